Background: an optimization exercise with open tools, aiming at small area, a short achievable clock period and few clock cycles. Do not read the settings as production practice. Function was checked by simulation only, so behaviour that the tests miss may differ from the original. The runs stand in the order in which they began. Some may have run side by side, so a run need not build on the results above it, and the first need not be the original design. The series may have gaps, and a smaller design here may also do less where the tests do not look.

==> flow/taylor_coeffs.mem <==
00111111100000000000000000000000
00111111100000000000000000000000
00111111000000000000000000000000
00111110001010101010101010101011
00111101001010101010101010101011
00111100000010001000100010001001
00111010101101100000101101100001
00111001010100000000110100000001
00110111110100000000110100000001
00110110001110001110111100011101
00110100100100111111001001111101
00110010110101110011001000101011
00110001000011110111011011000111
00101111001100001001001000110001
00101101010010011100101110100101
00101011010101110011111110011111
00101001010101110011111110011111
00100111010010101001011000111011
00100101001101000001001111000011
00100011000101111010010011011011
00100000111100101010000101011101
00011110101110001101110001110111
00011100100001100111000111001011
00011010001110110000110110100001
00010111111110010110011110000001
00010101100111111001111001100111
00010011010001000111010000101111
00010000111010001101010110001111
00001110100001010000110001010001
00001100000100101100111111001101
00001001100111001001100101100011
==> flow/run.sh <==
#!/bin/bash
# synth_recipe.tcl (not shown) runs the flow's synth.tcl, then flattens the netlist and writes it again
# the make line also repeats each setting of config.mk as NAME=value (left out here)
make -C /OpenROAD-flow-scripts/flow DESIGN_CONFIG=/design/flow/config.mk WORK_HOME=/design/flow/orfs CLKGATE_MAP_FILE= SYNTH_SCRIPT=/design/flow/synth_recipe.tcl finish
==> flow/config.mk <==
export PLATFORM = sky130hd
export DESIGN_NAME = mac
export DESIGN_NICKNAME = mac
export VERILOG_FILES = /design/flow/design.v
export SDC_FILE = /design/flow/constraint.sdc
export NUM_CORES = 4
export LEC_CHECK = 0
export CAP_MARGIN = 20
export CORE_MARGIN = 2
export CORE_UTILIZATION = 40
export SLEW_MARGIN = 20
==> flow/constraint.sdc <==
create_clock -name core_clock -period 6.0 [get_ports {clk_i}]
set_input_delay 1.2000 -clock core_clock [delete_from_list [all_inputs] [get_ports {clk_i}]]
set_output_delay 1.2000 -clock core_clock [all_outputs]
set_load 0.01 [all_outputs]
==> flow/design.v <==
module cntlz8(
  input wire [7:0] in,
  output reg [3:0] o
);
  always @(in) begin
    casez (in)
      8'b1???????: o = 0;
      8'b01??????: o = 1;
      8'b001?????: o = 2;
      8'b0001????: o = 3;
      8'b00001???: o = 4;
      8'b000001??: o = 5;
      8'b0000001?: o = 6;
      8'b00000001: o = 7;
      default: o = 8;
    endcase
  end
endmodule
module cntlz24(
  input [23:0] i,
  output [4:0] o
);
  wire [3:0] cnt1, cnt2, cnt3;
  cntlz8 u1 (i[7: 0],cnt1);
  cntlz8 u2 (i[15: 8],cnt2);
  cntlz8 u3 (i[23:16],cnt3);
  assign o =
    !cnt3[3] ? {1'b0, cnt3} :
    !cnt2[3] ? {1'b0, cnt2} + 4'b1000 :
      {1'b0, cnt1} + 5'b10000;
endmodule
module PE5B (
    input wire [31:0] in,
    output reg [4:0] out
);
    always @(*) begin
        casex (in)
            32'bxxxxxxxxxxxxxxxxxxxxxxxxxxxxxxx1: out = 5'd0;
            32'bxxxxxxxxxxxxxxxxxxxxxxxxxxxxxx10: out = 5'd1;
            32'bxxxxxxxxxxxxxxxxxxxxxxxxxxxxx100: out = 5'd2;
            32'bxxxxxxxxxxxxxxxxxxxxxxxxxxxx1000: out = 5'd3;
            32'bxxxxxxxxxxxxxxxxxxxxxxxxxxx10000: out = 5'd4;
            32'bxxxxxxxxxxxxxxxxxxxxxxxxxx100000: out = 5'd5;
            32'bxxxxxxxxxxxxxxxxxxxxxxxxx1000000: out = 5'd6;
            32'bxxxxxxxxxxxxxxxxxxxxxxxx10000000: out = 5'd7;
            32'bxxxxxxxxxxxxxxxxxxxxxxx100000000: out = 5'd8;
            32'bxxxxxxxxxxxxxxxxxxxxxx1000000000: out = 5'd9;
            32'bxxxxxxxxxxxxxxxxxxxxx10000000000: out = 5'd10;
            32'bxxxxxxxxxxxxxxxxxxxx100000000000: out = 5'd11;
            32'bxxxxxxxxxxxxxxxxxxx1000000000000: out = 5'd12;
            32'bxxxxxxxxxxxxxxxxxx10000000000000: out = 5'd13;
            32'bxxxxxxxxxxxxxxxxx100000000000000: out = 5'd14;
            32'bxxxxxxxxxxxxxxxx1000000000000000: out = 5'd15;
            32'bxxxxxxxxxxxxxxx10000000000000000: out = 5'd16;
            32'bxxxxxxxxxxxxxx100000000000000000: out = 5'd17;
            32'bxxxxxxxxxxxxx1000000000000000000: out = 5'd18;
            32'bxxxxxxxxxxxx10000000000000000000: out = 5'd19;
            32'bxxxxxxxxxxx100000000000000000000: out = 5'd20;
            32'bxxxxxxxxxx1000000000000000000000: out = 5'd21;
            32'bxxxxxxxxx10000000000000000000000: out = 5'd22;
            32'bxxxxxxxx100000000000000000000000: out = 5'd23;
            32'bxxxxxxx1000000000000000000000000: out = 5'd24;
            32'bxxxxxx10000000000000000000000000: out = 5'd25;
            32'bxxxxx100000000000000000000000000: out = 5'd26;
            32'bxxxx1000000000000000000000000000: out = 5'd27;
            32'bxxx10000000000000000000000000000: out = 5'd28;
            32'bxx100000000000000000000000000000: out = 5'd29;
            32'bx1000000000000000000000000000000: out = 5'd30;
            32'b10000000000000000000000000000000: out = 5'd31;
            default: out = 5'b00000;
        endcase
    end
endmodule
`timescale 1ns / 100ps
module dual_port_ram #(
  parameter DATA_WIDTH = 32,                                  
  parameter ADDR_LINES = 4,                                  
  parameter RAM_DEPTH = 1 << ADDR_LINES                      
) (
  input wire [ADDR_LINES-1:0] addra,          
  input wire [ADDR_LINES-1:0] addrb,          
  input wire [DATA_WIDTH-1:0] dina,            
  input wire clk_i,                           
  input wire wea,                             
  input wire ena,                             
  input wire enb,                             
  input wire rstnb,                           
  input wire regceb,                          
  output wire [DATA_WIDTH-1:0] doutb           
);
  reg [DATA_WIDTH-1:0] BRAM [RAM_DEPTH-1:0];
  reg [DATA_WIDTH-1:0] ram_data_b;
  always @(posedge clk_i)
    if (ena)
      if (wea) BRAM[addra] <= dina;
  always @(posedge clk_i)
    if (enb)
      ram_data_b <= BRAM[addrb];
  generate
    reg [DATA_WIDTH-1:0] doutb_reg;
    always @(posedge clk_i) begin
        if (~rstnb)
            doutb_reg <= {DATA_WIDTH{1'b0}};
        else if (regceb)
            doutb_reg <= ram_data_b;
    end
    assign doutb = doutb_reg;
  endgenerate
endmodule
`timescale 1ns / 100ps
module rom_block #(
    parameter DATA_WIDTH = 32,
    parameter ADDR_LINES = 5,
    parameter INIT_FILE = "taylor_coeffs.mem"
) (
    input wire clk_i,
    input wire [ADDR_LINES-1:0] addr,      
    input wire rd_en_i,                      
    output reg [DATA_WIDTH-1:0] data_o      
);
    reg [DATA_WIDTH-1:0] ROM [(1 << ADDR_LINES)-1:0];
    always @(posedge clk_i) begin
        if (rd_en_i)
            data_o <= ROM[addr];
    end
    initial begin
        $readmemb("taylor_coeffs.mem", ROM);
    end
endmodule
`timescale 1ns / 100ps
module CoeffROM #(
    parameter DATA_WIDTH = 32,
    parameter ADDR_LINES = 5,
    parameter INIT_FILE = "taylor_coeffs.mem"
) (
    input wire clk_i,
    input wire rd_en_i,
    input wire [ADDR_LINES-1:0] coeff_addr_i,
    output wire [DATA_WIDTH-1:0] data_o
);
    rom_block #(
        .DATA_WIDTH(DATA_WIDTH),
        .ADDR_LINES(ADDR_LINES),
        .INIT_FILE(INIT_FILE)
    ) ROM (
        .clk_i(clk_i),
        .addr(coeff_addr_i),
        .rd_en_i(rd_en_i),
        .data_o(data_o)
    );
endmodule
`timescale 1ns / 100ps
module InputFIFO #(
    parameter DATA_WIDTH = 32,
    parameter ADDR_LINES = 5
) (
    input wire clk_i,
    input wire rstn_i,
    input wire wr_en_i,    
    input wire rd_en_i,    
    input wire [DATA_WIDTH-1:0] data_i,
    output wire full_o, empty_o, idle_o,
    output wire [DATA_WIDTH-1:0] data_o
);
    reg [(1 << ADDR_LINES)-1:0] status;
    wire [ADDR_LINES - 1:0] wr_ptr, rd_ptr;
     PE5B cntr_write (       
         .in(~status),
         .out(wr_ptr)
     );
     PE5B cntr_read (        
         .in(status),
         .out(rd_ptr)
     );
    always @ (posedge clk_i or negedge rstn_i) begin
        if (~rstn_i)
            status <= 'b0;
        else begin
            if (wr_en_i) begin
                if(~status[wr_ptr])
                    status[wr_ptr] <= ~status[wr_ptr];
            end
            else if (rd_en_i) begin
                if (status[rd_ptr])
                    status[rd_ptr] <= ~status[rd_ptr];
            end
        end
    end
    assign full_o = status[(1 << ADDR_LINES)-1];
    assign empty_o = (status == 'b0);
    assign idle_o = ~(wr_en_i | rd_en_i);
    dual_port_ram #(
        .DATA_WIDTH(DATA_WIDTH),     
        .ADDR_LINES(ADDR_LINES)      
    ) FIFO (
        .addra(wr_ptr),              
        .addrb(rd_ptr),              
        .dina(data_i),               
        .clk_i(clk_i),               
        .wea(wr_en_i),                 
        .ena(~full_o),               
        .enb(status[rd_ptr]),        
        .rstnb(rstn_i),              
        .regceb(rd_en_i),              
        .doutb(data_o)               
    );
endmodule
`timescale 1ns / 1ps
module R4Booth #(
  parameter N = 24
)(
  input clk_i, input rstn_i,
  input [N-1:0] multiplicand,
  input [N-1:0] multiplier,
  output reg [(2*N)-1:0] product
);
  reg [2*N-1:0] partial_product[0:N/2];
  reg [2*N-1:0] partial_product_hold[0:N/2];
  reg [2:0] mul_mod[0:N/2];
  wire [(N % 2 == 0) ? (N+2): (N+1) : 0] _multiplier_; 
  wire [N:0] _multiplicand;
  reg [2*N-1:0] val[0:N/4-1];
  reg [2*N-1:0] val_next[0:N/4-1];
  reg [N-1:0] multiplicand_hold;
  reg [N-1:0] multiplier_hold;
  reg [2*N-1:0] partial_product_last;
  reg  [(2*N)-1:0] accum;
  integer i;
  always @(posedge clk_i or negedge rstn_i) begin
    if (~rstn_i) begin
      multiplicand_hold <= 'b0;
      multiplier_hold <= 'b0;
    end else begin
      multiplicand_hold <= multiplicand;
      multiplier_hold <= multiplier;
    end
  end
  assign _multiplier_ = (N % 2 == 0) ? {1'b0, 1'b0, multiplier_hold, 1'b0} : {1'b0, multiplier_hold, 1'b0};
  assign _multiplicand = {1'b0, multiplicand_hold};
  always @(*) begin
    for (i = 0; i < N/2+1; i=i+1)
        mul_mod[i] = _multiplier_[2*i +: 3];
    for (i = 0; i < N/2+1; i = i + 1) begin
      case(mul_mod[i])
        3'b000: partial_product[i] = 'b0;
        3'b001: partial_product[i] = _multiplicand;
        3'b010: partial_product[i] = _multiplicand;
        3'b011: partial_product[i] = _multiplicand << 1;
        3'b100: partial_product[i] = ~(_multiplicand << 1) + 1'b1;
        3'b101: partial_product[i] = ~_multiplicand + 1'b1;
        3'b110: partial_product[i] = ~_multiplicand + 1'b1;
        3'b111: partial_product[i] = 'b0;
      endcase
    end
  end
  always @(posedge clk_i or negedge rstn_i) begin
    if (~rstn_i)
      for (i = 0; i < N/2 + 1; i = i + 1)
        partial_product_hold[i] <= 'b0;
    else
      for (i = 0; i < N/2 + 1; i = i + 1)
        partial_product_hold[i] <= partial_product[i];
  end
  always @(*) begin
    for (i = 0; i < N/4; i = i + 1) 
      val[i] = partial_product_hold[2*i] + (partial_product_hold[2*i+1] << 2);
  end
  always @(posedge clk_i or negedge rstn_i) begin
    if (~rstn_i)
      for (i = 0; i < N/4; i = i + 1)
        val_next[i] <= 'b0;
    else
      for (i = 0; i < N/4; i = i + 1)
        val_next[i] <= val[i];
  end
  always @(posedge clk_i or negedge rstn_i) begin
    if (~rstn_i) 
      partial_product_last <= 'b0;
    else 
      partial_product_last <= (N % 2 == 0) ? (partial_product_hold[N/2] << N) : (partial_product_hold[N/2] << (N-1));
  end
  always @(*) begin
    accum = partial_product_last;
    for (i = 0; i < N/4; i = i + 1) 
      accum = accum + (val_next[i] << (4 * i));
  end
  always @(posedge clk_i or negedge rstn_i) begin
    if (~rstn_i) 
      product <= 'b0;
    else 
      product <= accum;
  end
endmodule
`timescale 1ns / 1ps
module karatsuba #(
    parameter WIDTH = 24
) (
    input logic clk_i,
    input logic rstn_i,
    input logic [WIDTH-1:0] multiplicand,
    input logic [WIDTH-1:0] multiplier,
    output logic [(2*WIDTH)-1:0] product
);
    localparam HALF_WIDTH = WIDTH / 2;
    localparam MID_WIDTH = HALF_WIDTH + 1;
    logic [HALF_WIDTH-1:0] A_high, A_low, B_high, B_low;
    always_ff @(posedge clk_i or negedge rstn_i) begin
        if (!rstn_i) begin
            A_high <= 0;
            A_low  <= 0;
            B_high <= 0;
            B_low  <= 0;
        end else begin
            A_high <= multiplicand[WIDTH-1:HALF_WIDTH];
            A_low  <= multiplicand[HALF_WIDTH-1:0];
            B_high <= multiplier[WIDTH-1:HALF_WIDTH];
            B_low  <= multiplier[HALF_WIDTH-1:0];
        end
    end
    logic [WIDTH-1:0] P_low_raw, P_high_raw;
    logic [WIDTH+1:0] P_middle;
    R4Booth #(HALF_WIDTH) booth_mult1 (
        .clk_i(clk_i),
        .rstn_i(rstn_i),
        .multiplicand(A_low),
        .multiplier(B_low),
        .product(P_low_raw)
    );
    R4Booth #(HALF_WIDTH) booth_mult2 (
        .clk_i(clk_i),
        .rstn_i(rstn_i),
        .multiplicand(A_high),
        .multiplier(B_high),
        .product(P_high_raw)
    );
    logic [MID_WIDTH-1:0] temp1, temp2;
    always_ff @(posedge clk_i or negedge rstn_i) begin
        if (!rstn_i) begin
            temp1 <= 0;
            temp2 <= 0;
        end else begin
            temp1 <= A_high + A_low;
            temp2 <= B_high + B_low;
        end
    end
    R4Booth #(MID_WIDTH) booth_mult3 (
        .clk_i(clk_i),
        .rstn_i(rstn_i),
        .multiplicand(temp1),
        .multiplier(temp2),
        .product(P_middle)
    );
    logic [WIDTH-1:0] P_high, P_low;
    always_ff @(posedge clk_i or negedge rstn_i) begin
        if (!rstn_i) begin
            P_high <= 0;
            P_low  <= 0;
        end else begin
            P_high <= P_high_raw;
            P_low  <= P_low_raw;
        end
    end
    logic [WIDTH+1:0] temp3_stage1, P_low2;
    always_ff @(posedge clk_i or negedge rstn_i) begin
        if (!rstn_i) begin
            temp3_stage1 <= 0;
            P_low2 <= 'b0;
        end else begin
            temp3_stage1 <= P_middle - P_high;
            P_low2 <= P_low;
        end
    end
    logic [WIDTH:0] temp3;
    always_ff @(posedge clk_i or negedge rstn_i) begin
        if (!rstn_i) begin
            temp3 <= 0;
        end else begin
            temp3 <= temp3_stage1 - P_low2;
        end
    end
    logic [(2*WIDTH)-1:0] P_high_shifted, P_high_shifted1, P_high_shifted2;
    always_ff @(posedge clk_i or negedge rstn_i) begin
        if (!rstn_i) begin
            P_high_shifted <= 0;
            P_high_shifted1 <= 0;
            P_high_shifted2 <= 0;
        end else begin
            P_high_shifted <= P_high << WIDTH;
            P_high_shifted1 <= P_high_shifted;
            P_high_shifted2 <= P_high_shifted1;
        end
    end
    logic [(2*WIDTH)-1:0] temp3_shifted;
    always_ff @(posedge clk_i or negedge rstn_i) begin
        if (!rstn_i) begin
            temp3_shifted <= 0;
        end else begin
            temp3_shifted <= temp3 << HALF_WIDTH;
        end
    end
    logic [(2*WIDTH)-1:0] partial_product;
    always_ff @(posedge clk_i or negedge rstn_i) begin
        if (!rstn_i) begin
            partial_product <= 0;
        end else begin
            partial_product <= P_high_shifted2 + temp3_shifted;
        end
    end
    logic [(2*WIDTH)-1:0] P_low_extended, P_low_extended1, P_low_extended2;
    always_ff @(posedge clk_i or negedge rstn_i) begin
        if (!rstn_i) begin
            P_low_extended <= 0;
            P_low_extended1 <= 0;
            P_low_extended2 <= 0;
        end else begin
            P_low_extended <= P_low2;
            P_low_extended1 <= P_low_extended;
            P_low_extended2 <= P_low_extended1;
        end
    end
    always_ff @(posedge clk_i or negedge rstn_i) begin
        if (!rstn_i) begin
            product <= 0;
        end else begin
            product <= partial_product + P_low_extended2;
        end
    end
endmodule
`timescale 1ns / 100ps
module multiply_32 (
    input wire clk_i,
    input wire rstn_i,
    input wire valid_i,         
    input wire [31:0] A,
    input wire [31:0] B,
    output wire [31:0] Result,
    output wire done_o          
);
    reg [23:0] A_Mantissa, B_Mantissa;
    reg [7:0] A_Exponent, B_Exponent;
    reg sign, sign_A, sign_B;
    reg [7:0] Temp_Exponent;
    wire [47:0] Temp_Mantissa;
    reg [22:0] intermediateMan, ManChoice1, ManChoice2;
    reg [7:0] intermediateExp, ExpChoice1, ExpChoice2;
    reg intermediateSign, signChoice, choice;
    localparam bias = 7'b1111111;  
    localparam shiftStages = 5;
    reg valid_stage [0:shiftStages+3];
    always @(posedge clk_i or negedge rstn_i) begin
        if (~rstn_i) begin
            valid_stage[0] <= 1'b0;
        end else begin
            valid_stage[0] <= valid_i;
        end
    end
    always @(posedge clk_i) begin
        if (valid_i) begin
            if ((~|A[30:0]) | (~|B[30:0])) begin
                sign_A <= 'b0;
                sign_B <= 'b0;
                A_Mantissa <= 'b0;
                A_Exponent <= 'b0;
                B_Mantissa <= 'b0;
                B_Exponent <= 'b0;
            end else begin
                sign_A <= A[31];
                sign_B <= B[31];
                A_Mantissa <= {1'b1, A[22:0]};
                A_Exponent <= A[30:23] - bias;
                B_Mantissa <= {1'b1, B[22:0]};
                B_Exponent <= B[30:23];
            end
        end
    end
    karatsuba #(24) karatsuba (
        .clk_i(clk_i),
        .rstn_i(rstn_i),
        .multiplicand(A_Mantissa),
        .multiplier(B_Mantissa),
        .product(Temp_Mantissa)
    );
    reg capture_valid;
    always @(posedge clk_i or negedge rstn_i) begin
        if (~rstn_i) begin
            capture_valid <= 1'b0;
        end else begin
            capture_valid <= valid_stage[0];
        end
    end
    reg [7:0] A_Exponent_reg, B_Exponent_reg;
    always @(posedge clk_i) begin
        if (valid_stage[0]) begin
            sign <= sign_A ^ sign_B;
            A_Exponent_reg <= A_Exponent;
            B_Exponent_reg <= B_Exponent;
        end
    end
    reg lowest_valid, second_valid, third_valid, final_valid;
    always @(posedge clk_i or negedge rstn_i) begin
        if (~rstn_i) begin
            lowest_valid <= 1'b0;
            second_valid <= 1'b0;
            third_valid <= 1'b0;
            final_valid <= 1'b0;
        end else begin
            lowest_valid <= capture_valid;
            second_valid <= lowest_valid;
            third_valid <= second_valid;
            final_valid <= third_valid;
        end
    end
    reg [2:0] lowest_sum, second_sum, third_sum;
    reg [4:0] final_sum;
    always @(posedge clk_i) begin
        if (capture_valid) begin
            lowest_sum <= A_Exponent_reg[1:0] + B_Exponent_reg[1:0];
        end
    end
    always @(posedge clk_i) begin
        if (lowest_valid) begin
            second_sum <= A_Exponent_reg[3:2] + B_Exponent_reg[3:2] + lowest_sum[2];
        end
    end
    always @(posedge clk_i) begin
        if (second_valid) begin
            third_sum <= A_Exponent_reg[5:4] + B_Exponent_reg[5:4] + second_sum[2];
        end
    end
    always @(posedge clk_i) begin
        if (third_valid) begin
            final_sum <= A_Exponent_reg[7:6] + B_Exponent_reg[7:6] + third_sum[2];
        end
    end
    always @(posedge clk_i or negedge rstn_i) begin
        if (~rstn_i) begin
            valid_stage[1] <= 1'b0;
        end else begin
            valid_stage[1] <= final_valid;
        end
    end
    always @(posedge clk_i) begin
        if (final_valid) begin
            Temp_Exponent <= {final_sum[3:0], third_sum[1:0], second_sum[1:0], lowest_sum[1:0]};
        end
    end
    always @(posedge clk_i or negedge rstn_i) begin
        if (~rstn_i) begin
            for (int i = 1; i <= shiftStages; i = i + 1) begin
                valid_stage[i + 1] <= 1'b0;
            end
        end else begin
            for (int i = 1; i <= shiftStages; i = i + 1) begin
                valid_stage[i + 1] <= valid_stage[i];
            end
        end
    end
    reg pipe_sign [1:shiftStages];
    reg [7:0] pipe_Exponent [1:shiftStages];
    always @(posedge clk_i) begin
        for (int i = 1; i <= shiftStages; i = i + 1) begin
            if (valid_stage[i]) begin
                pipe_sign[i] <= (i == 1) ? sign : pipe_sign[i - 1];
                pipe_Exponent[i] <= (i == 1) ? Temp_Exponent : pipe_Exponent[i - 1];
            end
        end
    end
    always @(posedge clk_i or negedge rstn_i) begin
        if (~rstn_i) begin
            valid_stage[7] <= 1'b0;
            valid_stage[8] <= 1'b0;
        end else begin
            valid_stage[7] <= valid_stage[6];
            valid_stage[8] <= valid_stage[7];
        end
    end
    always @(posedge clk_i) begin
        if (valid_stage[6]) begin
            choice <= Temp_Mantissa[47];
            signChoice <= pipe_sign[shiftStages];
            ExpChoice1 <= pipe_Exponent[shiftStages] + 1'b1;
            ExpChoice2 <= pipe_Exponent[shiftStages];
            ManChoice1 <= Temp_Mantissa[46:24];
            ManChoice2 <= Temp_Mantissa[45:23];
        end
    end
    always @(posedge clk_i) begin
        if (valid_stage[7]) begin
            intermediateSign <= signChoice;
            intermediateExp <= choice ? ExpChoice1 : ExpChoice2;
            intermediateMan <= choice ? ManChoice1 : ManChoice2;
        end
    end
    assign Result[31] = intermediateSign;
    assign Result[30:23] = intermediateExp;
    assign Result[22:0] = intermediateMan;
    assign done_o = valid_stage[8];
endmodule
`timescale 1ns / 100ps
module Adder_32 (
     input wire clk_i,
     input wire rstn_i,
     input wire valid_i,
     input wire [31:0] A,
     input wire [31:0] B,
     output wire [31:0] Result,
     output wire done_o
);
    wire [4:0] zerocount;
    reg Sign;
    reg [7:0] Exponent;
    reg [22:0] Mantissa;
    wire comp, magcheck, zero;
    reg carry, check, check_delayed, check_delayed_delayed;
    reg [7:0] BigExp, BigExp_delayed, BigExp_delayed_delayed, BigExp_delayed_delayed_delayed;
    reg [7:0] SmallExp, DifferenceExp;
    reg [23:0] BigMan, BigMan_delayed, BigMan_delayed_delayed, SmallMan;
    reg [23:0] SmallMan_delayed, Temp_SmallMan, TempMan;
    reg valid_stage1, valid_stage2, valid_stage3, valid_stage4, valid_stage5, valid_stage6;
    reg A_sign, B_sign;
    reg sign, sign_delayed, sign_delayed_delayed, sign_delayed_delayed_delayed;
    reg [7:0] A_Exp, B_Exp;
    reg [22:0] A_Man, B_Man;
    always @(posedge clk_i or negedge rstn_i) begin
        if (~rstn_i) begin
            valid_stage1 <= 1'b0;
        end else begin
            valid_stage1 <= valid_i;
        end
    end
    always @(posedge clk_i) begin
        if (valid_i) begin
            A_sign <= A[31];
            B_sign <= B[31];
            A_Exp <= A[30:23];
            B_Exp <= B[30:23];
            A_Man <= A[22:0];
            B_Man <= B[22:0];
        end
    end
    assign comp = (A_Exp > B_Exp) ? 1'b1 : 1'b0;
    assign magcheck = (A_Exp ^ B_Exp) ? 1'b0 : ((A_Man > B_Man) ? 1'b1 : 1'b0);
    assign zero = (~|{A_Exp, A_Man} && ~|{B_Exp, B_Man});
    always @(posedge clk_i or negedge rstn_i) begin
        if (~rstn_i) begin
            valid_stage2 <= 1'b0;
        end else begin
            valid_stage2 <= valid_stage1;
        end
    end
    always @(posedge clk_i) begin
        if (valid_stage1) begin
            check <= A_sign ^ B_sign;
            sign <= (comp | magcheck) ? A_sign : (zero ? 1'b0 : B_sign);
            if (zero) begin
                BigExp <= 8'b0;
                SmallExp <= 8'b0;
                BigMan <= 24'b0;
                SmallMan <= 24'b0;
            end else begin
                BigExp <= comp ? A_Exp : B_Exp;
                SmallExp <= comp ? B_Exp : A_Exp;
                BigMan <= {1'b1, (comp | magcheck) ? A_Man : B_Man};
                SmallMan <= {1'b1, (comp | magcheck) ? B_Man : A_Man};
            end
        end
    end
    always @(posedge clk_i or negedge rstn_i) begin
        if (~rstn_i) begin
            valid_stage3 <= 1'b0;
        end else begin
            valid_stage3 <= valid_stage2;
        end
    end
    always @(posedge clk_i) begin
        if (valid_stage2) begin
            DifferenceExp <= BigExp - SmallExp;
            sign_delayed <= sign;
            SmallMan_delayed <= SmallMan;
            BigExp_delayed <= BigExp;
            BigMan_delayed <= BigMan;
            check_delayed <= check;
        end
    end
    always @(posedge clk_i or negedge rstn_i) begin
        if (~rstn_i) begin
            valid_stage4 <= 1'b0;
        end else begin
            valid_stage4 <= valid_stage3;
        end
    end
    always @(posedge clk_i) begin
        if (valid_stage3) begin
            Temp_SmallMan <= SmallMan_delayed >> DifferenceExp;
            sign_delayed_delayed <= sign_delayed;
            BigExp_delayed_delayed <= BigExp_delayed;
            BigMan_delayed_delayed <= BigMan_delayed;
            check_delayed_delayed <= check_delayed;
        end
    end
    always @(posedge clk_i or negedge rstn_i) begin
        if (~rstn_i) begin
            valid_stage5 <= 1'b0;
        end else begin
            valid_stage5 <= valid_stage4;
        end
    end
    always @(posedge clk_i) begin
        if (valid_stage4) begin
            {carry, TempMan} <= check_delayed_delayed ?
                (BigMan_delayed_delayed - Temp_SmallMan) :
                (BigMan_delayed_delayed + Temp_SmallMan);
            sign_delayed_delayed_delayed <= sign_delayed_delayed;
            BigExp_delayed_delayed_delayed <= BigExp_delayed_delayed;
        end
    end
    cntlz24 stage_31 (       
        .i(TempMan),
        .o(zerocount)
    );
    always @(posedge clk_i or negedge rstn_i) begin
        if (~rstn_i) begin
            valid_stage6 <= 1'b0;
            Sign <= 1'b0;         
            Exponent <= 8'b0;     
            Mantissa <= 23'b0;    
        end else begin
            valid_stage6 <= valid_stage5;
            if (valid_stage5) begin
                if (carry) begin
                    Mantissa <= TempMan[23:1];
                    Exponent <= BigExp_delayed_delayed_delayed + 1;
                end
                else if (|TempMan[22:0]) begin
                    Mantissa <= TempMan[22:0] << zerocount;
                    Exponent <= BigExp_delayed_delayed_delayed - {3'b0, zerocount};
                end else begin
                    Mantissa <= TempMan[22:0];
                    Exponent <= BigExp_delayed_delayed_delayed;
                end
                Sign <= sign_delayed_delayed_delayed;
            end
        end
    end
    assign Result = {Sign, Exponent, Mantissa};
    assign done_o = valid_stage6;
endmodule
`timescale 1ns / 100ps
module datapath #(parameter DATA_WIDTH = 32)
    (
        input wire clk_i,
        input wire rstn_i,
        input wire [DATA_WIDTH - 1:0] signal_i,
        input wire [DATA_WIDTH - 1:0] coeff_i,
        input wire load_result_i,
        input wire add_valid_i,
        input wire mul_valid_i,
        output wire add_done_o,
        output wire mul_done_o,
        output reg [DATA_WIDTH - 1:0] result_o
    );
    reg [DATA_WIDTH - 1:0] mul_in1, mul_in2, add_in1, add_in2;
    wire [DATA_WIDTH - 1:0] adder_result, mul_result;
    always @(posedge clk_i) begin
        add_in1 <= coeff_i;
        add_in2 <= mul_result;
        mul_in1 <= signal_i;
        mul_in2 <= adder_result;
        result_o <= load_result_i ? adder_result : result_o;
    end
    Adder_32 ADD (
        .clk_i(clk_i),
        .rstn_i(rstn_i),
        .valid_i(add_valid_i),
        .A(add_in1),
        .B(add_in2),
        .Result(adder_result),
        .done_o(add_done_o)
    );
    multiply_32 MUL (
        .clk_i(clk_i),
        .rstn_i(rstn_i),
        .valid_i(mul_valid_i),
        .A(mul_in1),
        .B(mul_in2),
        .Result(mul_result),
        .done_o(mul_done_o)
    );
endmodule
`timescale 1ns / 100ps
module controller #(
    parameter int ADDR_LINES = 5
) (
    input  logic                    clk_i,
    input  logic                    rstn_i,
    input  logic                    start_i,     
    input  logic                    empty_i,     
    input  logic [ADDR_LINES-1:0]   terms_i,     
    input  logic                    mul_done_i,
    input  logic                    add_done_i,
    output logic                    mul_valid_i,  
    output logic                    add_valid_i,  
    output logic                    dp_reset_o,   
    output logic                    rd_signal_o,    
    output logic                    rd_coeff_o,     
    output logic                    load_result_o,  
    output logic [ADDR_LINES-1:0]   coeff_addr_o,   
    output logic                    done_o          
);
    typedef enum logic [3:0] {
        IDLE,
        RESET_DATAPATH,
        LOAD_SIGNAL,
        LOAD_COEFF,
        MULTIPLY,
        WAIT_MUL,
        ADD,
        WAIT_ADD,
        CHECK_TERMS,
        STORE_RESULT
    } state_t;
    logic reload_o;
    state_t current_state, next_state;
    logic [ADDR_LINES-1:0] term_count;
    logic [ADDR_LINES-1:0] term_count_next;
    logic done_comb;
    logic [4:0] done_shift_reg;
    always_ff @(posedge clk_i or negedge rstn_i) begin
        if (!rstn_i) begin
            current_state <= IDLE;
            term_count <= '0;
            done_shift_reg <= 5'b0;
        end else begin
            current_state <= next_state;
            term_count <= term_count_next;
            done_shift_reg <= {done_shift_reg[3:0], done_comb};
        end
    end
    assign done_o = done_shift_reg[4];
    always_comb begin
        if (!rstn_i || reload_o) begin
            coeff_addr_o = terms_i - 1;
        end else begin
            coeff_addr_o = terms_i - 1 - term_count;
        end
    end
    always_comb begin
        next_state = current_state;
        term_count_next = term_count;
        mul_valid_i = 1'b0;
        add_valid_i = 1'b0;
        rd_signal_o = 1'b0;
        rd_coeff_o = 1'b0;
        reload_o = 1'b0;
        load_result_o = 1'b0;
        dp_reset_o = 1'b0;
        done_comb = 1'b0;   
        case (current_state)
            IDLE: begin
                term_count_next = '0;
                reload_o = 1'b1;
                if (start_i) begin
                    next_state = RESET_DATAPATH;
                end
            end
            RESET_DATAPATH: begin
                dp_reset_o = 1'b1;   
                next_state = LOAD_SIGNAL;
            end
            LOAD_SIGNAL: begin
                rd_signal_o = 1'b1;
                next_state = LOAD_COEFF;
            end
            LOAD_COEFF: begin
                rd_coeff_o = 1'b1;
                next_state = MULTIPLY;
            end
            MULTIPLY: begin
                mul_valid_i = 1'b1;
                next_state = WAIT_MUL;
            end
            WAIT_MUL: begin
                if (mul_done_i) begin
                    next_state = ADD;
                end
            end
            ADD: begin
                add_valid_i = 1'b1;
                next_state = WAIT_ADD;
            end
            WAIT_ADD: begin
                if (add_done_i) begin
                    next_state = CHECK_TERMS;
                end
            end
            CHECK_TERMS: begin
                if (term_count < terms_i - 1) begin
                    term_count_next = term_count + 1'b1;
                    next_state = LOAD_COEFF;
                end else begin
                    next_state = STORE_RESULT;
                end
            end
            STORE_RESULT: begin
                load_result_o = 1'b1;
                if (start_i) begin
                    next_state = IDLE;
                end else if (!empty_i) begin
                    reload_o = 1'b1;
                    term_count_next = '0;
                    done_comb = 1'b1;
                    next_state = RESET_DATAPATH;
                end else begin
                    next_state = IDLE;
                    done_comb = 1'b1;   
                end
            end
            default: begin
                next_state = IDLE;
            end
        endcase
    end
endmodule
`timescale 1ns / 100ps
module mac #(
    parameter int DATA_WIDTH    = 32,
    parameter int ADDR_LINES    = 5
) (
    input  logic                        clk_i,      
    input  logic                        rstn_i,    
    input  logic [DATA_WIDTH-1:0]       signal_i,   
    input  logic                        wr_en_i,    
    input  logic                        last_i,     
    input  logic [ADDR_LINES-1:0]       terms_i,    
    output logic                        full_o,     
    output logic                        empty_o,    
    output logic                        idle_o,     
    output logic [DATA_WIDTH-1:0]       result_o,   
    output logic done_o
);
    logic [DATA_WIDTH-1:0] signal_data, coeff_data;
    logic rd_en_signal, rd_en_coeff, load_result, dp_reset_o;
    logic add_valid, mul_valid, add_done, mul_done;
    logic [ADDR_LINES-1:0] coeff_addr;
    logic datapath_reset_n;
    assign datapath_reset_n = rstn_i & ~dp_reset_o;
    InputFIFO #(
        .DATA_WIDTH  (DATA_WIDTH),
        .ADDR_LINES  (ADDR_LINES)
    ) signal_fifo_inst (
        .clk_i      (clk_i),
        .rstn_i     (rstn_i),
        .full_o     (full_o),
        .empty_o    (empty_o),
        .idle_o     (idle_o),
        .wr_en_i    (wr_en_i),
        .rd_en_i    (rd_en_signal),
        .data_i     (signal_i),
        .data_o     (signal_data)
    );
    CoeffROM #(
        .DATA_WIDTH  (DATA_WIDTH),
        .ADDR_LINES  (ADDR_LINES),
        .INIT_FILE   ("taylor_coeffs.mem")
    ) coeff_rom_inst (
        .clk_i          (clk_i),
        .rd_en_i        (rd_en_coeff),
        .coeff_addr_i   (coeff_addr),
        .data_o         (coeff_data)
    );
    datapath #(
        .DATA_WIDTH  (DATA_WIDTH)
    ) datapath_inst (
        .clk_i          (clk_i),
        .rstn_i         (datapath_reset_n),   
        .signal_i       (signal_data),
        .coeff_i        (coeff_data),
        .load_result_i  (load_result),
        .add_valid_i    (add_valid),
        .mul_valid_i    (mul_valid),
        .add_done_o     (add_done),
        .mul_done_o     (mul_done),
        .result_o       (result_o)
    );
    controller #(
        .ADDR_LINES  (ADDR_LINES)
    ) controller_inst (
        .clk_i          (clk_i),
        .rstn_i         (rstn_i),
        .start_i        (last_i),
        .empty_i        (empty_o),
        .terms_i        (terms_i+1'd1),
        .mul_valid_i    (mul_valid),
        .mul_done_i     (mul_done),
        .add_valid_i    (add_valid),
        .add_done_i     (add_done),
        .rd_signal_o    (rd_en_signal),
        .rd_coeff_o     (rd_en_coeff),
        .load_result_o  (load_result),
        .coeff_addr_o   (coeff_addr),
        .dp_reset_o     (dp_reset_o),
        .done_o         (done_o)
    );
endmodule
==> results of run 1 <==
## cell usage after synthesis, types with 108 or more instances
library cell     n  share of area
nor2_1         616          0.018
edfxtp_1      1622           0.37
a21oi_1        609          0.023
and2_1         173         0.0083
mux2i_1        177          0.014
ha_1           442          0.042
xnor2_1        365          0.024
inv_1          316         0.0091
dfrtp_1       1226           0.23
mux2_2         108         0.0093
clkbuf_1       427          0.012
o22ai_1        131         0.0063
o21ai_0        464          0.018
dfxtp_1        158          0.024
nand2_1       1393          0.040
nor3_1         142         0.0054
and3_1         157         0.0075
nand3_1        457          0.018
## layout make-up
type                       instances  area share
sequential                      3006       0.559
inverter                         325     0.00837
tap                             4325      0.0367
multi-input combinational       6877       0.305
timing repair buffer             282      0.0177
clock buffer                     443      0.0622
clock inverter                   148      0.0106
antenna                            8    0.000136
## worst paths after layout
| kind | slack, ns | end | startpoint |
|---|---|---|---|
| max in group asynchronous | 3.67 | asynchronous set/reset pin | controller_inst.current_state[1]$_DFFE_PN0P_ |
| min in group asynchronous | 0.54 | controller_inst.current_state[0]$_DFFE_PN0P_ | rstn_i |
| worst max-delay path | 0.93 | signal_fifo_inst.FIFO.ram_data_b[24]$_DFFE_PP_ | signal_fifo_inst.status[5]$_DFFE_PN0P_ |
| worst min-delay path | 0.30 | datapath_inst.MUL.karatsuba.P_high[0]$_DFF_PN0_ | datapath_inst.MUL.karatsuba.booth_mult2.product[0]$_DFF_PN0_ |
| worst max register to register | 0.93 | signal_fifo_inst.FIFO.ram_data_b[24]$_DFFE_PP_ | signal_fifo_inst.status[5]$_DFFE_PN0P_ |
| worst min register to register | 0.30 | datapath_inst.MUL.karatsuba.P_high[0]$_DFF_PN0_ | datapath_inst.MUL.karatsuba.booth_mult2.product[0]$_DFF_PN0_ |
## stage by stage
step	utilization	setup WS [ns]	hold slack (ns)	setup TNS (ns)
5_1_grt	0.455	0.680	0.295	0
3_3_place_gp	0.421	0.739	0.328	0
4_1_cts	0.455	0.924	0.295	0
2_1_floorplan	-	-6.54	0.323	-7721.28
3_5_place_dp	0.421	0.859	0.328	0
6_report	0.455	0.932	0.296	0
## routing by layer
metal | up-vias | track usage
li1 | 39051 | -
met1 | 43190 | 0.289
met2 | 3112 | 0.360
met3 | 735 | 0.0262
met4 | 8 | 0.0795
met5 | - | 0
## critical path: cells and delay by family (launching register included)
family	cells	cell delay [ns]
AO/OA/AOI/OAI	5	1.03
flip-flops	1	0.46
AND/OR/NAND/NOR	4	2.01
buffers and inverters	3	1.27
## logic make-up (layout without fill, tap and decap cells)
family / after synthesis / in the layout / synth area share
XOR/XNOR: 450 / 450 / 0.0302
AO/OA/AOI/OAI: 2179 / 2179 / 0.108
buffers and inverters: 883 / 1198 / 0.0266
other: 1 / 9 / 0.0000287
adder cells (fa/ha/maj): 551 / 551 / 0.0589
multiplexers: 295 / 295 / 0.0244
AND/OR/NAND/NOR: 3401 / 3401 / 0.120
flip-flops: 3006 / 3006 / 0.632
==> impl_metrics.py, run 1 <==
metrics = {
    "logic_synthesis": {
        "netlist_instances": 10766,
        "synthArstFlopShare": 0.408,
        "synth-edff-count": 1622,
        "synth_cell_types": 98,
        "yosysWarningCount": 25,
        "syn_area_mm2": 0.131,
        "synth_seq_cells": 3006,
        "avgSynthCellArea_um2": 12.1,
        "synth_nets": 11356,
        "seq_area_frac_synth": 0.632,
        "synthFlopType": "edfxtp_1",
    },
    "clock_network": {
        "clock-sinks": 3006,
        "cts_resized": 0,
        "tritoncts": "done",
        "numCtsBuffers": 323,
        "post-cts-setup-buffers": 0,
        "clock_latency_ns": 0.92,
        "cts_max_level": 5,
        "holdBufCountCts": 0,
        "cts.path.max_buffers": 4,
        "clk_pin_slew_ns": 0.06,
        "root_buffer": "clkbuf_16",
    },
    "critical_path": {
        "worstPathRequired_ns": 6.72,
        "cp_slowest_cell": "nor4_1",
        "crit_path_end_kind": "flip-flop",
        "cp.arrival_ns": 5.79,
        "path_cells": "nor4_1 -> nand2_1 -> nor3b_1 -> o21ai_0 -> a21oi_1 -> or2_4 -> inv_8 -> buf_4 -> buf_4 -> a311oi_1 -> a31oi_1 -> o2111ai_1",
        "path_class": "reg -> reg",
        "reg2reg_depth": 12,
        "slowest_delay_ns": 0.77,
        "cp_max_fo": 75,
        "crit_top_cell": "buf_4",
        "crit_path_start_kind": "flip-flop",
    },
    "min_path": {
        "hp-class": "reg -> reg",
        "min_path_cells": 0,
    },
    "route": {
        "wl_met2_um": 175000,
        "drc": 0,
        "wl_um": 364000,
        "drtIter0Drc": 8276,
        "drt-met1-wl_um": 153000,
        "wire_per_inst_um": 23.6,
        "viasPerCell": 5.59,
        "met3_length_um": 21900,
        "top_layer": "met5",
        "dr.pass1.iters": 6,
        "num_vias": 86096,
        "postRouteAntennaNets": 0,
    },
    "run": {
        "drv_cap": 0,
    },
    "sta": {
        "setup_viol": 0,
        "fmax_ghz": 0.197,
        "slew_viol_final": 0,
        "fin_skew_ns": 0.0759,
        "relSlewSlack": 0.176,
        "rsz0062_at_grt": "false",
        "fin_crit_ns": 5.07,
        "worst_slew_pin_slew_ns": 1.23,
        "final_hold_viol_count": 0,
        "min_period_over_period": 0.845,
    },
    "cells_and_area": {
        "final_cell_mix": "edfxtp_1, nand2_1, dfrtp_1",
        "final_common_cell": "edfxtp_1",
        "nets": 11405,
        "syn_to_final_growth_pct": 13.0,
        "fillers": 28937,
        "drive_above_1_share": 0.0884,
        "largest_reg_flops": 1024,
        "ff_latch_area_mm2": 0.0826,
        "finalNonFillerCells": 15414,
        "multi_input_area_mm2": 0.0450,
        "stdcell_area_mm2": 0.148,
    },
    "global_route": {
        "grt_overflow": 0,
        "track_usage": 0.216,
        "grt_max_degree": 172,
        "grt_pass1_wl_um": 545000,
        "antenna_found_initial": 19,
        "grt_pass1_vias": 84921,
    },
    "placed_design": {
        "dp_cells": 14812,
        "dp_hpwl_um": 239000,
        "dpl-instance-area_mm2": 0.137,
        "routabilityCongestion": 0.914,
        "io_buffers": 76,
    },
    "die": {
        "die_w_um": 575,
        "die_area_mm2": 0.331,
        "chipHeight_um": 575,
        "start_util": 0.402,
        "rows": 209,
        "core-area_mm2": 0.325,
        "io_pins": 77,
    },
    "status": {
        "status": "timing/DRC/antenna clean",
    },
}
Testbench counts, summed over its fixed seeds: cycles 296,700.
Power of run 1 is not shown: the default activity estimate is doubtful for this run.
==> inputs of run 2 (changes only) <==
==> flow/design.v (replaced) <==
`timescale 1ns / 100ps
module coef_rom (
    input  wire [4:0]  k,
    output reg  [30:0] q
);
    always @(*) begin
        case (k)
            5'd0: q = 31'h3f800000;
            5'd1: q = 31'h3f800000;
            5'd2: q = 31'h3f000000;
            5'd3: q = 31'h3e2aaaab;
            5'd4: q = 31'h3d2aaaab;
            5'd5: q = 31'h3c088889;
            5'd6: q = 31'h3ab60b61;
            5'd7: q = 31'h39500d01;
            5'd8: q = 31'h37d00d01;
            5'd9: q = 31'h3638ef1d;
            5'd10: q = 31'h3493f27d;
            5'd11: q = 31'h32d7322b;
            5'd12: q = 31'h310f76c7;
            5'd13: q = 31'h2f309231;
            5'd14: q = 31'h2d49cba5;
            5'd15: q = 31'h2b573f9f;
            5'd16: q = 31'h29573f9f;
            5'd17: q = 31'h274a963b;
            5'd18: q = 31'h253413c3;
            5'd19: q = 31'h2317a4db;
            5'd20: q = 31'h20f2a15d;
            5'd21: q = 31'h1eb8dc77;
            5'd22: q = 31'h1c8671cb;
            5'd23: q = 31'h1a3b0da1;
            5'd24: q = 31'h17f96781;
            5'd25: q = 31'h159f9e67;
            5'd26: q = 31'h1344742f;
            5'd27: q = 31'h10e8d58f;
            5'd28: q = 31'h0e850c51;
            5'd29: q = 31'h0c12cfcd;
            5'd30: q = 31'h099c9963;
            default: q = 31'h00000000;
        endcase
    end
endmodule
`timescale 1ns / 100ps
module first_rom (
    input  wire [4:0]  k,
    output reg  [31:0] q
);
    always @(*) begin
        case (k)
            5'd0: q = 32'h3f800000;
            5'd1: q = 32'h3f800000;
            5'd2: q = 32'h3f000000;
            5'd3: q = 32'h3e2aaaab;
            5'd4: q = 32'h3d2aaaab;
            5'd5: q = 32'h3c088889;
            5'd6: q = 32'h3ab60b61;
            5'd7: q = 32'h39500d01;
            5'd8: q = 32'h37d00d01;
            5'd9: q = 32'h3638ef1d;
            5'd10: q = 32'h3493f27d;
            5'd11: q = 32'h32d7322b;
            5'd12: q = 32'h310f76c7;
            5'd13: q = 32'h2f309231;
            5'd14: q = 32'h2d49cba5;
            5'd15: q = 32'h2b573f9f;
            5'd16: q = 32'h29573f9f;
            5'd17: q = 32'h274a963b;
            5'd18: q = 32'h253413c3;
            5'd19: q = 32'h2317a4db;
            5'd20: q = 32'h20f2a15d;
            5'd21: q = 32'h1eb8dc77;
            5'd22: q = 32'h1c8671cb;
            5'd23: q = 32'h1a3b0da1;
            5'd24: q = 32'h17f96781;
            5'd25: q = 32'h159f9e67;
            5'd26: q = 32'h1344742f;
            5'd27: q = 32'h10e8d58f;
            5'd28: q = 32'h0e850c51;
            5'd29: q = 32'h0c12cfcd;
            5'd30: q = 32'h099c9973;
            default: q = 32'h00000000;
        endcase
    end
endmodule
`timescale 1ns / 100ps
module mac #(
    parameter int DATA_WIDTH    = 32,
    parameter int ADDR_LINES    = 5
) (
    input  logic                        clk_i,
    input  logic                        rstn_i,
    input  logic [DATA_WIDTH-1:0]       signal_i,
    input  logic                        wr_en_i,
    input  logic                        last_i,
    input  logic [ADDR_LINES-1:0]       terms_i,
    output logic                        full_o,
    output logic                        empty_o,
    output logic                        idle_o,
    output logic [DATA_WIDTH-1:0]       result_o,
    output logic                        done_o
);
    localparam int D = 4;
    logic [31:0] mem [0:31];
    logic [5:0]  count;
    logic        run;        
    logic        zrun;       
    wire         busy = run | zrun;
    wire         wr   = wr_en_i & ~busy & ~count[5];
    always_ff @(posedge clk_i)
        if (wr) mem[count[4:0]] <= signal_i;
    assign full_o  = count[5];
    assign empty_o = (count == 6'd0);
    assign idle_o  = ~wr_en_i;
    logic [5:0]  nlast;      
    logic [4:0]  tq;         
    logic [31:0] a0r;        
    logic [1:0]  s;          
    logic [4:0]  it;         
    logic [5:0]  rp;         
    logic [5:0]  gb;         
    wire [31:0]  a0_tab;
    first_rom u_first (.k(terms_i), .q(a0_tab));
    wire         fin_done;   
    wire         start = ~busy & last_i;
    always_ff @(posedge clk_i or negedge rstn_i) begin
        if (!rstn_i) begin
            count <= 6'd0;
            run   <= 1'b0;
            zrun  <= 1'b0;
        end else begin
            if (wr) count <= count + 6'd1;
            if (start) begin
                run  <= (terms_i != 5'd0);
                zrun <= (terms_i == 5'd0);
            end else if (fin_done) begin
                run   <= 1'b0;
                zrun  <= 1'b0;
                count <= 6'd0;
            end
        end
    end
    always_ff @(posedge clk_i) begin
        if (start) begin
            nlast <= count + {5'd0, wr} - 6'd1;
            tq    <= terms_i;
            a0r   <= a0_tab;
            s     <= 2'd0;
            it    <= 5'd1;
            rp    <= 6'd0;
            gb    <= 6'd0;
        end else if (busy) begin
            if (zrun) begin
                rp <= rp + 6'd1;
            end else if (s == 2'(D-1)) begin
                s <= 2'd0;
                if (it == tq) begin
                    it <= 5'd1;
                    gb <= gb + 6'(D);
                    rp <= gb + 6'(D);
                end else begin
                    it <= it + 5'd1;
                    rp <= gb;
                end
            end else begin
                s  <= s + 2'd1;
                rp <= rp + 6'd1;
            end
        end
    end
    logic [31:0] acc_new;            
    logic [31:0] a_r;                
    logic        xs_r, xz_r;
    logic [7:0]  xe_r;               
    logic [11:0] one_r, two_r, neg_r;
    logic [4:0]  k_r;
    logic        v_r, f_r, l_r;
    wire  [31:0] xrd = mem[rp[4:0]];
    wire  [24:0] xb  = {1'b1, xrd[22:0], 1'b0};
    logic [11:0] b_one, b_two, b_neg;
    always_comb
        for (int i = 0; i < 12; i++) begin
            b_one[i] = xb[2*i+1] ^ xb[2*i];
            b_two[i] = (xb[2*i+2] & ~xb[2*i+1] & ~xb[2*i]) | (~xb[2*i+2] & xb[2*i+1] & xb[2*i]);
            b_neg[i] = xb[2*i+2] & ~(xb[2*i+1] & xb[2*i]);
        end
    always_ff @(posedge clk_i) begin
        a_r  <= (it == 5'd1) ? a0r : acc_new;
        xs_r <= xrd[31];
        xz_r <= (xrd[30:0] == 31'd0);
        xe_r <= xrd[30:23] - 8'd127;
        one_r <= b_one;
        two_r <= b_two;
        neg_r <= b_neg;
        k_r  <= tq - it;
        f_r  <= (it == tq);
        l_r  <= (it == tq) && (rp == nlast);
    end
    always_ff @(posedge clk_i or negedge rstn_i)
        if (!rstn_i) v_r <= 1'b0;
        else         v_r <= run && (rp <= nlast);
    wire [23:0] am = {1'b1, a_r[22:0]};
    logic [47:0] row [0:12];
    always_comb begin
        logic [24:0] v [0:11];
        for (int i = 0; i < 12; i++)
            v[i] = (one_r[i] ? {1'b0, am} : two_r[i] ? {am, 1'b0} : 25'd0) ^ {25{neg_r[i]}};
        row[0] = {20'd0, ~neg_r[0], neg_r[0], neg_r[0], v[0]};
        for (int i = 1; i < 11; i++)
            row[i] = ({21'd0, 1'b1, ~neg_r[i], v[i]} << (2*i)) | ({47'd0, neg_r[i-1]} << (2*i-2));
        row[11] = {~neg_r[11], v[11], 22'd0} | ({47'd0, neg_r[10]} << 20);
        row[12] = {am, 24'd0} | ({47'd0, neg_r[11]} << 22);
    end
    function automatic [95:0] csa(input [47:0] x, input [47:0] y, input [47:0] z);
        csa = {x ^ y ^ z, ((x & y) | (x & z) | (y & z)) << 1};
    endfunction
    logic [47:0] t1 [0:8];
    logic [47:0] t2 [0:5];
    logic [47:0] t3 [0:3];
    logic [47:0] t4 [0:2];
    logic [47:0] t5 [0:1];
    always_comb begin
        {t1[0], t1[1]} = csa(row[0], row[1], row[2]);
        {t1[2], t1[3]} = csa(row[3], row[4], row[5]);
        {t1[4], t1[5]} = csa(row[6], row[7], row[8]);
        {t1[6], t1[7]} = csa(row[9], row[10], row[11]);
        t1[8] = row[12];
        {t2[0], t2[1]} = csa(t1[0], t1[1], t1[2]);
        {t2[2], t2[3]} = csa(t1[3], t1[4], t1[5]);
        {t2[4], t2[5]} = csa(t1[6], t1[7], t1[8]);
        {t3[0], t3[1]} = csa(t2[0], t2[1], t2[2]);
        {t3[2], t3[3]} = csa(t2[3], t2[4], t2[5]);
        {t4[0], t4[1]} = csa(t3[0], t3[1], t3[2]);
        t4[2] = t3[3];
        {t5[0], t5[1]} = csa(t4[0], t4[1], t4[2]);
    end
    wire  [30:0] c_tab;
    coef_rom u_coef (.k(k_r), .q(c_tab));
    logic [47:0] ps1, pc1;
    logic        z1, sg1;
    logic [7:0]  pe1;
    logic [30:0] c1;
    logic        v1, f1, l1;
    always_ff @(posedge clk_i) begin
        ps1 <= t5[0];
        pc1 <= t5[1];
        z1  <= xz_r | (a_r[30:0] == 31'd0);
        sg1 <= xs_r ^ a_r[31];
        pe1 <= xe_r + a_r[30:23];
        c1  <= c_tab;
        f1  <= f_r;
        l1  <= l_r;
    end
    always_ff @(posedge clk_i or negedge rstn_i)
        if (!rstn_i) v1 <= 1'b0;
        else         v1 <= v_r;
    wire [47:0] P   = ps1 + pc1;
    wire        p47 = P[47];
    wire [7:0]  be  = z1 ? 8'd0  : pe1 + {7'd0, p47};
    wire [22:0] bm  = z1 ? 23'd0 : (p47 ? P[46:24] : P[45:23]);
    wire        bs  = z1 ? 1'b0  : sg1;
    wire [7:0]  ce  = c1[30:23];
    wire [22:0] cm  = c1[22:0];
    wire        comp = ce > be;
    wire        swap = c1 > {be, bm};
    logic [23:0] big2, small2;
    logic [7:0]  bex2, dif2;
    logic        sub2, sgn2;
    logic        v2, f2, l2;
    always_ff @(posedge clk_i) begin
        big2   <= {1'b1, swap ? cm : bm};
        small2 <= {1'b1, swap ? bm : cm};
        bex2   <= comp ? ce : be;
        dif2   <= comp ? ce - be : be - ce;
        sub2   <= bs;
        sgn2   <= swap ? 1'b0 : bs;
        f2     <= f1;
        l2     <= l1;
    end
    always_ff @(posedge clk_i or negedge rstn_i)
        if (!rstn_i) v2 <= 1'b0;
        else         v2 <= v1;
    wire [23:0] sh  = (dif2 >= 8'd24) ? 24'd0 : (small2 >> dif2[4:0]);
    wire [24:0] sum = sub2 ? ({1'b0, big2} - {1'b0, sh}) : ({1'b0, big2} + {1'b0, sh});
    logic [24:0] sum3;
    logic [7:0]  bex3;
    logic        sgn3;
    logic        v3, f3, l3;
    always_ff @(posedge clk_i) begin
        sum3 <= sum;
        bex3 <= bex2;
        sgn3 <= sgn2;
        f3   <= f2;
        l3   <= l2;
    end
    always_ff @(posedge clk_i or negedge rstn_i)
        if (!rstn_i) v3 <= 1'b0;
        else         v3 <= v2;
    logic [4:0] lz;
    always_comb begin
        lz = 5'd24;
        for (int i = 0; i < 24; i++)
            if (sum3[i]) lz = 5'(23 - i);
    end
    logic [7:0]  ne;
    logic [22:0] nm;
    always_comb begin
        if (sum3[24]) begin
            nm = sum3[23:1];
            ne = bex3 + 8'd1;
        end else if (|sum3[22:0]) begin
            nm = sum3[22:0] << lz;
            ne = bex3 - {3'd0, lz};
        end else begin
            nm = sum3[22:0];
            ne = bex3;
        end
    end
    assign acc_new = {sgn3, ne, nm};
    wire zlast = zrun && (rp == nlast);
    assign fin_done = (v3 & f3 & l3) | zlast;
    always_ff @(posedge clk_i)
        result_o <= zrun ? a0r : acc_new;
    always_ff @(posedge clk_i or negedge rstn_i)
        if (!rstn_i) done_o <= 1'b0;
        else         done_o <= (v3 & f3) | zrun;
endmodule
--- a/flow/config.mk
+++ b/flow/config.mk
@@ -9,3 +9,4 @@
 export CORE_MARGIN = 2
-export CORE_UTILIZATION = 40
+export CORE_UTILIZATION = 55
+export SETUP_SLACK_MARGIN = 2.0
 export SLEW_MARGIN = 20
removed: flow/taylor_coeffs.mem
==> run 2 against run 1 <==
  * First-iteration DRC count shrank 43%
  * Cell count fell by 48%
  * Setup slack better by 0.11 ns
  * Register-to-register slack better by 0.11 ns
  * Maximum frequency is 2.3% higher
  * Critical path type unchanged
  * Critical endpoint is now big2[6]$_DFF_P_
==> impl_metrics.py, run 2 <==
metrics = {
    "sta": {
        "fin_crit_ns": 4.95,
        "final_hold_viol_count": 0,
        "slew_viol_final": 0,
        "relSlewSlack": 0.299,
        "fin_skew_ns": 0.0525,
        "setup_viol": 0,
        "worst_slew_pin_slew_ns": 1.05,
        "min_period_over_period": 0.825,
        "fmax_ghz": 0.202,
        "rsz0062_at_grt": "true",
        "final.setup.tns_ns": 0,
    },
    "critical_path": {
        "worstPathRequired_ns": 6.65,
        "path_class": "reg -> reg",
        "cp.arrival_ns": 5.60,
        "cp_max_fo": 5,
        "crit_path_end_kind": "flip-flop",
        "crit_path_start_kind": "flip-flop",
    },
    "logic_synthesis": {
        "synth_top_area_frac": 0.422,
        "synthMuxAreaShare": 0.119,
        "yosysWarningCount": 10,
        "avgSynthCellArea_um2": 13.0,
        "synth_top_family_by_area": "multiplexers",
        "synth-compound-area-share": 0.0879,
        "synth_commonest_cells": "edfxtp_1, inv_1, nand2_1, dfxtp_1, mux4_2",
        "synthFlopType": "edfxtp_1",
        "syn_area_mm2": 0.0758,
        "synth_largest_area_cell": "edfxtp_1",
        "synth-edff-count": 1065,
        "synth_cell_types": 98,
        "netlist_instances": 5841,
        "synth_fa_ha_area_frac": 0.112,
        "synthTopCellsByArea": "edfxtp_1, mux4_2, dfxtp_1",
        "yosys.cell_count.top_type": "edfxtp_1",
        "yosys.area_share.simple": 0.0649,
        "synth_seq_cells": 1446,
        "synthArstFlopShare": 0.00899,
        "synth_xor_xnor_area_share": 0.0477,
        "seq_area_frac_synth": 0.523,
        "synth_nets": 6401,
    },
    "global_route": {
        "track_usage": 0.307,
        "grt_pass1_wl_um": 320000,
        "grt_max_degree": 76,
        "antenna_found_initial": 4,
        "grt_overflow": 0,
        "grt_pass1_vias": 48363,
    },
    "placed_design": {
        "dp_hpwl_um": 135000,
        "io_buffers": 76,
        "routabilityCongestion": 0.937,
    },
    "clock_network": {
        "numCtsBuffers": 154,
        "clock-sinks": 1446,
        "clock_latency_ns": 0.79,
        "cts_max_level": 4,
        "tritoncts": "done",
        "root_buffer": "clkbuf_16",
        "clk_pin_slew_ns": 0.06,
        "cts.path.max_buffers": 3,
    },
    "route": {
        "wire_per_inst_um": 27.6,
        "drtIter0Drc": 4707,
        "postRouteAntennaNets": 0,
        "wl_um": 220000,
        "num_vias": 49406,
        "dr.pass1.iters": 6,
        "viasPerCell": 6.18,
        "drc": 0,
    },
    "run": {
        "drv_cap": 0,
    },
    "die": {
        "io_pins": 77,
        "core-area_mm2": 0.137,
        "die_w_um": 375,
        "rows": 136,
        "chipHeight_um": 375,
        "start_util": 0.553,
        "die_area_mm2": 0.141,
    },
    "cells_and_area": {
        "largest_reg_flops": 1024,
        "drive_above_1_share": 0.231,
        "fillers": 10247,
        "ff_latch_area_mm2": 0.0399,
        "multi_input_area_mm2": 0.0349,
        "nets": 6626,
        "final_common_cell": "edfxtp_1",
        "antenna-diode-count": 0,
        "syn_to_final_growth_pct": 17.2,
        "final_cell_mix": "edfxtp_1, inv_1, nand2_1",
    },
    "min_path": {
        "hp-class": "reg -> reg",
    },
    "status": {
        "status": "timing/DRC/antenna clean",
    },
}
==> run 2: changes by cell type after synthesis, moves of 142 or more <==
cell	change
a21oi_1	-398
and2_1	-156
dfrtp_1	-1213
dfxtp_1	+210
edfxtp_1	-557
fa_1	+159
ha_1	-189
inv_1	+142
mux4_2	+331
nand2_1	-942
nand3_1	-389
nor2_1	-335
o21ai_0	-163
==> run 2: worst paths after layout <==
| path | startpoint | to | slack, ns | depth (start not counted) |
|---|---|---|---|---|
| max | pc1[35]$_DFF_P_ | big2[6]$_DFF_P_ | 1.05 | 26 |
| min | bex2[4]$_DFF_P_ | bex3[4]$_DFF_P_ | 0.32 | 0 |
| max reg2reg | pc1[35]$_DFF_P_ | big2[6]$_DFF_P_ | 1.05 | 26 |
| min reg2reg | bex2[4]$_DFF_P_ | bex3[4]$_DFF_P_ | 0.32 | 0 |
| max in group asynchronous | rstn_i | count[4]$_DFF_PN0_ | 4.73 | 1 |
| min in group asynchronous | rstn_i | count[1]$_DFF_PN0_ | 0.81 | 1 |
==> run 2: what timing repair did <==
item | CTS | global route
buffers inserted | 85 | 110
setup endpoints to repair | 150 | 142
resized for setup | 326 | 254
hold endpoints to repair | 0 | 0
gates cloned | 15 | 12
pin swaps | 118 | 202
hold buffers | 0 | 0
==> run 2: per-layer routing <==
| metal | track usage | wire length [um] |
|---|---|---|
| met1 | 0.414 | 87800 |
| met2 | 0.513 | 107000 |
| met3 | 0.0399 | 15300 |
| met4 | 0.114 | 9710 |
| met5 | 0 | 0 |
==> run 2: stage by stage <==
step	instance area (um2)	std cells	hold WS, ns	utilization	setup WS, ns
floorplan	76300	5841	0.310	-	1.53
global route	88900	7989	0.331	0.648	0.865
finish	88900	7989	0.324	0.648	1.05
detailed placement	79200	7482	0.312	0.577	0.260
global placement	79200	7482	0.311	0.577	0.202
CTS	86500	7867	0.325	0.631	1.12
==> run 2: worst max-delay path, cell delays in order, from the launching register on <==
cell and delay [ns]:
dfxtp_1 0.36, ha_4 0.23, o21a_1 0.20, o21a_1 0.21
a221oi_4 0.33, buf_6 0.16, nand2_1 0.08, nand3_1 0.14
o21bai_4 0.10, xor2_4 0.18, buf_6 0.16, buf_6 0.12
buf_16 0.13, o311a_1 0.34, nor4_2 0.25, buf_4 0.18
inv_4 0.03, ha_4 0.25, nor2b_4 0.13, o21ai_2 0.06
a21oi_2 0.14, a211oi_2 0.06, o21a_1 0.20, a21oi_4 0.20
buf_6 0.16, buf_12 0.13, mux2_4 0.29
==> run 2: area by class of cell <==
type	instances	area share
Sequential cell	1446	0.449
Multi-Input combinational cell	3534	0.392
Timing Repair Buffer	455	0.0564
Clock buffer	205	0.0474
Tap cell	1794	0.0253
Inverter	475	0.0205
Clock inverter	80	0.00956
==> run 2: cell families after synthesis <==
kind of cell    after synthesis
mux                         474
buf+inv                     863
simple gates               1091
compound gates             1036
flops                      1446
fa+ha+maj                   519
xor+xnor                    412
Testbench counts for the RTL of run 2, summed over its fixed seeds: cycles 13,338.
Power of run 2 is not shown: default switching activity piles up to over one toggle a cycle in this logic, so the estimate is an artifact.
==> inputs of run 3 (changes only) <==
--- a/flow/design.v
+++ b/flow/design.v
@@ -101,3 +101,4 @@
 );
-    localparam int D = 4;
+    localparam int D  = 8;               
+    localparam int SW = 3;               
     logic [31:0] mem [0:31];
@@ -113,13 +114,13 @@
     assign idle_o  = ~wr_en_i;
-    logic [5:0]  nlast;      
-    logic [4:0]  tq;         
-    logic [31:0] a0r;        
-    logic [1:0]  s;          
-    logic [4:0]  it;         
-    logic [5:0]  rp;         
-    logic [5:0]  gb;         
-    wire [31:0]  a0_tab;
+    logic [5:0]    nlast;    
+    logic [4:0]    tq;       
+    logic [31:0]   a0r;      
+    logic [SW-1:0] s;        
+    logic [4:0]    it;       
+    logic [5:0]    rp;       
+    logic [5:0]    gb;       
+    wire  [31:0]   a0_tab;
     first_rom u_first (.k(terms_i), .q(a0_tab));
-    wire         fin_done;   
-    wire         start = ~busy & last_i;
+    wire           fin_done;   
+    wire           start = ~busy & last_i;
     always_ff @(posedge clk_i or negedge rstn_i) begin
@@ -146,3 +147,3 @@
             a0r   <= a0_tab;
-            s     <= 2'd0;
+            s     <= '0;
             it    <= 5'd1;
@@ -153,4 +154,4 @@
                 rp <= rp + 6'd1;
-            end else if (s == 2'(D-1)) begin
-                s <= 2'd0;
+            end else if (s == SW'(D-1)) begin
+                s <= '0;
                 if (it == tq) begin
@@ -164,3 +165,3 @@
             end else begin
-                s  <= s + 2'd1;
+                s  <= s + SW'(1);
                 rp <= rp + 6'd1;
@@ -169,2 +170,25 @@
     end
+    logic          vq, fq, lq, firstq;
+    logic [4:0]    kq;
+    always_ff @(posedge clk_i or negedge rstn_i)
+        if (!rstn_i) vq <= 1'b0;
+        else         vq <= run && (rp <= nlast);
+    always_ff @(posedge clk_i) begin
+        fq     <= (it == tq);
+        lq     <= (it == tq) && (rp == nlast);
+        firstq <= (it == 5'd1);
+        kq     <= tq - it;
+    end
+    logic [D-1:0] vp;
+    logic [D-1:0] fp, lp;
+    logic [4:0]   kp [0:D-1];
+    always_ff @(posedge clk_i or negedge rstn_i)
+        if (!rstn_i) vp <= '0;
+        else         vp <= {vp[D-2:0], vq};
+    always_ff @(posedge clk_i) begin
+        fp    <= {fp[D-2:0], fq};
+        lp    <= {lp[D-2:0], lq};
+        kp[0] <= kq;
+        for (int i = 1; i < D; i++) kp[i] <= kp[i-1];
+    end
     logic [31:0] acc_new;            
@@ -174,5 +198,4 @@
     logic [11:0] one_r, two_r, neg_r;
-    logic [4:0]  k_r;
-    logic        v_r, f_r, l_r;
-    wire  [31:0] xrd = mem[rp[4:0]];
+    logic [31:0] xrd;
+    always_ff @(posedge clk_i) xrd <= mem[rp[4:0]];
     wire  [24:0] xb  = {1'b1, xrd[22:0], 1'b0};
@@ -186,6 +209,6 @@
     always_ff @(posedge clk_i) begin
-        a_r  <= (it == 5'd1) ? a0r : acc_new;
-        xs_r <= xrd[31];
-        xz_r <= (xrd[30:0] == 31'd0);
-        xe_r <= xrd[30:23] - 8'd127;
+        a_r   <= firstq ? a0r : acc_new;
+        xs_r  <= xrd[31];
+        xz_r  <= (xrd[30:0] == 31'd0);
+        xe_r  <= xrd[30:23] - 8'd127;
         one_r <= b_one;
@@ -193,9 +216,6 @@
         neg_r <= b_neg;
-        k_r  <= tq - it;
-        f_r  <= (it == tq);
-        l_r  <= (it == tq) && (rp == nlast);
     end
-    always_ff @(posedge clk_i or negedge rstn_i)
-        if (!rstn_i) v_r <= 1'b0;
-        else         v_r <= run && (rp <= nlast);
+    function automatic [95:0] csa(input [47:0] x, input [47:0] y, input [47:0] z);
+        csa = {x ^ y ^ z, ((x & y) | (x & z) | (y & z)) << 1};
+    endfunction
     wire [23:0] am = {1'b1, a_r[22:0]};
@@ -212,10 +232,4 @@
     end
-    function automatic [95:0] csa(input [47:0] x, input [47:0] y, input [47:0] z);
-        csa = {x ^ y ^ z, ((x & y) | (x & z) | (y & z)) << 1};
-    endfunction
     logic [47:0] t1 [0:8];
     logic [47:0] t2 [0:5];
-    logic [47:0] t3 [0:3];
-    logic [47:0] t4 [0:2];
-    logic [47:0] t5 [0:1];
     always_comb begin
@@ -229,18 +243,8 @@
         {t2[4], t2[5]} = csa(t1[6], t1[7], t1[8]);
-        {t3[0], t3[1]} = csa(t2[0], t2[1], t2[2]);
-        {t3[2], t3[3]} = csa(t2[3], t2[4], t2[5]);
-        {t4[0], t4[1]} = csa(t3[0], t3[1], t3[2]);
-        t4[2] = t3[3];
-        {t5[0], t5[1]} = csa(t4[0], t4[1], t4[2]);
     end
-    wire  [30:0] c_tab;
-    coef_rom u_coef (.k(k_r), .q(c_tab));
-    logic [47:0] ps1, pc1;
+    logic [47:0] r1 [0:5];
     logic        z1, sg1;
     logic [7:0]  pe1;
-    logic [30:0] c1;
-    logic        v1, f1, l1;
     always_ff @(posedge clk_i) begin
-        ps1 <= t5[0];
-        pc1 <= t5[1];
+        for (int i = 0; i < 6; i++) r1[i] <= t2[i];
         z1  <= xz_r | (a_r[30:0] == 31'd0);
@@ -248,51 +252,86 @@
         pe1 <= xe_r + a_r[30:23];
-        c1  <= c_tab;
-        f1  <= f_r;
-        l1  <= l_r;
     end
-    always_ff @(posedge clk_i or negedge rstn_i)
-        if (!rstn_i) v1 <= 1'b0;
-        else         v1 <= v_r;
-    wire [47:0] P   = ps1 + pc1;
-    wire        p47 = P[47];
-    wire [7:0]  be  = z1 ? 8'd0  : pe1 + {7'd0, p47};
-    wire [22:0] bm  = z1 ? 23'd0 : (p47 ? P[46:24] : P[45:23]);
-    wire        bs  = z1 ? 1'b0  : sg1;
-    wire [7:0]  ce  = c1[30:23];
-    wire [22:0] cm  = c1[22:0];
-    wire        comp = ce > be;
-    wire        swap = c1 > {be, bm};
-    logic [23:0] big2, small2;
-    logic [7:0]  bex2, dif2;
-    logic        sub2, sgn2;
-    logic        v2, f2, l2;
-    always_ff @(posedge clk_i) begin
-        big2   <= {1'b1, swap ? cm : bm};
-        small2 <= {1'b1, swap ? bm : cm};
-        bex2   <= comp ? ce : be;
-        dif2   <= comp ? ce - be : be - ce;
-        sub2   <= bs;
-        sgn2   <= swap ? 1'b0 : bs;
-        f2     <= f1;
-        l2     <= l1;
+    logic [47:0] t3 [0:3];
+    logic [47:0] t4 [0:2];
+    logic [47:0] t5 [0:1];
+    always_comb begin
+        {t3[0], t3[1]} = csa(r1[0], r1[1], r1[2]);
+        {t3[2], t3[3]} = csa(r1[3], r1[4], r1[5]);
+        {t4[0], t4[1]} = csa(t3[0], t3[1], t3[2]);
+        t4[2] = t3[3];
+        {t5[0], t5[1]} = csa(t4[0], t4[1], t4[2]);
     end
-    always_ff @(posedge clk_i or negedge rstn_i)
-        if (!rstn_i) v2 <= 1'b0;
-        else         v2 <= v1;
-    wire [23:0] sh  = (dif2 >= 8'd24) ? 24'd0 : (small2 >> dif2[4:0]);
-    wire [24:0] sum = sub2 ? ({1'b0, big2} - {1'b0, sh}) : ({1'b0, big2} + {1'b0, sh});
-    logic [24:0] sum3;
-    logic [7:0]  bex3;
-    logic        sgn3;
-    logic        v3, f3, l3;
-    always_ff @(posedge clk_i) begin
-        sum3 <= sum;
-        bex3 <= bex2;
-        sgn3 <= sgn2;
-        f3   <= f2;
-        l3   <= l2;
+    wire  [30:0] c_tab;
+    coef_rom u_coef (.k(kp[1]), .q(c_tab));
+    logic [47:0] ps2, pc2;
+    logic        z2, sg2;
+    logic [7:0]  pe2;
+    logic [30:0] c2;
+    always_ff @(posedge clk_i) begin
+        ps2 <= t5[0];
+        pc2 <= t5[1];
+        z2  <= z1;
+        sg2 <= sg1;
+        pe2 <= pe1;
+        c2  <= c_tab;
+    end
+    wire [23:0] plo  = {1'b0, ps2[22:0]} + {1'b0, pc2[22:0]};
+    wire [25:0] phi0 = {1'b0, ps2[47:23], 1'b0} + {1'b0, pc2[47:23], 1'b0};
+    wire [25:0] phi1 = {1'b0, ps2[47:23], 1'b1} + {1'b0, pc2[47:23], 1'b1};
+    wire [24:0] Ph   = plo[23] ? phi1[25:1] : phi0[25:1];    
+    wire        p47 = ~z2 & Ph[24];
+    wire [7:0]  pez = z2 ? 8'd0 : pe2;               
+    wire [7:0]  ce2 = c2[30:23];
+    wire [8:0]  d0  = {1'b0, ce2} - {1'b0, pez};     
+    wire [7:0]  pez1 = pez + 8'd1;                   
+    wire [8:0]  d1  = {1'b0, ce2} - {1'b0, pez1};    
+    wire        comp0 = ~d0[8] & (d0[7:0] != 8'd0);  
+    wire        comp1 = ~d1[8] & (d1[7:0] != 8'd0);
+    wire [7:0]  dif0  = d0[8] ? -d0[7:0] : d0[7:0];   
+    wire [7:0]  dif1  = d1[8] ? -d1[7:0] : d1[7:0];
+    logic [22:0] bm3, cm3;
+    logic [7:0]  be3, ce3, dif3;
+    logic        bs3, comp3, eq3;
+    always_ff @(posedge clk_i) begin
+        bm3   <= z2 ? 23'd0 : (p47 ? Ph[23:1] : Ph[22:0]);
+        be3   <= p47 ? pez1 : pez;
+        bs3   <= ~z2 & sg2;
+        cm3   <= c2[22:0];
+        ce3   <= ce2;
+        comp3 <= p47 ? comp1 : comp0;
+        eq3   <= p47 ? (d1 == 9'd0) : (d0 == 9'd0);
+        dif3  <= p47 ? dif1 : dif0;
+    end
+    wire        swap = comp3 | (eq3 & (cm3 > bm3));
+    logic [23:0] big4, small4;
+    logic [7:0]  bex4, dif4;
+    logic        sub4, sgn4;
+    always_ff @(posedge clk_i) begin
+        big4   <= {1'b1, swap ? cm3 : bm3};
+        small4 <= {1'b1, swap ? bm3 : cm3};
+        bex4   <= comp3 ? ce3 : be3;
+        dif4   <= dif3;
+        sub4   <= bs3;
+        sgn4   <= swap ? 1'b0 : bs3;
+    end
+    logic [23:0] big5;
+    logic [24:0] sh5;            
+    logic [7:0]  bex5;
+    logic        sub5, sgn5;
+    always_ff @(posedge clk_i) begin
+        big5 <= big4;
+        sh5  <= {1'b0, (dif4 >= 8'd24) ? 24'd0 : (small4 >> dif4[4:0])} ^ {25{sub4}};
+        bex5 <= bex4;
+        sub5 <= sub4;
+        sgn5 <= sgn4;
+    end
+    wire  [25:0] sum5 = {1'b0, big5, 1'b1} + {sh5, sub5};
+    logic [24:0] sum6;
+    logic [7:0]  bex6;
+    logic        sgn6;
+    always_ff @(posedge clk_i) begin
+        sum6 <= sum5[25:1];
+        bex6 <= bex5;
+        sgn6 <= sgn5;
     end
-    always_ff @(posedge clk_i or negedge rstn_i)
-        if (!rstn_i) v3 <= 1'b0;
-        else         v3 <= v2;
     logic [4:0] lz;
@@ -301,3 +340,15 @@
         for (int i = 0; i < 24; i++)
-            if (sum3[i]) lz = 5'(23 - i);
+            if (sum6[i]) lz = 5'(23 - i);
+    end
+    logic [24:0] sum7;
+    logic [4:0]  lz7;
+    logic        nz7;
+    logic [7:0]  bex7;
+    logic        sgn7;
+    always_ff @(posedge clk_i) begin
+        sum7 <= sum6;
+        lz7  <= lz;
+        nz7  <= |sum6[22:0];
+        bex7 <= bex6;
+        sgn7 <= sgn6;
     end
@@ -306,16 +357,16 @@
     always_comb begin
-        if (sum3[24]) begin
-            nm = sum3[23:1];
-            ne = bex3 + 8'd1;
-        end else if (|sum3[22:0]) begin
-            nm = sum3[22:0] << lz;
-            ne = bex3 - {3'd0, lz};
+        if (sum7[24]) begin
+            nm = sum7[23:1];
+            ne = bex7 + 8'd1;
+        end else if (nz7) begin
+            nm = sum7[22:0] << lz7;
+            ne = bex7 - {3'd0, lz7};
         end else begin
-            nm = sum3[22:0];
-            ne = bex3;
+            nm = sum7[22:0];
+            ne = bex7;
         end
     end
-    assign acc_new = {sgn3, ne, nm};
+    assign acc_new = {sgn7, ne, nm};
     wire zlast = zrun && (rp == nlast);
-    assign fin_done = (v3 & f3 & l3) | zlast;
+    assign fin_done = (vp[D-1] & fp[D-1] & lp[D-1]) | zlast;
     always_ff @(posedge clk_i)
@@ -324,3 +375,3 @@
         if (!rstn_i) done_o <= 1'b0;
-        else         done_o <= (v3 & f3) | zrun;
+        else         done_o <= (vp[D-1] & fp[D-1]) | zrun;
 endmodule
--- a/flow/config.mk
+++ b/flow/config.mk
@@ -10,3 +10,3 @@
 export CORE_UTILIZATION = 55
-export SETUP_SLACK_MARGIN = 2.0
+export SETUP_SLACK_MARGIN = 2.5
 export SLEW_MARGIN = 20
==> run 3 against run 2 <==
  * Clock-buffer cell count increased by 38
  * Clock skew grew 0.018 ns
  * Worst hold slack worse by 0.012 ns
  * Global-route usage down 1.4 points
  * Core utilization down 2.7 points
  * Register-to-register slack better by 1.5 ns
  * Final area grew 4.9%
  * Maximum frequency grew 42%
  * Critical path depth decreased by 11
  * Sequential share of layout area grew 6.7 points
  * Wire length increased by 1.3%
  * Critical path type unchanged
==> impl_metrics.py, run 3 <==
metrics = {
    "route": {
        "dr.pass1.iters": 7,
        "drtIter0Drc": 5302,
        "drc": 0,
        "num_vias": 49227,
        "wl_um": 223000,
        "viasPerCell": 5.93,
        "postRouteAntennaNets": 0,
        "wire_per_inst_um": 26.9,
    },
    "min_path": {
        "hp-class": "reg -> reg",
        "min-delay-start": "big4[18]$_DFF_P_",
        "min_to": "big5[18]$_DFF_P_",
        "min_path_cells": 0,
    },
    "critical_path": {
        "worst-path-buf-inv": 2,
        "critical_path.top_delay_family": "simple AND/OR/NAND/NOR gates",
        "slowest_delay_ns": 0.49,
        "r2r-start": "pc2[23]$_DFF_P_",
        "cp_max_fo": 4,
        "crit_path_end_kind": "flip-flop",
        "crit_path_start_kind": "flip-flop",
        "cp.arrival_ns": 4.21,
        "path_class": "reg -> reg",
        "cp_slowest_cell": "or4_1",
        "reg2reg_depth": 15,
        "r2r-end": "comp3$_DFF_P_",
        "path_cells": "ha_1 -> inv_1 -> fa_2 -> and3b_2 -> o21ai_4 -> a211oi_4 -> o21ai_2 -> o211a_1 -> or3_4 -> a31oi_4 -> o22ai_4 -> xnor2_4 -> buf_12 -> or4_1 -> o31ai_1",
        "worstPathRequired_ns": 6.73,
        "reg2reg_slack_ns": 2.52,
    },
    "clock_network": {
        "clock-sinks": 1864,
        "clk_pin_slew_ns": 0.06,
        "cts_max_level": 4,
        "cts.path.max_buffers": 3,
        "clock_latency_ns": 0.83,
        "root_buffer": "clkbuf_16",
        "numCtsBuffers": 187,
        "tritoncts": "done",
    },
    "logic_synthesis": {
        "syn_area_mm2": 0.0833,
        "synth_top_area_frac": 0.384,
        "netlist_instances": 6093,
        "synth_nets": 6657,
        "synth-edff-count": 1065,
        "synthArstFlopShare": 0.00966,
        "synthTopCellsByArea": "edfxtp_1, dfxtp_1, mux4_2",
        "yosys.cell_count.top_type": "edfxtp_1",
        "synthFlopType": "edfxtp_1",
        "yosysWarningCount": 21,
        "synth_commonest_cells": "edfxtp_1, dfxtp_1, nand2_1, o21ai_0, xnor2_1",
        "synth_largest_area_cell": "edfxtp_1",
        "seq_area_frac_synth": 0.577,
        "synth_cell_types": 78,
        "synth_seq_cells": 1864,
        "avgSynthCellArea_um2": 13.7,
    },
    "sta": {
        "relSlewSlack": 0.216,
        "worst_slew_pin_slew_ns": 1.17,
        "setup_viol": 0,
        "fin_crit_ns": 3.48,
        "fin_skew_ns": 0.0708,
        "setup_ws_ns": 2.52,
        "min_period_over_period": 0.580,
        "slew_viol_final": 0,
        "rsz0062_at_grt": "true",
        "final_hold_viol_count": 0,
        "final.setup.tns_ns": 0,
        "fmax_ghz": 0.287,
        "holdWs_ns": 0.313,
    },
    "cells_and_area": {
        "nets": 6694,
        "drive_above_1_share": 0.162,
        "fillers": 11515,
        "syn_to_final_growth_pct": 12.0,
        "antenna-diode-count": 0,
        "final_common_cell": "edfxtp_1",
        "largest_reg_flops": 1024,
        "final_cell_mix": "edfxtp_1, dfxtp_1, nand2_1",
    },
    "global_route": {
        "grt_max_degree": 92,
        "antenna_found_initial": 16,
        "grt_pass1_wl_um": 329000,
        "grt_pass1_vias": 48248,
        "grt_overflow": 0,
        "track_usage": 0.293,
    },
    "placed_design": {
        "dp_hpwl_um": 151000,
        "routabilityCongestion": 0.872,
        "place_ws_ns": 1.68,
        "io_buffers": 76,
    },
    "die": {
        "rows": 142,
        "io_pins": 77,
        "chipHeight_um": 393,
        "die_w_um": 393,
        "core-area_mm2": 0.150,
        "die_area_mm2": 0.155,
        "start_util": 0.555,
    },
    "status": {
        "status": "timing/DRC/antenna clean",
    },
    "run": {
        "drv_cap": 0,
    },
}
[run 3: routing by layer]
| layer | routed length [um] | vias to the layer above | track usage |
|---|---|---|---|
| li1 | - | 22002 | - |
| met1 | 95000 | 24965 | 0.422 |
| met2 | 105000 | 1909 | 0.460 |
| met3 | 15700 | 341 | 0.0424 |
| met4 | 7840 | 10 | 0.103 |
| met5 | 74 | - | 0 |
[run 3: cell families (layout without fill, tap and decap cells)]
logic type	after synthesis	count (layout)	share of synthesized area
xor gates and xnor gates	440	440	0.0464
DFF	1864	1864	0.577
AOI/OAI and AO/OA	929	929	0.0686
adders and majority gates	523	523	0.103
and+or+nand+nor	1127	1128	0.0596
buffers and inverters	700	896	0.0319
muxes	510	510	0.113
[run 3: area by class of cell]
| type | count | area, um2 | share of cell area |
|---|---|---|---|
| sequential | 1864 | 48100 | 0.516 |
| multi-input combinational | 3530 | 33000 | 0.354 |
| clock buffer | 243 | 5190 | 0.0557 |
| tap | 2016 | 2520 | 0.0270 |
| timing repair buffer | 225 | 1950 | 0.0209 |
| clock inverter | 106 | 1250 | 0.0134 |
| inverter | 322 | 1210 | 0.0130 |
[run 3: worst max path at each step]
stage                                  start                    to  slack [ns]  cells after the start
after global routing              z2$_DFF_P_         comp3$_DFF_P_        2.32                     16
after detailed placement     ps2[12]$_DFF_P_           eq3$_DFF_P_        1.68                     12
after floorplan                      wr_en_i  mem[15][0]$_DFFE_PP_        2.55                      4
after CTS                 count[2]$_DFF_PN0_               empty_o        2.50                      4
after global placement       ps2[12]$_DFF_P_        be3[3]$_DFF_P_        1.77                     12
final                        pc2[23]$_DFF_P_         comp3$_DFF_P_        2.52                     15
[run 3: repair_timing]
item,4_1_cts,5_1_grt
resized for setup,43,14
setup buffers,9,8
hold buffers,0,0
pin swaps,14,3
setup endpoints to repair,53,89
gates cloned,1,2
[run 3: per-stage QoR]
stage	area, um2	cells	utilization
2_1_floorplan	83400	6093	-
3_3_place_gp	86400	7936	0.575
3_5_place_dp	86400	7936	0.575
4_1_cts	93100	8295	0.620
5_1_grt	93300	8306	0.621
6_report	93300	8306	0.621
Testbench counts for the RTL of run 3, summed over its fixed seeds: cycles 14,556.
Power of run 3 is not shown: the default activity estimate is doubtful for this run.
==> inputs of run 4 (changes only) <==
--- a/flow/design.v
+++ b/flow/design.v
@@ -270,4 +270,4 @@
     always_ff @(posedge clk_i) begin
-        ps2 <= t5[0];
-        pc2 <= t5[1];
+        ps2 <= z1 ? 48'd0 : t5[0];       
+        pc2 <= z1 ? 48'd0 : t5[1];
         z2  <= z1;
@@ -280,27 +280,32 @@
     wire [25:0] phi1 = {1'b0, ps2[47:23], 1'b1} + {1'b0, pc2[47:23], 1'b1};
-    wire [24:0] Ph   = plo[23] ? phi1[25:1] : phi0[25:1];    
-    wire        p47 = ~z2 & Ph[24];
-    wire [7:0]  pez = z2 ? 8'd0 : pe2;               
-    wire [7:0]  ce2 = c2[30:23];
-    wire [8:0]  d0  = {1'b0, ce2} - {1'b0, pez};     
+    wire [7:0]  pez  = z2 ? 8'd0 : pe2;              
     wire [7:0]  pez1 = pez + 8'd1;                   
-    wire [8:0]  d1  = {1'b0, ce2} - {1'b0, pez1};    
-    wire        comp0 = ~d0[8] & (d0[7:0] != 8'd0);  
-    wire        comp1 = ~d1[8] & (d1[7:0] != 8'd0);
-    wire [7:0]  dif0  = d0[8] ? -d0[7:0] : d0[7:0];   
-    wire [7:0]  dif1  = d1[8] ? -d1[7:0] : d1[7:0];
-    logic [22:0] bm3, cm3;
-    logic [7:0]  be3, ce3, dif3;
-    logic        bs3, comp3, eq3;
+    wire [7:0]  ce2  = c2[30:23];
+    wire [8:0]  d0   = {1'b0, ce2} - {1'b0, pez};    
+    wire [8:0]  d1   = {1'b0, ce2} - {1'b0, pez1};   
+    logic [24:0] ph3;                                
+    logic [22:0] cm3;
+    logic [7:0]  ce3, be03, be13, dif03, dif13;
+    logic        bs3, comp03, comp13, eq03, eq13;
     always_ff @(posedge clk_i) begin
-        bm3   <= z2 ? 23'd0 : (p47 ? Ph[23:1] : Ph[22:0]);
-        be3   <= p47 ? pez1 : pez;
-        bs3   <= ~z2 & sg2;
-        cm3   <= c2[22:0];
-        ce3   <= ce2;
-        comp3 <= p47 ? comp1 : comp0;
-        eq3   <= p47 ? (d1 == 9'd0) : (d0 == 9'd0);
-        dif3  <= p47 ? dif1 : dif0;
+        ph3    <= plo[23] ? phi1[25:1] : phi0[25:1];
+        bs3    <= ~z2 & sg2;
+        cm3    <= c2[22:0];
+        ce3    <= ce2;
+        be03   <= pez;
+        be13   <= pez1;
+        comp03 <= ~d0[8] & (d0[7:0] != 8'd0);        
+        comp13 <= ~d1[8] & (d1[7:0] != 8'd0);
+        eq03   <= (d0 == 9'd0);
+        eq13   <= (d1 == 9'd0);
+        dif03  <= d0[8] ? -d0[7:0] : d0[7:0];        
+        dif13  <= d1[8] ? -d1[7:0] : d1[7:0];
     end
-    wire        swap = comp3 | (eq3 & (cm3 > bm3));
+    wire        p47  = ph3[24];
+    wire [22:0] bm   = p47 ? ph3[23:1] : ph3[22:0];
+    wire [7:0]  be   = p47 ? be13 : be03;
+    wire        comp = p47 ? comp13 : comp03;
+    wire        eq   = p47 ? eq13 : eq03;
+    wire        gt   = p47 ? (cm3 > ph3[23:1]) : (cm3 > ph3[22:0]);
+    wire        swap = comp | (eq & gt);
     logic [23:0] big4, small4;
@@ -309,6 +314,6 @@
     always_ff @(posedge clk_i) begin
-        big4   <= {1'b1, swap ? cm3 : bm3};
-        small4 <= {1'b1, swap ? bm3 : cm3};
-        bex4   <= comp3 ? ce3 : be3;
-        dif4   <= dif3;
+        big4   <= {1'b1, swap ? cm3 : bm};
+        small4 <= {1'b1, swap ? bm : cm3};
+        bex4   <= comp ? ce3 : be;
+        dif4   <= p47 ? dif13 : dif03;
         sub4   <= bs3;
--- a/flow/config.mk
+++ b/flow/config.mk
@@ -9,4 +9,4 @@
 export CORE_MARGIN = 2
-export CORE_UTILIZATION = 55
-export SETUP_SLACK_MARGIN = 2.5
+export CORE_UTILIZATION = 65
+export SETUP_SLACK_MARGIN = 3.0
 export SLEW_MARGIN = 20
==> run 4 against run 3 <==
  * Still clean on timing, DRC and antenna
  * Worst hold slack improved by 0.010 ns
  * Via count increased by 6.1%
  * Synthesized area increased by 1.7%
  * Synthesized cell count increased by 3.4%
  * Die area decreased by 14%
  * Non-clock buffer count increased by 75
  * Wire length increased by 2.7%
==> impl_metrics.py, run 4 <==
metrics = {
    "status": {
        "status": "timing/DRC/antenna clean",
    },
    "clock_network": {
        "clk_pin_slew_ns": 0.07,
        "clock-sinks": 1884,
        "root_buffer": "clkbuf_16",
        "tritoncts": "done",
        "cts.path.max_buffers": 3,
        "cts_max_level": 4,
        "clock_latency_ns": 0.83,
        "numCtsBuffers": 186,
        "holdBufCountCts": 0,
    },
    "logic_synthesis": {
        "synthArstFlopShare": 0.00955,
        "avgSynthCellArea_um2": 13.4,
        "synthFlopType": "edfxtp_1",
        "synth_largest_area_cell": "edfxtp_1",
        "syn_area_mm2": 0.0847,
        "synth_seq_cells": 1884,
        "netlist_instances": 6302,
        "yosysWarningCount": 21,
        "synth_xor_xnor_area_share": 0.0454,
        "seq_area_frac_synth": 0.572,
        "synth_cell_types": 78,
        "synth_top_family_by_area": "multiplexers",
        "synth-edff-count": 1065,
        "synth_fa_ha_area_frac": 0.105,
        "synth_commonest_cells": "edfxtp_1, dfxtp_1, nand2_1, o21ai_0, xnor2_1",
        "synth_top_area_frac": 0.378,
        "synthMuxAreaShare": 0.109,
        "synthTopCellsByArea": "edfxtp_1, dfxtp_1, mux4_2",
        "synth_nets": 6890,
        "synth-compound-area-share": 0.0702,
        "yosys.area_share.simple": 0.0662,
        "yosys.cell_count.top_type": "edfxtp_1",
    },
    "placed_design": {
        "dp_hpwl_um": 142000,
        "io_buffers": 76,
        "routabilityCongestion": 0.901,
    },
    "critical_path": {
        "worstPathRequired_ns": 4.80,
        "cp.arrival_ns": 2.22,
        "r2r-start": "cm3[1]$_DFF_P_",
        "cp_max_fo": 5,
        "setup.worst_path.start": "count[3]$_DFF_PN0_",
        "path_class": "reg -> out",
        "crit_path_end_kind": "primary output",
        "crit_path_start_kind": "flip-flop",
    },
    "sta": {
        "final.setup.tns_ns": 0,
        "slew_viol_final": 0,
        "min_period_over_period": 0.570,
        "setup_viol": 0,
        "relSlewSlack": 0.210,
        "fmax_ghz": 0.293,
        "rsz0062_at_grt": "true",
        "worst_slew_pin_slew_ns": 1.18,
        "fin_crit_ns": 3.42,
        "final_hold_viol_count": 0,
        "fin_skew_ns": 0.0596,
    },
    "die": {
        "rows": 132,
        "io_pins": 77,
        "die_area_mm2": 0.133,
        "core-area_mm2": 0.129,
        "chipHeight_um": 365,
        "die_w_um": 365,
        "start_util": 0.654,
    },
    "route": {
        "drc": 0,
        "postRouteAntennaNets": 0,
        "dr.pass1.iters": 6,
        "drtIter0Drc": 6260,
        "num_vias": 52208,
        "viasPerCell": 6.28,
        "wire_per_inst_um": 27.5,
        "wl_um": 229000,
    },
    "cells_and_area": {
        "drive_above_1_share": 0.172,
        "postLayoutCoreUtil": 0.738,
        "largest_reg_flops": 1024,
        "nets": 7011,
        "final_common_cell": "edfxtp_1",
        "final_cell_mix": "edfxtp_1, dfxtp_1, nand2_1",
        "fillers": 8217,
        "syn_to_final_growth_pct": 12.8,
    },
    "global_route": {
        "grt_pass1_wl_um": 337000,
        "antenna_found_initial": 14,
        "track_usage": 0.347,
        "grt_overflow": 0,
        "grt_pass1_vias": 51555,
        "grt_max_degree": 88,
    },
    "min_path": {
        "hp-class": "reg -> reg",
        "min-delay-start": "big4[11]$_DFF_P_",
    },
    "run": {
        "drv_cap": 0,
    },
}
## run 4: final timing paths
path,slack (ns),cells after the start,endpoint
max,2.58,3,empty_o
min,0.32,0,big5[11]$_DFF_P_
max reg2reg,3.03,14,big4[4]$_DFF_P_
min reg2reg,0.32,0,big5[11]$_DFF_P_
max in group asynchronous,4.38,1,count[5]$_DFF_PN0_
min in group asynchronous,0.92,1,count[1]$_DFF_PN0_
## run 4: area by class of cell
class | instances | area [um2] | share of cell area
Antenna cell | 4 | 10.0 | 0.000105
Clock buffer | 260 | 5280 | 0.0552
Clock inverter | 79 | 1010 | 0.0105
Inverter | 332 | 1260 | 0.0132
Multi-Input combinational cell | 3718 | 34400 | 0.360
Sequential cell | 1884 | 48500 | 0.508
Tap cell | 1742 | 2180 | 0.0228
Timing Repair Buffer | 300 | 2830 | 0.0296
Timing Repair inverter | 1 | 5.00 | 0.0000524
## run 4: stage by stage
step	instances	hold slack, ns	area, um2	setup slack, ns
global placement	7846	0.310	87300	1.37
finish	8320	0.323	95500	2.58
floorplan	6302	0.310	84700	2.38
CTS	8274	0.325	94900	2.29
detailed placement	7846	0.312	87300	1.29
global route	8317	0.329	95500	2.54
## run 4: cells by family (layout without fill, tap and decap cells)
kind of cell,after synthesis,after routing
buf+inv,721,972
fa+ha+maj,547,547
simple gates,1249,1270
flops,1884,1884
mux,487,487
compound gates,975,975
other cells,0,4
xor+xnor,439,439
## run 4: metal layers
metal,wire (um),GRT usage,up-vias
met5,89,0,-
li1,-,-,22812
met3,21000,0.0635,571
met4,12000,0.161,12
met2,110000,0.559,2940
met1,86200,0.463,25873
## run 4: critical path, stage by stage (launching register included)
cell     delay (ns)
dfrtp_2        0.45
or3_4          0.41
nor3b_4        0.32
buf_2          0.21
## run 4: timing repair
| action | 4_1_cts | 5_1_grt |
|---|---|---|
| resized for setup | 99 | 76 |
| pin swaps | 23 | 27 |
| buffers inserted | 67 | 38 |
| gates cloned | 22 | 4 |
| setup endpoints to repair | 1281 | 1117 |
Testbench counts for the RTL of run 4, summed over its fixed seeds: cycles 14,556.
Power of run 4 is not shown: the default activity estimate is doubtful for this run.
==> inputs of run 5 (changes only) <==
--- a/flow/design.v
+++ b/flow/design.v
@@ -103,14 +103,17 @@
     localparam int SW = 3;               
-    logic [31:0] mem [0:31];
-    logic [5:0]  count;
-    logic        run;        
-    logic        zrun;       
-    wire         busy = run | zrun;
-    wire         wr   = wr_en_i & ~busy & ~count[5];
+    logic [1023:0] st;       
+    logic [5:0]    count;
+    logic          run;      
+    logic          zrun;     
+    logic [2:0]    g;        
+    wire           busy = run | zrun;
+    wire           wr   = wr_en_i & ~busy & ~count[5];
     always_ff @(posedge clk_i)
-        if (wr) mem[count[4:0]] <= signal_i;
-    assign full_o  = count[5];
-    assign empty_o = (count == 6'd0);
+        for (int b = 0; b < 4; b++)
+            if ((wr && count[4:3] == 2'(b)) || (run && g == 3'(b))) begin
+                st[b*256 +: 224]     <= st[b*256+32 +: 224];
+                st[b*256+224 +: 32]  <= run ? st[b*256 +: 32] : signal_i;
+            end
     assign idle_o  = ~wr_en_i;
-    logic [5:0]    nlast;    
+    logic [4:0]    nl;       
     logic [4:0]    tq;       
@@ -119,4 +122,2 @@
     logic [4:0]    it;       
-    logic [5:0]    rp;       
-    logic [5:0]    gb;       
     wire  [31:0]   a0_tab;
@@ -125,9 +126,16 @@
     wire           start = ~busy & last_i;
+    wire  [4:0]    ncount = count[4:0] + {4'd0, wr} - 5'd1;
     always_ff @(posedge clk_i or negedge rstn_i) begin
         if (!rstn_i) begin
-            count <= 6'd0;
-            run   <= 1'b0;
-            zrun  <= 1'b0;
+            count   <= 6'd0;
+            full_o  <= 1'b0;
+            empty_o <= 1'b1;
+            run     <= 1'b0;
+            zrun    <= 1'b0;
         end else begin
-            if (wr) count <= count + 6'd1;
+            if (wr) begin
+                count   <= count + 6'd1;
+                full_o  <= (count == 6'd31);
+                empty_o <= 1'b0;
+            end
             if (start) begin
@@ -136,5 +144,7 @@
             end else if (fin_done) begin
-                run   <= 1'b0;
-                zrun  <= 1'b0;
-                count <= 6'd0;
+                run     <= 1'b0;
+                zrun    <= 1'b0;
+                count   <= 6'd0;
+                full_o  <= 1'b0;
+                empty_o <= 1'b1;
             end
@@ -144,25 +154,19 @@
         if (start) begin
-            nlast <= count + {5'd0, wr} - 6'd1;
-            tq    <= terms_i;
-            a0r   <= a0_tab;
-            s     <= '0;
-            it    <= 5'd1;
-            rp    <= 6'd0;
-            gb    <= 6'd0;
-        end else if (busy) begin
-            if (zrun) begin
-                rp <= rp + 6'd1;
-            end else if (s == SW'(D-1)) begin
-                s <= '0;
+            nl <= ncount;
+            tq <= terms_i;
+            a0r <= a0_tab;
+            s  <= '0;
+            it <= 5'd1;
+            g  <= 3'd0;
+        end else if (zrun) begin
+            {g[1:0], s} <= {g[1:0], s} + 5'd1;
+        end else if (run) begin
+            s <= s + SW'(1);
+            if (s == SW'(D-1)) begin
                 if (it == tq) begin
                     it <= 5'd1;
-                    gb <= gb + 6'(D);
-                    rp <= gb + 6'(D);
+                    g  <= g + 3'd1;
                 end else begin
                     it <= it + 5'd1;
-                    rp <= gb;
                 end
-            end else begin
-                s  <= s + SW'(1);
-                rp <= rp + 6'd1;
             end
@@ -170,13 +174,7 @@
     end
-    logic          vq, fq, lq, firstq;
-    logic [4:0]    kq;
-    always_ff @(posedge clk_i or negedge rstn_i)
-        if (!rstn_i) vq <= 1'b0;
-        else         vq <= run && (rp <= nlast);
-    always_ff @(posedge clk_i) begin
-        fq     <= (it == tq);
-        lq     <= (it == tq) && (rp == nlast);
-        firstq <= (it == 5'd1);
-        kq     <= tq - it;
-    end
+    wire          lastg = (g == {1'b0, nl[4:3]});
+    wire          vq = run && ((g < {1'b0, nl[4:3]}) || (lastg && s >= ~nl[2:0]));
+    wire          fq = (it == tq);
+    wire          lq = fq && lastg && (s == SW'(D-1));
+    wire  [4:0]   kq = tq - it;
     logic [D-1:0] vp;
@@ -198,4 +196,3 @@
     logic [11:0] one_r, two_r, neg_r;
-    logic [31:0] xrd;
-    always_ff @(posedge clk_i) xrd <= mem[rp[4:0]];
+    wire  [31:0] xrd = st[g[1:0]*256 +: 32];
     wire  [24:0] xb  = {1'b1, xrd[22:0], 1'b0};
@@ -209,3 +206,3 @@
     always_ff @(posedge clk_i) begin
-        a_r   <= firstq ? a0r : acc_new;
+        a_r   <= (it == 5'd1) ? a0r : acc_new;
         xs_r  <= xrd[31];
@@ -374,3 +371,3 @@
     assign acc_new = {sgn7, ne, nm};
-    wire zlast = zrun && (rp == nlast);
+    wire zlast = zrun && ({g[1:0], s} == nl);
     assign fin_done = (vp[D-1] & fp[D-1] & lp[D-1]) | zlast;
--- a/flow/config.mk
+++ b/flow/config.mk
@@ -9,4 +9,4 @@
 export CORE_MARGIN = 2
-export CORE_UTILIZATION = 65
-export SETUP_SLACK_MARGIN = 3.0
+export CORE_UTILIZATION = 60
+export SETUP_SLACK_MARGIN = 3.1
 export SLEW_MARGIN = 20
==> run 5 against run 4 <==
  * Non-clock buffer count shrank 76
  * Critical path depth grew 12
  * Die area shrank 1.1%
  * Synthesized area shrank 8.7%
  * Worst hold slack lost 0.0086 ns
  * Clock-buffer cell count shrank 23
  * Critical endpoint is now small4[8]$_DFF_P_
  * Largest cell class unchanged
  * Highest routed layer unchanged
==> impl_metrics.py, run 5 <==
metrics = {
    "logic_synthesis": {
        "synth_commonest_cells": "edfxtp_1, nand2_1, dfxtp_1, o21ai_0, xnor2_1",
        "synthArstFlopShare": 0.0103,
        "synth-edff-count": 1064,
        "synth_largest_area_cell": "edfxtp_1",
        "synth_nets": 6572,
        "seq_area_frac_synth": 0.615,
        "synth_seq_cells": 1838,
        "synthFlopType": "edfxtp_1",
        "netlist_instances": 5985,
        "yosys.cell_count.top_type": "edfxtp_1",
        "yosysWarningCount": 21,
        "syn_area_mm2": 0.0773,
        "synthTopCellsByArea": "edfxtp_1, dfxtp_1, fa_1",
        "synth_cell_types": 82,
        "avgSynthCellArea_um2": 12.9,
        "synth_top_area_frac": 0.413,
    },
    "status": {
        "status": "timing/DRC/antenna clean",
    },
    "route": {
        "viasPerCell": 5.71,
        "dr.pass1.iters": 5,
        "wl_um": 179000,
        "num_vias": 45100,
        "drc": 0,
        "drtIter0Drc": 4733,
        "wire_per_inst_um": 22.6,
        "postRouteAntennaNets": 0,
    },
    "global_route": {
        "grt_pass1_vias": 43979,
        "grt_max_degree": 128,
        "grt_pass1_wl_um": 270000,
        "track_usage": 0.272,
        "grt_overflow": 0,
        "antenna_found_initial": 12,
    },
    "clock_network": {
        "tritoncts": "done",
        "root_buffer": "clkbuf_16",
        "numCtsBuffers": 180,
        "clock_latency_ns": 0.82,
        "clock-sinks": 1838,
        "cts.path.max_buffers": 3,
        "clk_pin_slew_ns": 0.07,
        "cts_max_level": 4,
        "holdBufCountCts": 0,
    },
    "cells_and_area": {
        "final_cell_mix": "edfxtp_1, nand2_1, dfxtp_1",
        "syn_to_final_growth_pct": 12.8,
        "largest_reg_flops": 1024,
        "nets": 6666,
        "drive_above_1_share": 0.114,
        "final_common_cell": "edfxtp_1",
    },
    "critical_path": {
        "cp.arrival_ns": 3.78,
        "crit_path_start_kind": "flip-flop",
        "crit_path_end_kind": "flip-flop",
        "slowest_delay_ns": 0.35,
        "reg2reg_slack_ns": 2.92,
        "r2r-start": "cm3[1]$_DFF_P_",
        "path_class": "reg -> reg",
        "path_cells": "ha_4 -> nor2b_4 -> o21a_1 -> o21a_1 -> o21a_1 -> o21a_1 -> o21ai_2 -> o2111ai_2 -> a221oi_2 -> buf_4 -> o221a_4 -> buf_12 -> buf_12 -> buf_16 -> mux2_4",
        "r2r-end": "small4[8]$_DFF_P_",
        "cp_max_fo": 7,
        "setup.worst_path.start": "cm3[1]$_DFF_P_",
        "cp-endpoint": "small4[8]$_DFF_P_",
        "cp_slowest_cell": "dfxtp_4",
        "crit_top_cell": "o21a_1",
        "critical_path.top_delay_family": "compound AO/OA/AOI/OAI gates",
        "worstPathRequired_ns": 6.70,
        "worst-path-buf-inv": 4,
        "reg2reg_depth": 15,
        "cp.depth": 15,
    },
    "sta": {
        "slew_viol_final": 0,
        "min_period_over_period": 0.513,
        "relSlewSlack": 0.257,
        "fin_skew_ns": 0.0361,
        "final.setup.tns_ns": 0,
        "setup_viol": 0,
        "rsz0062_at_grt": "true",
        "fmax_ghz": 0.325,
        "final_hold_viol_count": 0,
        "fin_crit_ns": 3.08,
        "worst_slew_pin_slew_ns": 1.11,
    },
    "placed_design": {
        "routabilityCongestion": 0.918,
        "io_buffers": 76,
        "dp_hpwl_um": 116000,
    },
    "die": {
        "rows": 131,
        "chipHeight_um": 363,
        "core-area_mm2": 0.128,
        "io_pins": 77,
        "die_w_um": 363,
        "start_util": 0.606,
        "die_area_mm2": 0.132,
    },
    "min_path": {
        "min_path_cells": 0,
        "hp-class": "reg -> reg",
    },
    "run": {
        "drv_cap": 0,
    },
}
[run 5: kinds of logic after synthesis]
family	Yosys count	share of synthesized area
fa+ha+maj	546	0.114
flops	1838	0.615
simple gates	1381	0.0791
compound gates	931	0.0736
xor+xnor	440	0.0498
mux	201	0.0357
buf+inv	648	0.0324
[run 5: worst min-delay path by stage]
stage / start / end / slack [ns]
after global placement: big4[14]$_DFF_P_ / big5[14]$_DFF_P_ / 0.31
after detailed placement: bex4[7]$_SDFF_PP0_ / bex5[7]$_DFF_P_ / 0.31
after CTS: c2[18]$_DFF_P_ / cm3[18]$_DFF_P_ / 0.32
final: c2[18]$_DFF_P_ / cm3[18]$_DFF_P_ / 0.31
after floorplan: bex4[0]$_DFF_P_ / bex5[0]$_DFF_P_ / 0.31
after global routing: c2[18]$_DFF_P_ / cm3[18]$_DFF_P_ / 0.33
[run 5: through the flow]
stage,setup slack [ns],instances,hold WS [ns],util,cell area [um2]
global route,2.84,7891,0.328,0.683,87200
CTS,2.90,7854,0.319,0.677,86500
finish,2.92,7894,0.314,0.683,87200
floorplan,-2.34,5985,0.310,-,77400
global placement,1.77,7491,0.311,0.625,79800
detailed placement,1.80,7491,0.312,0.625,79800
[run 5: cell type report]
class                      instances  area, um2
sequential                      1838      47600
tap                             1662       2080
timing repair buffer             224       2250
clock buffer                     237       4960
antenna                            3       7.51
inverter                         327       1230
fill                            9072      40500
clock inverter                    95       1000
multi-input combinational       3508      28000
[run 5: per-layer routing]
metal	part of all wire	GRT usage	up-vias
met2	0.45	0.408	1570
li1	-	-	20949
met1	0.46	0.408	22316
met4	0.024	0.0770	4
met5	0.00011	0	-
met3	0.072	0.0521	261
[run 5: timing repair]
action / CTS / global route
setup buffers: 18 / 32
endpoints found under the setup margin: 1100 / 612
pin swaps: 16 / 35
gates resized for setup: 141 / 80
gates cloned: 13 / 5
Testbench counts for the RTL of run 5, summed over its fixed seeds: cycles 14,644.
Power of run 5 is left out: the tool's default activity adds up to more than one toggle a clock period on the data nets, which glitch-free logic cannot reach.
==> inputs of run 6 (changes only) <==
--- a/flow/design.v
+++ b/flow/design.v
@@ -112,3 +112,3 @@
         for (int b = 0; b < 4; b++)
-            if ((wr && count[4:3] == 2'(b)) || (run && g == 3'(b))) begin
+            if ((wr && count[4:3] == 2'(b)) || (run && (g == 3'(b) || (pr != 3'd0 && nl[4:3] == 2'(b))))) begin
                 st[b*256 +: 224]     <= st[b*256+32 +: 224];
@@ -122,2 +122,5 @@
     logic [4:0]    it;       
+    logic [SW-1:0] s0;       
+    logic [SW-1:0] pr;       
+    wire           lastg = (g == {1'b0, nl[4:3]});
     wire  [31:0]   a0_tab;
@@ -160,2 +163,4 @@
             g  <= 3'd0;
+            s0 <= (ncount[4:3] != 2'd0) ? ~ncount[2:0] : 3'd0;
+            pr <= (ncount[4:3] != 2'd0) ? ~ncount[2:0] : 3'd0;
         end else if (zrun) begin
@@ -163,4 +168,4 @@
         end else if (run) begin
-            s <= s + SW'(1);
-            if (s == SW'(D-1)) begin
+            if (pr != 3'd0) pr <= pr - 3'd1;
+            if (s == (lastg ? s0 - SW'(1) : SW'(D-1))) begin
                 if (it == tq) begin
@@ -168,5 +173,9 @@
                     g  <= g + 3'd1;
+                    s  <= (g + 3'd1 == {1'b0, nl[4:3]}) ? s0 : s + SW'(1);
                 end else begin
                     it <= it + 5'd1;
+                    s  <= s + SW'(1);
                 end
+            end else begin
+                s <= s + SW'(1);
             end
@@ -174,3 +183,2 @@
     end
-    wire          lastg = (g == {1'b0, nl[4:3]});
     wire          vq = run && ((g < {1'b0, nl[4:3]}) || (lastg && s >= ~nl[2:0]));
@@ -305,35 +313,28 @@
     wire        eq   = p47 ? eq13 : eq03;
+    wire [7:0]  dif  = p47 ? dif13 : dif03;
     wire        gt   = p47 ? (cm3 > ph3[23:1]) : (cm3 > ph3[22:0]);
     wire        swap = comp | (eq & gt);
-    logic [23:0] big4, small4;
-    logic [7:0]  bex4, dif4;
+    wire [23:0] shin = {1'b1, comp ? bm : cm3};
+    wire [23:0] shd  = (dif >= 8'd24) ? 24'd0 : (shin >> dif[4:0]);
+    wire [23:0] sml  = (eq & gt) ? {1'b1, bm} : shd;
+    logic [23:0] big4;
+    logic [24:0] sh4;            
+    logic [7:0]  bex4;
     logic        sub4, sgn4;
     always_ff @(posedge clk_i) begin
-        big4   <= {1'b1, swap ? cm3 : bm};
-        small4 <= {1'b1, swap ? bm : cm3};
-        bex4   <= comp ? ce3 : be;
-        dif4   <= p47 ? dif13 : dif03;
-        sub4   <= bs3;
-        sgn4   <= swap ? 1'b0 : bs3;
+        big4 <= {1'b1, swap ? cm3 : bm};
+        sh4  <= {1'b0, sml} ^ {25{bs3}};
+        bex4 <= comp ? ce3 : be;
+        sub4 <= bs3;
+        sgn4 <= swap ? 1'b0 : bs3;
     end
-    logic [23:0] big5;
-    logic [24:0] sh5;            
+    wire  [25:0] sum4 = {1'b0, big4, 1'b1} + {sh4, sub4};
+    logic [24:0] sum5;
     logic [7:0]  bex5;
-    logic        sub5, sgn5;
+    logic        sgn5;
     always_ff @(posedge clk_i) begin
-        big5 <= big4;
-        sh5  <= {1'b0, (dif4 >= 8'd24) ? 24'd0 : (small4 >> dif4[4:0])} ^ {25{sub4}};
+        sum5 <= sum4[25:1];
         bex5 <= bex4;
-        sub5 <= sub4;
         sgn5 <= sgn4;
     end
-    wire  [25:0] sum5 = {1'b0, big5, 1'b1} + {sh5, sub5};
-    logic [24:0] sum6;
-    logic [7:0]  bex6;
-    logic        sgn6;
-    always_ff @(posedge clk_i) begin
-        sum6 <= sum5[25:1];
-        bex6 <= bex5;
-        sgn6 <= sgn5;
-    end
     logic [4:0] lz;
@@ -342,15 +343,15 @@
         for (int i = 0; i < 24; i++)
-            if (sum6[i]) lz = 5'(23 - i);
+            if (sum5[i]) lz = 5'(23 - i);
     end
-    logic [24:0] sum7;
-    logic [4:0]  lz7;
-    logic        nz7;
-    logic [7:0]  bex7;
-    logic        sgn7;
+    logic [24:0] sum6;
+    logic [4:0]  lz6;
+    logic        nz6;
+    logic [7:0]  bex6;
+    logic        sgn6;
     always_ff @(posedge clk_i) begin
-        sum7 <= sum6;
-        lz7  <= lz;
-        nz7  <= |sum6[22:0];
-        bex7 <= bex6;
-        sgn7 <= sgn6;
+        sum6 <= sum5;
+        lz6  <= lz;
+        nz6  <= |sum5[22:0];
+        bex6 <= bex5;
+        sgn6 <= sgn5;
     end
@@ -359,21 +360,23 @@
     always_comb begin
-        if (sum7[24]) begin
-            nm = sum7[23:1];
-            ne = bex7 + 8'd1;
-        end else if (nz7) begin
-            nm = sum7[22:0] << lz7;
-            ne = bex7 - {3'd0, lz7};
+        if (sum6[24]) begin
+            nm = sum6[23:1];
+            ne = bex6 + 8'd1;
+        end else if (nz6) begin
+            nm = sum6[22:0] << lz6;
+            ne = bex6 - {3'd0, lz6};
         end else begin
-            nm = sum7[22:0];
-            ne = bex7;
+            nm = sum6[22:0];
+            ne = bex6;
         end
     end
-    assign acc_new = {sgn7, ne, nm};
-    wire zlast = zrun && ({g[1:0], s} == nl);
-    assign fin_done = (vp[D-1] & fp[D-1] & lp[D-1]) | zlast;
+    logic [31:0] acc7;
     always_ff @(posedge clk_i)
-        result_o <= zrun ? a0r : acc_new;
+        acc7 <= zrun ? a0r : {sgn6, ne, nm};
+    assign acc_new = acc7;
+    wire zlast = zrun && ({g[1:0], s} == nl);
+    assign fin_done = (vp[D-2] & fp[D-2] & lp[D-2]) | zlast;
+    assign result_o = acc7;
     always_ff @(posedge clk_i or negedge rstn_i)
         if (!rstn_i) done_o <= 1'b0;
-        else         done_o <= (vp[D-1] & fp[D-1]) | zrun;
+        else         done_o <= (vp[D-2] & fp[D-2]) | zrun;
 endmodule
==> run 6 against run 5 <==
  * Clock-buffer cell count increased by 6
  * Clock skew increased by 0.016 ns
  * Cell count fell by 0.28%
  * Via count grew 0.38%
  * Critical endpoint is now ph3[11]$_DFF_P_
  * Wire length grew 0.43%
  * Register-to-register slack better by 0.09 ns
  * Non-clock buffer count increased by 19
  * Core utilization grew 0.26 points
  * Global-route usage is 0.10 points lower
  * Sequential share of layout area decreased by 1.4 points
  * Largest cell class unchanged
  * Critical path depth decreased by 2
==> impl_metrics.py, run 6 <==
metrics = {
    "cells_and_area": {
        "final_cell_mix": "edfxtp_1, nand2_1, dfxtp_1",
        "largest_reg_flops": 1024,
        "final_common_cell": "edfxtp_1",
        "finalNonFillerCells": 7872,
        "syn_to_final_growth_pct": 13.6,
        "fillers": 9121,
        "nets": 6651,
        "postLayoutCoreUtil": 0.686,
        "drive_above_1_share": 0.132,
        "antenna-diode-count": 0,
    },
    "logic_synthesis": {
        "synth_cell_types": 87,
        "synthFlopType": "edfxtp_1",
        "synth_commonest_cells": "edfxtp_1, nand2_1, dfxtp_1, xnor2_1, inv_1",
        "synth_nets": 6549,
        "netlist_instances": 5959,
        "seq_area_frac_synth": 0.603,
        "synthTopCellsByArea": "edfxtp_1, dfxtp_1, fa_1",
        "syn_area_mm2": 0.0768,
        "synth_seq_cells": 1777,
        "synthArstFlopShare": 0.0101,
        "synth-edff-count": 1070,
        "synth_largest_area_cell": "edfxtp_1",
        "avgSynthCellArea_um2": 12.9,
        "synth_top_area_frac": 0.418,
        "yosys.cell_count.top_type": "edfxtp_1",
        "yosysWarningCount": 21,
    },
    "sta": {
        "fin_skew_ns": 0.0520,
        "slew_viol_final": 0,
        "min_period_over_period": 0.498,
        "rsz0062_at_grt": "true",
        "relSlewSlack": 0.326,
        "setup_viol": 0,
        "final_hold_viol_count": 0,
        "worst_slew_pin_slew_ns": 1.01,
        "fmax_ghz": 0.335,
        "fin_crit_ns": 2.99,
        "setup_ws_ns": 3.01,
    },
    "critical_path": {
        "path_class": "reg -> reg",
        "crit_path_start_kind": "flip-flop",
        "cp_max_fo": 5,
        "cp.arrival_ns": 3.64,
        "crit_path_end_kind": "flip-flop",
        "worstPathRequired_ns": 6.65,
    },
    "die": {
        "chipHeight_um": 362,
        "start_util": 0.603,
        "rows": 131,
        "io_pins": 77,
        "die_w_um": 362,
        "die_area_mm2": 0.131,
        "core-area_mm2": 0.127,
    },
    "route": {
        "met3_length_um": 11200,
        "num_vias": 45272,
        "dr.pass1.iters": 5,
        "viasPerCell": 5.75,
        "wl_met2_um": 81300,
        "drc": 0,
        "wire_per_inst_um": 22.8,
        "drtIter0Drc": 4211,
        "drt-met1-wl_um": 82800,
        "postRouteAntennaNets": 0,
        "wl_um": 180000,
        "top_layer": "met4",
    },
    "clock_network": {
        "cts.path.max_buffers": 3,
        "holdBufCountCts": 0,
        "clk_pin_slew_ns": 0.06,
        "numCtsBuffers": 177,
        "clock-sinks": 1777,
        "tritoncts": "done",
        "clock_latency_ns": 0.80,
        "cts_max_level": 4,
        "root_buffer": "clkbuf_16",
    },
    "run": {
        "drv_cap": 0,
    },
    "global_route": {
        "antenna_found_initial": 5,
        "grt_pass1_vias": 44011,
        "grt_overflow": 0,
        "grt_pass1_wl_um": 269000,
        "track_usage": 0.271,
        "grt_max_degree": 99,
    },
    "placed_design": {
        "io_buffers": 76,
        "routabilityCongestion": 0.910,
        "dp_hpwl_um": 115000,
        "dp_cells": 7460,
        "place_ws_ns": 1.90,
    },
    "status": {
        "status": "timing/DRC/antenna clean",
    },
    "min_path": {
        "hp-class": "reg -> reg",
    },
}
==> run 6: cell count changes in the layout (fill, tap and decap cells not counted), sizes merged, moves of 11 or more <==
| cell | change |
|---|---|
| dfxtp | -66 |
| mux2i | +37 |
| a211oi | +22 |
| mux4 | +17 |
| o221ai | -15 |
| o21ai | -49 |
| buf | +18 |
| a21oi | +11 |
| nand2b | -38 |
| xnor2 | +13 |
| a21o | -14 |
==> run 6: path summary, 6_finish.rpt <==
check                              startpoint            endpoint  slack, ns  cells past startpoint
hold reg to reg                pe1[3]$_DFF_P_      pe2[3]$_DFF_P_       0.33                      0
setup reg to reg           ps2[16]$_SDFF_PP0_     ph3[11]$_DFF_P_       3.01                     13
hold / removal                 pe1[3]$_DFF_P_      pe2[3]$_DFF_P_       0.33                      0
min in group asynchronous              rstn_i  count[4]$_DFF_PN0_       0.88                      1
setup / recovery           ps2[16]$_SDFF_PP0_     ph3[11]$_DFF_P_       3.01                     13
max in group asynchronous              rstn_i     run$_DFFE_PN0P_       4.51                      1
==> run 6: critical path: stages, from the launching register on <==
cell and delay (ns):
dfxtp_1 0.37, ha_4 0.21, and3_4 0.16, a221o_1 0.35, a221oi_4 0.31, buf_12 0.17
o21ai_4 0.07, o311ai_4 0.40, buf_4 0.20, buf_6 0.09, a21oi_4 0.05, a21oi_2 0.20
o21ai_2 0.09, xor2_1 0.17
==> run 6: per-layer routing <==
| metal | GRT usage | vias up |
|---|---|---|
| li1 | - | 20985 |
| met1 | 0.407 | 22590 |
| met2 | 0.410 | 1435 |
| met3 | 0.0468 | 262 |
| met4 | 0.0748 | 0 |
| met5 | 0 | - |
==> run 6: layout make-up <==
type                       instances  area (um2)  share of cell area
timing repair inverter             1        5.00           0.0000573
clock buffer                     243        4920              0.0564
sequential                      1777       46500               0.532
inverter                         340        1300              0.0149
tap                             1662        2080              0.0238
multi-input combinational       3521       29100               0.334
clock inverter                    85         918              0.0105
timing repair buffer             243        2470              0.0283
==> run 6: cell families after synthesis <==
kind of cell    Yosys count  synth area share
compound gates          933            0.0761
xor+xnor                443            0.0505
simple gates           1337            0.0762
buf+inv                 668            0.0334
flops                  1777             0.603
fa+ha+maj               549             0.116
mux                     252            0.0447
==> run 6: through the flow <==
stage	setup TNS, ns	hold WS (ns)	cell area [um2]
after detailed placement	0	0.312	79400
after global routing	0	0.329	87300
final	0	0.326	87300
after global placement	0	0.310	79300
after CTS	0	0.325	86100
after floorplan	-522.02	0.310	77000
==> run 6: repair_timing <==
item	in CTS	in global routing
buffers inserted	38	30
resized for setup	155	173
cloned	7	9
pin swaps	29	48
endpoints found under the setup margin	1320	108
Testbench counts for the RTL of run 6, summed over its fixed seeds: cycles 14,498.
Power of run 6 is left out for the same reason.
==> inputs of run 7 (changes only) <==
--- a/flow/design.v
+++ b/flow/design.v
@@ -289,3 +289,5 @@
     wire [8:0]  d0   = {1'b0, ce2} - {1'b0, pez};    
-    wire [8:0]  d1   = {1'b0, ce2} - {1'b0, pez1};   
+    wire [7:0]  n0   = pez - ce2;                    
+    wire [8:0]  d1   = (pez == 8'hff) ? {1'b0, ce2} : ({1'b0, ce2} + {1'b1, ~pez});
+    wire [7:0]  n1   = pez - ce2 + 8'd1;
     logic [24:0] ph3;                                
@@ -305,4 +307,4 @@
         eq13   <= (d1 == 9'd0);
-        dif03  <= d0[8] ? -d0[7:0] : d0[7:0];        
-        dif13  <= d1[8] ? -d1[7:0] : d1[7:0];
+        dif03  <= d0[8] ? n0 : d0[7:0];              
+        dif13  <= d1[8] ? n1 : d1[7:0];
     end
@@ -314,7 +316,4 @@
     wire [7:0]  dif  = p47 ? dif13 : dif03;
-    wire        gt   = p47 ? (cm3 > ph3[23:1]) : (cm3 > ph3[22:0]);
-    wire        swap = comp | (eq & gt);
     wire [23:0] shin = {1'b1, comp ? bm : cm3};
     wire [23:0] shd  = (dif >= 8'd24) ? 24'd0 : (shin >> dif[4:0]);
-    wire [23:0] sml  = (eq & gt) ? {1'b1, bm} : shd;
     logic [23:0] big4;
@@ -322,19 +321,26 @@
     logic [7:0]  bex4;
-    logic        sub4, sgn4;
+    logic        sub4, sgn4, eqs4;
     always_ff @(posedge clk_i) begin
-        big4 <= {1'b1, swap ? cm3 : bm};
-        sh4  <= {1'b0, sml} ^ {25{bs3}};
+        big4 <= {1'b1, comp ? cm3 : bm};
+        sh4  <= {1'b0, shd} ^ {25{bs3}};
         bex4 <= comp ? ce3 : be;
         sub4 <= bs3;
-        sgn4 <= swap ? 1'b0 : bs3;
+        sgn4 <= comp ? 1'b0 : bs3;
+        eqs4 <= eq & bs3;
     end
-    wire  [25:0] sum4 = {1'b0, big4, 1'b1} + {sh4, sub4};
-    logic [24:0] sum5;
+    wire  [25:0] suma = {1'b0, big4, 1'b1} + {sh4, sub4};
+    wire  [24:0] sumb = {~sh4[23:0], 1'b1} + {~big4, 1'b1};
+    logic [24:0] suma5;
+    logic [23:0] sumb5;
     logic [7:0]  bex5;
-    logic        sgn5;
+    logic        sgn5, eqs5;
     always_ff @(posedge clk_i) begin
-        sum5 <= sum4[25:1];
-        bex5 <= bex4;
-        sgn5 <= sgn4;
+        suma5 <= suma[25:1];
+        sumb5 <= sumb[24:1];
+        bex5  <= bex4;
+        sgn5  <= sgn4;
+        eqs5  <= eqs4;
     end
+    wire        cbig  = eqs5 & suma5[24];       
+    wire [24:0] sum5  = cbig ? {1'b0, sumb5} : suma5;
     logic [4:0] lz;
@@ -355,3 +361,3 @@
         bex6 <= bex5;
-        sgn6 <= sgn5;
+        sgn6 <= cbig ? 1'b0 : sgn5;
     end
--- a/flow/config.mk
+++ b/flow/config.mk
@@ -10,3 +10,3 @@
 export CORE_UTILIZATION = 60
-export SETUP_SLACK_MARGIN = 3.1
+export SETUP_SLACK_MARGIN = 3.2
 export SLEW_MARGIN = 20
==> run 7 against run 6 <==
  * Still clean
  * Maximum frequency fell by 8.5%
  * Non-clock buffer count increased by 11
  * Sequential share of layout area rose by 0.079 points
  * Core utilization is 0.36 points higher
  * Wire length fell by 1.5%
  * Clock skew is 0.016 ns lower
  * Cell count grew 2.4%
==> impl_metrics.py, run 7 <==
metrics = {
    "logic_synthesis": {
        "seq_area_frac_synth": 0.605,
        "avgSynthCellArea_um2": 12.6,
        "synth_largest_area_cell": "edfxtp_1",
        "synth_seq_cells": 1803,
        "synth_top_area_frac": 0.414,
        "synth_commonest_cells": "edfxtp_1, nand2_1, dfxtp_1, xnor2_1, o21ai_0",
        "synthTopCellsByArea": "edfxtp_1, dfxtp_1, fa_1",
        "synth_cell_types": 79,
        "netlist_instances": 6150,
        "synth_nets": 6716,
        "synth-edff-count": 1070,
        "yosys.cell_count.top_type": "edfxtp_1",
        "yosysWarningCount": 21,
        "synthFlopType": "edfxtp_1",
        "synthArstFlopShare": 0.00998,
        "syn_area_mm2": 0.0776,
    },
    "sta": {
        "min_period_over_period": 0.544,
        "rsz0062_at_grt": "true",
        "worst_slew_pin_slew_ns": 1.04,
        "relSlewSlack": 0.310,
        "fin_skew_ns": 0.0357,
        "fmax_ghz": 0.306,
        "final_hold_viol_count": 0,
        "slew_viol_final": 0,
        "setup_viol": 0,
        "fin_crit_ns": 3.27,
        "setup_ws_ns": 2.73,
    },
    "global_route": {
        "grt_pass1_vias": 45049,
        "grt_max_degree": 87,
        "grt_overflow": 0,
        "grt_pass1_wl_um": 268000,
        "antenna_found_initial": 7,
        "track_usage": 0.269,
    },
    "critical_path": {
        "cp_max_fo": 3,
        "worstPathRequired_ns": 6.67,
        "crit_path_end_kind": "flip-flop",
        "path_class": "reg -> reg",
        "cp.arrival_ns": 3.94,
        "crit_path_start_kind": "flip-flop",
    },
    "placed_design": {
        "dp_hpwl_um": 115000,
        "place_ws_ns": 1.79,
        "dpl-instance-area_mm2": 0.0800,
        "routabilityCongestion": 0.867,
        "io_buffers": 76,
    },
    "status": {
        "status": "timing/DRC/antenna clean",
    },
    "route": {
        "wire_per_inst_um": 21.9,
        "drc": 0,
        "dr.pass1.iters": 6,
        "wl_um": 177000,
        "viasPerCell": 5.67,
        "drtIter0Drc": 4220,
        "num_vias": 45734,
        "postRouteAntennaNets": 0,
    },
    "die": {
        "die_w_um": 364,
        "chipHeight_um": 364,
        "core-area_mm2": 0.128,
        "io_pins": 77,
        "die_area_mm2": 0.132,
        "rows": 131,
        "start_util": 0.607,
    },
    "clock_network": {
        "cts_max_level": 4,
        "clk_pin_slew_ns": 0.06,
        "root_buffer": "clkbuf_16",
        "tritoncts": "done",
        "cts.path.max_buffers": 3,
        "clock_latency_ns": 0.82,
        "numCtsBuffers": 177,
        "clock-sinks": 1803,
    },
    "cells_and_area": {
        "drive_above_1_share": 0.123,
        "nets": 6811,
        "syn_to_final_growth_pct": 13.6,
        "stdcell_area_mm2": 0.0881,
        "largest_reg_flops": 1024,
        "final_common_cell": "edfxtp_1",
        "final_cell_mix": "edfxtp_1, nand2_1, dfxtp_1",
    },
    "min_path": {
        "hp-class": "reg -> reg",
    },
    "run": {
        "drv_cap": 0,
    },
}
-- run 7: worst paths after layout --
| path | from | slack (ns) | to | cells after the start |
|---|---|---|---|---|
| max in group asynchronous | rstn_i | 4.48 | run$_DFFE_PN0P_ | 1 |
| setup reg to reg | ps2[20]$_SDFF_PP0_ | 2.73 | ph3[22]$_DFF_P_ | 10 |
| min in group asynchronous | rstn_i | 0.88 | count[5]$_DFF_PN0_ | 1 |
| setup / recovery | ps2[20]$_SDFF_PP0_ | 2.73 | ph3[22]$_DFF_P_ | 10 |
| hold reg to reg | c2[4]$_DFF_P_ | 0.31 | cm3[4]$_DFF_P_ | 0 |
| hold / removal | c2[4]$_DFF_P_ | 0.31 | cm3[4]$_DFF_P_ | 0 |
-- run 7: stage by stage --
step | hold slack [ns] | utilization | setup TNS, ns | std cells
2_1_floorplan | 0.310 | - | -1027.54 | 6150
3_3_place_gp | 0.309 | 0.625 | 0 | 7625
3_5_place_dp | 0.312 | 0.625 | 0 | 7626
4_1_cts | 0.307 | 0.683 | 0 | 8013
5_1_grt | 0.325 | 0.689 | 0 | 8056
6_report | 0.311 | 0.689 | 0 | 8060
-- run 7: critical path: stages (launching register included) --
cell and delay, ns:
dfxtp_1 0.32, ha_4 0.27, and4_4 0.23, nand4_1 0.17
or4_4 0.66, a311o_1 0.41, a311oi_4 0.34, o21a_2 0.19
o41a_4 0.16, a21oi_4 0.07, o311a_1 0.30
-- run 7: cell families after synthesis --
family | count (synthesis) | share of synthesized area
AO/OA/AOI/OAI | 974 | 0.0770
XOR/XNOR | 458 | 0.0517
adder cells (fa/ha/maj) | 525 | 0.111
buffers and inverters | 720 | 0.0350
flip-flops | 1803 | 0.605
multiplexers | 239 | 0.0396
AND/OR/NAND/NOR | 1431 | 0.0812
-- run 7: metal layers --
metal,global-route usage,share of wire
met1,0.384,0.44
met2,0.422,0.46
met3,0.0447,0.061
met4,0.0894,0.030
met5,0,0.000068
-- run 7: timing repair --
action / in CTS / in global routing
cloned: 7 / 2
setup buffers: 54 / 39
gates resized for setup: 177 / 95
pin swaps: 42 / 43
hold buffers: 0 / 0
setup endpoints to repair: 1379 / 155
-- run 7: area by class of cell --
| type | instances | area (um2) |
|---|---|---|
| timing repair inverter | 1 | 5.00 |
| sequential | 1803 | 47000 |
| inverter | 375 | 1430 |
| tap | 1662 | 2080 |
| timing repair buffer | 254 | 2420 |
| clock buffer | 234 | 4960 |
| clock inverter | 92 | 1330 |
| fill | 9080 | 39700 |
| multi-input combinational | 3633 | 28900 |
| antenna | 6 | 15.0 |
Testbench counts for the RTL of run 7, summed over its fixed seeds: cycles 14,498.
Power of run 7 is left out for the same reason.
==> inputs of run 8 (changes only) <==
--- a/flow/design.v
+++ b/flow/design.v
@@ -118,4 +118,3 @@
     logic [4:0]    nl;       
-    logic [4:0]    tq;       
-    logic [31:0]   a0r;      
+    wire  [4:0]    tq = terms_i;
     logic [SW-1:0] s;        
@@ -125,4 +124,4 @@
     wire           lastg = (g == {1'b0, nl[4:3]});
-    wire  [31:0]   a0_tab;
-    first_rom u_first (.k(terms_i), .q(a0_tab));
+    wire  [31:0]   a0r;      
+    first_rom u_first (.k(terms_i), .q(a0r));
     wire           fin_done;   
@@ -158,4 +157,2 @@
             nl <= ncount;
-            tq <= terms_i;
-            a0r <= a0_tab;
             s  <= '0;
@@ -269,3 +266,3 @@
     wire  [30:0] c_tab;
-    coef_rom u_coef (.k(kp[1]), .q(c_tab));
+    coef_rom u_coef (.k(kp[2]), .q(c_tab));
     logic [47:0] ps2, pc2;
@@ -273,3 +270,2 @@
     logic [7:0]  pe2;
-    logic [30:0] c2;
     always_ff @(posedge clk_i) begin
@@ -280,3 +276,2 @@
         pe2 <= pe1;
-        c2  <= c_tab;
     end
@@ -287,3 +282,3 @@
     wire [7:0]  pez1 = pez + 8'd1;                   
-    wire [7:0]  ce2  = c2[30:23];
+    wire [7:0]  ce2  = c_tab[30:23];
     wire [8:0]  d0   = {1'b0, ce2} - {1'b0, pez};    
@@ -294,3 +289,3 @@
     logic [22:0] cm3;
-    logic [7:0]  ce3, be03, be13, dif03, dif13;
+    logic [7:0]  ce3, pez3, dif03, dif13;
     logic        bs3, comp03, comp13, eq03, eq13;
@@ -299,6 +294,5 @@
         bs3    <= ~z2 & sg2;
-        cm3    <= c2[22:0];
+        cm3    <= c_tab[22:0];
         ce3    <= ce2;
-        be03   <= pez;
-        be13   <= pez1;
+        pez3   <= pez;
         comp03 <= ~d0[8] & (d0[7:0] != 8'd0);        
@@ -312,3 +306,3 @@
     wire [22:0] bm   = p47 ? ph3[23:1] : ph3[22:0];
-    wire [7:0]  be   = p47 ? be13 : be03;
+    wire [7:0]  be   = pez3 + {7'd0, p47};
     wire        comp = p47 ? comp13 : comp03;
--- a/flow/config.mk
+++ b/flow/config.mk
@@ -10,2 +10,3 @@
 export CORE_UTILIZATION = 60
+export CTS_BUF_LIST = sky130_fd_sc_hd__clkbuf_8
 export SETUP_SLACK_MARGIN = 3.2
==> run 8 against run 7 <==
  * Still clean on timing, DRC and antenna
  * Sequential share of layout area is 0.22 points higher
  * Setup slack better by 0.0027 ns
  * Critical path depth up 1
  * Register-to-register slack hardly changed
  * Global-route usage grew 0.68 points
  * Die area fell by 1.6%
  * Via count is 1.8% higher
  * Worst hold slack worse by 0.033 ns
  * Clock skew up 0.031 ns
  * Synthesized cell count is 0.34% lower
==> impl_metrics.py, run 8 <==
metrics = {
    "status": {
        "status": "timing/DRC/antenna clean",
    },
    "logic_synthesis": {
        "synthTopCellsByArea": "edfxtp_1, dfxtp_1, fa_1",
        "netlist_instances": 6129,
        "synthFlopType": "edfxtp_1",
        "syn_area_mm2": 0.0763,
        "avgSynthCellArea_um2": 12.4,
        "seq_area_frac_synth": 0.599,
        "synth_top_area_frac": 0.407,
        "synth_cell_types": 73,
        "synth-edff-count": 1035,
        "synth_largest_area_cell": "edfxtp_1",
        "synthArstFlopShare": 0.0102,
        "synth_seq_cells": 1760,
        "synth_nets": 6687,
        "yosysWarningCount": 21,
        "synth_commonest_cells": "edfxtp_1, nand2_1, dfxtp_1, o21ai_0, inv_1",
        "yosys.cell_count.top_type": "edfxtp_1",
    },
    "critical_path": {
        "crit_path_start_kind": "flip-flop",
        "path_class": "reg -> reg",
        "r2r-start": "ps2[7]$_SDFF_PP0_",
        "worstPathRequired_ns": 6.85,
        "setup.worst_path.start": "ps2[7]$_SDFF_PP0_",
        "cp.arrival_ns": 4.12,
        "reg2reg_depth": 11,
        "cp_max_fo": 4,
        "crit_path_end_kind": "flip-flop",
    },
    "sta": {
        "min_period_over_period": 0.544,
        "worst_slew_pin_slew_ns": 1.12,
        "setup_viol": 0,
        "fin_crit_ns": 3.26,
        "fmax_ghz": 0.307,
        "slew_viol_final": 0,
        "final_hold_viol_count": 0,
        "fin_skew_ns": 0.0668,
        "relSlewSlack": 0.250,
        "final.setup.tns_ns": 0,
        "rsz0062_at_grt": "true",
    },
    "cells_and_area": {
        "syn_to_final_growth_pct": 12.2,
        "final_cell_mix": "edfxtp_1, nand2_1, dfxtp_1",
        "drive_above_1_share": 0.133,
        "nets": 6867,
        "largest_reg_flops": 1024,
        "final_common_cell": "edfxtp_1",
        "postLayoutCoreUtil": 0.680,
    },
    "global_route": {
        "grt_overflow": 0,
        "grt_pass1_wl_um": 274000,
        "grt_pass1_vias": 45878,
        "antenna_found_initial": 7,
        "track_usage": 0.275,
        "grt_max_degree": 90,
    },
    "route": {
        "dr.pass1.iters": 8,
        "viasPerCell": 5.70,
        "drtIter0Drc": 4380,
        "num_vias": 46579,
        "postRouteAntennaNets": 0,
        "drc": 0,
        "wire_per_inst_um": 22.0,
        "wl_um": 179000,
    },
    "die": {
        "core-area_mm2": 0.126,
        "start_util": 0.606,
        "die_area_mm2": 0.130,
        "die_w_um": 361,
        "chipHeight_um": 361,
        "rows": 130,
        "io_pins": 77,
    },
    "clock_network": {
        "clk_pin_slew_ns": 0.06,
        "cts.path.max_buffers": 4,
        "root_buffer": "clkbuf_8",
        "cts_max_level": 5,
        "clock-sinks": 1760,
        "tritoncts": "done",
        "clock_latency_ns": 0.99,
        "numCtsBuffers": 296,
        "holdBufCountCts": 0,
    },
    "placed_design": {
        "dp_hpwl_um": 118000,
        "routabilityCongestion": 0.888,
        "io_buffers": 76,
    },
    "min_path": {
        "min_path_cells": 0,
        "min-delay-start": "bex5[0]$_DFF_P_",
        "hp-class": "reg -> reg",
    },
    "run": {
        "drv_cap": 0,
    },
}
-- run 8: cell count changes after synthesis, sizes merged, moves of 8 or more --
cell    before   now
edfxtp    1070  1035
a22o         1    10
dfxtp      715   707
ha         256   248
nor2       220   198
nand2      816   842
xor2        85   108
nand2b      53    83
mux2        64    32
nor3        46    31
xnor2      373   352
o21ai      369   389
a211oi      30    41
-- run 8: cells by family after synthesis --
family | count (synthesis) | share of synthesized area
AOI/OAI and AO/OA | 1010 | 0.0815
buffers and inverters | 724 | 0.0359
DFF | 1760 | 0.599
and+or+nand+nor | 1456 | 0.0845
xor gates and xnor gates | 460 | 0.0528
adders and majority gates | 517 | 0.111
muxes | 202 | 0.0352
-- run 8: cell type report --
class	count	area [um2]
sequential	1760	45800
fill	9282	40300
multi-input combinational	3654	28700
clock buffer	330	4540
timing repair buffer	227	2130
tap	1650	2060
inverter	369	1400
clock inverter	173	927
timing repair inverter	1	5.00
antenna	1	2.50
-- run 8: worst paths after layout --
check | to | slack (ns)
max | ph3[24]$_DFF_P_ | 2.74
min | bex6[0]$_DFF_P_ | 0.28
max reg2reg | ph3[24]$_DFF_P_ | 2.74
min reg2reg | bex6[0]$_DFF_P_ | 0.28
max in group asynchronous | run$_DFFE_PN0P_ | 4.55
min in group asynchronous | count[3]$_DFF_PN0_ | 0.74
-- run 8: through the flow --
stage                     hold WS (ns)  setup slack [ns]  cells  instance area (um2)
after floorplan                  0.310              2.16   6129                76400
after global routing             0.283              2.63   8165                85600
after detailed placement         0.312              1.91   7583                78600
after CTS                        0.269              2.57   8128                84900
final                            0.279              2.74   8165                85600
after global placement           0.310              1.95   7583                78600
-- run 8: metal layers --
| layer | routed length [um] | track usage | vias to the layer above |
|---|---|---|---|
| met3 | 11400 | 0.0505 | 296 |
| met2 | 82600 | 0.425 | 1618 |
| li1 | - | - | 21542 |
| met1 | 80900 | 0.401 | 23121 |
| met5 | 7 | 0 | - |
| met4 | 4320 | 0.0834 | 2 |
-- run 8: what timing repair did --
item,4_1_cts,5_1_grt
gates resized for setup,317,107
endpoints found under the setup margin,1360,298
buffers inserted,33,33
gates cloned,9,2
pin swaps,36,50
-- run 8: worst max-delay path, stage by stage (launching register included) --
cell,delay [ns]
dfxtp_2,0.32
ha_4,0.20
a41o_1,0.18
a2111o_1,0.38
a221o_2,0.48
a21o_4,0.28
mux2i_4,0.23
a31oi_4,0.14
a211o_4,0.40
a21oi_4,0.25
nor4_2,0.08
a311oi_2,0.18
Testbench counts for the RTL of run 8, summed over its fixed seeds: cycles 14,498.
Power of run 8 is left out for the same reason.
==> inputs of run 9 (changes only) <==
--- a/flow/design.v
+++ b/flow/design.v
@@ -267,3 +267,17 @@
     coef_rom u_coef (.k(kp[2]), .q(c_tab));
-    logic [47:0] ps2, pc2;
+    wire [22:0] lgn = t5[0][22:0] & t5[1][22:0];
+    wire [22:0] lpr = t5[0][22:0] | t5[1][22:0];
+    logic [5:0] bg, bp;
+    always_comb
+        for (int b = 0; b < 6; b++) begin
+            bg[b] = 1'b0;
+            bp[b] = 1'b1;
+            for (int i = 0; i < 4; i++)
+                if (4*b + i < 23) begin
+                    bg[b] = lgn[4*b+i] | (lpr[4*b+i] & bg[b]);
+                    bp[b] = bp[b] & lpr[4*b+i];
+                end
+        end
+    logic [24:0] ps2, pc2;               
+    logic [5:0]  bg2, bp2;
     logic        z2, sg2;
@@ -271,4 +285,6 @@
     always_ff @(posedge clk_i) begin
-        ps2 <= z1 ? 48'd0 : t5[0];       
-        pc2 <= z1 ? 48'd0 : t5[1];
+        ps2 <= z1 ? 25'd0 : t5[0][47:23];    
+        pc2 <= z1 ? 25'd0 : t5[1][47:23];
+        bg2 <= z1 ? 6'd0  : bg;
+        bp2 <= bp;
         z2  <= z1;
@@ -277,5 +293,8 @@
     end
-    wire [23:0] plo  = {1'b0, ps2[22:0]} + {1'b0, pc2[22:0]};
-    wire [25:0] phi0 = {1'b0, ps2[47:23], 1'b0} + {1'b0, pc2[47:23], 1'b0};
-    wire [25:0] phi1 = {1'b0, ps2[47:23], 1'b1} + {1'b0, pc2[47:23], 1'b1};
+    logic c23;
+    always_comb begin
+        c23 = 1'b0;
+        for (int b = 0; b < 6; b++) c23 = bg2[b] | (bp2[b] & c23);
+    end
+    wire [25:0] phi  = {ps2, 1'b1} + {pc2, c23};
     wire [7:0]  pez  = z2 ? 8'd0 : pe2;              
@@ -292,3 +311,3 @@
     always_ff @(posedge clk_i) begin
-        ph3    <= plo[23] ? phi1[25:1] : phi0[25:1];
+        ph3    <= phi[25:1];
         bs3    <= ~z2 & sg2;
--- a/flow/config.mk
+++ b/flow/config.mk
@@ -10,4 +10,3 @@
 export CORE_UTILIZATION = 60
-export CTS_BUF_LIST = sky130_fd_sc_hd__clkbuf_8
-export SETUP_SLACK_MARGIN = 3.2
+export SETUP_SLACK_MARGIN = 3.0
 export SLEW_MARGIN = 20
==> run 9 against run 8 <==
  * Critical path type unchanged
  * Critical path depth up 1
  * Clock-buffer cell count shrank 101
  * Critical endpoint is now ph3[17]$_DFF_P_
  * Highest routed layer unchanged
  * Synthesized cell count fell by 1.4%
==> impl_metrics.py, run 9 <==
metrics = {
    "global_route": {
        "antenna_found_initial": 10,
        "track_usage": 0.272,
        "grt_overflow": 0,
        "grt_pass1_wl_um": 268000,
        "grt_pass1_vias": 43960,
        "grt_max_degree": 89,
    },
    "placed_design": {
        "io_buffers": 76,
        "dp_cells": 7519,
        "routabilityCongestion": 0.881,
        "place_ws_ns": 1.62,
        "dpl-instance-area_mm2": 0.0784,
        "dp_hpwl_um": 117000,
    },
    "logic_synthesis": {
        "seq_area_frac_synth": 0.595,
        "synth_top_area_frac": 0.409,
        "synth_seq_cells": 1734,
        "synth-edff-count": 1035,
        "synthFlopType": "edfxtp_1",
        "synth_cell_types": 84,
        "yosys.cell_count.top_type": "edfxtp_1",
        "synth_nets": 6582,
        "synthTopCellsByArea": "edfxtp_1, dfxtp_1, fa_1",
        "synthArstFlopShare": 0.0104,
        "avgSynthCellArea_um2": 12.6,
        "synth_largest_area_cell": "edfxtp_1",
        "syn_area_mm2": 0.0759,
        "yosysWarningCount": 21,
        "synth_commonest_cells": "edfxtp_1, nand2_1, dfxtp_1, xnor2_1, inv_1",
        "netlist_instances": 6041,
    },
    "critical_path": {
        "cp_slowest_cell": "o41a_1",
        "path_cells": "a211oi_4 -> o21bai_4 -> a21o_1 -> fa_2 -> a211oi_4 -> o21a_1 -> o41ai_4 -> o41a_1 -> a21oi_1 -> inv_1 -> a41o_1 -> xor2_1",
        "slowest_delay_ns": 0.39,
        "crit_path_start_kind": "flip-flop",
        "cp.arrival_ns": 3.72,
        "crit_top_cell": "a211oi_4",
        "path_class": "reg -> reg",
        "cp_max_fo": 3,
        "worstPathRequired_ns": 6.70,
        "crit_path_end_kind": "flip-flop",
    },
    "sta": {
        "relSlewSlack": 0.230,
        "final_hold_viol_count": 0,
        "min_period_over_period": 0.505,
        "setup_viol": 0,
        "fin_skew_ns": 0.0391,
        "rsz0062_at_grt": "true",
        "worst_slew_pin_slew_ns": 1.15,
        "fin_crit_ns": 3.03,
        "slew_viol_final": 0,
        "fmax_ghz": 0.330,
        "setup_ws_ns": 2.97,
    },
    "run": {
        "drv_cap": 0,
    },
    "clock_network": {
        "cts_max_level": 4,
        "numCtsBuffers": 170,
        "clock-sinks": 1734,
        "root_buffer": "clkbuf_16",
        "tritoncts": "done",
        "clk_pin_slew_ns": 0.06,
        "clock_latency_ns": 0.81,
        "cts.path.max_buffers": 3,
    },
    "route": {
        "wl_um": 177000,
        "num_vias": 45508,
        "dr.pass1.iters": 6,
        "drtIter0Drc": 4712,
        "drc": 0,
        "viasPerCell": 5.78,
        "postRouteAntennaNets": 0,
        "wire_per_inst_um": 22.5,
    },
    "cells_and_area": {
        "syn_to_final_growth_pct": 12.0,
        "postLayoutCoreUtil": 0.677,
        "finalNonFillerCells": 7875,
        "stdcell_area_mm2": 0.0850,
        "final_common_cell": "edfxtp_1",
        "antenna-diode-count": 0,
        "fillers": 9137,
        "largest_reg_flops": 1024,
        "drive_above_1_share": 0.100,
        "final_cell_mix": "edfxtp_1, nand2_1, dfxtp_1",
        "nets": 6620,
    },
    "die": {
        "die_area_mm2": 0.129,
        "start_util": 0.605,
        "core-area_mm2": 0.126,
        "io_pins": 77,
        "rows": 130,
        "chipHeight_um": 360,
        "die_w_um": 360,
    },
    "min_path": {
        "hp-class": "reg -> reg",
    },
    "status": {
        "status": "timing/DRC/antenna clean",
    },
}
==> run 9: changes by cell type after synthesis, sizes merged, moves of 26 or more <==
cell and change:
dfxtp -26, nand2 -61, nor2b -37, nor2 +35, nand2b -36, o21ai -78, mux2i +74
==> run 9: cells by family (layout without fill, tap and decap cells) <==
| logic type | after synthesis | count (layout) | share of synthesized area |
|---|---|---|---|
| flops | 1734 | 1734 | 0.595 |
| fa+ha+maj | 506 | 506 | 0.110 |
| simple gates | 1378 | 1378 | 0.0795 |
| buf+inv | 712 | 893 | 0.0356 |
| mux | 286 | 287 | 0.0470 |
| compound gates | 967 | 969 | 0.0806 |
| xor+xnor | 458 | 458 | 0.0528 |
==> run 9: worst max-delay path: cells and delay by family (launching register included) <==
kind / cells / cell delay [ns]
AOI/OAI and AO/OA: 9 / 2.02
xor gates and xnor gates: 1 / 0.13
adders and majority gates: 1 / 0.38
buffers and inverters: 1 / 0.08
DFF: 1 / 0.32
==> run 9: routing by layer <==
metal	wire length [um]	part of all wire	track usage
met4	4600	0.026	0.0812
met2	80100	0.45	0.414
met1	81200	0.46	0.406
met3	11500	0.065	0.0438
met5	13	0.000073	0
==> run 9: worst paths after layout <==
| kind | slack, ns | end | depth (start not counted) | from |
|---|---|---|---|---|
| max | 2.97 | ph3[17]$_DFF_P_ | 12 | bp2[2]$_DFF_P_ |
| min | 0.32 | cm3[2]$_DFF_P_ | 0 | c_tab[2]$_DFF_P_ |
| max reg2reg | 2.97 | ph3[17]$_DFF_P_ | 12 | bp2[2]$_DFF_P_ |
| min reg2reg | 0.32 | cm3[2]$_DFF_P_ | 0 | c_tab[2]$_DFF_P_ |
| max in group asynchronous | 4.43 | run$_DFFE_PN0P_ | 1 | rstn_i |
| min in group asynchronous | 0.90 | count[5]$_DFF_PN0_ | 1 | rstn_i |
==> run 9: timing repair <==
action	in CTS	in global routing
hold buffers	0	0
buffers inserted	24	10
setup endpoints to repair	1237	75
cloned	4	0
resized for setup	88	34
pin swaps	13	14
==> run 9: area by class of cell <==
class	count	area (um2)	area share
Inverter	362	1370	0.0161
Timing Repair inverter	1	5.00	0.0000589
Clock inverter	89	1130	0.0133
Multi-Input combinational cell	3598	28500	0.335
Sequential cell	1734	45200	0.532
Timing Repair Buffer	212	1990	0.0234
Clock buffer	229	4700	0.0553
Tap cell	1650	2060	0.0243
==> run 9: through the flow <==
| step | TNS (ns) | hold WS [ns] |
|---|---|---|
| after detailed placement | 0 | 0.312 |
| after global placement | 0 | 0.311 |
| after CTS | 0 | 0.323 |
| after floorplan | -1032.45 | 0.310 |
| final | 0 | 0.324 |
| after global routing | 0 | 0.332 |
Testbench counts for the RTL of run 9, summed over its fixed seeds: cycles 14,498.
Power of run 9 is left out for the same reason.
==> inputs of run 10 (changes only) <==
--- a/flow/design.v
+++ b/flow/design.v
@@ -280,3 +280,19 @@
         end
-    logic [24:0] ps2, pc2;               
+    wire  [24:0] hs = t5[0][47:23];
+    wire  [24:0] hc = t5[1][47:23];
+    wire  [24:0] hp = hs ^ hc;
+    wire  [24:0] hg = hs & hc;
+    logic [6:0]  hbg, hbp;
+    always_comb
+        for (int b = 0; b < 7; b++) begin
+            hbg[b] = 1'b0;
+            hbp[b] = 1'b1;
+            for (int i = 0; i < 4; i++)
+                if (4*b + i < 25) begin
+                    hbg[b] = hg[4*b+i] | (hp[4*b+i] & hbg[b]);
+                    hbp[b] = hbp[b] & hp[4*b+i];
+                end
+        end
+    logic [24:0] hp2, hg2;
+    logic [6:0]  hbg2, hbp2;
     logic [5:0]  bg2, bp2;
@@ -285,4 +301,6 @@
     always_ff @(posedge clk_i) begin
-        ps2 <= z1 ? 25'd0 : t5[0][47:23];    
-        pc2 <= z1 ? 25'd0 : t5[1][47:23];
+        hp2  <= z1 ? 25'd0 : hp;             
+        hg2  <= z1 ? 25'd0 : hg;
+        hbg2 <= z1 ? 7'd0  : hbg;
+        hbp2 <= hbp;
         bg2 <= z1 ? 6'd0  : bg;
@@ -293,3 +311,5 @@
     end
-    logic c23;
+    logic        c23;
+    logic [6:0]  hbc;
+    logic [24:0] hcy, phs;
     always_comb begin
@@ -297,4 +317,8 @@
         for (int b = 0; b < 6; b++) c23 = bg2[b] | (bp2[b] & c23);
+        hbc[0] = c23;
+        for (int b = 1; b < 7; b++) hbc[b] = hbg2[b-1] | (hbp2[b-1] & hbc[b-1]);
+        for (int j = 0; j < 25; j++)
+            hcy[j] = (j % 4 == 0) ? hbc[j/4] : (hg2[j-1] | (hp2[j-1] & hcy[j-1]));
+        phs = hp2 ^ hcy;
     end
-    wire [25:0] phi  = {ps2, 1'b1} + {pc2, c23};
     wire [7:0]  pez  = z2 ? 8'd0 : pe2;              
@@ -311,3 +335,3 @@
     always_ff @(posedge clk_i) begin
-        ph3    <= phi[25:1];
+        ph3    <= phs;
         bs3    <= ~z2 & sg2;
--- a/flow/config.mk
+++ b/flow/config.mk
@@ -10,3 +10,3 @@
 export CORE_UTILIZATION = 60
-export SETUP_SLACK_MARGIN = 3.0
+export SETUP_SLACK_MARGIN = 3.1
 export SLEW_MARGIN = 20
==> run 10 against run 9 <==
  * Register-to-register slack better by 0.17 ns
  * Sequential cell count up 5
  * Sequential share of layout area down 0.23 points
  * Global-route usage about the same
  * First-iteration DRC count down 9.0%
  * Wire length down 0.11%
  * Die area up 0.85%
  * Synthesized area up 0.87%
  * Clock skew up 0.0091 ns
  * Synthesized cell count up 1.6%
  * Still clean on timing, DRC and antenna
  * Critical endpoint is now hbg2[1]$_SDFF_PP0_
  * Core utilization down 0.38 points
  * Worst hold slack worse by 0.0038 ns
==> impl_metrics.py, run 10 <==
metrics = {
    "route": {
        "postRouteAntennaNets": 0,
        "wl_um": 177000,
        "viasPerCell": 5.76,
        "drc": 0,
        "dr.pass1.iters": 6,
        "drtIter0Drc": 4286,
        "num_vias": 45926,
        "wire_per_inst_um": 22.2,
    },
    "logic_synthesis": {
        "yosysWarningCount": 21,
        "synth_largest_area_cell": "edfxtp_1",
        "synth-edff-count": 1035,
        "synth_commonest_cells": "edfxtp_1, nand2_1, dfxtp_1, inv_1, xnor2_1",
        "synth_top_area_frac": 0.406,
        "synthTopCellsByArea": "edfxtp_1, dfxtp_1, fa_1",
        "seq_area_frac_synth": 0.591,
        "synthArstFlopShare": 0.0104,
        "synthFlopType": "edfxtp_1",
        "synth_cell_types": 98,
        "syn_area_mm2": 0.0766,
        "synth_seq_cells": 1739,
        "yosys.cell_count.top_type": "edfxtp_1",
        "netlist_instances": 6139,
        "synth_nets": 6696,
        "avgSynthCellArea_um2": 12.5,
    },
    "die": {
        "rows": 131,
        "die_w_um": 361,
        "io_pins": 77,
        "chipHeight_um": 361,
        "start_util": 0.602,
        "core-area_mm2": 0.127,
        "die_area_mm2": 0.131,
    },
    "global_route": {
        "grt_pass1_vias": 44869,
        "antenna_found_initial": 8,
        "track_usage": 0.272,
        "grt_pass1_wl_um": 270000,
        "grt_use_met1": 0.403,
        "grt_max_degree": 85,
        "grt_use_met3": 0.0450,
        "grt_overflow": 0,
        "met2_usage": 0.419,
        "grt_busiest_layer": "met2",
    },
    "cells_and_area": {
        "antenna-diode-count": 0,
        "postLayoutCoreUtil": 0.673,
        "nets": 6723,
        "final_common_cell": "edfxtp_1",
        "largest_reg_flops": 1024,
        "fillers": 9279,
        "syn_to_final_growth_pct": 11.8,
        "final_cell_mix": "edfxtp_1, nand2_1, dfxtp_1",
        "multi_input_area_mm2": 0.0288,
        "drive_above_1_share": 0.109,
        "ff_latch_area_mm2": 0.0454,
    },
    "sta": {
        "final_hold_viol_count": 0,
        "setup_viol": 0,
        "fmax_ghz": 0.349,
        "fin_skew_ns": 0.0482,
        "min_period_over_period": 0.477,
        "fin_crit_ns": 2.86,
        "relSlewSlack": 0.238,
        "slew_viol_final": 0,
        "rsz0062_at_grt": "true",
        "worst_slew_pin_slew_ns": 1.14,
    },
    "clock_network": {
        "clock-sinks": 1739,
        "clock_latency_ns": 0.82,
        "tritoncts": "done",
        "clk_pin_slew_ns": 0.06,
        "cts_max_level": 4,
        "root_buffer": "clkbuf_16",
        "cts.path.max_buffers": 3,
        "numCtsBuffers": 172,
    },
    "critical_path": {
        "crit_path_end_kind": "flip-flop",
        "worstPathRequired_ns": 6.66,
        "cp_max_fo": 3,
        "crit_path_start_kind": "flip-flop",
        "cp.arrival_ns": 3.52,
        "path_class": "reg -> reg",
    },
    "placed_design": {
        "io_buffers": 76,
        "routabilityCongestion": 0.900,
        "dp_hpwl_um": 118000,
    },
    "min_path": {
        "hp-class": "reg -> reg",
    },
    "run": {
        "drv_cap": 0,
    },
    "status": {
        "status": "timing/DRC/antenna clean",
    },
}
## run 10: cell types whose count changed after synthesis, moves of 8 or more
cell / before / now
a21oi_1: 209 / 221
mux4_2: 52 / 75
mux2i_1: 193 / 113
ha_1: 232 / 249
a221o_1: 0 / 9
inv_1: 351 / 411
nor2_1: 233 / 245
nor3_1: 46 / 55
buf_1: 46 / 32
nand2_1: 781 / 825
o21ai_0: 308 / 300
## run 10: final timing paths
check	startpoint	end	slack, ns	cells after the start
max in group asynchronous	rstn_i	run$_DFFE_PN0P_	4.45	1
setup / recovery	r1[0][27]$_DFF_P_	hbg2[1]$_SDFF_PP0_	3.14	10
min in group asynchronous	rstn_i	count[2]$_DFF_PN0_	0.90	1
hold / removal	c_tab[20]$_DFF_P_	cm3[20]$_DFF_P_	0.32	0
hold reg to reg	c_tab[20]$_DFF_P_	cm3[20]$_DFF_P_	0.32	0
setup reg to reg	r1[0][27]$_DFF_P_	hbg2[1]$_SDFF_PP0_	3.14	10
## run 10: kinds of logic (layout without fill, tap and decap cells)
logic type,count (synthesis),count (layout),synth area share
compound gates,962,965,0.0792
xor+xnor,444,444,0.0508
fa+ha+maj,520,520,0.111
buf+inv,777,947,0.0393
flops,1739,1739,0.591
mux,234,234,0.0448
simple gates,1463,1463,0.0839
## run 10: what timing repair did
| item | in CTS | in global routing |
|---|---|---|
| endpoints found under the setup margin | 1303 | 75 |
| buffers inserted | 26 | 16 |
| pin swaps | 9 | 28 |
| gates resized for setup | 123 | 64 |
| cloned | 4 | 0 |
| hold buffers | 0 | 0 |
## run 10: through the flow
stage | instances | hold WS [ns] | setup TNS (ns) | area [um2] | setup WS, ns
2_1_floorplan | 6139 | 0.310 | -1001.25 | 76700 | -1.93
3_3_place_gp | 7608 | 0.310 | 0 | 78900 | 1.47
3_5_place_dp | 7608 | 0.312 | 0 | 78900 | 1.45
4_1_cts | 7958 | 0.323 | 0 | 85300 | 3.10
5_1_grt | 7974 | 0.329 | 0 | 85600 | 3.05
6_report | 7974 | 0.320 | 0 | 85600 | 3.14
## run 10: per-layer routing
layer | vias to the layer above | part of all wire
met4 | 6 | 0.024
met1 | 22909 | 0.46
li1 | 21284 | -
met5 | - | 0.00026
met2 | 1479 | 0.45
met3 | 248 | 0.063
## run 10: critical path: stages, from the launching register on
cell     delay, ns
dfxtp_2       0.34
fa_1          0.55
inv_2         0.04
fa_1          0.50
fa_1          0.46
inv_1         0.12
ha_4          0.22
a21o_1        0.17
a21o_1        0.15
a21oi_2       0.14
nor2_1        0.06
## run 10: final cells by class
class                   count  share of cell area
clock buffers             229              0.0562
repair buffers            200              0.0221
inverters                 427              0.0190
well taps                1662              0.0243
flip-flops and latches   1739               0.530
clock inverters            91              0.0118
multi-input cells        3626               0.337
Testbench counts for the RTL of run 10, summed over its fixed seeds: cycles 14,498.
Power of run 10 is left out for the same reason.
==> inputs of run 11 (changes only) <==
--- a/flow/design.v
+++ b/flow/design.v
@@ -102,3 +102,2 @@
     localparam int D  = 8;               
-    localparam int SW = 3;               
     logic [1023:0] st;       
@@ -108,7 +107,21 @@
     logic [2:0]    g;        
+    logic [3:0]    s;        
+    logic [4:0]    nl;       
+    logic [1:0]    gz;       
+    logic          ext;      
+    logic [2:0]    s0;       
+    logic [2:0]    pr;       
     wire           busy = run | zrun;
     wire           wr   = wr_en_i & ~busy & ~count[5];
+    wire           lastg = (g == {1'b0, gz});
+    wire  [3:0]    rx   = {1'b0, nl[2:0]} + 4'd1;   
+    logic [3:0]    rot;      
+    always_comb
+        for (int b = 0; b < 4; b++)
+            rot[b] = run && ((g == 3'(b) && !s[3])
+                          || (ext && lastg && g + 3'd1 == 3'(b) && (s[3] || s < 4'd8 - rx))
+                          || (pr != 3'd0 && nl[4:3] == 2'(b)));
     always_ff @(posedge clk_i)
         for (int b = 0; b < 4; b++)
-            if ((wr && count[4:3] == 2'(b)) || (run && (g == 3'(b) || (pr != 3'd0 && nl[4:3] == 2'(b))))) begin
+            if ((wr && count[4:3] == 2'(b)) || rot[b]) begin
                 st[b*256 +: 224]     <= st[b*256+32 +: 224];
@@ -117,9 +130,4 @@
     assign idle_o  = ~wr_en_i;
-    logic [4:0]    nl;       
     wire  [4:0]    tq = terms_i;
-    logic [SW-1:0] s;        
     logic [4:0]    it;       
-    logic [SW-1:0] s0;       
-    logic [SW-1:0] pr;       
-    wire           lastg = (g == {1'b0, nl[4:3]});
     wire  [31:0]   a0r;      
@@ -129,2 +137,3 @@
     wire  [4:0]    ncount = count[4:0] + {4'd0, wr} - 5'd1;
+    wire           next_ext = (ncount[4:3] != 2'd0) && (ncount[2:0] < 3'd4);
     always_ff @(posedge clk_i or negedge rstn_i) begin
@@ -154,15 +163,18 @@
     end
+    wire  [3:0]    swrap = !lastg ? 4'd7 : ext ? 4'd7 + rx : {1'b0, s0 - 3'd1};
     always_ff @(posedge clk_i) begin
         if (start) begin
-            nl <= ncount;
-            s  <= '0;
-            it <= 5'd1;
-            g  <= 3'd0;
-            s0 <= (ncount[4:3] != 2'd0) ? ~ncount[2:0] : 3'd0;
-            pr <= (ncount[4:3] != 2'd0) ? ~ncount[2:0] : 3'd0;
+            nl  <= ncount;
+            gz  <= next_ext ? ncount[4:3] - 2'd1 : ncount[4:3];
+            ext <= next_ext;
+            s   <= 4'd0;
+            it  <= 5'd1;
+            g   <= 3'd0;
+            s0  <= (ncount[4:3] != 2'd0 && !next_ext) ? ~ncount[2:0] : 3'd0;
+            pr  <= (ncount[4:3] != 2'd0 && !next_ext) ? ~ncount[2:0] : 3'd0;
         end else if (zrun) begin
-            {g[1:0], s} <= {g[1:0], s} + 5'd1;
+            {g[1:0], s[2:0]} <= {g[1:0], s[2:0]} + 5'd1;
         end else if (run) begin
             if (pr != 3'd0) pr <= pr - 3'd1;
-            if (s == (lastg ? s0 - SW'(1) : SW'(D-1))) begin
+            if (s == swrap) begin
                 if (it == tq) begin
@@ -170,9 +182,9 @@
                     g  <= g + 3'd1;
-                    s  <= (g + 3'd1 == {1'b0, nl[4:3]}) ? s0 : s + SW'(1);
+                    s  <= (g + 3'd1 == {1'b0, gz} && !ext) ? {1'b0, s0} : 4'd0;
                 end else begin
                     it <= it + 5'd1;
-                    s  <= s + SW'(1);
+                    s  <= (lastg && !ext) ? {1'b0, s0} : 4'd0;
                 end
             end else begin
-                s <= s + SW'(1);
+                s <= (s == 4'd7 && !(lastg && ext)) ? 4'd0 : s + 4'd1;
             end
@@ -180,5 +192,5 @@
     end
-    wire          vq = run && ((g < {1'b0, nl[4:3]}) || (lastg && s >= ~nl[2:0]));
+    wire          vq = run && ((g < {1'b0, gz}) || (lastg && (ext || s >= {1'b0, ~nl[2:0]})));
     wire          fq = (it == tq);
-    wire          lq = fq && lastg && (s == SW'(D-1));
+    wire          lq = fq && lastg && (s == (ext ? 4'd7 + rx : 4'd7));
     wire  [4:0]   kq = tq - it;
@@ -197,2 +209,7 @@
     logic [31:0] acc_new;            
+    logic [31:0] dl [0:3];
+    always_ff @(posedge clk_i) begin
+        dl[0] <= acc_new;
+        for (int i = 1; i < 4; i++) dl[i] <= dl[i-1];
+    end
     logic [31:0] a_r;                
@@ -201,3 +218,4 @@
     logic [11:0] one_r, two_r, neg_r;
-    wire  [31:0] xrd = st[g[1:0]*256 +: 32];
+    wire  [1:0]  xbank = g[1:0] + {1'b0, s[3]};
+    wire  [31:0] xrd = st[xbank*256 +: 32];
     wire  [24:0] xb  = {1'b1, xrd[22:0], 1'b0};
@@ -211,3 +229,3 @@
     always_ff @(posedge clk_i) begin
-        a_r   <= (it == 5'd1) ? a0r : acc_new;
+        a_r   <= (it == 5'd1) ? a0r : (ext && lastg) ? dl[nl[1:0]] : acc_new;
         xs_r  <= xrd[31];
@@ -418,3 +436,3 @@
     assign acc_new = acc7;
-    wire zlast = zrun && ({g[1:0], s} == nl);
+    wire zlast = zrun && ({g[1:0], s[2:0]} == nl);
     assign fin_done = (vp[D-2] & fp[D-2] & lp[D-2]) | zlast;
==> run 11 against run 10 <==
  * First-iteration DRC count is 30% higher
  * Setup slack worse by 0.72 ns
  * Sequential share of layout area decreased by 2.0 points
  * Die area is 5.4% higher
==> impl_metrics.py, run 11 <==
metrics = {
    "status": {
        "status": "timing/DRC/antenna clean",
    },
    "cells_and_area": {
        "stdcell_area_mm2": 0.0942,
        "final_common_cell": "edfxtp_1",
        "final_cell_mix": "edfxtp_1, nand2_1, dfxtp_1",
        "nets": 7408,
        "fillers": 9081,
        "drive_above_1_share": 0.128,
        "syn_to_final_growth_pct": 16.7,
        "largest_reg_flops": 1024,
    },
    "logic_synthesis": {
        "synth_largest_area_cell": "edfxtp_1",
        "netlist_instances": 6660,
        "synthTopCellsByArea": "edfxtp_1, dfxtp_1, fa_1",
        "synth_cell_types": 87,
        "synthArstFlopShare": 0.00962,
        "synth_seq_cells": 1871,
        "syn_area_mm2": 0.0808,
        "avgSynthCellArea_um2": 12.1,
        "seq_area_frac_synth": 0.594,
        "synth_nets": 7226,
        "synth_commonest_cells": "edfxtp_1, nand2_1, dfxtp_1, inv_1, xnor2_1",
        "synth_top_area_frac": 0.386,
        "yosysWarningCount": 23,
        "synth-edff-count": 1038,
        "yosys.cell_count.top_type": "edfxtp_1",
        "synthFlopType": "edfxtp_1",
    },
    "sta": {
        "fin_skew_ns": 0.0662,
        "relSlewSlack": 0.226,
        "rsz0062_at_grt": "true",
        "slew_viol_final": 0,
        "min_period_over_period": 0.597,
        "setup_ws_ns": 2.42,
        "final_hold_viol_count": 0,
        "setup_viol": 0,
        "fin_crit_ns": 3.58,
        "worst_slew_pin_slew_ns": 1.16,
        "fmax_ghz": 0.279,
    },
    "clock_network": {
        "cts_max_level": 4,
        "root_buffer": "clkbuf_16",
        "cts.path.max_buffers": 3,
        "holdBufCountCts": 0,
        "clock_latency_ns": 0.83,
        "clock-sinks": 1871,
        "tritoncts": "done",
        "clk_pin_slew_ns": 0.06,
        "numCtsBuffers": 183,
    },
    "critical_path": {
        "cp_max_fo": 8,
        "path_class": "reg -> reg",
        "crit_path_end_kind": "flip-flop",
        "cp.arrival_ns": 4.16,
        "worstPathRequired_ns": 6.58,
        "crit_path_start_kind": "flip-flop",
        "reg2reg_depth": 15,
    },
    "global_route": {
        "grt_pass1_vias": 50598,
        "antenna_found_initial": 3,
        "grt_max_degree": 70,
        "grt_pass1_wl_um": 313000,
        "grt_overflow": 0,
        "track_usage": 0.303,
    },
    "min_path": {
        "min_path_cells": 0,
        "hp-class": "reg -> reg",
    },
    "die": {
        "chipHeight_um": 371,
        "core-area_mm2": 0.133,
        "die_w_um": 371,
        "die_area_mm2": 0.138,
        "io_pins": 77,
        "start_util": 0.605,
        "rows": 134,
    },
    "placed_design": {
        "dpl-instance-area_mm2": 0.0832,
        "place_ws_ns": 1.47,
        "dp_hpwl_um": 133000,
        "routabilityCongestion": 0.915,
        "io_buffers": 76,
    },
    "route": {
        "postRouteAntennaNets": 0,
        "drtIter0Drc": 5565,
        "dr.pass1.iters": 6,
        "drc": 0,
        "wl_um": 225000,
        "wire_per_inst_um": 25.6,
        "num_vias": 52547,
        "viasPerCell": 6.00,
    },
    "run": {
        "drv_cap": 0,
    },
}
## run 11: cell types whose count changed after synthesis, moves of 25 or more
cell and delta:
a211oi_1 +36, clkbuf_1 +38, dfxtp_1 +129, a21oi_1 +99, nand2_1 +45, a222oi_1 +34
nor2_1 +85, nor3_1 +25
## run 11: layout make-up
cell class	instances	area, um2	area share
Timing Repair Buffer	381	5760	0.0611
Multi-Input combinational cell	3974	30600	0.325
Clock inverter	80	891	0.00946
Tap cell	1768	2210	0.0235
Sequential cell	1871	48000	0.510
Inverter	431	1640	0.0174
Clock buffer	254	5100	0.0541
Antenna cell	1	2.50	0.0000266
## run 11: routing by layer
| layer | GRT usage | up-vias | part of all wire |
|---|---|---|---|
| li1 | - | 23529 | - |
| met1 | 0.425 | 26147 | 0.41 |
| met2 | 0.477 | 2430 | 0.47 |
| met3 | 0.0607 | 441 | 0.082 |
| met4 | 0.102 | 0 | 0.038 |
| met5 | 0 | - | 0 |
## run 11: worst max-delay path, stage by stage (launching register included)
cell	delay, ns
edfxtp_1	0.44
buf_6	0.16
inv_8	0.06
ha_4	0.22
or2_4	0.27
a21oi_4	0.12
o21ai_2	0.09
ha_1	0.30
a21oi_2	0.06
o2111a_2	0.29
buf_4	0.15
a221oi_4	0.33
o32ai_4	0.24
buf_4	0.29
buf_6	0.16
clkbuf_16	0.17
## run 11: path summary, 6_finish.rpt
kind / from / slack, ns / endpoint
worst min register to register: c_tab[15]$_DFF_P_ / 0.30 / cm3[15]$_DFF_P_
worst max-delay path: nl[0]$_DFFE_PP_ / 2.42 / st[149]$_DFFE_PP_
min in group asynchronous: rstn_i / 0.84 / full_o$_DFF_PN0_
max in group asynchronous: rstn_i / 4.54 / run$_DFFE_PN0P_
worst max register to register: nl[0]$_DFFE_PP_ / 2.42 / st[149]$_DFFE_PP_
worst min-delay path: c_tab[15]$_DFF_P_ / 0.30 / cm3[15]$_DFF_P_
## run 11: cells by family after synthesis
family | count (synthesis) | share of synthesized area
compound gates | 1144 | 0.0888
xor+xnor | 454 | 0.0493
fa+ha+maj | 530 | 0.107
buf+inv | 825 | 0.0391
flops | 1871 | 0.594
mux | 194 | 0.0338
other cells | 1 | 0.0000464
simple gates | 1641 | 0.0885
## run 11: stage by stage
| stage | hold WS (ns) | setup TNS [ns] | utilization | instances |
|---|---|---|---|---|
| floorplan | 0.310 | -1225.61 | - | 6660 |
| global placement | 0.310 | 0 | 0.624 | 8206 |
| detailed placement | 0.312 | 0 | 0.624 | 8206 |
| CTS | 0.288 | 0 | 0.689 | 8654 |
| global route | 0.299 | 0 | 0.706 | 8759 |
| finish | 0.296 | 0 | 0.706 | 8760 |
## run 11: repair_timing
| item | 4_1_cts | 5_1_grt |
|---|---|---|
| setup buffers | 59 | 47 |
| pin swaps | 40 | 40 |
| hold endpoints to repair | 0 | 0 |
| cloned | 55 | 58 |
| endpoints found under the setup margin | 1328 | 1168 |
| resized for setup | 263 | 187 |
Testbench counts for the RTL of run 11, summed over its fixed seeds: cycles 13,488.
Power of run 11 is left out for the same reason.
==> inputs of run 12 (changes only) <==
--- a/flow/design.v
+++ b/flow/design.v
@@ -113,2 +113,4 @@
     logic [2:0]    pr;       
+    logic [3:0]    rl;       
+    logic [3:0]    lb;       
     wire           busy = run | zrun;
@@ -121,4 +123,4 @@
             rot[b] = run && ((g == 3'(b) && !s[3])
-                          || (ext && lastg && g + 3'd1 == 3'(b) && (s[3] || s < 4'd8 - rx))
-                          || (pr != 3'd0 && nl[4:3] == 2'(b)));
+                          || (ext && lastg && lb[b] && (s[3] || s < rl))
+                          || (pr != 3'd0 && lb[b]));
     always_ff @(posedge clk_i)
@@ -174,2 +176,4 @@
             pr  <= (ncount[4:3] != 2'd0 && !next_ext) ? ~ncount[2:0] : 3'd0;
+            rl  <= 4'd7 - {1'b0, ncount[2:0]};
+            lb  <= 4'b0001 << ncount[4:3];
         end else if (zrun) begin
==> run 12 against run 11 <==
  * Final area is 2.8% lower
  * Worst hold slack worse by 0.029 ns
  * Largest cell class unchanged
  * Non-clock buffer count is 131 lower
  * Core utilization is 2.2 points lower
  * Clock skew is 0.0037 ns lower
  * First-iteration DRC count is 12% lower
  * Wire length is 7.9% lower
  * Sequential cell count is 7 higher
  * Synthesized cell count is 1.6% lower
  * Setup slack better by 0.59 ns
==> impl_metrics.py, run 12 <==
metrics = {
    "clock_network": {
        "tritoncts": "done",
        "clk_pin_slew_ns": 0.07,
        "numCtsBuffers": 182,
        "clock-sinks": 1878,
        "clock_latency_ns": 0.84,
        "cts_max_level": 4,
        "cts.path.max_buffers": 3,
        "root_buffer": "clkbuf_16",
        "holdBufCountCts": 0,
    },
    "critical_path": {
        "critical_path.top_delay_family": "adder cells",
        "slowest_delay_ns": 0.79,
        "crit_top_cell": "fa_1",
        "crit_path_start_kind": "flip-flop",
        "worstPathRequired_ns": 6.70,
        "cp.arrival_ns": 3.69,
        "setup.worst_path.start": "two_r[4]$_DFF_P_",
        "path_class": "reg -> reg",
        "path_cells": "nor2b_2 -> a22oi_1 -> xnor2_1 -> fa_1 -> fa_1",
        "crit_path_end_kind": "flip-flop",
        "cp_slowest_cell": "nor2b_2",
        "worst-path-buf-inv": 0,
        "cp_max_fo": 10,
        "r2r-start": "two_r[4]$_DFF_P_",
    },
    "sta": {
        "setup_viol": 0,
        "final_hold_viol_count": 0,
        "relSlewSlack": 0.229,
        "min_period_over_period": 0.499,
        "rsz0062_at_grt": "true",
        "fin_skew_ns": 0.0625,
        "slew_viol_final": 0,
        "worst_slew_pin_slew_ns": 1.15,
        "fmax_ghz": 0.334,
        "fin_crit_ns": 3.00,
    },
    "logic_synthesis": {
        "seq_area_frac_synth": 0.593,
        "synthArstFlopShare": 0.00958,
        "yosysWarningCount": 23,
        "avgSynthCellArea_um2": 12.4,
        "synthTopCellsByArea": "edfxtp_1, dfxtp_1, fa_1",
        "synth_cell_types": 84,
        "yosys.cell_count.top_type": "edfxtp_1",
        "synth_largest_area_cell": "edfxtp_1",
        "synth-edff-count": 1045,
        "synth_top_area_frac": 0.387,
        "synth_nets": 7106,
        "netlist_instances": 6555,
        "synthFlopType": "edfxtp_1",
        "synth_seq_cells": 1878,
        "syn_area_mm2": 0.0812,
        "synth_commonest_cells": "edfxtp_1, nand2_1, dfxtp_1, inv_1, xnor2_1",
    },
    "min_path": {
        "hp-class": "reg -> reg",
        "min-delay-start": "c_tab[6]$_DFF_P_",
    },
    "die": {
        "die_w_um": 372,
        "io_pins": 77,
        "die_area_mm2": 0.138,
        "rows": 134,
        "chipHeight_um": 372,
        "core-area_mm2": 0.134,
        "start_util": 0.607,
    },
    "route": {
        "drtIter0Drc": 4886,
        "postRouteAntennaNets": 0,
        "wl_um": 207000,
        "wire_per_inst_um": 24.2,
        "viasPerCell": 5.90,
        "dr.pass1.iters": 5,
        "num_vias": 50335,
        "drc": 0,
    },
    "cells_and_area": {
        "final_common_cell": "edfxtp_1",
        "final_cell_mix": "edfxtp_1, nand2_1, dfxtp_1",
        "nets": 7155,
        "syn_to_final_growth_pct": 12.8,
        "antenna-diode-count": 0,
        "drive_above_1_share": 0.115,
        "largest_reg_flops": 1024,
        "finalNonFillerCells": 8526,
    },
    "global_route": {
        "grt_pass1_wl_um": 307000,
        "grt_pass1_vias": 49481,
        "track_usage": 0.297,
        "grt_overflow": 0,
        "grt_max_degree": 79,
        "antenna_found_initial": 3,
    },
    "placed_design": {
        "dp_cells": 8107,
        "io_buffers": 76,
        "dp_hpwl_um": 133000,
        "routabilityCongestion": 0.945,
    },
    "status": {
        "status": "timing/DRC/antenna clean",
    },
    "run": {
        "drv_cap": 0,
    },
}
## run 12: cell types whose count changed in the layout (fill, tap and decap cells not counted), moves of 28 or more
| cell | previous run | this run |
|---|---|---|
| a222oi_1 | 34 | 0 |
| a21oi_1 | 307 | 265 |
| mux4_2 | 60 | 99 |
| nor2_1 | 322 | 240 |
| buf_12 | 45 | 15 |
| buf_16 | 57 | 13 |
| nand2_1 | 866 | 832 |
| clkbuf_16 | 221 | 193 |
## run 12: worst paths after layout
kind                                       to  slack (ns)  depth (start not counted)
max                         r1[0][28]$_DFF_P_        3.00                          5
min                            cm3[6]$_DFF_P_        0.27                          0
max reg2reg                 r1[0][28]$_DFF_P_        3.00                          5
min reg2reg                    cm3[6]$_DFF_P_        0.27                          0
max in group asynchronous     run$_DFFE_PN0P_        4.46                          1
min in group asynchronous  count[1]$_DFF_PN0_        0.88                          1
## run 12: per-stage QoR
stage	hold WS [ns]	setup TNS, ns	utilization	cell area [um2]	setup WS (ns)
finish	0.267	0	0.684	91500	3.00
global route	0.270	0	0.684	91500	2.95
CTS	0.257	0	0.678	90800	3.03
detailed placement	0.312	0	0.625	83600	1.58
global placement	0.310	0	0.625	83600	1.58
floorplan	0.310	-964.87	-	81200	-1.88
## run 12: cells by family (layout without fill, tap and decap cells)
group / count (synthesis) / count (layout) / synth area share
AO/OA/AOI/OAI: 1108 / 1112 / 0.0855
buffers and inverters: 826 / 1024 / 0.0388
adder cells (fa/ha/maj): 514 / 514 / 0.104
multiplexers: 254 / 254 / 0.0471
XOR/XNOR: 444 / 444 / 0.0480
AND/OR/NAND/NOR: 1530 / 1531 / 0.0834
flip-flops: 1878 / 1878 / 0.593
other: 1 / 1 / 0.0000462
## run 12: cell type report
| type | count | area [um2] |
|---|---|---|
| clock buffer | 225 | 4850 |
| clock inverter | 113 | 1280 |
| fill | 9556 | 42300 |
| inverter | 435 | 1660 |
| multi-input combinational | 3856 | 30500 |
| sequential | 1878 | 48200 |
| tap | 1768 | 2210 |
| timing repair buffer | 250 | 2760 |
| timing repair inverter | 1 | 5.00 |
## run 12: routing by layer
layer  vias up  share of wire  GRT usage
met3       362          0.075     0.0564
met1     24990           0.44      0.431
met2      2008           0.46      0.456
met5         -        0.00018          0
li1      22971              -          -
met4         4          0.030     0.0910
## run 12: what timing repair did
item,in CTS,in global routing
pin swaps,23,25
setup endpoints to repair,1303,764
setup buffers,35,21
gates resized for setup,170,87
cloned,12,13
Testbench counts for the RTL of run 12, summed over its fixed seeds: cycles 13,488.
Power of run 12 is left out for the same reason.
==> inputs of run 13 (changes only) <==
==> flow/design.v: back to that of run 10 <==
--- a/flow/config.mk
+++ b/flow/config.mk
@@ -9,3 +9,5 @@
 export CORE_MARGIN = 2
-export CORE_UTILIZATION = 60
+export CORE_UTILIZATION = 65
+export CTS_CLUSTER_DIAMETER = 100
+export CTS_CLUSTER_SIZE = 24
 export SETUP_SLACK_MARGIN = 3.1
==> run 13 against run 12 <==
  * Die area decreased by 13%
  * Largest cell class unchanged
  * Still clean on timing, DRC and antenna
  * Synthesized area decreased by 5.6%
  * Maximum frequency increased by 4.1%
  * Sequential cell count decreased by 139
  * Via count decreased by 8.9%
  * Core utilization increased by 2.6 points
  * Worst hold slack improved by 0.047 ns
  * Register-to-register slack improved by 0.15 ns
  * Critical path type is now in -> out
  * Sequential share of layout area increased by 2.2 points
==> impl_metrics.py, run 13 <==
metrics = {
    "status": {
        "status": "timing/DRC/antenna clean",
    },
    "logic_synthesis": {
        "synth_commonest_cells": "edfxtp_1, nand2_1, dfxtp_1, inv_1, xnor2_1",
        "netlist_instances": 6139,
        "synth_nets": 6696,
        "synthFlopType": "edfxtp_1",
        "synth_seq_cells": 1739,
        "yosys.cell_count.top_type": "edfxtp_1",
        "yosysWarningCount": 21,
        "synth_largest_area_cell": "edfxtp_1",
        "synth_cell_types": 98,
        "synth_top_area_frac": 0.406,
        "synthTopCellsByArea": "edfxtp_1, dfxtp_1, fa_1",
        "avgSynthCellArea_um2": 12.5,
        "syn_area_mm2": 0.0766,
        "seq_area_frac_synth": 0.591,
        "synthArstFlopShare": 0.0104,
        "synth-edff-count": 1035,
    },
    "critical_path": {
        "reg2reg_slack_ns": 3.15,
        "path_cells": "buf_2 -> inv_1 -> dlygate4sd2_1",
        "crit_path_start_kind": "input port",
        "cp_slowest_cell": "dlygate4sd2_1",
        "worstPathRequired_ns": 4.80,
        "path_class": "in -> out",
        "cp.arrival_ns": 1.68,
        "crit_path_end_kind": "primary output",
        "slowest_delay_ns": 0.28,
        "cp_max_fo": 2,
        "reg2reg_depth": 10,
    },
    "die": {
        "die_w_um": 347,
        "core-area_mm2": 0.117,
        "io_pins": 77,
        "start_util": 0.657,
        "rows": 125,
        "die_area_mm2": 0.121,
        "chipHeight_um": 347,
    },
    "sta": {
        "final.setup.tns_ns": 0,
        "fmax_ghz": 0.347,
        "relSlewSlack": 0.176,
        "worst_slew_pin_slew_ns": 1.24,
        "setup_viol": 0,
        "min_period_over_period": 0.480,
        "slew_viol_final": 0,
        "fin_skew_ns": 0.0383,
        "holdWs_ns": 0.314,
        "fin_crit_ns": 2.88,
        "final_hold_viol_count": 0,
        "rsz0062_at_grt": "true",
    },
    "placed_design": {
        "io_buffers": 76,
        "dpl-instance-area_mm2": 0.0789,
        "dp_cells": 7496,
        "routabilityCongestion": 0.929,
        "dp_hpwl_um": 120000,
    },
    "cells_and_area": {
        "largest_reg_flops": 1024,
        "syn_to_final_growth_pct": 7.98,
        "drive_above_1_share": 0.0911,
        "final_common_cell": "edfxtp_1",
        "stdcell_area_mm2": 0.0827,
        "nets": 6662,
        "finalNonFillerCells": 7697,
        "final_cell_mix": "edfxtp_1, nand2_1, dfxtp_1",
        "fillers": 8013,
    },
    "min_path": {
        "hp-class": "reg -> reg",
        "min_path_cells": 0,
    },
    "route": {
        "wire_per_inst_um": 23.2,
        "wl_um": 179000,
        "num_vias": 45869,
        "drtIter0Drc": 5234,
        "drc": 0,
        "dr.pass1.iters": 7,
        "postRouteAntennaNets": 0,
        "viasPerCell": 5.96,
    },
    "clock_network": {
        "clk_pin_slew_ns": 0.09,
        "numCtsBuffers": 85,
        "cts.path.max_buffers": 3,
        "tritoncts": "done",
        "clock-sinks": 1739,
        "clock_latency_ns": 0.73,
        "root_buffer": "clkbuf_16",
        "cts_max_level": 3,
    },
    "global_route": {
        "grt_pass1_vias": 44347,
        "track_usage": 0.295,
        "antenna_found_initial": 11,
        "grt_overflow": 0,
        "grt_max_degree": 91,
        "grt_pass1_wl_um": 270000,
    },
    "run": {
        "drv_cap": 0,
    },
}
## run 13: cell count changes after synthesis, sizes merged, moves of 24 or more
cell,delta
a21oi,-47
and3,-24
nor3,-24
dfxtp,-129
a211oi,-32
## run 13: repair_timing
action,4_1_cts,5_1_grt
gates cloned,3,1
setup buffers,24,17
hold buffers,0,0
endpoints found under the setup margin,1299,239
pin swaps,18,34
resized for setup,118,89
## run 13: path summary, 6_finish.rpt
kind	startpoint	end
worst max-delay path	wr_en_i	idle_o
worst min-delay path	eqs4$_DFF_P_	eqs5$_DFF_P_
worst max register to register	r1[0][28]$_DFF_P_	hbg2[1]$_SDFF_PP0_
worst min register to register	eqs4$_DFF_P_	eqs5$_DFF_P_
max in group asynchronous	rstn_i	run$_DFFE_PN0P_
min in group asynchronous	rstn_i	count[1]$_DFF_PN0_
## run 13: cells by family after synthesis
family                   count (synthesis)  synth area share
multiplexers                           234            0.0448
AND/OR/NAND/NOR                       1463            0.0839
buffers and inverters                  777            0.0393
AO/OA/AOI/OAI                          962            0.0792
flip-flops                            1739             0.591
XOR/XNOR                               444            0.0508
adder cells (fa/ha/maj)                520             0.111
## run 13: worst max-delay path, delay by kind of cell
| family | cells | cell delay, ns |
|---|---|---|
| buf+inv | 3 | 0.48 |
## run 13: cell type report
class                   instances  area [um2]  share of cell area
clock inverters                16         300             0.00363
inverters                     427        1630              0.0198
flip-flops and latches       1739       45400               0.549
diodes                          5        12.5            0.000151
well taps                    1524        1910              0.0231
multi-input cells            3626       28900               0.350
clock buffers                 134        2340              0.0283
repair buffers                226        2170              0.0263
## run 13: metal layers
metal	routed length, um	share of wire	global-route usage
met5	25	0.00014	0
met4	4920	0.028	0.0830
met3	12100	0.068	0.0337
met2	83000	0.46	0.467
met1	78600	0.44	0.438
## run 13: metrics by stage
| stage | util | setup slack (ns) |
|---|---|---|
| 2_1_floorplan | - | -1.93 |
| 3_3_place_gp | 0.677 | 1.57 |
| 3_5_place_dp | 0.677 | 1.57 |
| 4_1_cts | 0.705 | 3.04 |
| 5_1_grt | 0.710 | 3.00 |
| 6_report | 0.710 | 3.12 |
Testbench counts for the RTL of run 13, summed over its fixed seeds: cycles 14,498.
Power of run 13 is left out for the same reason.
==> inputs of run 14 (changes only) <==
==> flow/design.v: back to that of run 12 <==
==> run 14 against run 13 <==
  * Maximum frequency fell by 3.1%
  * Register-to-register slack got worse by 0.12 ns
  * Clock-buffer cell count fell by 7
  * Wire length rose by 11%
  * Sequential cell count rose by 139
  * Global-route usage rose by 1.5 points
  * Critical path type is now reg -> reg
  * Synthesized area rose by 6.0%
  * Worst hold slack improved by 0.013 ns
  * Critical path depth rose by 12
  * Die area rose by 5.9%
  * Final area rose by 6.6%
  * Setup slack got worse by 0.092 ns
==> impl_metrics.py, run 14 <==
metrics = {
    "status": {
        "status": "timing/DRC/antenna clean",
    },
    "sta": {
        "final_hold_viol_count": 0,
        "worst_slew_pin_slew_ns": 1.25,
        "min_period_over_period": 0.495,
        "fin_crit_ns": 2.97,
        "relSlewSlack": 0.168,
        "setup_ws_ns": 3.03,
        "fmax_ghz": 0.337,
        "setup_viol": 0,
        "fin_skew_ns": 0.0271,
        "final.setup.tns_ns": 0,
        "slew_viol_final": 0,
        "rsz0062_at_grt": "true",
    },
    "die": {
        "chipHeight_um": 357,
        "die_w_um": 357,
        "core-area_mm2": 0.124,
        "rows": 129,
        "die_area_mm2": 0.128,
        "start_util": 0.656,
        "io_pins": 77,
    },
    "route": {
        "num_vias": 50009,
        "viasPerCell": 6.09,
        "drc": 0,
        "wire_per_inst_um": 24.2,
        "drtIter0Drc": 5482,
        "wl_um": 199000,
        "dr.pass1.iters": 7,
        "postRouteAntennaNets": 0,
    },
    "clock_network": {
        "cts_max_level": 3,
        "tritoncts": "done",
        "clk_pin_slew_ns": 0.09,
        "clock-sinks": 1878,
        "clock_latency_ns": 0.76,
        "cts.path.max_buffers": 3,
        "root_buffer": "clkbuf_16",
        "numCtsBuffers": 91,
    },
    "global_route": {
        "grt_pass1_wl_um": 298000,
        "antenna_found_initial": 3,
        "track_usage": 0.311,
        "grt_pass1_vias": 48179,
        "grt_max_degree": 77,
        "grt_overflow": 0,
    },
    "placed_design": {
        "io_buffers": 76,
        "routabilityCongestion": 0.931,
        "place_ws_ns": 1.84,
        "dpl-instance-area_mm2": 0.0835,
        "dp_hpwl_um": 130000,
    },
    "logic_synthesis": {
        "synthArstFlopShare": 0.00958,
        "seq_area_frac_synth": 0.593,
        "yosysWarningCount": 23,
        "synth_nets": 7106,
        "netlist_instances": 6555,
        "synth_seq_cells": 1878,
        "yosys.cell_count.top_type": "edfxtp_1",
        "synth_largest_area_cell": "edfxtp_1",
        "synth_top_area_frac": 0.387,
        "synth_cell_types": 84,
        "synthFlopType": "edfxtp_1",
        "synthTopCellsByArea": "edfxtp_1, dfxtp_1, fa_1",
        "avgSynthCellArea_um2": 12.4,
        "synth_commonest_cells": "edfxtp_1, nand2_1, dfxtp_1, inv_1, xnor2_1",
        "syn_area_mm2": 0.0812,
        "synth-edff-count": 1045,
    },
    "min_path": {
        "hp-class": "reg -> reg",
        "min_path_cells": 0,
    },
    "cells_and_area": {
        "nets": 7076,
        "largest_reg_flops": 1024,
        "final_common_cell": "edfxtp_1",
        "stdcell_area_mm2": 0.0882,
        "final_cell_mix": "edfxtp_1, nand2_1, dfxtp_1",
        "drive_above_1_share": 0.0943,
        "syn_to_final_growth_pct": 8.65,
        "fillers": 8429,
    },
    "critical_path": {
        "worstPathRequired_ns": 6.67,
        "crit_path_start_kind": "flip-flop",
        "reg2reg_slack_ns": 3.03,
        "cp-endpoint": "ph3[23]$_DFF_P_",
        "path_cells": "a21o_1 -> a21o_4 -> a2111oi_4 -> buf_4 -> buf_6 -> o311ai_4 -> buf_6 -> a21o_1 -> ha_2 -> or2_4 -> ha_4 -> or2_4 -> ha_4 -> nor2_4 -> xnor2_2",
        "cp_slowest_cell": "dfxtp_2",
        "critical_path.top_delay_family": "compound AO/OA/AOI/OAI gates",
        "r2r-start": "bp2[2]$_DFF_P_",
        "cp.depth": 15,
        "setup.worst_path.start": "bp2[2]$_DFF_P_",
        "cp.arrival_ns": 3.64,
        "r2r-end": "ph3[23]$_DFF_P_",
        "reg2reg_depth": 15,
        "slowest_delay_ns": 0.32,
        "crit_path_end_kind": "flip-flop",
        "path_class": "reg -> reg",
        "cp_max_fo": 2,
        "worst-path-buf-inv": 3,
    },
    "run": {
        "drv_cap": 0,
    },
}
[run 14: changes by cell type after synthesis, moves of 33 or more]
cell	before	now
a211oi_1	30	65
buf_1	32	65
a21oi_1	221	271
dfxtp_1	686	815
[run 14: through the flow]
step | util | hold slack, ns | cells
floorplan | - | 0.310 | 6555
global placement | 0.674 | 0.312 | 7977
detailed placement | 0.674 | 0.312 | 7978
CTS | 0.706 | 0.331 | 8170
global route | 0.712 | 0.330 | 8211
finish | 0.712 | 0.327 | 8212
[run 14: routing by layer]
layer,global-route usage,vias to the layer above,wire (um),part of all wire
met5,0,-,19,0.000095
met4,0.105,2,7360,0.037
met3,0.0486,356,15900,0.080
met2,0.473,2229,89600,0.45
met1,0.460,24757,86000,0.43
li1,-,22665,-,-
[run 14: final cells by class]
cell class,count,area [um2],area share
Antenna cell,1,2.50,0.0000284
Clock buffer,127,2420,0.0275
Clock inverter,15,278,0.00315
Inverter,435,1660,0.0188
Multi-Input combinational cell,3856,30700,0.348
Sequential cell,1878,48200,0.547
Tap cell,1637,2050,0.0232
Timing Repair Buffer,263,2870,0.0326
[run 14: repair_timing]
| item | 4_1_cts | 5_1_grt |
|---|---|---|
| hold buffers | 0 | 0 |
| setup endpoints to repair | 1285 | 1079 |
| gates cloned | 20 | 2 |
| pin swaps | 29 | 27 |
| buffers inserted | 30 | 39 |
| gates resized for setup | 164 | 97 |
[run 14: cell families after synthesis]
| family | share of synthesized area |
|---|---|
| AOI/OAI and AO/OA | 0.0855 |
| xor gates and xnor gates | 0.0480 |
| adders and majority gates | 0.104 |
| buffers and inverters | 0.0388 |
| DFF | 0.593 |
| muxes | 0.0471 |
| other | 0.0000462 |
| and+or+nand+nor | 0.0834 |
[run 14: worst min path at each step]
stage,startpoint,to
finish,c_tab[19]$_DFF_P_,cm3[19]$_DFF_P_
floorplan,bex4[0]$_DFF_P_,bex5[0]$_DFF_P_
global placement,c_tab[14]$_DFF_P_,cm3[14]$_DFF_P_
CTS,c_tab[19]$_DFF_P_,cm3[19]$_DFF_P_
detailed placement,bex4[1]$_DFF_P_,bex5[1]$_DFF_P_
global route,c_tab[19]$_DFF_P_,cm3[19]$_DFF_P_
Testbench counts for the RTL of run 14, summed over its fixed seeds: cycles 13,488.
Power of run 14 is left out for the same reason.
==> inputs of run 15 (changes only) <==
==> flow/design.v: back to that of run 10 <==
--- a/flow/config.mk
+++ b/flow/config.mk
@@ -7,2 +7,3 @@
 export LEC_CHECK = 0
+export ABC_AREA = 1
 export CAP_MARGIN = 20
==> run 15 against run 14 <==
  * Synthesized cell count shrank 2.9%
  * Global-route usage shrank 0.79 points
  * Wire length down 9.4%
  * Worst hold slack got worse by 0.030 ns
  * Critical path depth up 6
  * Die area decreased by 8.3%
  * Critical endpoint unchanged
  * Clock-buffer cell count is 7 higher
  * Synthesized area down 8.4%
  * Sequential cell count down 139
  * Clock skew rose by 0.032 ns
==> impl_metrics.py, run 15 <==
metrics = {
    "clock_network": {
        "holdBufCountCts": 0,
        "root_buffer": "clkbuf_16",
        "tritoncts": "done",
        "clock_latency_ns": 0.73,
        "clk_pin_slew_ns": 0.10,
        "numCtsBuffers": 85,
        "cts.path.max_buffers": 3,
        "cts_max_level": 3,
        "clock-sinks": 1739,
    },
    "sta": {
        "fmax_ghz": 0.332,
        "final_hold_viol_count": 0,
        "setup_ws_ns": 2.99,
        "fin_crit_ns": 3.01,
        "relSlewSlack": 0.358,
        "setup_viol": 0,
        "min_period_over_period": 0.501,
        "fin_skew_ns": 0.0588,
        "rsz0062_at_grt": "true",
        "worst_slew_pin_slew_ns": 0.963,
        "slew_viol_final": 0,
        "holdWs_ns": 0.297,
    },
    "cells_and_area": {
        "final_common_cell": "edfxtp_1",
        "drive_above_1_share": 0.0804,
        "largest_reg_flops": 1024,
        "nets": 6924,
        "final_cell_mix": "edfxtp_1, nand2_1, inv_1",
        "fillers": 7992,
        "syn_to_final_growth_pct": 8.65,
    },
    "run": {
        "drv_cap": 0,
    },
    "route": {
        "wire_per_inst_um": 22.7,
        "dr.pass1.iters": 6,
        "drtIter0Drc": 5475,
        "drc": 0,
        "postRouteAntennaNets": 0,
        "num_vias": 46599,
        "wl_um": 180000,
        "viasPerCell": 5.87,
    },
    "logic_synthesis": {
        "syn_area_mm2": 0.0743,
        "synth-edff-count": 1035,
        "avgSynthCellArea_um2": 11.7,
        "synthMuxAreaShare": 0.00328,
        "synthFlopType": "edfxtp_1",
        "netlist_instances": 6365,
        "synth_top_area_frac": 0.418,
        "synthArstFlopShare": 0.0104,
        "synth_cell_types": 63,
        "yosys.cell_count.top_type": "edfxtp_1",
        "seq_area_frac_synth": 0.609,
        "synth_commonest_cells": "edfxtp_1, nand2_1, inv_1, dfxtp_1, xor2_1",
        "synth_fa_ha_area_frac": 0.114,
        "synthTopCellsByArea": "edfxtp_1, dfxtp_1, fa_1",
        "synth_seq_cells": 1739,
        "synth_nets": 6922,
        "synth_xor_xnor_area_share": 0.0505,
        "synth_largest_area_cell": "edfxtp_1",
        "synth_top_family_by_area": "adder cells",
        "yosysWarningCount": 21,
        "synth-compound-area-share": 0.0908,
        "yosys.area_share.simple": 0.0766,
    },
    "die": {
        "io_pins": 77,
        "die_w_um": 342,
        "rows": 124,
        "die_area_mm2": 0.117,
        "start_util": 0.653,
        "core-area_mm2": 0.114,
        "chipHeight_um": 342,
    },
    "critical_path": {
        "critical_path.top_delay_family": "simple AND/OR/NAND/NOR gates",
        "worstPathRequired_ns": 6.65,
        "cp_slowest_cell": "dfxtp_2",
        "cp.arrival_ns": 3.66,
        "slowest_delay_ns": 0.33,
        "worst-path-buf-inv": 0,
        "path_class": "reg -> reg",
        "path_cells": "a21o_1 -> a21oi_4 -> nor2_4 -> o21ai_2 -> nand2_2 -> a21o_1 -> nand2_1 -> nand2_2 -> nand2_2 -> nand2_2 -> nand2_2 -> nand2_4 -> nand2_2 -> nand2_2 -> ha_4 -> or2_4 -> ha_4 -> or2_4 -> ha_4 -> nor2_4 -> xnor2_1",
        "cp_max_fo": 2,
        "crit_top_cell": "nand2_2",
        "crit_path_start_kind": "flip-flop",
        "crit_path_end_kind": "flip-flop",
    },
    "global_route": {
        "met2_usage": 0.480,
        "track_usage": 0.303,
        "antenna_found_initial": 9,
        "grt_use_met3": 0.0427,
        "grt_overflow": 0,
        "grt_busiest_layer": "met2",
        "grt_pass1_vias": 45035,
        "grt_pass1_wl_um": 269000,
        "grt_use_met1": 0.434,
        "grt_max_degree": 107,
    },
    "placed_design": {
        "io_buffers": 76,
        "routabilityCongestion": 0.960,
        "dp_hpwl_um": 120000,
        "place_ws_ns": 1.86,
    },
    "min_path": {
        "hp-class": "reg -> reg",
    },
    "status": {
        "status": "timing/DRC/antenna clean",
    },
}
run 15: cell types whose count changed after synthesis, moves of 87 or more:
| cell | change |
|---|---|
| inv_1 | +336 |
| a22oi_1 | -137 |
| dfxtp_1 | -129 |
| xor2_1 | +294 |
| nor2b_1 | -87 |
| mux4_2 | -99 |
| xnor2_1 | -308 |
| o22ai_1 | +254 |
| mux2i_1 | -98 |
run 15: per-stage QoR:
stage	area [um2]	TNS, ns	std cells	util
4_1_cts	80000	0	7895	0.703
6_report	80800	0	7941	0.709
3_5_place_dp	76500	0	7716	0.672
5_1_grt	80800	0	7940	0.709
3_3_place_gp	76500	0	7715	0.672
2_1_floorplan	74500	-1054.59	6365	-
run 15: area by class of cell:
type | count | area [um2] | share of cell area
diodes | 2 | 5.00 | 0.0000620
clock buffers | 134 | 2330 | 0.0289
clock inverters | 13 | 300 | 0.00372
inverters | 803 | 3160 | 0.0391
multi-input cells | 3528 | 25600 | 0.318
flip-flops and latches | 1739 | 45400 | 0.562
well taps | 1512 | 1890 | 0.0234
repair buffers | 191 | 1940 | 0.0241
repair inverters | 19 | 130 | 0.00161
run 15: repair_timing:
item	in CTS	in global routing
setup endpoints to repair	1067	206
pin swaps	26	38
gates resized for setup	191	104
cloned	13	13
setup buffers	19	31
run 15: worst paths after layout:
check                                  start               end  slack [ns]  cells after the start
max                           bp2[2]$_DFF_P_   ph3[23]$_DFF_P_        2.99                     21
min                        c_tab[10]$_DFF_P_   cm3[10]$_DFF_P_        0.30                      0
max reg2reg                   bp2[2]$_DFF_P_   ph3[23]$_DFF_P_        2.99                     21
min reg2reg                c_tab[10]$_DFF_P_   cm3[10]$_DFF_P_        0.30                      0
max in group asynchronous             rstn_i  zrun$_DFFE_PN0P_        4.41                      1
min in group asynchronous             rstn_i   vp[0]$_DFF_PN0_        0.96                      1
run 15: logic make-up (layout without fill, tap and decap cells):
kind of cell / count (synthesis) / count (layout)
flops: 1739 / 1739
simple gates: 1410 / 1411
compound gates: 1148 / 1148
buf+inv: 1099 / 1160
fa+ha+maj: 516 / 516
xor+xnor: 429 / 429
mux: 24 / 24
other cells: 0 / 2
run 15: metal layers:
layer / part of all wire / routed length [um] / vias to the layer above
li1: - / - / 21379
met1: 0.42 / 76000 / 22664
met2: 0.46 / 82500 / 2168
met3: 0.083 / 15000 / 386
met4: 0.037 / 6710 / 2
met5: 0.000067 / 12 / -
Testbench counts for the RTL of run 15, summed over its fixed seeds: cycles 14,498.
Power of run 15 is left out for the same reason.
==> inputs of run 16 (changes only) <==
--- a/flow/config.mk
+++ b/flow/config.mk
@@ -7,3 +7,2 @@
 export LEC_CHECK = 0
-export ABC_AREA = 1
 export CAP_MARGIN = 20
@@ -13,3 +12,3 @@
 export CTS_CLUSTER_SIZE = 24
-export SETUP_SLACK_MARGIN = 3.1
+export SETUP_SLACK_MARGIN = 3.0
 export SLEW_MARGIN = 20
==> run 16 against run 15 <==
  * Still clean on timing, DRC and antenna
  * Synthesized area rose by 3.0%
  * Non-clock buffer count rose by 33
  * Setup slack improved by 0.0039 ns
  * Synthesized cell count fell by 3.6%
  * Final area rose by 2.0%
  * Wire length fell by 1.1%
  * Die area rose by 3.0%
  * Sequential share of layout area fell by 1.2 points
  * Global-route usage fell by 0.85 points
==> impl_metrics.py, run 16 <==
metrics = {
    "critical_path": {
        "critical_path.top_delay_family": "buffers and inverters",
        "slowest_delay_ns": 0.52,
        "path_class": "in -> reg",
        "cp.arrival_ns": 3.59,
        "worst-path-buf-inv": 4,
        "crit_path_start_kind": "input port",
        "path_cells": "clkdlybuf4s50_1 -> buf_12 -> clkinvlp_4 -> ha_4 -> buf_4 -> nor2b_1 -> o21ai_0 -> o31ai_1 -> a21oi_1 -> a221o_1",
        "crit_path_end_kind": "flip-flop",
        "cp_max_fo": 14,
        "cp_slowest_cell": "clkdlybuf4s50_1",
        "worstPathRequired_ns": 6.58,
    },
    "sta": {
        "fin_crit_ns": 3.00,
        "fmax_ghz": 0.333,
        "fin_skew_ns": 0.0363,
        "worst_slew_pin_slew_ns": 1.29,
        "relSlewSlack": 0.137,
        "final_hold_viol_count": 0,
        "slew_viol_final": 0,
        "rsz0062_at_grt": "true",
        "min_period_over_period": 0.501,
        "setup_viol": 0,
    },
    "clock_network": {
        "cts_max_level": 3,
        "clock-sinks": 1739,
        "holdBufCountCts": 0,
        "numCtsBuffers": 85,
        "cts.path.max_buffers": 3,
        "root_buffer": "clkbuf_16",
        "clk_pin_slew_ns": 0.09,
        "tritoncts": "done",
        "clock_latency_ns": 0.72,
    },
    "cells_and_area": {
        "drive_above_1_share": 0.0830,
        "final_common_cell": "edfxtp_1",
        "final_cell_mix": "edfxtp_1, nand2_1, dfxtp_1",
        "finalNonFillerCells": 7692,
        "largest_reg_flops": 1024,
        "nets": 6659,
        "syn_to_final_growth_pct": 7.59,
    },
    "die": {
        "die_w_um": 347,
        "core-area_mm2": 0.117,
        "die_area_mm2": 0.121,
        "rows": 125,
        "start_util": 0.657,
        "io_pins": 77,
        "chipHeight_um": 347,
    },
    "global_route": {
        "track_usage": 0.294,
        "grt_pass1_vias": 44211,
        "antenna_found_initial": 8,
        "grt_overflow": 0,
        "grt_pass1_wl_um": 270000,
        "grt_max_degree": 91,
    },
    "status": {
        "status": "timing/DRC/antenna clean",
    },
    "logic_synthesis": {
        "synth-edff-count": 1035,
        "synthArstFlopShare": 0.0104,
        "avgSynthCellArea_um2": 12.5,
        "yosys.cell_count.top_type": "edfxtp_1",
        "seq_area_frac_synth": 0.591,
        "yosysWarningCount": 21,
        "synth_top_area_frac": 0.406,
        "synth_cell_types": 98,
        "synth_nets": 6696,
        "netlist_instances": 6139,
        "synth_seq_cells": 1739,
        "synthTopCellsByArea": "edfxtp_1, dfxtp_1, fa_1",
        "synth_largest_area_cell": "edfxtp_1",
        "synth_commonest_cells": "edfxtp_1, nand2_1, dfxtp_1, inv_1, xnor2_1",
        "syn_area_mm2": 0.0766,
        "synthFlopType": "edfxtp_1",
    },
    "route": {
        "dr.pass1.iters": 6,
        "wl_um": 178000,
        "num_vias": 45877,
        "postRouteAntennaNets": 0,
        "drc": 0,
        "drtIter0Drc": 5109,
        "viasPerCell": 5.96,
        "wire_per_inst_um": 23.2,
    },
    "run": {
        "drv_cap": 0,
    },
    "placed_design": {
        "routabilityCongestion": 0.929,
        "io_buffers": 76,
        "dp_hpwl_um": 120000,
        "dp_cells": 7496,
    },
    "min_path": {
        "hp-class": "reg -> reg",
    },
}
## run 16: cell types whose count changed in the layout (fill, tap and decap cells not counted), sizes merged, moves of 43 or more
cell    previous run  this run
inv              777       419
xnor2             36       354
xor2             393        90
o22ai            287        16
o21ai            447       307
a22oi              5       136
nor2b              0       108
mux2i             21       116
mux4               0        80
nor2             320       246
nand2b             0        53
a21o               2        45
nand2            868       825
## run 16: cell type report
type,count,area (um2)
sequential,1739,45300
multi-input combinational,3625,28800
clock inverter,16,300
timing repair buffer,224,2120
fill,8038,34100
clock buffer,134,2340
inverter,427,1630
antenna,3,7.51
tap,1524,1910
## run 16: logic make-up (layout without fill, tap and decap cells)
group	after synthesis	in the layout	share of synthesized area
mux	234	234	0.0448
buf+inv	777	801	0.0393
other cells	0	3	0
compound gates	962	964	0.0792
simple gates	1463	1463	0.0839
xor+xnor	444	444	0.0508
flops	1739	1739	0.591
fa+ha+maj	520	520	0.111
## run 16: repair_timing
item,CTS,global route
setup endpoints to repair,1235,65
pin swaps,7,18
gates resized for setup,58,51
cloned,3,0
buffers inserted,19,21
## run 16: per-stage QoR
step	utilization	instance area [um2]	hold WS, ns	setup WS (ns)	TNS, ns
after global routing	0.707	82400	0.320	2.89	0
final	0.707	82400	0.320	3.00	0
after floorplan	-	76700	0.310	-1.93	-1001.25
after CTS	0.704	82000	0.307	2.98	0
after detailed placement	0.677	78900	0.312	1.57	0
after global placement	0.677	78900	0.310	1.57	0
## run 16: routing by layer
metal / up-vias / track usage / routed length [um]
met5: - / 0 / 40
met4: 6 / 0.0836 / 4750
met3: 279 / 0.0326 / 12000
met2: 1822 / 0.464 / 82800
met1: 22710 / 0.437 / 78700
li1: 21060 / - / -
## run 16: path summary, 6_finish.rpt
kind,cells after the start,startpoint,slack (ns),to
min in group asynchronous,1,rstn_i,0.96,count[1]$_DFF_PN0_
hold / removal,0,eqs4$_DFF_P_,0.32,eqs5$_DFF_P_
setup / recovery,10,terms_i[0],3.00,acc7[20]$_DFF_P_
max in group asynchronous,1,rstn_i,4.41,run$_DFFE_PN0P_
hold reg to reg,0,eqs4$_DFF_P_,0.32,eqs5$_DFF_P_
setup reg to reg,13,bp2[2]$_DFF_P_,3.09,ph3[23]$_DFF_P_
Power of run 16 is left out for the same reason.
==> inputs of run 17 (changes only) <==
--- a/flow/config.mk
+++ b/flow/config.mk
@@ -12,3 +12,3 @@
 export CTS_CLUSTER_SIZE = 24
-export SETUP_SLACK_MARGIN = 3.0
+export SETUP_SLACK_MARGIN = 3.2
 export SLEW_MARGIN = 20
==> run 17 against run 16 <==
  * Non-clock buffer count is 23 higher
  * Via count grew 0.74%
  * Clock-buffer cell count unchanged
  * Critical path depth unchanged
  * Synthesized area did not move
  * Sequential share of layout area decreased by 0.31 points
  * Core utilization rose by 0.54 points
  * Register-to-register slack better by 0.06 ns
  * Highest routed layer unchanged
  * Sequential cell count unchanged
  * Setup slack better by 0.15 ns
  * Global-route usage is 0.29 points higher
==> impl_metrics.py, run 17 <==
metrics = {
    "logic_synthesis": {
        "synth-compound-area-share": 0.0792,
        "synth_largest_area_cell": "edfxtp_1",
        "synthMuxAreaShare": 0.0448,
        "synthFlopType": "edfxtp_1",
        "synthArstFlopShare": 0.0104,
        "synth_top_family_by_area": "adder cells",
        "yosys.cell_count.top_type": "edfxtp_1",
        "yosys.area_share.simple": 0.0839,
        "synth_nets": 6696,
        "avgSynthCellArea_um2": 12.5,
        "synth_xor_xnor_area_share": 0.0508,
        "synthTopCellsByArea": "edfxtp_1, dfxtp_1, fa_1",
        "synth_seq_cells": 1739,
        "seq_area_frac_synth": 0.591,
        "synth_top_area_frac": 0.406,
        "netlist_instances": 6139,
        "synth-edff-count": 1035,
        "synth_fa_ha_area_frac": 0.111,
        "syn_area_mm2": 0.0766,
        "synth_commonest_cells": "edfxtp_1, nand2_1, dfxtp_1, inv_1, xnor2_1",
        "synth_cell_types": 98,
        "yosysWarningCount": 21,
    },
    "route": {
        "viasPerCell": 5.99,
        "wl_um": 180000,
        "dr.pass1.iters": 7,
        "drtIter0Drc": 5255,
        "postRouteAntennaNets": 0,
        "wire_per_inst_um": 23.3,
        "num_vias": 46215,
        "drc": 0,
    },
    "placed_design": {
        "dp_hpwl_um": 120000,
        "routabilityCongestion": 0.929,
        "place_ws_ns": 1.57,
        "io_buffers": 76,
    },
    "sta": {
        "relSlewSlack": 0.324,
        "fin_crit_ns": 2.85,
        "fmax_ghz": 0.351,
        "setup_viol": 0,
        "slew_viol_final": 0,
        "min_period_over_period": 0.475,
        "rsz0062_at_grt": "true",
        "worst_slew_pin_slew_ns": 1.01,
        "setup_ws_ns": 3.15,
        "fin_skew_ns": 0.0397,
        "final_hold_viol_count": 0,
    },
    "die": {
        "rows": 125,
        "die_area_mm2": 0.121,
        "die_w_um": 347,
        "start_util": 0.657,
        "io_pins": 77,
        "chipHeight_um": 347,
        "core-area_mm2": 0.117,
    },
    "global_route": {
        "grt_pass1_vias": 44537,
        "grt_overflow": 0,
        "track_usage": 0.297,
        "grt_max_degree": 91,
        "grt_pass1_wl_um": 272000,
        "antenna_found_initial": 11,
    },
    "cells_and_area": {
        "final_common_cell": "edfxtp_1",
        "drive_above_1_share": 0.102,
        "syn_to_final_growth_pct": 8.42,
        "final_cell_mix": "edfxtp_1, nand2_1, dfxtp_1",
        "nets": 6683,
        "largest_reg_flops": 1024,
    },
    "critical_path": {
        "cp_max_fo": 3,
        "crit_path_start_kind": "flip-flop",
        "cp.arrival_ns": 3.42,
        "crit_path_end_kind": "flip-flop",
        "path_class": "reg -> reg",
        "worstPathRequired_ns": 6.56,
    },
    "status": {
        "status": "timing/DRC/antenna clean",
    },
    "clock_network": {
        "cts.path.max_buffers": 3,
        "clock_latency_ns": 0.72,
        "root_buffer": "clkbuf_16",
        "numCtsBuffers": 85,
        "cts_max_level": 3,
        "clk_pin_slew_ns": 0.09,
        "tritoncts": "done",
        "clock-sinks": 1739,
    },
    "run": {
        "drv_cap": 0,
    },
    "min_path": {
        "hp-class": "reg -> reg",
    },
}
[run 17: cell types whose count changed in the layout (fill, tap and decap cells not counted), sizes merged]
cell           before  now
dlygate4sd2         2   35
buf               150  175
inv               419  421
dlymetal6s2s        0    1
clkdlybuf4s15       1    0
a32o                2    3
clkdlybuf4s50      70   35
clkinvlp            5    3
[run 17: through the flow]
step	std cells	util	hold WS (ns)	cell area [um2]	TNS, ns
detailed placement	7496	0.677	0.312	78900	0
finish	7716	0.713	0.313	83000	0
CTS	7686	0.707	0.307	82400	0
global route	7716	0.713	0.320	83000	0
global placement	7495	0.677	0.310	78900	0
floorplan	6139	-	0.310	76700	-1001.25
[run 17: routing by layer]
metal | GRT usage | vias to the layer above | wire [um]
li1 | - | 21120 | -
met1 | 0.439 | 22998 | 79600
met2 | 0.468 | 1815 | 83800
met3 | 0.0350 | 276 | 11600
met4 | 0.0876 | 6 | 4750
met5 | 0 | - | 38
[run 17: worst paths after layout]
check / end / slack (ns) / from / cells past startpoint
setup / recovery: hbg2[1]$_SDFF_PP0_ / 3.15 / r1[0][28]$_DFF_P_ / 10
setup reg to reg: hbg2[1]$_SDFF_PP0_ / 3.15 / r1[0][28]$_DFF_P_ / 10
hold / removal: eqs5$_DFF_P_ / 0.31 / eqs4$_DFF_P_ / 0
hold reg to reg: eqs5$_DFF_P_ / 0.31 / eqs4$_DFF_P_ / 0
max in group asynchronous: run$_DFFE_PN0P_ / 4.40 / rstn_i / 1
min in group asynchronous: count[4]$_DFF_PN0_ / 0.96 / rstn_i / 1
[run 17: cells by family (layout without fill, tap and decap cells)]
logic type,count (synthesis),count (layout)
DFF,1739,1739
other,0,3
buffers and inverters,777,824
xor gates and xnor gates,444,444
AOI/OAI and AO/OA,962,965
adders and majority gates,520,520
muxes,234,234
and+or+nand+nor,1463,1463
[run 17: worst max-delay path: stages (launching register included)]
cell and delay, ns:
dfxtp_2 0.34, fa_1 0.57, inv_2 0.05, fa_1 0.49, fa_1 0.54, inv_2 0.05
ha_4 0.21, a21o_1 0.16, a21o_1 0.16, a21oi_2 0.11, nor2_1 0.05
[run 17: repair_timing]
action                                  4_1_cts  5_1_grt
gates resized for setup                     188      111
buffers inserted                             36       27
pin swaps                                    41       51
hold buffers                                  0        0
cloned                                        4        0
endpoints found under the setup margin     1325      140
[run 17: cell type report]
class	count	area, um2
sequential	1739	45400
fill	7994	33500
multi-input combinational	3626	29200
clock buffer	134	2340
timing repair buffer	247	2280
tap	1524	1910
inverter	427	1630
clock inverter	16	300
antenna	3	7.51
Power of run 17 is left out for the same reason.
==> inputs of run 18 (changes only) <==
--- a/flow/config.mk
+++ b/flow/config.mk
@@ -12,3 +12,3 @@
 export CTS_CLUSTER_SIZE = 24
-export SETUP_SLACK_MARGIN = 3.2
+export SETUP_SLACK_MARGIN = 3.3
 export SLEW_MARGIN = 20
==> run 18 against run 17 <==
  * Still clean on timing, DRC and antenna
  * Core utilization rose by 0.36 points
  * Global-route usage rose by 0.26 points
  * Register-to-register slack barely moved
  * First-iteration DRC count rose by 3.1%
  * Setup slack got worse by 0.0074 ns
  * Maximum frequency fell by 0.26%
  * Synthesized cell count did not move
  * Critical path depth fell by 1
  * Sequential cell count did not move
  * Synthesized area did not move
  * Wire length rose by 1.4%
  * Critical path type unchanged
  * Largest cell class unchanged
==> impl_metrics.py, run 18 <==
metrics = {
    "status": {
        "status": "timing/DRC/antenna clean",
    },
    "logic_synthesis": {
        "netlist_instances": 6139,
        "synthFlopType": "edfxtp_1",
        "synth_cell_types": 98,
        "synth_top_area_frac": 0.406,
        "yosysWarningCount": 21,
        "synth_seq_cells": 1739,
        "synth-edff-count": 1035,
        "avgSynthCellArea_um2": 12.5,
        "synth_commonest_cells": "edfxtp_1, nand2_1, dfxtp_1, inv_1, xnor2_1",
        "synth_largest_area_cell": "edfxtp_1",
        "yosys.cell_count.top_type": "edfxtp_1",
        "synthTopCellsByArea": "edfxtp_1, dfxtp_1, fa_1",
        "synthArstFlopShare": 0.0104,
        "synth_nets": 6696,
        "syn_area_mm2": 0.0766,
        "seq_area_frac_synth": 0.591,
    },
    "cells_and_area": {
        "final_cell_mix": "edfxtp_1, nand2_1, dfxtp_1",
        "nets": 6694,
        "largest_reg_flops": 1024,
        "postLayoutCoreUtil": 0.716,
        "syn_to_final_growth_pct": 8.96,
        "drive_above_1_share": 0.109,
        "final_common_cell": "edfxtp_1",
    },
    "sta": {
        "fin_crit_ns": 2.86,
        "relSlewSlack": 0.348,
        "fmax_ghz": 0.350,
        "min_period_over_period": 0.477,
        "slew_viol_final": 0,
        "setup_ws_ns": 3.14,
        "worst_slew_pin_slew_ns": 0.977,
        "rsz0062_at_grt": "true",
        "final.setup.tns_ns": 0,
        "setup_viol": 0,
        "fin_skew_ns": 0.0377,
        "final_hold_viol_count": 0,
    },
    "clock_network": {
        "clock-sinks": 1739,
        "numCtsBuffers": 85,
        "tritoncts": "done",
        "root_buffer": "clkbuf_16",
        "cts_max_level": 3,
        "cts.path.max_buffers": 3,
        "clk_pin_slew_ns": 0.09,
        "clock_latency_ns": 0.73,
    },
    "die": {
        "die_w_um": 347,
        "core-area_mm2": 0.117,
        "io_pins": 77,
        "start_util": 0.657,
        "chipHeight_um": 347,
        "die_area_mm2": 0.121,
        "rows": 125,
    },
    "route": {
        "drc": 0,
        "drtIter0Drc": 5416,
        "postRouteAntennaNets": 0,
        "dr.pass1.iters": 6,
        "wire_per_inst_um": 23.6,
        "wl_um": 182000,
        "viasPerCell": 6.00,
        "num_vias": 46384,
    },
    "min_path": {
        "min-delay-start": "eqs4$_DFF_P_",
        "hp-class": "reg -> reg",
    },
    "global_route": {
        "track_usage": 0.300,
        "antenna_found_initial": 9,
        "grt_overflow": 0,
        "grt_pass1_wl_um": 274000,
        "grt_max_degree": 91,
        "grt_pass1_vias": 44734,
    },
    "placed_design": {
        "place_ws_ns": 1.57,
        "io_buffers": 76,
        "dp_hpwl_um": 120000,
        "routabilityCongestion": 0.929,
    },
    "critical_path": {
        "cp.arrival_ns": 3.45,
        "r2r-start": "r1[0][17]$_DFF_P_",
        "cp_max_fo": 2,
        "cp_slowest_cell": "fa_1",
        "worstPathRequired_ns": 6.59,
        "crit_path_start_kind": "flip-flop",
        "crit_path_end_kind": "flip-flop",
        "critical_path.top_delay_family": "adder cells",
        "worst-path-buf-inv": 2,
        "path_class": "reg -> reg",
        "setup.worst_path.start": "r1[0][17]$_DFF_P_",
        "crit_top_cell": "fa_1",
        "slowest_delay_ns": 0.53,
        "path_cells": "fa_1 -> inv_1 -> fa_1 -> inv_1 -> fa_1 -> nor2_2 -> o31ai_1 -> maj3_1 -> nor2b_1",
    },
    "run": {
        "drv_cap": 0,
    },
}
run 18: cell counts after synthesis:
Identical to the previous run, type by type.
run 18: layer usage:
metal | wire (um) | vias to the layer above | share of wire | global-route usage
li1 | - | 21169 | - | -
met1 | 80300 | 23064 | 0.44 | 0.445
met5 | 13 | - | 0.000071 | 0
met3 | 12500 | 288 | 0.069 | 0.0352
met2 | 84400 | 1861 | 0.46 | 0.472
met4 | 5030 | 2 | 0.028 | 0.0868
run 18: final timing paths:
check / end / slack, ns / cells after the start
min in group asynchronous: count[4]$_DFF_PN0_ / 0.97 / 1
max: bg2[4]$_SDFF_PP0_ / 3.14 / 9
min: eqs5$_DFF_P_ / 0.32 / 0
max reg2reg: bg2[4]$_SDFF_PP0_ / 3.14 / 9
min reg2reg: eqs5$_DFF_P_ / 0.32 / 0
max in group asynchronous: run$_DFFE_PN0P_ / 4.39 / 1
run 18: timing repair:
| action | in CTS | in global routing |
|---|---|---|
| hold buffers | 0 | 0 |
| gates cloned | 5 | 4 |
| buffers inserted | 48 | 21 |
| pin swaps | 55 | 47 |
| gates resized for setup | 253 | 115 |
| setup endpoints to repair | 1358 | 293 |
run 18: cells by family (layout without fill, tap and decap cells):
family / after synthesis / count (layout) / synth area share
other: 0 / 2 / 0
and+or+nand+nor: 1463 / 1466 / 0.0839
AOI/OAI and AO/OA: 962 / 965 / 0.0792
muxes: 234 / 234 / 0.0448
buffers and inverters: 777 / 832 / 0.0393
DFF: 1739 / 1739 / 0.591
xor gates and xnor gates: 444 / 444 / 0.0508
adders and majority gates: 520 / 520 / 0.111
run 18: area by class of cell:
class | instances | area, um2
repair buffers | 255 | 2420
clock inverters | 16 | 300
well taps | 1524 | 1910
flip-flops and latches | 1739 | 45400
clock buffers | 134 | 2340
diodes | 2 | 5.00
multi-input cells | 3629 | 29400
fillers | 7936 | 33100
inverters | 427 | 1630
run 18: stage by stage:
stage / hold slack, ns / area, um2 / instances
after global placement: 0.310 / 78900 / 7495
after global routing: 0.319 / 83500 / 7725
final: 0.322 / 83500 / 7726
after CTS: 0.307 / 82800 / 7699
after detailed placement: 0.312 / 78900 / 7496
after floorplan: 0.310 / 76700 / 6139
Power of run 18 is left out for the same reason.
==> inputs of run 19 (changes only) <==
--- a/flow/config.mk
+++ b/flow/config.mk
@@ -10,5 +10,5 @@
 export CORE_UTILIZATION = 65
-export CTS_CLUSTER_DIAMETER = 100
+export CTS_CLUSTER_DIAMETER = 80
 export CTS_CLUSTER_SIZE = 24
-export SETUP_SLACK_MARGIN = 3.3
+export SETUP_SLACK_MARGIN = 3.2
 export SLEW_MARGIN = 20
==> run 19 against run 18 <==
  * Still clean
  * Die area unchanged
  * Synthesized area is the same
  * Clock skew is essentially flat
  * Wire length shrank 0.99%
  * Synthesized cell count is the same
  * Clock-buffer cell count rose by 2
  * Register-to-register slack better by 0.03 ns
  * Cell count about the same
  * Core utilization decreased by 0.21 points
  * Global-route usage shrank 0.23 points
  * Via count decreased by 0.26%
  * Non-clock buffer count decreased by 14
  * Highest routed layer unchanged
==> impl_metrics.py, run 19 <==
metrics = {
    "critical_path": {
        "path_cells": "fa_1 -> inv_1 -> fa_1 -> fa_1 -> inv_2 -> ha_4 -> a21o_1 -> a21o_1 -> a21oi_2 -> nor2_1",
        "worstPathRequired_ns": 6.60,
        "crit_path_end_kind": "flip-flop",
        "cp.arrival_ns": 3.43,
        "r2r-end": "hbg2[1]$_SDFF_PP0_",
        "cp_max_fo": 3,
        "reg2reg_slack_ns": 3.17,
        "cp-endpoint": "hbg2[1]$_SDFF_PP0_",
        "setup.worst_path.start": "r1[3][28]$_DFF_P_",
        "crit_path_start_kind": "flip-flop",
        "crit_top_cell": "fa_1",
        "path_class": "reg -> reg",
        "r2r-start": "r1[3][28]$_DFF_P_",
        "reg2reg_depth": 10,
        "slowest_delay_ns": 0.54,
        "cp_slowest_cell": "fa_1",
    },
    "logic_synthesis": {
        "synth_cell_types": 98,
        "synth_largest_area_cell": "edfxtp_1",
        "synth-edff-count": 1035,
        "synth_seq_cells": 1739,
        "synth_top_area_frac": 0.406,
        "synthArstFlopShare": 0.0104,
        "yosysWarningCount": 21,
        "syn_area_mm2": 0.0766,
        "synthTopCellsByArea": "edfxtp_1, dfxtp_1, fa_1",
        "netlist_instances": 6139,
        "seq_area_frac_synth": 0.591,
        "synthFlopType": "edfxtp_1",
        "yosys.cell_count.top_type": "edfxtp_1",
        "synth_nets": 6696,
        "synth_commonest_cells": "edfxtp_1, nand2_1, dfxtp_1, inv_1, xnor2_1",
        "avgSynthCellArea_um2": 12.5,
    },
    "clock_network": {
        "holdBufCountCts": 0,
        "cts_max_level": 3,
        "clk_pin_slew_ns": 0.09,
        "clock-sinks": 1739,
        "root_buffer": "clkbuf_16",
        "clock_latency_ns": 0.74,
        "tritoncts": "done",
        "cts.path.max_buffers": 3,
        "numCtsBuffers": 91,
    },
    "cells_and_area": {
        "nets": 6683,
        "syn_to_final_growth_pct": 8.64,
        "drive_above_1_share": 0.101,
        "final_common_cell": "edfxtp_1",
        "final_cell_mix": "edfxtp_1, nand2_1, dfxtp_1",
        "largest_reg_flops": 1024,
    },
    "die": {
        "start_util": 0.657,
        "io_pins": 77,
        "die_area_mm2": 0.121,
        "die_w_um": 347,
        "core-area_mm2": 0.117,
        "rows": 125,
        "chipHeight_um": 347,
    },
    "placed_design": {
        "routabilityCongestion": 0.929,
        "place_ws_ns": 1.57,
        "dp_hpwl_um": 120000,
        "io_buffers": 76,
    },
    "route": {
        "viasPerCell": 5.99,
        "drtIter0Drc": 4967,
        "drc": 0,
        "dr.pass1.iters": 9,
        "num_vias": 46264,
        "wl_um": 180000,
        "wire_per_inst_um": 23.4,
        "postRouteAntennaNets": 0,
    },
    "global_route": {
        "grt_pass1_vias": 44675,
        "grt_pass1_wl_um": 272000,
        "grt_overflow": 0,
        "antenna_found_initial": 10,
        "grt_max_degree": 91,
        "track_usage": 0.297,
    },
    "sta": {
        "relSlewSlack": 0.335,
        "fmax_ghz": 0.353,
        "fin_skew_ns": 0.0375,
        "rsz0062_at_grt": "true",
        "final_hold_viol_count": 0,
        "min_period_over_period": 0.472,
        "setup_ws_ns": 3.17,
        "fin_crit_ns": 2.83,
        "setup_viol": 0,
        "slew_viol_final": 0,
        "worst_slew_pin_slew_ns": 0.996,
    },
    "min_path": {
        "hp-class": "reg -> reg",
    },
    "run": {
        "drv_cap": 0,
    },
    "status": {
        "status": "timing/DRC/antenna clean",
    },
}
==> run 19: critical path, delay by kind of cell (launching register included) <==
family,cells,cell delay [ns]
buf+inv,2,0.12
flops,1,0.34
compound gates,3,0.42
fa+ha+maj,4,1.79
simple gates,1,0.05
==> run 19: stage by stage <==
| stage | util | area [um2] | instances | hold slack [ns] | setup TNS, ns |
|---|---|---|---|---|---|
| floorplan | - | 76700 | 6139 | 0.310 | -1001.25 |
| global placement | 0.677 | 78900 | 7495 | 0.310 | 0 |
| detailed placement | 0.677 | 78900 | 7496 | 0.312 | 0 |
| CTS | 0.709 | 82700 | 7699 | 0.326 | 0 |
| global route | 0.714 | 83200 | 7725 | 0.337 | 0 |
| finish | 0.714 | 83200 | 7725 | 0.329 | 0 |
==> run 19: worst min path at each step <==
stage / start / endpoint / depth (start not counted)
3_5_place_dp: bex4[0]$_DFF_P_ / bex5[0]$_DFF_P_ / 0
6_report: kp[0][3]$_DFF_P_ / kp[1][3]$_DFF_P_ / 0
3_3_place_gp: lp[5]$_DFF_P_ / lp[6]$_DFF_P_ / 0
5_1_grt: eqs4$_DFF_P_ / eqs5$_DFF_P_ / 0
2_1_floorplan: bex4[0]$_DFF_P_ / bex5[0]$_DFF_P_ / 0
4_1_cts: c_tab[22]$_DFF_P_ / cm3[22]$_DFF_P_ / 0
==> run 19: layer usage <==
layer  global-route usage  vias up  part of all wire
li1                     -    21138                 -
met1                0.436    22962              0.44
met2                0.473     1850              0.47
met3               0.0351      308             0.068
met4               0.0891        6             0.029
met5                    0        -           0.00016
==> run 19: repair_timing <==
action / 4_1_cts / 5_1_grt
buffers inserted: 34 / 23
pin swaps: 39 / 42
gates cloned: 3 / 1
setup endpoints to repair: 1325 / 177
resized for setup: 187 / 91
==> run 19: cells by family (layout without fill, tap and decap cells) <==
group	Yosys count	in the layout	share of synthesized area
other cells	0	2	0
xor+xnor	444	444	0.0508
buf+inv	777	834	0.0393
simple gates	1463	1463	0.0839
fa+ha+maj	520	520	0.111
mux	234	234	0.0448
flops	1739	1739	0.591
compound gates	962	965	0.0792
==> run 19: final cells by class <==
| type | count | area [um2] |
|---|---|---|
| Multi-Input combinational cell | 3626 | 29100 |
| Inverter | 427 | 1630 |
| Fill cell | 7941 | 33300 |
| Timing Repair Buffer | 241 | 2250 |
| Clock inverter | 30 | 465 |
| Tap cell | 1524 | 1910 |
| Sequential cell | 1739 | 45400 |
| Clock buffer | 136 | 2450 |
| Antenna cell | 2 | 5.00 |
Power of run 19 is left out for the same reason.
==> inputs of run 20 (changes only) <==
--- a/flow/config.mk
+++ b/flow/config.mk
@@ -9,5 +9,5 @@
 export CORE_MARGIN = 2
-export CORE_UTILIZATION = 65
-export CTS_CLUSTER_DIAMETER = 80
-export CTS_CLUSTER_SIZE = 24
+export CORE_UTILIZATION = 67
+export CTS_CLUSTER_DIAMETER = 100
+export CTS_CLUSTER_SIZE = 22
 export SETUP_SLACK_MARGIN = 3.2
==> run 20 against run 19 <==
  * Via count increased by 0.21%
  * Cell count shrank 0.85%
  * Clock skew is 0.0070 ns higher
  * Largest cell class unchanged
  * Critical path depth stayed put
  * Synthesized cell count did not move
  * Sequential cell count did not move
  * Non-clock buffer count decreased by 34
  * Die area is 2.9% lower
  * Sequential share of layout area is 0.33 points higher
==> impl_metrics.py, run 20 <==
metrics = {
    "cells_and_area": {
        "stdcell_area_mm2": 0.0827,
        "final_cell_mix": "edfxtp_1, nand2_1, dfxtp_1",
        "fillers": 7513,
        "multi_input_area_mm2": 0.0291,
        "syn_to_final_growth_pct": 7.96,
        "nets": 6650,
        "ff_latch_area_mm2": 0.0454,
        "largest_reg_flops": 1024,
        "final_common_cell": "edfxtp_1",
        "drive_above_1_share": 0.0937,
    },
    "global_route": {
        "grt_max_degree": 120,
        "grt_overflow": 0,
        "antenna_found_initial": 8,
        "grt_pass1_wl_um": 273000,
        "track_usage": 0.309,
        "grt_pass1_vias": 44963,
    },
    "logic_synthesis": {
        "synthFlopType": "edfxtp_1",
        "synth-edff-count": 1035,
        "synth_commonest_cells": "edfxtp_1, nand2_1, dfxtp_1, inv_1, xnor2_1",
        "avgSynthCellArea_um2": 12.5,
        "synth_largest_area_cell": "edfxtp_1",
        "yosysWarningCount": 21,
        "netlist_instances": 6139,
        "synth_top_area_frac": 0.406,
        "synth_seq_cells": 1739,
        "synthArstFlopShare": 0.0104,
        "synth_cell_types": 98,
        "synth_nets": 6696,
        "yosys.cell_count.top_type": "edfxtp_1",
        "syn_area_mm2": 0.0766,
        "seq_area_frac_synth": 0.591,
        "synthTopCellsByArea": "edfxtp_1, dfxtp_1, fa_1",
    },
    "status": {
        "status": "timing/DRC/antenna clean",
    },
    "sta": {
        "setup_ws_ns": 3.15,
        "fmax_ghz": 0.350,
        "rsz0062_at_grt": "true",
        "setup_viol": 0,
        "final_hold_viol_count": 0,
        "final.setup.tns_ns": 0,
        "fin_skew_ns": 0.0445,
        "relSlewSlack": 0.355,
        "fin_crit_ns": 2.85,
        "min_period_over_period": 0.476,
        "worst_slew_pin_slew_ns": 0.966,
        "slew_viol_final": 0,
    },
    "placed_design": {
        "io_buffers": 76,
        "dp_hpwl_um": 120000,
        "routabilityCongestion": 0.925,
        "dpl-instance-area_mm2": 0.0787,
        "place_ws_ns": 1.61,
    },
    "clock_network": {
        "root_buffer": "clkbuf_16",
        "cts.path.max_buffers": 3,
        "cts_max_level": 3,
        "tritoncts": "done",
        "clock_latency_ns": 0.72,
        "numCtsBuffers": 91,
        "clock-sinks": 1739,
        "clk_pin_slew_ns": 0.09,
    },
    "die": {
        "die_w_um": 342,
        "rows": 124,
        "core-area_mm2": 0.114,
        "start_util": 0.673,
        "die_area_mm2": 0.117,
        "chipHeight_um": 342,
        "io_pins": 77,
    },
    "critical_path": {
        "r2r-start": "r1[3][28]$_DFF_P_",
        "critical_path.top_delay_family": "adder cells",
        "worst-path-buf-inv": 2,
        "cp_slowest_cell": "fa_1",
        "path_class": "reg -> reg",
        "cp.arrival_ns": 3.42,
        "slowest_delay_ns": 0.55,
        "crit_path_end_kind": "flip-flop",
        "worstPathRequired_ns": 6.57,
        "setup.worst_path.start": "r1[3][28]$_DFF_P_",
        "crit_top_cell": "fa_1",
        "path_cells": "fa_1 -> inv_1 -> fa_1 -> fa_1 -> inv_2 -> ha_4 -> a21o_1 -> a21o_1 -> a21oi_1 -> nor2_1",
        "crit_path_start_kind": "flip-flop",
        "cp_max_fo": 3,
    },
    "route": {
        "dr.pass1.iters": 8,
        "postRouteAntennaNets": 0,
        "drc": 0,
        "viasPerCell": 6.05,
        "wire_per_inst_um": 23.7,
        "num_vias": 46359,
        "wl_um": 182000,
        "drtIter0Drc": 5176,
    },
    "run": {
        "drv_cap": 0,
    },
    "min_path": {
        "hp-class": "reg -> reg",
        "min-delay-start": "lp[1]$_DFF_P_",
    },
}
run 20: cell counts after synthesis:
No cell type changed its count.
run 20: cell type report:
class,count,area share
tap,1512,0.0229
clock inverter,14,0.00280
timing repair buffer,207,0.0239
antenna,1,0.0000303
multi-input combinational,3627,0.352
inverter,427,0.0198
sequential,1739,0.549
clock buffer,132,0.0296
run 20: final timing paths:
path	slack, ns	cells after the start	end
max	3.15	10	hbg2[1]$_SDFF_PP0_
min	0.33	0	lp[2]$_DFF_P_
max reg2reg	3.15	10	hbg2[1]$_SDFF_PP0_
min reg2reg	0.33	0	lp[2]$_DFF_P_
max in group asynchronous	4.40	1	run$_DFFE_PN0P_
min in group asynchronous	0.97	1	count[4]$_DFF_PN0_
run 20: per-stage QoR:
step,utilization,cells,hold WS (ns)
after CTS,0.722,7638,0.323
final,0.726,7659,0.326
after detailed placement,0.692,7467,0.312
after global routing,0.726,7658,0.333
after floorplan,-,6139,0.310
after global placement,0.691,7467,0.311
run 20: repair_timing:
| item | CTS | global route |
|---|---|---|
| setup endpoints to repair | 1343 | 362 |
| gates resized for setup | 183 | 93 |
| pin swaps | 29 | 45 |
| buffers inserted | 21 | 17 |
| cloned | 4 | 3 |
| hold buffers | 0 | 0 |
run 20: worst register-to-register path, stage by stage (launching register included):
cell and delay [ns]:
dfxtp_1 0.33, fa_1 0.53, inv_1 0.06, fa_1 0.55, fa_1 0.43, inv_2 0.09
ha_4 0.20, a21o_1 0.15, a21o_1 0.17, a21oi_1 0.13, nor2_1 0.07
run 20: kinds of logic (layout without fill, tap and decap cells):
group,Yosys count,in the layout,share of synthesized area
AOI/OAI and AO/OA,962,964,0.0792
xor gates and xnor gates,444,444,0.0508
adders and majority gates,520,520,0.111
buffers and inverters,777,780,0.0393
DFF,1739,1739,0.591
muxes,234,234,0.0448
other,0,1,0
and+or+nand+nor,1463,1465,0.0839
run 20: layer usage:
layer | GRT usage | part of all wire
met1 | 0.449 | 0.42
met2 | 0.492 | 0.47
met3 | 0.0423 | 0.076
met4 | 0.0882 | 0.028
met5 | 0 | 0.000072
Power of run 20 is left out for the same reason.
==> inputs of run 21 (changes only) <==
--- a/flow/config.mk
+++ b/flow/config.mk
@@ -10,3 +10,3 @@
 export CORE_UTILIZATION = 67
-export CTS_CLUSTER_DIAMETER = 100
+export CTS_CLUSTER_DIAMETER = 80
 export CTS_CLUSTER_SIZE = 22
==> run 21 against run 20 <==
  * Critical endpoint unchanged
  * Critical path depth unchanged
  * Still clean
  * Largest cell class unchanged
  * Setup slack worse by 0.058 ns
  * Register-to-register slack worse by 0.06 ns
  * Cell count up 0.27%
==> impl_metrics.py, run 21 <==
metrics = {
    "logic_synthesis": {
        "synthTopCellsByArea": "edfxtp_1, dfxtp_1, fa_1",
        "yosys.cell_count.top_type": "edfxtp_1",
        "avgSynthCellArea_um2": 12.5,
        "netlist_instances": 6139,
        "synth_commonest_cells": "edfxtp_1, nand2_1, dfxtp_1, inv_1, xnor2_1",
        "synth_nets": 6696,
        "synth_cell_types": 98,
        "synth-edff-count": 1035,
        "synthArstFlopShare": 0.0104,
        "yosysWarningCount": 21,
        "syn_area_mm2": 0.0766,
        "synthFlopType": "edfxtp_1",
        "synth_top_area_frac": 0.406,
        "synth_largest_area_cell": "edfxtp_1",
        "seq_area_frac_synth": 0.591,
        "synth_seq_cells": 1739,
    },
    "sta": {
        "setup_viol": 0,
        "min_period_over_period": 0.485,
        "final.setup.tns_ns": 0,
        "fin_skew_ns": 0.0502,
        "worst_slew_pin_slew_ns": 0.967,
        "slew_viol_final": 0,
        "relSlewSlack": 0.355,
        "holdWs_ns": 0.317,
        "rsz0062_at_grt": "true",
        "fmax_ghz": 0.343,
        "fin_crit_ns": 2.91,
        "final_hold_viol_count": 0,
        "setup_ws_ns": 3.09,
    },
    "clock_network": {
        "cts.path.max_buffers": 3,
        "clock_latency_ns": 0.74,
        "root_buffer": "clkbuf_16",
        "cts_max_level": 3,
        "holdBufCountCts": 0,
        "numCtsBuffers": 96,
        "tritoncts": "done",
        "clock-sinks": 1739,
        "clk_pin_slew_ns": 0.09,
    },
    "cells_and_area": {
        "drive_above_1_share": 0.0988,
        "largest_reg_flops": 1024,
        "nets": 6662,
        "final_cell_mix": "edfxtp_1, nand2_1, dfxtp_1",
        "syn_to_final_growth_pct": 8.48,
        "finalNonFillerCells": 7680,
        "fillers": 7403,
        "final_common_cell": "edfxtp_1",
    },
    "route": {
        "drt-met1-wl_um": 77800,
        "met3_length_um": 14500,
        "postRouteAntennaNets": 0,
        "top_layer": "met5",
        "wl_met2_um": 87300,
        "drtIter0Drc": 5190,
        "num_vias": 46617,
        "dr.pass1.iters": 5,
        "drc": 0,
        "wire_per_inst_um": 24.1,
        "viasPerCell": 6.07,
        "wl_um": 185000,
    },
    "min_path": {
        "hp-class": "reg -> reg",
        "min_path_cells": 0,
        "min-delay-start": "c_tab[22]$_DFF_P_",
        "min_to": "cm3[22]$_DFF_P_",
    },
    "critical_path": {
        "worstPathRequired_ns": 6.57,
        "crit_path_end_kind": "flip-flop",
        "cp_max_fo": 3,
        "crit_path_start_kind": "flip-flop",
        "r2r-end": "hbg2[1]$_SDFF_PP0_",
        "path_class": "reg -> reg",
        "reg2reg_depth": 10,
        "cp.arrival_ns": 3.48,
        "r2r-start": "r1[2][28]$_DFF_P_",
        "reg2reg_slack_ns": 3.09,
    },
    "status": {
        "status": "timing/DRC/antenna clean",
    },
    "die": {
        "die_w_um": 342,
        "io_pins": 77,
        "start_util": 0.673,
        "core-area_mm2": 0.114,
        "rows": 124,
        "die_area_mm2": 0.117,
        "chipHeight_um": 342,
    },
    "placed_design": {
        "place_ws_ns": 1.61,
        "dp_cells": 7467,
        "dp_hpwl_um": 120000,
        "io_buffers": 76,
        "routabilityCongestion": 0.925,
    },
    "global_route": {
        "track_usage": 0.312,
        "grt_overflow": 0,
        "grt_max_degree": 120,
        "grt_pass1_wl_um": 277000,
        "grt_pass1_vias": 45340,
        "antenna_found_initial": 6,
    },
    "run": {
        "drv_cap": 0,
    },
}
-- run 21: worst max-delay path by stage --
stage / from / to / slack [ns] / cells after the start
2_1_floorplan: wr_en_i / st[0]$_DFFE_PP_ / -1.93 / 4
3_3_place_gp: terms_i[1] / a_r[26]$_DFF_P_ / 1.64 / 7
3_5_place_dp: terms_i[1] / a_r[26]$_DFF_P_ / 1.61 / 7
4_1_cts: bg2[1]$_SDFF_PP0_ / ph3[23]$_DFF_P_ / 3.12 / 14
5_1_grt: r1[2][28]$_DFF_P_ / hbg2[1]$_SDFF_PP0_ / 2.99 / 10
6_report: r1[2][28]$_DFF_P_ / hbg2[1]$_SDFF_PP0_ / 3.09 / 10
-- run 21: cell type report --
cell class / count / area, um2 / share of cell area
Sequential cell: 1739 / 45400 / 0.546
Multi-Input combinational cell: 3627 / 29200 / 0.351
Clock buffer: 133 / 2540 / 0.0306
Timing Repair Buffer: 214 / 2080 / 0.0250
Tap cell: 1512 / 1890 / 0.0228
Inverter: 427 / 1640 / 0.0197
Clock inverter: 24 / 355 / 0.00428
Antenna cell: 4 / 10.0 / 0.000120
-- run 21: critical path, cell delays in order, from the launching register on --
cell and delay, ns:
dfxtp_2 0.33, fa_1 0.57, inv_2 0.05, fa_1 0.50
fa_1 0.57, inv_2 0.06, ha_4 0.22, a21o_1 0.15
a21o_1 0.16, a21oi_2 0.11, nor2_1 0.06
-- run 21: cells by family (layout without fill, tap and decap cells) --
group / after synthesis / after routing / synth area share
multiplexers: 234 / 234 / 0.0448
other: 0 / 4 / 0
flip-flops: 1739 / 1739 / 0.591
AND/OR/NAND/NOR: 1463 / 1465 / 0.0839
adder cells (fa/ha/maj): 520 / 520 / 0.111
AO/OA/AOI/OAI: 962 / 964 / 0.0792
buffers and inverters: 777 / 798 / 0.0393
XOR/XNOR: 444 / 444 / 0.0508
-- run 21: layer usage --
metal	up-vias	track usage
met1	23090	0.450
met3	309	0.0447
li1	21100	-
met5	-	0
met2	2116	0.500
met4	2	0.0917
-- run 21: what timing repair did --
| action | CTS | global route |
|---|---|---|
| gates resized for setup | 182 | 117 |
| gates cloned | 6 | 3 |
| setup buffers | 25 | 18 |
| pin swaps | 29 | 58 |
| endpoints found under the setup margin | 1342 | 372 |
-- run 21: per-stage QoR --
stage                     cell area [um2]   util
after floorplan                     76700      -
after global placement              78700  0.691
after detailed placement            78700  0.692
after CTS                           82500  0.724
after global routing                83100  0.730
final                               83100  0.730
Power of run 21 is left out for the same reason.
==> inputs of run 22 (changes only) <==
--- a/flow/config.mk
+++ b/flow/config.mk
@@ -9,6 +9,6 @@
 export CORE_MARGIN = 2
-export CORE_UTILIZATION = 67
+export CORE_UTILIZATION = 65
 export CTS_CLUSTER_DIAMETER = 80
-export CTS_CLUSTER_SIZE = 22
-export SETUP_SLACK_MARGIN = 3.2
+export CTS_CLUSTER_SIZE = 24
+export SETUP_SLACK_MARGIN = 3.25
 export SLEW_MARGIN = 20
==> run 22 against run 21 <==
  * Synthesized area is the same
  * Still clean
  * Wire length fell by 1.9%
  * Non-clock buffer count increased by 36
  * Critical path depth is the same
  * First-iteration DRC count shrank 2.4%
  * Synthesized cell count did not move
  * Setup slack better by 0.078 ns
  * Sequential share of layout area fell by 0.18 points
  * Cell count rose by 0.73%
  * Register-to-register slack better by 0.08 ns
  * Critical path type unchanged
  * Global-route usage shrank 1.4 points
==> impl_metrics.py, run 22 <==
metrics = {
    "placed_design": {
        "place_ws_ns": 1.57,
        "dp_hpwl_um": 120000,
        "io_buffers": 76,
        "routabilityCongestion": 0.929,
    },
    "logic_synthesis": {
        "netlist_instances": 6139,
        "synth_cell_types": 98,
        "synthArstFlopShare": 0.0104,
        "synth-edff-count": 1035,
        "avgSynthCellArea_um2": 12.5,
        "synth_top_area_frac": 0.406,
        "yosysWarningCount": 21,
        "synth_largest_area_cell": "edfxtp_1",
        "synthFlopType": "edfxtp_1",
        "yosys.cell_count.top_type": "edfxtp_1",
        "syn_area_mm2": 0.0766,
        "synthTopCellsByArea": "edfxtp_1, dfxtp_1, fa_1",
        "seq_area_frac_synth": 0.591,
        "synth_seq_cells": 1739,
        "synth_commonest_cells": "edfxtp_1, nand2_1, dfxtp_1, inv_1, xnor2_1",
        "synth_nets": 6696,
    },
    "route": {
        "drc": 0,
        "viasPerCell": 5.99,
        "wl_um": 181000,
        "dr.pass1.iters": 6,
        "postRouteAntennaNets": 0,
        "drtIter0Drc": 5063,
        "num_vias": 46375,
        "wire_per_inst_um": 23.4,
    },
    "sta": {
        "relSlewSlack": 0.331,
        "fin_crit_ns": 2.83,
        "worst_slew_pin_slew_ns": 1.00,
        "setup_ws_ns": 3.17,
        "rsz0062_at_grt": "true",
        "final_hold_viol_count": 0,
        "min_period_over_period": 0.472,
        "slew_viol_final": 0,
        "final.setup.tns_ns": 0,
        "setup_viol": 0,
        "fmax_ghz": 0.353,
        "fin_skew_ns": 0.0391,
    },
    "min_path": {
        "min-delay-start": "c_tab[22]$_DFF_P_",
        "min_path_cells": 0,
        "hp-class": "reg -> reg",
        "min_to": "cm3[22]$_DFF_P_",
    },
    "critical_path": {
        "slowest_delay_ns": 0.55,
        "setup.worst_path.start": "r1[3][28]$_DFF_P_",
        "path_class": "reg -> reg",
        "reg2reg_slack_ns": 3.17,
        "crit_top_cell": "fa_1",
        "cp_slowest_cell": "fa_1",
        "cp_max_fo": 3,
        "crit_path_end_kind": "flip-flop",
        "cp.arrival_ns": 3.44,
        "reg2reg_depth": 10,
        "critical_path.top_delay_family": "adder cells",
        "cp.depth": 10,
        "worstPathRequired_ns": 6.60,
        "path_cells": "fa_1 -> inv_2 -> fa_1 -> fa_1 -> inv_2 -> ha_4 -> a21o_1 -> a21o_1 -> a21oi_2 -> nor2_1",
        "r2r-start": "r1[3][28]$_DFF_P_",
        "worst-path-buf-inv": 2,
        "crit_path_start_kind": "flip-flop",
        "r2r-end": "hbg2[1]$_SDFF_PP0_",
    },
    "global_route": {
        "grt_pass1_wl_um": 273000,
        "track_usage": 0.298,
        "antenna_found_initial": 12,
        "grt_overflow": 0,
        "grt_pass1_vias": 44805,
        "grt_max_degree": 91,
    },
    "cells_and_area": {
        "largest_reg_flops": 1024,
        "drive_above_1_share": 0.105,
        "nets": 6693,
        "syn_to_final_growth_pct": 8.88,
        "final_common_cell": "edfxtp_1",
        "final_cell_mix": "edfxtp_1, nand2_1, dfxtp_1",
        "fillers": 7893,
    },
    "status": {
        "status": "timing/DRC/antenna clean",
    },
    "die": {
        "die_w_um": 347,
        "chipHeight_um": 347,
        "start_util": 0.657,
        "rows": 125,
        "core-area_mm2": 0.117,
        "io_pins": 77,
        "die_area_mm2": 0.121,
    },
    "clock_network": {
        "holdBufCountCts": 0,
        "cts_max_level": 3,
        "clock-sinks": 1739,
        "tritoncts": "done",
        "root_buffer": "clkbuf_16",
        "clk_pin_slew_ns": 0.10,
        "cts.path.max_buffers": 3,
        "clock_latency_ns": 0.74,
        "numCtsBuffers": 91,
    },
    "run": {
        "drv_cap": 0,
    },
}
run 22: cell counts after synthesis:
Identical to the previous run, type by type.
run 22: routing by layer:
layer / vias up / track usage / part of all wire
li1: 21173 / - / -
met1: 22974 / 0.437 / 0.44
met2: 1920 / 0.471 / 0.47
met3: 304 / 0.0350 / 0.069
met4: 4 / 0.0962 / 0.031
met5: - / 0 / 0.00015
run 22: kinds of logic after synthesis:
group	after synthesis	share of synthesized area
flip-flops	1739	0.591
buffers and inverters	777	0.0393
multiplexers	234	0.0448
AND/OR/NAND/NOR	1463	0.0839
adder cells (fa/ha/maj)	520	0.111
AO/OA/AOI/OAI	962	0.0792
XOR/XNOR	444	0.0508
run 22: how the worst max path moves through the flow:
stage	endpoint	slack [ns]
after floorplan	st[0]$_DFFE_PP_	-1.93
after global placement	a_r[26]$_DFF_P_	1.57
after detailed placement	a_r[26]$_DFF_P_	1.57
after CTS	hbg2[1]$_SDFF_PP0_	3.11
after global routing	hbg2[1]$_SDFF_PP0_	3.08
final	hbg2[1]$_SDFF_PP0_	3.17
run 22: area by class of cell:
type,instances,area [um2],share of cell area
tap,1524,1910,0.0229
multi-input combinational,3627,29200,0.350
timing repair buffer,250,2340,0.0281
clock buffer,136,2450,0.0293
inverter,427,1630,0.0195
sequential,1739,45400,0.545
clock inverter,30,465,0.00558
antenna,3,7.51,0.0000900
run 22: through the flow:
step	instances	cell area (um2)	utilization	hold WS, ns
6_report	7736	83400	0.716	0.328
5_1_grt	7735	83400	0.716	0.337
4_1_cts	7703	82700	0.710	0.326
3_5_place_dp	7496	78900	0.677	0.312
3_3_place_gp	7495	78900	0.677	0.310
2_1_floorplan	6139	76700	-	0.310
run 22: worst register-to-register path, cell delays in order, from the launching register on:
cell and delay (ns):
dfxtp_2 0.34, fa_1 0.55, inv_2 0.04, fa_1 0.49, fa_1 0.54, inv_2 0.06
ha_4 0.22, a21o_1 0.16, a21o_1 0.16, a21oi_2 0.11, nor2_1 0.05
run 22: what timing repair did:
item	in CTS	in global routing
pin swaps	42	42
buffers inserted	37	28
resized for setup	202	109
cloned	4	2
endpoints found under the setup margin	1345	138
Power of run 22 is left out for the same reason.

## static timing again, ports no longer ideal
Ports are ideal in the flow. The routed layouts listed here were re-timed in OpenROAD.
Step 1: set_driving_cell puts a clkbuf_16 on clk_i and a buf_2 on each other input, an assumption about the parent block.
Step 2 adds t to the input delays and takes it off the output delays; t is the mean of the earliest and latest rising clock arrival at the registers after step 1. Input paths then give back, and output paths get back, about the clock's delay inside the block.
a / b / c = no drivers / after step 1 / after step 2; a / b = the first two.
run	shift t [ns]	setup WS [ns]	pins driven straight from the clock port
run 1	0.983	0.932 / 0.932 / 0.781	1
run 2	0.846	1.047 / 1.047 / 1.047	1
run 3	0.883	2.521 / 2.485 / 1.876	1
run 4	0.892	2.582 / 2.497 / 2.230	1
run 5	0.881	2.924 / 2.924 / 2.354	1
run 6	0.855	3.013 / 3.013 / 2.435	1
run 7	0.877	2.735 / 2.735 / 2.409	1
run 8	1.024	2.738 / 2.738 / 2.264	1
run 9	0.873	2.972 / 2.972 / 2.169	1
run 10	0.877	3.137 / 3.062 / 2.185	1
run 11	0.893	2.417 / 2.417 / 2.339	1
run 12	0.889	3.005 / 3.005 / 2.348	1
run 13	0.782	3.122 / 3.063 / 2.314	1
run 14	0.816	3.030 / 3.030 / 2.415	1
run 15	0.785	2.991 / 2.991 / 2.529	1
run 16	0.774	2.995 / 2.949 / 2.174	1
run 17	0.778	3.147 / 3.147 / 2.486	1
run 18	0.783	3.140 / 3.140 / 2.546	1
run 19	0.801	3.169 / 3.169 / 2.418	1
run 20	0.775	3.146 / 3.146 / 2.458	1
run 21	0.784	3.088 / 3.088 / 2.473	1
run 22	0.796	3.165 / 3.165 / 2.513	1
After both steps setup and hold are still met in every run listed. The setup slack of run 10, which loses most, moves by -0.075 ns with the drivers and by -0.952 ns with both steps.
